This design comes from an exercise in tuning for small area on the open sky130 flow, not from production work.
Where RTL was checked, it was by simulation tests only, not by an equivalence proof against the original.
The runs stand in the order in which they began. Some may have run side by side, so a run need not build on the results above it, and the first need not be the original design.
The series may have gaps, and a smaller design here may also do less where the tests do not look.
Only the layout flow was run in runs 1 to 3 and 26; the RTL was not checked for function there.
The flow treats the clock pin as an ideal source. Dropping or thinning the clock tree relies on that and would not hold on a real chip.

==> design.v <==
`timescale 1ns / 1ps
module  n4fpga_PWM_detection #(
	parameter				WIDTH = 20              
	) (
	input 					clock_3,                 
	input 					RGBval,                  
	input                   Reset,		             
	output reg	[WIDTH-1:0]	high_counter,		     
	output reg	[WIDTH-1:0]	low_counter              
	);
	reg			[WIDTH-1:0]	counter1;                 
	reg			[WIDTH-1:0]	counter2;                 
	reg 					lastval; 		          
always@(posedge clock_3) begin
if(Reset)begin                                        
    counter1<={WIDTH{1'b0}};                          
    counter2<={WIDTH{1'b0}};                          
    high_counter<={WIDTH{1'b0}};                      
    low_counter<={WIDTH{1'b0}};                       
    lastval<=1'b0;                                   
    end
else begin
	if (RGBval == 1'b1) begin                          
			if (lastval == 1'b0)                         
			begin
					high_counter<=counter1;                
					counter1<={WIDTH{1'b0}};                
					lastval<=1'b1;                          
			end
			else begin
					counter1 <= counter1 + 1'b1;            
					lastval<=1'b1;                          
			end
	end
	else begin                                              
			if(lastval==1'b1)                               
			begin
				low_counter <= counter2;                     
				counter2<={WIDTH{1'b0}};                     
				lastval<=1'b0;                               
			end
			else begin
				counter2<=counter2+1'b1;                     
				lastval<=1'b0;                               
			end
		end
end
end
endmodule
`timescale 1ns / 1ps
module color_wheel_pwm (
    input               clk,
    input               reset,           
    input               rgb_red,
    input               rgb_green,
    input               rgb_blue,
    output [19:0]       red_high,
    output [19:0]       red_low,
    output [19:0]       green_high,
    output [19:0]       green_low,
    output [19:0]       blue_high,
    output [19:0]       blue_low
);
n4fpga_PWM_detection #(.WIDTH(20)) Red
           (
               .clock_3(clk),
               .Reset(reset),
               .RGBval(rgb_red),
               .high_counter(red_high),
               .low_counter(red_low)
           );
n4fpga_PWM_detection #(.WIDTH(20)) Green
           (
               .clock_3(clk),
               .Reset(reset),
               .RGBval(rgb_green),
               .high_counter(green_high),
               .low_counter(green_low)
           );
n4fpga_PWM_detection #(.WIDTH(20)) Blue
           (
               .clock_3(clk),
               .Reset(reset),
               .RGBval(rgb_blue),
               .high_counter(blue_high),
               .low_counter(blue_low)
           );
endmodule
==> run.sh <==
#!/bin/bash
# synth_recipe.tcl (not shown) runs the flow's synth.tcl, then flattens the netlist and writes it again
# the make line also repeats each setting of config.mk as NAME=value (left out here)
make -C /OpenROAD-flow-scripts/flow DESIGN_CONFIG=/design/flow/config.mk WORK_HOME=/design/flow/orfs CLKGATE_MAP_FILE= SYNTH_SCRIPT=/design/flow/synth_recipe.tcl finish
==> config.mk <==
export PLATFORM = sky130hd
export DESIGN_NAME = color_wheel_pwm
export DESIGN_NICKNAME = color_wheel_pwm
export VERILOG_FILES = /design/flow/design.v
export SDC_FILE = /design/flow/constraint.sdc
export NUM_CORES = 4
export LEC_CHECK = 0
export CAP_MARGIN = 20
export CORE_MARGIN = 2
export CORE_UTILIZATION = 40
export SLEW_MARGIN = 20
==> constraint.sdc <==
create_clock -name core_clock -period 6.0 [get_ports {clk}]
set_input_delay 1.2000 -clock core_clock [delete_from_list [all_inputs] [get_ports {clk}]]
set_output_delay 1.2000 -clock core_clock [all_outputs]
set_load 0.01 [all_outputs]
==> results.cfg, run 1 <==
[clock_tree]
clk_pin_slew_ns = 0.06
cts_sinks = 243
clock-root-buffer = clkbuf_16
postCtsSetupBuffers = 0
cts_max_level = 1
cts_resized = 0
cts_tree = done
clk_path_buf_depth = 3
cts_inserted_buffers = 27
clk_latency_ns = 0.53
postCtsHoldBufs = 0

[yosys]
synthArstFlopShare_pct = 0
syn_inst = 1165
yosys_warnings = 1
synth.distinct_cells = 40
ys_ff_latch = 243
yosysSeqAreaShare_pct = 50.71
synth_ff_type = dfxtp_1
synth.avg_cell_area_um2 = 8.234
synth_edf_count = 0
syn-cell-area_mm2 = 0.009593
syn_nets = 1176

[setup_path]
worst_r2r_path_depth = 3
worstPathCellList = clkdlybuf4s50_1 -> nand2b_1 -> nand2b_1 -> a21oi_1
crit_top_cell = nand2b_1
critPathSlowestCell = clkdlybuf4s50_1
r2r_start = Blue.lastval$_SDFF_PP0_
worstSetupStartpointType = input port
rrSetupSlack_ns = 3.87
timing.rr.end = Blue.counter1[15]$_SDFFE_PP0P_
worstPathMaxFanout = 21
slowest_delay_ns = 0.88
cp-end-kind = register
cp-startpoint = rgb_green
cp.arrival_ns = 3.63
crit_type = in -> reg
required_ns = 6.44

[global_route]
grt_pass1_vias = 7494
grt_use_total_pct = 16.49
grt_first_pass_wirelength_mm = 36.16
antenna_found_initial = 0
gr-total-overflow = 0
grt_max_degree = 75

[routing]
post_drt_wl_per_cell_um = 13.20
dr.first_iter.drc_count = 362
route.vias.total = 7900
via_per_inst = 4.925
ant_nets = 0
routed_wl_mm = 21.17
drtPass1Iterations = 4
drcViolationCount = 0

[place]
gp_congestion = 0.7646
port_buffers = 124
place_hpwl_mm = 14.02

[sta]
slew_headroom_pct = 43.40
worst_slew_pin_slew_ns = 0.8489
post-route-min-period_ns = 3.195
rsz0062_at_grt = false
post-route-period-util_pct = 53.25
clock_skew_ns = 0.01340
slew_violations = 0
setup-violations-final = 0
hold_violations = 0
fmax_mhz = 313.0
setup_tns_ns = 0

[layout]
final_layout_size_suffix_gt1_share_pct = 4.669
n_antenna_cell = 0
fill_cells = 2339
layout_commonest_cell = nand2_1
area_delta_synth_final_pct = 24.25
final_nets = 1276
layout_common_cells = nand2_1 (280), dfxtp_1 (243), a21oi_1 (164)

[min_path]
hp-start = Blue.high_counter[14]$_SDFFE_PP0P_
hold_class = reg -> reg
holdPathEnd = Blue.high_counter[14]$_SDFFE_PP0P_
holdPathStages = 2

[floorplanning]
rows = 56
die_y_um = 158.9
die_area_mm2 = 0.02524
initial_core_util_pct = 40.75
die_x_um = 158.9
core_area_mm2 = 0.02354
io_pins = 125

[run_status]
status = timing/DRC/antenna clean

[run]
drv_cap = 0
-- synth_stat cells, types with 2 or more instances --
master	n	area share (%)
nand2_1	280	11
dfxtp_1	243	51
a21oi_1	164	8.6
nor2_1	79	3.1
clkbuf_1	59	2.3
nand4_1	39	2.5
or3_1	37	2.4
xor2_1	35	3.2
o21ai_0	33	1.7
nand3_1	31	1.6
xnor2_1	30	2.7
and4_1	14	1.3
inv_1	14	0.55
nand2b_1	14	0.91
nor2b_1	12	0.78
nor4_1	11	0.72
nor3_1	9	0.47
and3_1	8	0.52
or4_1	7	0.55
ha_1	6	0.78
mux2i_1	5	0.52
o31ai_1	5	0.39
a211o_1	3	0.27
a22oi_1	3	0.23
buf_2	3	0.16
nand4b_1	3	0.27
and2_1	2	0.13
and3b_1	2	0.18
and4b_1	2	0.21
nand4_2	2	0.26
-- worst max-delay path: cells and delay by family --
family                 cells  cell delay [ns]
AO/OA/AOI/OAI              1             0.27
buffers and inverters      1             0.88
AND/OR/NAND/NOR            2             1.27
-- metrics by stage --
step	hold slack, ns	util (%)	worst slack, ns	instance area [µm²]	std cells
6_report	0.4507	50.63	2.805	11920	1604
3_5_place_dp	0.4456	47.00	2.264	11070	1555
5_1_grt	0.4678	50.63	2.517	11920	1604
2_1_floorplan	0.4319	-	3.425	9593	1165
4_1_cts	0.4538	50.62	2.797	11920	1604
3_3_place_gp	0.4437	47.00	2.317	11070	1555
-- cell families (layout without fill, tap and decap cells) --
| group | count (synthesis) | in the layout | share of synthesized area, % |
|---|---|---|---|
| buffers and inverters | 77 | 197 | 3.052 |
| AOI/OAI and AO/OA | 210 | 210 | 11.35 |
| muxes | 5 | 5 | 0.5217 |
| and+or+nand+nor | 559 | 559 | 27.65 |
| adders and majority gates | 6 | 6 | 0.7826 |
| xor gates and xnor gates | 65 | 65 | 5.934 |
| DFF | 243 | 243 | 50.71 |
-- per-layer routing --
metal	part of all wire (%)	vias up	track usage (%)
li1	-	4177	-
met1	50	3583	22.41
met2	44	113	26.82
met3	4.9	27	3.683
met4	1.6	0	3.719
met5	0	-	0
-- how the worst max path moves through the flow --
stage	slack (ns)	depth (start not counted)	to
after floorplan	3.43	5	Red.counter2[19]$_SDFFE_PP0N_
after global routing	2.52	4	Green.counter2[19]$_SDFFE_PP0N_
after CTS	2.80	4	Green.counter2[19]$_SDFFE_PP0N_
final	2.81	4	Green.counter2[19]$_SDFFE_PP0N_
after global placement	2.32	6	Blue.counter2[16]$_SDFFE_PP0N_
after detailed placement	2.26	4	Green.counter2[5]$_SDFFE_PP0N_
-- area by class of cell --
cell class | count | area, µm² | share of cell area [%]
multi-input combinational | 845 | 4438 | 37.24
inverter | 14 | 52.55 | 0.4409
clock buffer | 40 | 774.5 | 6.498
timing repair buffer | 134 | 1314 | 11.02
sequential | 243 | 4865 | 40.81
clock inverter | 9 | 76.32 | 0.6404
tap | 319 | 399.1 | 3.349
Power of run 1 is not shown: the default activity estimate is doubtful for this run.
==> inputs of run 2 (changes only) <==
==> design.v (replaced) <==
`timescale 1ns / 1ps
module  n4fpga_PWM_detection #(
	parameter				WIDTH = 20              
	) (
	input 					clock_3,
	input 					RGBval,                  
	input                   Reset,                   
	output reg	[WIDTH-1:0]	high_counter,            
	output reg	[WIDTH-1:0]	low_counter              
	);
	reg			[WIDTH-1:0]	run;                     
	reg			[WIDTH-1:0]	frz;                     
	reg 					lastval;                 
	wire edge_det = RGBval ^ lastval;
always @(posedge clock_3) begin
	lastval <= RGBval & ~Reset;
	if (Reset | edge_det)
		run <= {WIDTH{1'b0}};
	else
		run <= run + 1'b1;
	if (Reset)
		frz <= {WIDTH{1'b0}};
	else if (edge_det)
		frz <= run;
	if (Reset)
		high_counter <= {WIDTH{1'b0}};
	else if (edge_det & RGBval)
		high_counter <= frz;
	if (Reset)
		low_counter <= {WIDTH{1'b0}};
	else if (edge_det & ~RGBval)
		low_counter <= frz;
end
endmodule
`timescale 1ns / 1ps
module color_wheel_pwm (
    input               clk,
    input               reset,           
    input               rgb_red,
    input               rgb_green,
    input               rgb_blue,
    output [19:0]       red_high,
    output [19:0]       red_low,
    output [19:0]       green_high,
    output [19:0]       green_low,
    output [19:0]       blue_high,
    output [19:0]       blue_low
);
n4fpga_PWM_detection #(.WIDTH(20)) Red
           (
               .clock_3(clk),
               .Reset(reset),
               .RGBval(rgb_red),
               .high_counter(red_high),
               .low_counter(red_low)
           );
n4fpga_PWM_detection #(.WIDTH(20)) Green
           (
               .clock_3(clk),
               .Reset(reset),
               .RGBval(rgb_green),
               .high_counter(green_high),
               .low_counter(green_low)
           );
n4fpga_PWM_detection #(.WIDTH(20)) Blue
           (
               .clock_3(clk),
               .Reset(reset),
               .RGBval(rgb_blue),
               .high_counter(blue_high),
               .low_counter(blue_low)
           );
endmodule
==> results.cfg, run 2 <==
[routing]
post_drt_wl_per_cell_um = 14.24
drcViolationCount = 0
dr.first_iter.drc_count = 281
drtPass1Iterations = 6
route.vias.total = 6359
ant_nets = 0
routed_wl_mm = 18.65
via_per_inst = 4.854

[setup_path]
cp.arrival_ns = 3.53
rrSetupSlack_ns = 3.86
worstPathMaxFanout = 22
crit_buf_inv = 3
required_ns = 6.47
r2r_start = Red.lastval$_DFF_P_
worstSetupStartpointType = input port
slowest_delay_ns = 0.63
critPathTopFamily = simple AND/OR/NAND/NOR gates
cp-startpoint = rgb_red
crit_type = in -> reg
cp-end-kind = register
timing.rr.end = Red.run[16]$_SDFF_PP0_
critPathSlowestCell = or4_1
worst_r2r_path_depth = 5
worstPathCellList = clkdlybuf4s50_1 -> inv_1 -> ha_1 -> buf_4 -> nand2b_1 -> or4_1 -> nand2_1
cp_num_cells = 7

[yosys]
syn-cell-area_mm2 = 0.009020
ys_ff_latch = 243
netlist_top_cells_count = dfxtp_1 (243), nor2_1 (226), mux2i_1 (182), clkbuf_1 (38), xnor2_1 (27)
synth_edf_count = 0
synth_ff_type = dfxtp_1
synth.distinct_cells = 33
synth_top_cell_by_area = dfxtp_1
syn_inst = 899
yosysSeqAreaShare_pct = 53.93
syn_nets = 913
synthArstFlopShare_pct = 0
synthTopCellsByArea = dfxtp_1 (54%), mux2i_1 (20%), nor2_1 (9.4%)
yosysMostFrequentCell = dfxtp_1
synth.avg_cell_area_um2 = 10.03
yosys.area.top_type_share_pct = 53.93
yosys_warnings = 1

[clock_tree]
clk_path_buf_depth = 3
cts_tree = done
clk_latency_ns = 0.52
cts_max_level = 1
cts_sinks = 243
cts_resized = 0
postCtsSetupBuffers = 0
cts_inserted_buffers = 27
postCtsHoldBufs = 0
clk_pin_slew_ns = 0.06
clock-root-buffer = clkbuf_16

[place]
port_buffers = 124
place_hpwl_mm = 12.12
pre_cts_ws_ns = 2.334
gp_congestion = 0.7501

[floorplanning]
die_x_um = 154.2
initial_core_util_pct = 41.08
io_pins = 125
core_area_mm2 = 0.02196
rows = 54
die_y_um = 154.2
die_area_mm2 = 0.02377

[global_route]
gr-total-overflow = 0
grt_max_degree = 130
grt_use_total_pct = 15.54
use_met3_pct = 3.495
met2_usage_pct = 24.28
grt_first_pass_wirelength_mm = 31.31
gr-usage-met1_pct = 21.88
busiest_layer = met2
antenna_found_initial = 0
grt_pass1_vias = 5950

[run_status]
status = timing/DRC/antenna clean

[sta]
slew_headroom_pct = 33.08
setup-violations-final = 0
clock_skew_ns = 0.007909
post-route-period-util_pct = 51.01
hold_violations = 0
worst_slack_ns = 2.939
setup_tns_ns = 0
fmax_mhz = 326.7
rsz0062_at_grt = false
post-route-min-period_ns = 3.061
slew_violations = 0
worst_slew_pin_slew_ns = 1.004
holdWs_ns = 0.4625

[layout]
final_nets = 1026
seqCellArea_mm2 = 0.004865
layout_commonest_cell = dfxtp_1
final_layout_size_suffix_gt1_share_pct = 6.019
fill_cells = 1944
area_delta_synth_final_pct = 26.02
n_antenna_cell = 0
multiInputGateArea_mm2 = 0.003896
layout_common_cells = dfxtp_1 (243), nor2_1 (226), mux2i_1 (182)

[run]
drv_cap = 0

[min_path]
hp-start = Blue.run[0]$_SDFF_PP0_
holdPathEnd = Blue.run[0]$_SDFF_PP0_
holdPathStages = 1
hold_class = reg -> reg
==> run 2: cell count changes in the layout (fill, tap and decap cells not counted), sizes merged, moves of 21 or more <==
cell	before	now
nand2	280	17
a21oi	164	15
nand4	41	14
mux2i	5	182
xor2	35	9
o21ai	33	12
or3	38	16
nor2	79	226
==> run 2: worst max path at each step <==
stage / slack (ns) / endpoint
after global placement: 2.35 / Green.run[16]$_SDFF_PP0_
after global routing: 2.76 / Red.run[16]$_SDFF_PP0_
after floorplan: 3.61 / Red.frz[0]$_SDFFE_PP0P_
after detailed placement: 2.33 / Green.run[16]$_SDFF_PP0_
after CTS: 2.88 / Green.run[16]$_SDFF_PP0_
final: 2.94 / Red.run[16]$_SDFF_PP0_
==> run 2: logic make-up (layout without fill, tap and decap cells) <==
kind of cell               count (synthesis)  count (layout)  synth area share (%)
buffers and inverters                     66             197                 2.899
and+or+nand+nor                          332             332                 16.35
xor gates and xnor gates                  36              36                 3.496
DFF                                      243             243                 53.93
AOI/OAI and AO/OA                         31              31                 1.873
adders and majority gates                  9               9                 1.248
muxes                                    182             182                 20.20
==> run 2: per-stage QoR <==
stage / util [%] / std cells / cell area [µm²]
after global routing: 51.77 / 1310 / 11370
after CTS: 51.75 / 1310 / 11360
after floorplan: - / 899 / 9020
after global placement: 47.74 / 1263 / 10480
after detailed placement: 47.74 / 1263 / 10480
final: 51.77 / 1310 / 11370
==> run 2: area by class of cell <==
cell class                      count  share of cell area [%]
Multi-Input combinational cell    590                   34.28
Clock inverter                      7                  0.5944
Tap cell                          280                   3.082
Inverter                           17                  0.5614
Timing Repair Buffer              133                   11.52
Sequential cell                   243                   42.80
Clock buffer                       40                   7.166
==> run 2: worst reg2reg max path, delay by kind of cell (launching register included) <==
kind          cells  cell delay (ns)
fa+ha+maj         1             0.27
buf+inv           1             0.33
flops             1             0.31
simple gates      3             1.18
==> run 2: per-layer routing <==
layer  up-vias  share of wire, %
met4         0               2.0
met3        23               4.6
met5         -                 0
met1      2968                50
li1       3246                 -
met2       122                43
Power of run 2 is not shown: the default activity estimate is doubtful for this run.
==> inputs of run 3 (changes only) <==
--- a/config.mk
+++ b/config.mk
@@ -6,6 +6,9 @@
 export NUM_CORES = 4
 export LEC_CHECK = 0
+export ABC_AREA = 1
+export ABC_CLOCK_PERIOD_IN_PS = 6000
 export CAP_MARGIN = 20
 export CORE_MARGIN = 2
 export CORE_UTILIZATION = 40
+export CTS_BUF_LIST = sky130_fd_sc_hd__clkbuf_4 sky130_fd_sc_hd__clkbuf_8
 export SLEW_MARGIN = 20
==> results.cfg, run 3 <==
[run_status]
status = timing/DRC/antenna clean

[run]
drv_cap = 0

[floorplanning]
initial_core_util_pct = 40.91
rows = 54
die_area_mm2 = 0.02367
die_y_um = 153.9
die_x_um = 153.9
io_pins = 125
core_area_mm2 = 0.02196

[sta]
clock_skew_ns = 0.01522
post-route-min-period_ns = 3.252
worst_slew_pin_slew_ns = 0.9215
rsz0062_at_grt = false
post-route-period-util_pct = 54.20
holdWs_ns = 0.4683
hold_violations = 0
setup_tns_ns = 0
fmax_mhz = 307.5
slew_headroom_pct = 38.34
slew_violations = 0
setup-violations-final = 0

[yosys]
synth_ff_type = dfxtp_1
synth_top_cell_by_area = dfxtp_1
synth.avg_cell_area_um2 = 7.561
yosys.area.top_type_share_pct = 54.16
yosys_warnings = 1
yosysMostFrequentCell = nor2_1
synthArstFlopShare_pct = 0
synth_edf_count = 0
synth.distinct_cells = 20
syn-cell-area_mm2 = 0.008982
synthTopCellsByArea = dfxtp_1 (54%), nor2_1 (15%), o21ai_0 (11%)
ys_ff_latch = 243
yosysSeqAreaShare_pct = 54.16
syn_nets = 1202
netlist_top_cells_count = nor2_1 (366), dfxtp_1 (243), o21ai_0 (198), nand2_1 (99), a21oi_1 (80)
syn_inst = 1188

[routing]
post_drt_wl_per_cell_um = 14.44
via_per_inst = 4.874
drcViolationCount = 0
drtPass1Iterations = 5
ant_nets = 0
routed_wl_mm = 23.28
dr.first_iter.drc_count = 459
route.vias.total = 7857

[global_route]
met2_usage_pct = 32.48
busiest_layer = met2
antenna_found_initial = 0
gr-total-overflow = 0
gr-usage-met1_pct = 25.62
use_met3_pct = 3.749
grt_max_degree = 82
grt_pass1_vias = 7318
grt_use_total_pct = 19.54
grt_first_pass_wirelength_mm = 37.94

[setup_path]
rrSetupSlack_ns = 3.67
cp.arrival_ns = 3.71
crit_buf_inv = 4
crit_type = in -> reg
critPathTopFamily = buffers and inverters
slowest_delay_ns = 0.77
cp-end-kind = register
required_ns = 6.46
worstPathMaxFanout = 36
critPathSlowestCell = nor2_1
crit_top_cell = inv_1
worstSetupStartpointType = input port
worstPathCellList = clkdlybuf4s50_1 -> inv_1 -> ha_1 -> inv_2 -> nor2_1 -> inv_1 -> a21oi_1

[clock_tree]
cts_tree = done
postCtsHoldBufs = 0
postCtsSetupBuffers = 0
clock-root-buffer = clkbuf_8
clk_pin_slew_ns = 0.06
cts_inserted_buffers = 41
cts_resized = 0
cts_sinks = 243
clk_path_buf_depth = 3
clk_latency_ns = 0.53
cts_max_level = 2

[layout]
area_delta_synth_final_pct = 25.52
layout_commonest_cell = nor2_1
final_nets = 1316
fill_cells = 2196
final_layout_size_suffix_gt1_share_pct = 6.757
n_antenna_cell = 0
layout_common_cells = nor2_1 (366), dfxtp_1 (243), o21ai_0 (198)

[place]
port_buffers = 124
gp_congestion = 0.8381
place_hpwl_mm = 15.79

[min_path]
hold_class = reg -> reg
## run 3: cell types whose count changed in the layout (fill, tap and decap cells not counted), sizes merged, moves of 7 or more
cell	before	now
mux2i	182	0
nand2	17	99
nand3	19	28
inv	19	75
a21oi	15	80
xor2	9	2
xnor2	27	0
nor4	10	0
buf	10	2
nand4	14	7
or3	16	0
clkbuf	40	67
nor2	226	375
o21ai	12	208
## run 3: worst paths after layout
path / cells after the start / to / startpoint
max: 7 / Red.run[15]$_SDFF_PP0_ / rgb_red
min: 1 / Blue.run[0]$_SDFF_PP0_ / Blue.run[0]$_SDFF_PP0_
max reg2reg: 5 / Red.run[15]$_SDFF_PP0_ / Red.lastval$_DFF_P_
min reg2reg: 1 / Blue.run[0]$_SDFF_PP0_ / Blue.run[0]$_SDFF_PP0_
## run 3: worst register-to-register path: cells and delay by family, from the launching register on
kind | cells | cell delay [ns]
simple gates | 1 | 0.77
buf+inv | 2 | 0.59
flops | 1 | 0.31
fa+ha+maj | 1 | 0.40
compound gates | 1 | 0.19
## run 3: cell families after synthesis
family,Yosys count,share of synthesized area [%]
AND/OR/NAND/NOR,514,22.44
AO/OA/AOI/OAI,290,16.21
flip-flops,243,54.16
buffers and inverters,130,5.739
adder cells (fa/ha/maj),9,1.254
XOR/XNOR,2,0.1950
## run 3: through the flow
step                std cells  utilization (%)  area, µm²  worst slack [ns]
floorplan                1188                -       8982             3.772
global placement         1539            47.17      10360             2.179
detailed placement       1539            47.17      10360             2.178
CTS                      1612            51.34      11270             2.738
global route             1612            51.34      11270             2.542
finish                   1612            51.34      11270             2.748
## run 3: area by class of cell
type                            count  area [µm²]  share of cell area, %
Sequential cell                   243        4865                  43.15
Multi-Input combinational cell    815        3602                  31.95
Timing Repair Buffer              126        1256                  11.14
Clock buffer                       67       859.6                  7.624
Tap cell                          280       350.3                  3.107
Inverter                           75       284.0                  2.519
Clock inverter                      6       57.56                 0.5105
## run 3: layer usage
metal / wire length [µm] / vias to the layer above
li1: - / 4081
met1: 10980 / 3586
met2: 10900 / 146
met3: 889 / 44
met4: 516 / 0
met5: 0 / -
Power of run 3 is not shown: the default activity estimate is doubtful for this run.
==> inputs of run 4 (changes only) <==
--- a/design.v
+++ b/design.v
@@ -13,23 +13,57 @@
 	reg 					lastval;                 
 	wire edge_det = RGBval ^ lastval;
-always @(posedge clock_3) begin
-	lastval <= RGBval & ~Reset;
-	if (Reset | edge_det)
-		run <= {WIDTH{1'b0}};
-	else
-		run <= run + 1'b1;
-	if (Reset)
-		frz <= {WIDTH{1'b0}};
-	else if (edge_det)
-		frz <= run;
-	if (Reset)
-		high_counter <= {WIDTH{1'b0}};
-	else if (edge_det & RGBval)
-		high_counter <= frz;
-	if (Reset)
-		low_counter <= {WIDTH{1'b0}};
-	else if (edge_det & ~RGBval)
-		low_counter <= frz;
-end
+	wire clr      = Reset | edge_det;                
+	wire keep     = ~clr;
+	wire ld_f     = edge_det & ~Reset;               
+	wire hd_f     = ~edge_det & ~Reset;              
+	wire rise     = RGBval & ~lastval;
+	wire fall     = ~RGBval & lastval;
+	wire ld_h     = rise & ~Reset;                   
+	wire hd_h     = ~rise & ~Reset;                  
+	wire ld_l     = fall & ~Reset;                   
+	wire hd_l     = ~fall & ~Reset;                  
+	wire [WIDTH-1:0] run_d, frz_d, high_d, low_d;
+	wire [WIDTH:0]   carry;                          
+	wire [WIDTH-1:0] cnt_x;
+	assign carry[0] = 1'b1;
+	assign carry[1] = run[0];
+	cw_nor2 u_b0 (.a(clr), .b(run[0]), .y(run_d[0]));
+	genvar i;
+	generate
+		for (i = 1; i < WIDTH; i = i + 1) begin : g_cnt
+			cw_oai21 u_x (.a(run[i]), .b(carry[i]), .c(keep), .y(cnt_x[i]));
+			cw_aoi21 u_y (.a(run[i]), .b(carry[i]), .c(cnt_x[i]), .y(run_d[i]));
+			if (i < WIDTH - 1) begin : g_c
+				cw_and2 u_c (.a(carry[i]), .b(run[i]), .y(carry[i+1]));
+			end
+		end
+		for (i = 0; i < WIDTH; i = i + 1) begin : g_hold
+			cw_ao22 u_f (.a(ld_f), .b(run[i]), .c(hd_f), .d(frz[i]),          .y(frz_d[i]));
+			cw_ao22 u_h (.a(ld_h), .b(frz[i]), .c(hd_h), .d(high_counter[i]), .y(high_d[i]));
+			cw_ao22 u_l (.a(ld_l), .b(frz[i]), .c(hd_l), .d(low_counter[i]),  .y(low_d[i]));
+		end
+	endgenerate
+	always @(posedge clock_3) begin
+		lastval      <= RGBval & ~Reset;
+		run          <= run_d;
+		frz          <= frz_d;
+		high_counter <= high_d;
+		low_counter  <= low_d;
+	end
+endmodule
+module cw_nor2 (input a, input b, output y);
+	assign y = ~(a | b);
+endmodule
+module cw_and2 (input a, input b, output y);
+	assign y = a & b;
+endmodule
+module cw_oai21 (input a, input b, input c, output y);
+	assign y = ~((a | b) & c);
+endmodule
+module cw_aoi21 (input a, input b, input c, output y);
+	assign y = ~((a & b) | c);
+endmodule
+module cw_ao22 (input a, input b, input c, input d, output y);
+	assign y = (a & b) | (c & d);
 endmodule
 `timescale 1ns / 1ps
--- a/config.mk
+++ b/config.mk
@@ -10,5 +10,8 @@
 export CAP_MARGIN = 20
 export CORE_MARGIN = 2
-export CORE_UTILIZATION = 40
-export CTS_BUF_LIST = sky130_fd_sc_hd__clkbuf_4 sky130_fd_sc_hd__clkbuf_8
+export CORE_UTILIZATION = 70
+export CTS_BUF_LIST = sky130_fd_sc_hd__clkbuf_8 sky130_fd_sc_hd__clkbuf_16
+export CTS_CLUSTER_DIAMETER = 100
+export CTS_CLUSTER_SIZE = 30
 export SLEW_MARGIN = 20
+export SYNTH_HIERARCHICAL = 1
==> results.cfg, run 4 <==
[routing]
wl_met3_um = 620
drtPass1Iterations = 5
dr.first_iter.drc_count = 439
routed.top_layer = met4
via_per_inst = 5.034
post_drt_wl_per_cell_um = 12.45
route.vias.total = 6771
drcViolationCount = 0
dr_wl_met2_mm = 8.300
ant_nets = 0
routed_wl_mm = 16.75
wl_met1_mm = 7.410

[yosys]
synth_top_family_by_area = simple AND/OR/NAND/NOR gates
synthTopCellsByArea = dfxtp_1 (58%), nand2_1 (26%), a21oi_2 (5.9%)
synth_ff_type = dfxtp_1
yosys_warnings = 7
yosys.area.top_type_share_pct = 57.78
synth-simple-area-share_pct = 28.40
synthArstFlopShare_pct = 0
syn_nets = 1070
synth.distinct_cells = 11
netlist_top_cells_count = nand2_1 (594), dfxtp_1 (243), inv_1 (69), a21oi_2 (57), o21ai_1 (57)
synth_edf_count = 0
yosysMostFrequentCell = nand2_1
synthXorXnorAreaFrac_pct = 0
yosysSeqAreaShare_pct = 57.78
syn-cell-area_mm2 = 0.008419
ys_ff_latch = 243
synthAdderAreaFrac_pct = 0.8917
synthMuxAreaShare_pct = 0
synth.avg_cell_area_um2 = 7.950
synth_compound_area_share_pct = 9.318
synth_top_cell_by_area = dfxtp_1
syn_inst = 1059

[sta]
slew_violations = 0
rsz0062_at_grt = false
setup-violations-final = 0
post-route-min-period_ns = 3.704
worst_slew_pin_slew_ns = 0.9518
fmax_mhz = 270.0
post-route-period-util_pct = 61.73
slew_headroom_pct = 36.48
clock_skew_ns = 0.03159
hold_violations = 0
setup_tns_ns = 0
holdWs_ns = 0.4392

[global_route]
grt_pass1_vias = 6335
grt_max_degree = 40
grt_first_pass_wirelength_mm = 27.99
antenna_found_initial = 0
gr-total-overflow = 0
grt_use_total_pct = 25.82

[clock_tree]
cts_max_level = 1
postCtsSetupBuffers = 0
clock-root-buffer = clkbuf_16
cts_tree = done
clk_latency_ns = 0.47
cts_sinks = 243
clk_pin_slew_ns = 0.11
clk_path_buf_depth = 3
cts_inserted_buffers = 12
cts_resized = 0
postCtsHoldBufs = 0

[layout]
layout_common_cells = nand2_1 (594), dfxtp_1 (243), clkdlybuf4s50_1 (124)
final_nets = 1209
layout_commonest_cell = nand2_1
final_layout_size_suffix_gt1_share_pct = 8.514
area_delta_synth_final_pct = 21.10
finish.instance_area_mm2 = 0.01020
n_antenna_cell = 0

[setup_path]
slowest_delay_ns = 0.41
rrSetupSlack_ns = 2.30
cp.arrival_ns = 4.12
worstPathMaxFanout = 5
worst_r2r_path_depth = 38
critPathSlowestCell = dfxtp_1
worstSetupStartpointType = register
required_ns = 6.41
cp-end-kind = register
crit_type = reg -> reg

[run_status]
status = timing/DRC/antenna clean

[place]
port_buffers = 124
place_hpwl_mm = 11.04
gp_congestion = 0.7553
place_area_mm2 = 0.009841

[floorplanning]
die_x_um = 113.7
die_y_um = 113.7
rows = 40
io_pins = 125
die_area_mm2 = 0.01292
initial_core_util_pct = 70.98
core_area_mm2 = 0.01186

[min_path]
holdPathStages = 2
hold_class = reg -> reg

[run]
drv_cap = 0
[run 4: cell types whose count changed in the layout (fill, tap and decap cells not counted), sizes merged, moves of 5 or more]
cell and delta:
a21oi -23, clkbuf -54, nand2 +498, nand3 -28, nand4 -7, nor2 -351
nor3 -5, o21ai -151
[run 4: per-stage QoR]
step / util (%) / cells / setup slack [ns]
global placement: 82.96 / 1331 / 2.655
detailed placement: 82.96 / 1331 / 2.429
finish: 85.96 / 1345 / 2.296
CTS: 85.96 / 1345 / 2.304
global route: 85.96 / 1345 / 1.625
floorplan: - / 1059 / 2.825
[run 4: per-module statistics from Yosys (local to each module, per instance), excerpt]
| module | flops+latches | cells inside | cell area, µm² |
|---|---|---|---|
| cw_aoi21 | 0 | 1 | 8.758 |
| cw_and2 | 0 | 2 | 7.507 |
| cw_oai21 | 0 | 1 | 5.005 |
| cw_nor2 | 0 | 1 | 3.754 |
| cw_ao22 | 0 | 3 | 11.26 |
[run 4: kinds of logic after synthesis]
| family | Yosys count |
|---|---|
| adders and majority gates | 6 |
| DFF | 243 |
| buffers and inverters | 75 |
| and+or+nand+nor | 621 |
| AOI/OAI and AO/OA | 114 |
[run 4: worst paths after layout]
kind | startpoint | end
setup / recovery | Blue.run[0]$_DFF_P_ | Blue.run[19]$_DFF_P_
setup reg to reg | Blue.run[0]$_DFF_P_ | Blue.run[19]$_DFF_P_
hold / removal | Red.low_counter[2]$_DFF_P_ | Red.low_counter[2]$_DFF_P_
hold reg to reg | Red.low_counter[2]$_DFF_P_ | Red.low_counter[2]$_DFF_P_
[run 4: area by class of cell]
| type | instances | area, µm² |
|---|---|---|
| Sequential cell | 243 | 4865 |
| Multi-Input combinational cell | 741 | 3251 |
| Fill cell | 711 | 1665 |
| Timing Repair Buffer | 128 | 1271 |
| Clock buffer | 13 | 325.3 |
| Inverter | 72 | 270.3 |
| Tap cell | 147 | 183.9 |
| Clock inverter | 1 | 30.03 |
[run 4: critical path, delay by kind of cell (launching register included)]
family	cells	cell delay [ns]
AO/OA/AOI/OAI	2	0.24
buffers and inverters	18	1.81
AND/OR/NAND/NOR	18	1.17
flip-flops	1	0.41
[run 4: per-layer routing]
layer  vias to the layer above  GRT usage [%]
li1                       3525              -
met1                      3068          32.02
met2                       143          46.35
met3                        35          3.719
met4                         0          8.699
met5                         -              0
Power of run 4 is not shown: the default activity estimate is doubtful for this run.
==> inputs of run 5 (changes only) <==
--- a/config.mk
+++ b/config.mk
@@ -10,5 +10,5 @@
 export CAP_MARGIN = 20
 export CORE_MARGIN = 2
-export CORE_UTILIZATION = 70
+export CORE_UTILIZATION = 40
 export CTS_BUF_LIST = sky130_fd_sc_hd__clkbuf_8 sky130_fd_sc_hd__clkbuf_16
 export CTS_CLUSTER_DIAMETER = 100
==> results.cfg, run 5 <==
[yosys]
yosys_warnings = 7
yosysMostFrequentCell = nand2_1
syn_inst = 1059
synth_edf_count = 0
netlist_top_cells_count = nand2_1 (594), dfxtp_1 (243), inv_1 (69), a21oi_2 (57), o21ai_1 (57)
synth_compound_area_share_pct = 9.318
syn_nets = 1070
synthAdderAreaFrac_pct = 0.8917
ys_ff_latch = 243
synthTopCellsByArea = dfxtp_1 (58%), nand2_1 (26%), a21oi_2 (5.9%)
synth_ff_type = dfxtp_1
synthArstFlopShare_pct = 0
synth_top_cell_by_area = dfxtp_1
synth-simple-area-share_pct = 28.40
synth.distinct_cells = 11
synthXorXnorAreaFrac_pct = 0
syn-cell-area_mm2 = 0.008419
synth.avg_cell_area_um2 = 7.950
yosysSeqAreaShare_pct = 57.78
synthMuxAreaShare_pct = 0
synth_top_family_by_area = simple AND/OR/NAND/NOR gates
yosys.area.top_type_share_pct = 57.78

[setup_path]
crit_type = reg -> reg
critPathSlowestCell = dfxtp_1
worstSetupStartpointType = register
cp-end-kind = register
cp.arrival_ns = 3.94
required_ns = 6.43
slowest_delay_ns = 0.41
worstPathMaxFanout = 5

[sta]
hold_violations = 0
setup_tns_ns = 0
post-route-period-util_pct = 58.48
post-route-min-period_ns = 3.509
worst_slew_pin_slew_ns = 1.001
rsz0062_at_grt = false
clock_skew_ns = 0.03465
fmax_mhz = 285.0
slew_headroom_pct = 33.17
holdWs_ns = 0.4409
slew_violations = 0
setup-violations-final = 0

[clock_tree]
cts_max_level = 1
cts_resized = 0
clk_path_buf_depth = 3
postCtsSetupBuffers = 0
clock-root-buffer = clkbuf_16
postCtsHoldBufs = 0
clk_pin_slew_ns = 0.11
clk_latency_ns = 0.48
cts_sinks = 243
cts_inserted_buffers = 12
cts_tree = done

[layout]
layout_commonest_cell = nand2_1
area_delta_synth_final_pct = 23.01
seqCellArea_mm2 = 0.004865
final_layout_size_suffix_gt1_share_pct = 8.514
n_antenna_cell = 0
finish.instance_area_mm2 = 0.01036
fill_cells = 2078
final_nets = 1209
layout_common_cells = nand2_1 (594), dfxtp_1 (243), clkdlybuf4s50_1 (124)
multiInputGateArea_mm2 = 0.003251

[place]
place_area_mm2 = 0.01000
place_hpwl_mm = 11.12
gp_congestion = 0.7155
port_buffers = 124

[routing]
drtPass1Iterations = 4
ant_nets = 0
via_per_inst = 4.390
post_drt_wl_per_cell_um = 11.44
routed_wl_mm = 16.85
route.vias.total = 6466
dr.first_iter.drc_count = 293
drcViolationCount = 0

[floorplanning]
die_y_um = 149.1
io_pins = 125
core_area_mm2 = 0.02082
die_area_mm2 = 0.02222
initial_core_util_pct = 40.43
die_x_um = 149.1
rows = 53

[global_route]
gr-total-overflow = 0
grt_first_pass_wirelength_mm = 28.27
antenna_found_initial = 0
grt_pass1_vias = 5881
grt_max_degree = 40
grt_use_total_pct = 15.14

[run]
drv_cap = 0

[run_status]
status = timing/DRC/antenna clean

[min_path]
hold_class = reg -> reg
==> run 5: cell counts after synthesis <==
No cell type changed its count.
==> run 5: worst max-delay path, delay by kind of cell (launching register included) <==
family	cells	cell delay, ns
AND/OR/NAND/NOR	18	1.11
AO/OA/AOI/OAI	2	0.20
buffers and inverters	18	1.77
flip-flops	1	0.41
==> run 5: logic make-up (layout without fill, tap and decap cells) <==
| group | count (synthesis) | after routing |
|---|---|---|
| and+or+nand+nor | 621 | 621 |
| adders and majority gates | 6 | 6 |
| AOI/OAI and AO/OA | 114 | 114 |
| DFF | 243 | 243 |
| buffers and inverters | 75 | 214 |
==> run 5: worst paths after layout <==
path	slack, ns	from	end	cells after the start
max	2.49	Green.run[0]$_DFF_P_	Green.run[19]$_DFF_P_	38
min	0.44	Blue.high_counter[4]$_DFF_P_	Blue.high_counter[4]$_DFF_P_	2
max reg2reg	2.49	Green.run[0]$_DFF_P_	Green.run[19]$_DFF_P_	38
min reg2reg	0.44	Blue.high_counter[4]$_DFF_P_	Blue.high_counter[4]$_DFF_P_	2
==> run 5: area by class of cell <==
type	count	share of cell area [%]
Tap cell	275	3.322
Clock buffer	13	3.141
Sequential cell	243	46.97
Clock inverter	1	0.2900
Multi-Input combinational cell	741	31.39
Timing Repair Buffer	128	12.27
Inverter	72	2.610
==> run 5: per-layer routing <==
metal | vias to the layer above | track usage (%) | part of all wire (%)
met5 | - | 0 | 0
met4 | 0 | 3.381 | 1.2
met3 | 14 | 2.355 | 4.0
met2 | 88 | 24.93 | 44
met1 | 2846 | 21.07 | 50
li1 | 3518 | - | -
==> run 5: stage by stage <==
| step | instances | util (%) | worst slack, ns |
|---|---|---|---|
| final | 1473 | 49.74 | 2.491 |
| after global routing | 1473 | 49.74 | 1.856 |
| after CTS | 1473 | 49.74 | 2.456 |
| after detailed placement | 1459 | 48.03 | 2.487 |
| after global placement | 1459 | 48.03 | 2.583 |
| after floorplan | 1059 | - | 2.825 |
==> run 5: Yosys stat by module, one instance, submodules excluded, excerpt <==
module,copies in the design,cell area [µm²],flops+latches,cells inside
cw_aoi21,57,8.758,0,1
cw_oai21,57,5.005,0,1
cw_nor2,3,3.754,0,1
cw_and2,54,7.507,0,2
cw_ao22,180,11.26,0,3
Power of run 5 is not shown: the default activity estimate is doubtful for this run.
==> inputs of run 6 (changes only) <==
==> flow/run.sh (new file) <==
#!/bin/bash
# Layout flow: the standard ORFS flow (standard.sh) with three changes.
#  1. Synthesis maps logic with an area-oriented ABC script (amap) instead of
#     ORFS's delay-oriented one; everything else in synthesis is unchanged
#     (same registers, same names).
#  2. Port buffers use the smallest buffer cell (buf_1).
#  3. CTS uses no dummy loads and larger sink clusters.
# Each make run's full output goes to a log file in the work folder; ORFS
# also keeps its per-step logs under orfs/logs.
set -euo pipefail
W=$PWD

rm -rf "$W/scripts_area"
cp -r "$FLOW_HOME/scripts" "$W/scripts_area"
cp "$W/flow/abc_area.script" "$W/scripts_area/abc_area.script"

bash "$W/standard.sh" SCRIPTS_DIR="$W/scripts_area" synth > "$W/flow_synth.log" 2>&1

bash "$W/standard.sh" \
  BUFFER_PORTS_ARGS="-buffer_cell sky130_fd_sc_hd__buf_1" \
  CTS_ARGS="$(cat "$W/flow/cts_args.txt")" \
  finish > "$W/flow_layout.log" 2>&1
==> flow/abc_area.script (new file) <==
strash
dch
amap
topo
==> flow/cts_args.txt (new file) <==
-sink_clustering_enable -repair_clock_nets -dont_use_dummy_load -buf_list {sky130_fd_sc_hd__clkbuf_8 sky130_fd_sc_hd__clkbuf_16} -sink_clustering_size 30 -sink_clustering_max_diameter 100
==> standard.sh (new file) <==
#!/bin/bash
# synth_recipe.tcl (not shown) runs the flow's synth.tcl, then flattens the netlist and writes it again
# the make line also repeats each setting of config.mk as NAME=value (left out here)
make -C /OpenROAD-flow-scripts/flow DESIGN_CONFIG=/design/flow/config.mk WORK_HOME=/design/flow/orfs CLKGATE_MAP_FILE= SYNTH_SCRIPT=/design/flow/synth_recipe.tcl "${@:-finish}"
removed: run.sh
==> results.cfg, run 6 <==
[layout]
final_nets = 797
final_layout_size_suffix_gt1_share_pct = 4.209
multiInputGateArea_mm2 = 0.002680
layout_common_cells = dfxtp_1 (243), a22o_1 (180), buf_1 (124)
layout_commonest_cell = dfxtp_1
seqCellArea_mm2 = 0.004865
n_antenna_cell = 0
fill_cells = 1722
area_delta_synth_final_pct = 15.87

[yosys]
syn_nets = 641
syn-cell-area_mm2 = 0.007571
synth_ff_type = dfxtp_1
syn_inst = 630
synth_edf_count = 0
synth.avg_cell_area_um2 = 12.02
netlist_top_cells_count = dfxtp_1 (243), a22o_1 (180), a21oi_1 (57), o21ai_0 (57), and2_0 (54)
yosysMostFrequentCell = dfxtp_1
yosysSeqAreaShare_pct = 64.25
synth.distinct_cells = 9
yosys.area.top_type_share_pct = 64.25
yosys_warnings = 7
synth_top_cell_by_area = dfxtp_1
synthArstFlopShare_pct = 0
ys_ff_latch = 243
synthTopCellsByArea = dfxtp_1 (64%), a22o_1 (21%), and2_0 (4.5%)

[clock_tree]
clk_latency_ns = 0.47
postCtsHoldBufs = 0
cts_sinks = 243
cts_tree = done
postCtsSetupBuffers = 0
cts_inserted_buffers = 12
clk_path_buf_depth = 3
cts_resized = 0
cts_max_level = 1
clock-root-buffer = clkbuf_16
clk_pin_slew_ns = 0.11

[sta]
slew_violations = 0
hold_violations = 0
fmax_mhz = 245.5
post-route-min-period_ns = 4.074
slew_headroom_pct = 36.11
setup-violations-final = 0
clock_skew_ns = 0.05983
post-route-period-util_pct = 67.90
setup_tns_ns = 0
rsz0062_at_grt = false
worst_slew_pin_slew_ns = 0.9584

[routing]
post_drt_wl_per_cell_um = 15.84
route.vias.total = 5480
drtPass1Iterations = 4
ant_nets = 0
routed_wl_mm = 16.13
dr.first_iter.drc_count = 318
via_per_inst = 5.383
drcViolationCount = 0

[run_status]
status = timing/DRC/antenna clean

[floorplanning]
rows = 50
die_y_um = 141.6
die_x_um = 141.6
io_pins = 125
initial_core_util_pct = 40.61
die_area_mm2 = 0.02004
core_area_mm2 = 0.01864

[setup_path]
cp-end-kind = register
worstPathMaxFanout = 5
critPathSlowestCell = dfxtp_1
crit_top_cell = and2_0
worstSetupStartpointType = register
crit_type = reg -> reg
slowest_delay_ns = 0.36
worstPathCellList = and2_0 -> and2_0 -> and2_0 -> and2_0 -> and2_0 -> and2_0 -> and2_0 -> and2_0 -> and2_0 -> and2_0 -> and2_0 -> and2_0 -> and2_0 -> and2_0 -> and2_0 -> and2_0 -> and2_0 -> and2_0 -> o21ai_0 -> a21oi_1
cp.arrival_ns = 4.43
required_ns = 6.35

[global_route]
gr-total-overflow = 0
grt_pass1_vias = 5144
grt_max_degree = 41
grt_first_pass_wirelength_mm = 26.44
antenna_found_initial = 0
grt_use_total_pct = 15.68

[min_path]
hold_class = reg -> reg

[place]
port_buffers = 124
place_hpwl_mm = 11.00
gp_congestion = 0.7152

[run]
drv_cap = 0
run 6: path summary, 6_finish.rpt:
path / endpoint / startpoint / slack [ns] / cells after the start
setup / recovery: Red.run[19]$_DFF_P_ / Red.run[0]$_DFF_P_ / 1.93 / 20
hold / removal: Blue.low_counter[7]$_DFF_P_ / Blue.frz[7]$_DFF_P_ / 0.47 / 1
setup reg to reg: Red.run[19]$_DFF_P_ / Red.run[0]$_DFF_P_ / 1.93 / 20
hold reg to reg: Blue.low_counter[7]$_DFF_P_ / Blue.frz[7]$_DFF_P_ / 0.47 / 1
run 6: modules after synthesis (local to each module, per instance), excerpt:
| module | flops+latches | area, µm² | copies in the design | cells |
|---|---|---|---|---|
| cw_aoi21 | 0 | 5.005 | 57 | 1 |
| cw_nor2 | 0 | 3.754 | 3 | 1 |
| cw_oai21 | 0 | 5.005 | 57 | 1 |
| cw_ao22 | 0 | 8.758 | 180 | 1 |
| cw_and2 | 0 | 6.256 | 54 | 1 |
run 6: cell type report:
| class | instances | share of cell area (%) |
|---|---|---|
| multi-input combinational | 378 | 30.55 |
| inverter | 9 | 0.3851 |
| timing repair buffer | 142 | 6.846 |
| sequential | 243 | 55.46 |
| clock buffer | 12 | 3.423 |
| tap | 234 | 3.338 |
run 6: cells by family (layout without fill, tap and decap cells):
family | count (synthesis) | count (layout) | synth area share [%]
simple gates | 78 | 78 | 5.949
flops | 243 | 243 | 64.25
fa+ha+maj | 6 | 6 | 0.9915
buf+inv | 9 | 163 | 0.4462
compound gates | 294 | 294 | 28.36
run 6: stage by stage:
stage / utilization [%] / cell area [µm²] / setup WS, ns / instances / hold WS, ns
after floorplan: - / 7571 / 2.303 / 630 / 0.4302
after global placement: 45.44 / 8472 / 2.048 / 1006 / 0.4444
after detailed placement: 45.44 / 8472 / 1.973 / 1006 / 0.4640
after CTS: 47.05 / 8772 / 1.914 / 1018 / 0.4685
after global routing: 47.05 / 8772 / 1.467 / 1018 / 0.4817
final: 47.05 / 8772 / 1.926 / 1018 / 0.4727
run 6: critical path, delay by kind of cell, from the launching register on:
kind	cells	cell delay (ns)
AND/OR/NAND/NOR	18	3.35
flip-flops	1	0.36
AO/OA/AOI/OAI	2	0.23
run 6: layer usage:
metal / wire [µm] / vias up / GRT usage (%)
li1: - / 2705 / -
met1: 7583 / 2649 / 21.35
met2: 7704 / 113 / 26.88
met3: 633 / 13 / 2.126
met4: 205 / 0 / 3.105
met5: 0 / - / 0
Power of run 6 is not shown: the default activity estimate is doubtful for this run.
==> inputs of run 7 (changes only) <==
==> flow/cts_args.txt (replaced) <==
-sink_clustering_enable -repair_clock_nets -dont_use_dummy_load -buf_list {sky130_fd_sc_hd__clkbuf_8} -sink_clustering_size 18 -sink_clustering_max_diameter 80
==> results.cfg, run 7 <==
[run_status]
status = timing/DRC/antenna clean

[sta]
hold_violations = 0
post-route-min-period_ns = 4.060
rsz0062_at_grt = false
slew_headroom_pct = 38.08
fmax_mhz = 246.3
post-route-period-util_pct = 67.66
setup-violations-final = 0
clock_skew_ns = 0.05401
slew_violations = 0
worst_slew_pin_slew_ns = 0.9287
setup_tns_ns = 0

[floorplanning]
io_pins = 125
initial_core_util_pct = 40.61
core_area_mm2 = 0.01864
die_y_um = 141.6
die_area_mm2 = 0.02004
die_x_um = 141.6
rows = 50

[global_route]
antenna_found_initial = 0
grt_use_total_pct = 15.85
gr-total-overflow = 0
grt_max_degree = 41
grt_pass1_vias = 5184
grt_first_pass_wirelength_mm = 26.61

[layout]
final_nets = 802
layout_common_cells = dfxtp_1 (243), a22o_1 (180), buf_1 (124)
layout_commonest_cell = dfxtp_1
final_layout_size_suffix_gt1_share_pct = 4.816
n_antenna_cell = 0
area_delta_synth_final_pct = 14.99

[setup_path]
crit_buf_inv = 0
critPathTopFamily = simple AND/OR/NAND/NOR gates
crit_type = reg -> reg
worst_r2r_path_depth = 20
slowest_delay_ns = 0.36
worstSetupStartpointType = register
cp.arrival_ns = 4.49
critPathSlowestCell = dfxtp_1
worstPathCellList = and2_0 -> and2_0 -> and2_0 -> and2_0 -> and2_0 -> and2_0 -> and2_0 -> and2_0 -> and2_0 -> and2_0 -> and2_0 -> and2_0 -> and2_0 -> and2_0 -> and2_0 -> and2_0 -> and2_0 -> and2_0 -> o21ai_0 -> a21oi_1
cp-end-kind = register
worstPathMaxFanout = 5
crit_top_cell = and2_0
cp_num_cells = 20
required_ns = 6.43

[yosys]
syn_nets = 641
synth_ff_type = dfxtp_1
synth_edf_count = 0
synthArstFlopShare_pct = 0
synth_top_cell_by_area = dfxtp_1
yosys.area.top_type_share_pct = 64.25
netlist_top_cells_count = dfxtp_1 (243), a22o_1 (180), a21oi_1 (57), o21ai_0 (57), and2_0 (54)
synth.avg_cell_area_um2 = 12.02
syn_inst = 630
syn-cell-area_mm2 = 0.007571
yosysSeqAreaShare_pct = 64.25
yosysMostFrequentCell = dfxtp_1
synth.distinct_cells = 9
synthTopCellsByArea = dfxtp_1 (64%), a22o_1 (21%), and2_0 (4.5%)
ys_ff_latch = 243
yosys_warnings = 7

[routing]
route.vias.total = 5452
post_drt_wl_per_cell_um = 15.91
drtPass1Iterations = 4
ant_nets = 0
dr.first_iter.drc_count = 314
drcViolationCount = 0
routed.top_layer = met4
via_per_inst = 5.329
routed_wl_mm = 16.28
dr_wl_met2_mm = 7.692
wl_met3_um = 698
wl_met1_mm = 7.585

[clock_tree]
cts_max_level = 1
clock-root-buffer = clkbuf_8
clk_latency_ns = 0.53
cts_resized = 0
cts_sinks = 243
postCtsSetupBuffers = 0
clk_pin_slew_ns = 0.11
cts_tree = done
postCtsHoldBufs = 0
clk_path_buf_depth = 3
cts_inserted_buffers = 17

[place]
port_buffers = 124
gp_congestion = 0.7152
place_hpwl_mm = 11.00

[min_path]
holdPathStages = 1
hold_class = reg -> reg

[run]
drv_cap = 0
## run 7: cell counts after synthesis
No cell type changed its count.
## run 7: per-layer routing
metal / up-vias / track usage [%]
li1: 2705 / -
met1: 2614 / 21.23
met2: 111 / 26.83
met3: 22 / 2.565
met4: 0 / 4.105
met5: - / 0
## run 7: worst paths after layout
| kind | startpoint | end | slack, ns |
|---|---|---|---|
| max reg2reg | Red.run[0]$_DFF_P_ | Red.run[19]$_DFF_P_ | 1.94 |
| max | Red.run[0]$_DFF_P_ | Red.run[19]$_DFF_P_ | 1.94 |
| min | Green.run[0]$_DFF_P_ | Green.run[1]$_DFF_P_ | 0.45 |
| min reg2reg | Green.run[0]$_DFF_P_ | Green.run[1]$_DFF_P_ | 0.45 |
## run 7: cell families after synthesis
| family | synth area share [%] |
|---|---|
| AOI/OAI and AO/OA | 28.36 |
| DFF | 64.25 |
| and+or+nand+nor | 5.949 |
| buffers and inverters | 0.4462 |
| adders and majority gates | 0.9915 |
## run 7: cell type report
| type | instances | area, µm² |
|---|---|---|
| flip-flops and latches | 243 | 4865 |
| clock buffers | 17 | 234.0 |
| repair buffers | 142 | 600.6 |
| inverters | 9 | 33.78 |
| well taps | 234 | 292.8 |
| fillers | 1729 | 9937 |
| multi-input cells | 378 | 2680 |
## run 7: worst reg2reg max path, cell delays in order, from the launching register on
cell,delay [ns]
dfxtp_1,0.36
and2_0,0.19
and2_0,0.19
and2_0,0.19
and2_0,0.19
and2_0,0.19
and2_0,0.19
and2_0,0.19
and2_0,0.18
and2_0,0.18
and2_0,0.19
and2_0,0.19
and2_0,0.18
and2_0,0.19
and2_0,0.19
and2_0,0.19
and2_0,0.19
and2_0,0.18
and2_0,0.17
o21ai_0,0.17
a21oi_1,0.06
## run 7: Yosys stat by module (local to each module, per instance), excerpt
module / copies in the design / flip-flops and latches
cw_and2: 54 / 0
cw_nor2: 3 / 0
cw_oai21: 57 / 0
cw_aoi21: 57 / 0
cw_ao22: 180 / 0
## run 7: stage by stage
step	hold slack [ns]	area (µm²)	std cells	worst slack [ns]	util, %
2_1_floorplan	0.4302	7571	630	2.303	-
6_report	0.4472	8706	1023	1.940	46.70
5_1_grt	0.4721	8706	1023	1.477	46.70
3_3_place_gp	0.4444	8472	1006	2.048	45.44
3_5_place_dp	0.4640	8472	1006	1.973	45.44
4_1_cts	0.4644	8706	1023	1.912	46.70
Power of run 7 is not shown: the default activity estimate is doubtful for this run.
==> inputs of run 8 (changes only) <==
--- a/config.mk
+++ b/config.mk
@@ -8,5 +8,5 @@
 export ABC_AREA = 1
 export ABC_CLOCK_PERIOD_IN_PS = 6000
-export CAP_MARGIN = 20
+export CAP_MARGIN = 5
 export CORE_MARGIN = 2
 export CORE_UTILIZATION = 40
@@ -14,4 +14,4 @@
 export CTS_CLUSTER_DIAMETER = 100
 export CTS_CLUSTER_SIZE = 30
-export SLEW_MARGIN = 20
+export SLEW_MARGIN = 5
 export SYNTH_HIERARCHICAL = 1
==> results.cfg, run 8 <==
[sta]
hold_violations = 0
rsz0062_at_grt = false
worst_slew_pin_slew_ns = 0.9287
clock_skew_ns = 0.05401
fmax_mhz = 246.3
post-route-period-util_pct = 67.66
slew_headroom_pct = 38.08
setup_tns_ns = 0
post-route-min-period_ns = 4.060
slew_violations = 0
setup-violations-final = 0

[routing]
dr_wl_met2_mm = 7.692
post_drt_wl_per_cell_um = 15.91
wl_met1_mm = 7.585
routed_wl_mm = 16.28
drtPass1Iterations = 4
drcViolationCount = 0
routed.top_layer = met4
dr.first_iter.drc_count = 314
wl_met3_um = 698
via_per_inst = 5.329
ant_nets = 0
route.vias.total = 5452

[setup_path]
worst_r2r_path_depth = 20
critPathTopFamily = simple AND/OR/NAND/NOR gates
crit_type = reg -> reg
worstPathMaxFanout = 5
slowest_delay_ns = 0.36
worstPathCellList = and2_0 -> and2_0 -> and2_0 -> and2_0 -> and2_0 -> and2_0 -> and2_0 -> and2_0 -> and2_0 -> and2_0 -> and2_0 -> and2_0 -> and2_0 -> and2_0 -> and2_0 -> and2_0 -> and2_0 -> and2_0 -> o21ai_0 -> a21oi_1
required_ns = 6.43
critPathSlowestCell = dfxtp_1
worstSetupStartpointType = register
cp_num_cells = 20
crit_buf_inv = 0
cp-end-kind = register
cp.arrival_ns = 4.49
crit_top_cell = and2_0

[yosys]
yosys_warnings = 7
synth-simple-area-share_pct = 5.949
synth.distinct_cells = 9
synth_ff_type = dfxtp_1
netlist_top_cells_count = dfxtp_1 (243), a22o_1 (180), a21oi_1 (57), o21ai_0 (57), and2_0 (54)
synth_top_family_by_area = compound AO/OA/AOI/OAI gates
synthTopCellsByArea = dfxtp_1 (64%), a22o_1 (21%), and2_0 (4.5%)
syn_inst = 630
synth_edf_count = 0
synth_compound_area_share_pct = 28.36
yosysSeqAreaShare_pct = 64.25
ys_ff_latch = 243
yosysMostFrequentCell = dfxtp_1
synthAdderAreaFrac_pct = 0.9916
synthXorXnorAreaFrac_pct = 0
synthArstFlopShare_pct = 0
yosys.area.top_type_share_pct = 64.25
syn-cell-area_mm2 = 0.007571
synth_top_cell_by_area = dfxtp_1
synthMuxAreaShare_pct = 0
syn_nets = 641
synth.avg_cell_area_um2 = 12.02

[clock_tree]
postCtsSetupBuffers = 0
clk_pin_slew_ns = 0.11
cts_max_level = 1
postCtsHoldBufs = 0
clock-root-buffer = clkbuf_8
clk_latency_ns = 0.53
cts_tree = done
cts_inserted_buffers = 17
cts_sinks = 243
clk_path_buf_depth = 3
cts_resized = 0

[layout]
multiInputGateArea_mm2 = 0.002680
layout_commonest_cell = dfxtp_1
area_delta_synth_final_pct = 14.99
seqCellArea_mm2 = 0.004865
layout_common_cells = dfxtp_1 (243), a22o_1 (180), buf_1 (124)
n_antenna_cell = 0
final_nets = 802
fill_cells = 1729
final_layout_size_suffix_gt1_share_pct = 4.816

[global_route]
gr-total-overflow = 0
grt_pass1_vias = 5184
grt_first_pass_wirelength_mm = 26.61
antenna_found_initial = 0
grt_use_total_pct = 15.85
grt_max_degree = 41

[floorplanning]
initial_core_util_pct = 40.61
core_area_mm2 = 0.01864
die_x_um = 141.6
die_area_mm2 = 0.02004
io_pins = 125
rows = 50
die_y_um = 141.6

[place]
gp_congestion = 0.7152
place_hpwl_mm = 11.00
port_buffers = 124

[min_path]
hold_class = reg -> reg
holdPathStages = 1

[run_status]
status = timing/DRC/antenna clean

[run]
drv_cap = 0
==> run 8: cell type report <==
type	instances	area share (%)
multi-input combinational	378	30.78
sequential	243	55.88
clock buffer	17	2.688
tap	234	3.363
inverter	9	0.3880
timing repair buffer	142	6.899
==> run 8: modules after synthesis (local to each module, per instance), a selection <==
module | area (µm²) | times used | cells inside | flip-flops and latches
cw_ao22 | 8.758 | 180 | 1 | 0
cw_oai21 | 5.005 | 57 | 1 | 0
cw_and2 | 6.256 | 54 | 1 | 0
cw_aoi21 | 5.005 | 57 | 1 | 0
cw_nor2 | 3.754 | 3 | 1 | 0
==> run 8: cell families (layout without fill, tap and decap cells) <==
group	after synthesis	in the layout
AND/OR/NAND/NOR	78	78
buffers and inverters	9	168
AO/OA/AOI/OAI	294	294
flip-flops	243	243
adder cells (fa/ha/maj)	6	6
==> run 8: path summary, 6_finish.rpt <==
kind | start | slack, ns | to
worst max register to register | Red.run[0]$_DFF_P_ | 1.94 | Red.run[19]$_DFF_P_
worst max-delay path | Red.run[0]$_DFF_P_ | 1.94 | Red.run[19]$_DFF_P_
worst min-delay path | Green.run[0]$_DFF_P_ | 0.45 | Green.run[1]$_DFF_P_
worst min register to register | Green.run[0]$_DFF_P_ | 0.45 | Green.run[1]$_DFF_P_
==> run 8: worst register-to-register path: cells and delay by family, from the launching register on <==
kind	cells	cell delay, ns
and+or+nand+nor	18	3.36
AOI/OAI and AO/OA	2	0.23
DFF	1	0.36
==> run 8: metal layers <==
layer  global-route usage, %  up-vias
li1                        -     2705
met1                   21.23     2614
met2                   26.83      111
met3                   2.565       22
met4                   4.105        0
met5                       0        -
==> run 8: metrics by stage <==
step           area [µm²]  hold slack, ns  util (%)  setup WS [ns]  cells
2_1_floorplan        7571          0.4302         -          2.303    630
6_report             8706          0.4472     46.70          1.940   1023
3_3_place_gp         8472          0.4444     45.44          2.048   1006
5_1_grt              8706          0.4721     46.70          1.477   1023
4_1_cts              8706          0.4644     46.70          1.912   1023
3_5_place_dp         8472          0.4640     45.44          1.973   1006
Power of run 8 is not shown: the default activity estimate is doubtful for this run.
==> inputs of run 9 (changes only) <==
--- a/design.v
+++ b/design.v
@@ -12,21 +12,20 @@
 	reg			[WIDTH-1:0]	frz;                     
 	reg 					lastval;                 
-	wire edge_det = RGBval ^ lastval;
-	wire clr      = Reset | edge_det;                
-	wire keep     = ~clr;
-	wire ld_f     = edge_det & ~Reset;               
-	wire hd_f     = ~edge_det & ~Reset;              
-	wire rise     = RGBval & ~lastval;
-	wire fall     = ~RGBval & lastval;
-	wire ld_h     = rise & ~Reset;                   
-	wire hd_h     = ~rise & ~Reset;                  
-	wire ld_l     = fall & ~Reset;                   
-	wire hd_l     = ~fall & ~Reset;                  
+	wire rise, fall;                                 
+	wire ld_h, hd_h, ld_l, hd_l, ld_f, keep, lastval_d;
+	cw_nor2b u_rise (.a(lastval), .bn(RGBval),  .y(rise));    
+	cw_nor2b u_fall (.a(RGBval),  .bn(lastval), .y(fall));    
+	cw_nor2b u_ldh  (.a(Reset), .bn(rise), .y(ld_h));         
+	cw_nor2  u_hdh  (.a(Reset), .b(rise),  .y(hd_h));         
+	cw_nor2b u_ldl  (.a(Reset), .bn(fall), .y(ld_l));         
+	cw_nor2  u_hdl  (.a(Reset), .b(fall),  .y(hd_l));         
+	cw_or2   u_ldf  (.a(ld_h), .b(ld_l), .y(ld_f));           
+	cw_nor3  u_keep (.a(Reset), .b(rise), .c(fall), .y(keep));  
+	cw_nor2b u_last (.a(Reset), .bn(RGBval), .y(lastval_d));
 	wire [WIDTH-1:0] run_d, frz_d, high_d, low_d;
-	wire [WIDTH:0]   carry;                          
+	wire [WIDTH-1:0] carry;                          
 	wire [WIDTH-1:0] cnt_x;
-	assign carry[0] = 1'b1;
 	assign carry[1] = run[0];
-	cw_nor2 u_b0 (.a(clr), .b(run[0]), .y(run_d[0]));
+	cw_nor2b u_b0 (.a(run[0]), .bn(keep), .y(run_d[0]));
 	genvar i;
 	generate
@@ -39,5 +38,5 @@
 		end
 		for (i = 0; i < WIDTH; i = i + 1) begin : g_hold
-			cw_ao22 u_f (.a(ld_f), .b(run[i]), .c(hd_f), .d(frz[i]),          .y(frz_d[i]));
+			cw_ao22 u_f (.a(ld_f), .b(run[i]), .c(keep), .d(frz[i]),          .y(frz_d[i]));
 			cw_ao22 u_h (.a(ld_h), .b(frz[i]), .c(hd_h), .d(high_counter[i]), .y(high_d[i]));
 			cw_ao22 u_l (.a(ld_l), .b(frz[i]), .c(hd_l), .d(low_counter[i]),  .y(low_d[i]));
@@ -45,5 +44,5 @@
 	endgenerate
 	always @(posedge clock_3) begin
-		lastval      <= RGBval & ~Reset;
+		lastval      <= lastval_d;
 		run          <= run_d;
 		frz          <= frz_d;
@@ -54,4 +53,13 @@
 module cw_nor2 (input a, input b, output y);
 	assign y = ~(a | b);
+endmodule
+module cw_nor2b (input a, input bn, output y);
+	assign y = ~a & bn;
+endmodule
+module cw_nor3 (input a, input b, input c, output y);
+	assign y = ~(a | b | c);
+endmodule
+module cw_or2 (input a, input b, output y);
+	assign y = a | b;
 endmodule
 module cw_and2 (input a, input b, output y);
--- a/config.mk
+++ b/config.mk
@@ -8,5 +8,5 @@
 export ABC_AREA = 1
 export ABC_CLOCK_PERIOD_IN_PS = 6000
-export CAP_MARGIN = 5
+export CAP_MARGIN = 20
 export CORE_MARGIN = 2
 export CORE_UTILIZATION = 40
@@ -14,4 +14,5 @@
 export CTS_CLUSTER_DIAMETER = 100
 export CTS_CLUSTER_SIZE = 30
-export SLEW_MARGIN = 5
+export GPL_TIMING_DRIVEN = 0
+export SLEW_MARGIN = 20
 export SYNTH_HIERARCHICAL = 1
==> results.cfg, run 9 <==
[clock_tree]
clk_latency_ns = 0.51
cts_max_level = 1
clk_path_buf_depth = 3
cts_tree = done
postCtsHoldBufs = 0
cts_resized = 0
postCtsSetupBuffers = 0
cts_inserted_buffers = 17
clk_pin_slew_ns = 0.11
clock-root-buffer = clkbuf_8
cts_sinks = 243

[sta]
rsz0062_at_grt = false
setup_tns_ns = 0
clock_skew_ns = 0.03225
post-route-period-util_pct = 69.27
worst_slew_pin_slew_ns = 0.9747
holdWs_ns = 0.4560
setup-violations-final = 0
fmax_mhz = 240.6
slew_headroom_pct = 34.95
post-route-min-period_ns = 4.156
hold_violations = 0
slew_violations = 0

[floorplanning]
die_y_um = 141.1
initial_core_util_pct = 40.46
die_area_mm2 = 0.01991
die_x_um = 141.1
rows = 50
core_area_mm2 = 0.01858
io_pins = 125

[yosys]
syn_nets = 626
syn_inst = 621
synthArstFlopShare_pct = 0
ys_ff_latch = 243
synthTopCellsByArea = dfxtp_1 (65%), a22o_1 (21%), and2_0 (4.5%)
synth.avg_cell_area_um2 = 12.11
syn-cell-area_mm2 = 0.007518
synth_edf_count = 0
yosysMostFrequentCell = dfxtp_1
synth.distinct_cells = 9
yosys.area.top_type_share_pct = 64.70
netlist_top_cells_count = dfxtp_1 (243), a22o_1 (180), a21oi_1 (57), o21ai_0 (57), and2_0 (54)
synth_ff_type = dfxtp_1
yosysSeqAreaShare_pct = 64.70
yosys_warnings = 7
synth_top_cell_by_area = dfxtp_1

[routing]
dr.first_iter.drc_count = 221
post_drt_wl_per_cell_um = 15.79
drtPass1Iterations = 4
via_per_inst = 5.291
drcViolationCount = 0
route.vias.total = 5349
wl_met3_um = 502
wl_met1_mm = 7.758
routed_wl_mm = 15.97
ant_nets = 0
routed.top_layer = met4
dr_wl_met2_mm = 7.342

[layout]
seqCellArea_mm2 = 0.004865
final_nets = 784
layout_common_cells = dfxtp_1 (243), a22o_1 (180), buf_1 (123)
n_antenna_cell = 0
fill_cells = 1715
layout_commonest_cell = dfxtp_1
final_layout_size_suffix_gt1_share_pct = 6.178
area_delta_synth_final_pct = 16.01
multiInputGateArea_mm2 = 0.002699

[setup_path]
worstPathMaxFanout = 5
rrSetupSlack_ns = 1.84
crit_type = reg -> reg
worstSetupStartpointType = register
required_ns = 6.42
cp-end-kind = register
cp.arrival_ns = 4.58

[place]
port_buffers = 124
place_hpwl_mm = 10.98
gp_congestion = 0.7208

[run_status]
status = timing/DRC/antenna clean

[global_route]
gr-total-overflow = 0
grt_first_pass_wirelength_mm = 26.23
grt_max_degree = 21
grt_use_total_pct = 15.63
antenna_found_initial = 0
grt_pass1_vias = 5148

[min_path]
hold_class = reg -> reg

[run]
drv_cap = 0
run 9: cell types whose count changed in the layout (fill, tap and decap cells not counted):
cell	change
ha_1	-6
buf_4	-11
nor2_1	-15
or2_1	+3
nor3_2	+3
buf_1	-1
nor2_2	+6
nor2b_1	+6
clkbuf_2	+1
buf_6	+2
clkinv_1	-9
nor2b_2	+3
buf_8	+6
run 9: modules after synthesis (local to each module, per instance), a selection:
module,cells inside,cell area (µm²)
cw_ao22,1,8.758
cw_or2,1,6.256
cw_oai21,1,5.005
cw_nor3,1,5.005
cw_aoi21,1,5.005
cw_nor2,1,3.754
run 9: layer usage:
metal | vias to the layer above | GRT usage (%)
met2 | 95 | 25.98
met3 | 22 | 2.310
li1 | 2675 | -
met1 | 2557 | 21.23
met5 | - | 0
met4 | 0 | 4.526
run 9: critical path, cell delays in order, from the launching register on:
cell and delay [ns]:
dfxtp_1 0.40, and2_0 0.19, and2_0 0.19, and2_0 0.18, and2_0 0.18, and2_0 0.20, and2_0 0.21, and2_0 0.21
and2_0 0.20, and2_0 0.19, and2_0 0.18, and2_0 0.19, and2_0 0.18, and2_0 0.19, and2_0 0.22, and2_0 0.20
and2_0 0.19, and2_0 0.19, and2_0 0.16, o21ai_0 0.09, a21oi_1 0.14
run 9: path summary, 6_finish.rpt:
| path | startpoint | end | cells after the start |
|---|---|---|---|
| worst max-delay path | Blue.run[0]$_DFF_P_ | Blue.run[19]$_DFF_P_ | 20 |
| worst min-delay path | Red.run[19]$_DFF_P_ | Red.run[19]$_DFF_P_ | 1 |
| worst max register to register | Blue.run[0]$_DFF_P_ | Blue.run[19]$_DFF_P_ | 20 |
| worst min register to register | Red.run[19]$_DFF_P_ | Red.run[19]$_DFF_P_ | 1 |
run 9: logic make-up after synthesis:
| group | after synthesis | share of synthesized area, % |
|---|---|---|
| simple gates | 84 | 6.740 |
| compound gates | 294 | 28.56 |
| flops | 243 | 64.70 |
run 9: stage by stage:
stage               setup slack (ns)  cells  instance area, µm²  util, %
floorplan                      2.303    621                7518        -
global placement               1.086    979                8277    44.55
detailed placement             1.902    994                8487    45.68
CTS                            1.803   1011                8721    46.94
global route                   1.253   1011                8722    46.94
finish                         1.844   1011                8722    46.94
run 9: cell type report:
| type | instances | area share [%] |
|---|---|---|
| tap | 234 | 3.357 |
| sequential | 243 | 55.77 |
| multi-input combinational | 378 | 30.94 |
| timing repair buffer | 139 | 7.244 |
| clock buffer | 17 | 2.683 |
Power of run 9 is not shown: the default activity estimate is doubtful for this run.
==> inputs of run 10 (changes only) <==
--- a/config.mk
+++ b/config.mk
@@ -8,5 +8,5 @@
 export ABC_AREA = 1
 export ABC_CLOCK_PERIOD_IN_PS = 6000
-export CAP_MARGIN = 20
+export CAP_MARGIN = 5
 export CORE_MARGIN = 2
 export CORE_UTILIZATION = 40
@@ -15,4 +15,4 @@
 export CTS_CLUSTER_SIZE = 30
 export GPL_TIMING_DRIVEN = 0
-export SLEW_MARGIN = 20
+export SLEW_MARGIN = 5
 export SYNTH_HIERARCHICAL = 1
==> results.cfg, run 10 <==
[yosys]
netlist_top_cells_count = dfxtp_1 (243), a22o_1 (180), a21oi_1 (57), o21ai_0 (57), and2_0 (54)
synth_top_cell_by_area = dfxtp_1
ys_ff_latch = 243
synth.avg_cell_area_um2 = 12.11
synthTopCellsByArea = dfxtp_1 (65%), a22o_1 (21%), and2_0 (4.5%)
synth_ff_type = dfxtp_1
yosysMostFrequentCell = dfxtp_1
synth.distinct_cells = 9
yosys_warnings = 7
syn_nets = 626
syn_inst = 621
synthArstFlopShare_pct = 0
synth_edf_count = 0
yosys.area.top_type_share_pct = 64.70
syn-cell-area_mm2 = 0.007518
yosysSeqAreaShare_pct = 64.70

[routing]
dr.first_iter.drc_count = 179
dr_wl_met2_mm = 7.182
routed.top_layer = met4
routed_wl_mm = 15.79
drtPass1Iterations = 4
drcViolationCount = 0
post_drt_wl_per_cell_um = 15.68
route.vias.total = 5366
via_per_inst = 5.329
wl_met1_mm = 7.592
ant_nets = 0
wl_met3_um = 637

[setup_path]
crit_type = reg -> reg
cp-end-kind = register
worstPathMaxFanout = 5
cp.arrival_ns = 4.53
required_ns = 6.40
worstSetupStartpointType = register

[run_status]
status = timing/DRC/antenna clean

[clock_tree]
cts_tree = done
cts_max_level = 1
clk_path_buf_depth = 3
postCtsSetupBuffers = 0
cts_sinks = 243
cts_inserted_buffers = 17
clk_pin_slew_ns = 0.11
cts_resized = 0
clk_latency_ns = 0.51
postCtsHoldBufs = 0
clock-root-buffer = clkbuf_8

[floorplanning]
die_y_um = 141.1
die_x_um = 141.1
die_area_mm2 = 0.01991
io_pins = 125
rows = 50
initial_core_util_pct = 40.46
core_area_mm2 = 0.01858

[sta]
setup-violations-final = 0
post-route-min-period_ns = 4.130
setup_tns_ns = 0
fmax_mhz = 242.1
hold_violations = 0
worst_slew_pin_slew_ns = 1.264
slew_violations = 0
rsz0062_at_grt = false
clock_skew_ns = 0.03720
post-route-period-util_pct = 68.84
slew_headroom_pct = 15.73

[run]
drv_cap = 0

[layout]
n_antenna_cell = 0
final_layout_size_suffix_gt1_share_pct = 5.563
area_delta_synth_final_pct = 15.54
layout_common_cells = dfxtp_1 (243), a22o_1 (180), buf_1 (124)
fin_cells = 1007
final_nets = 780
layout_commonest_cell = dfxtp_1

[place]
place_hpwl_mm = 10.70
port_buffers = 124
dp_cells = 990
gp_congestion = 0.7208

[min_path]
hold_class = reg -> reg

[global_route]
gr-total-overflow = 0
grt_first_pass_wirelength_mm = 25.96
grt_use_total_pct = 15.48
grt_pass1_vias = 5074
grt_max_degree = 22
antenna_found_initial = 0
## run 10: cell counts after synthesis
No cell type changed its count.
## run 10: final cells by class
type                    instances  area (µm²)
fillers                      1713        9893
flip-flops and latches        243        4865
multi-input cells             378        2699
repair buffers                135       596.8
well taps                     234       292.8
clock buffers                  17       234.0
## run 10: final timing paths
path | end | slack (ns) | depth (start not counted) | start
max | Blue.run[19]$_DFF_P_ | 1.87 | 20 | Blue.run[0]$_DFF_P_
max reg2reg | Blue.run[19]$_DFF_P_ | 1.87 | 20 | Blue.run[0]$_DFF_P_
min reg2reg | Red.run[19]$_DFF_P_ | 0.46 | 1 | Red.run[19]$_DFF_P_
min | Red.run[19]$_DFF_P_ | 0.46 | 1 | Red.run[19]$_DFF_P_
## run 10: stage by stage
step                      setup slack (ns)  util, %  hold WS, ns  area [µm²]
final                                1.870    46.75       0.4564        8687
after global routing                 1.318    46.75       0.4661        8687
after CTS                            1.881    46.75       0.4599        8687
after detailed placement             1.907    45.49       0.4472        8453
after global placement               1.086    44.55       0.4488        8277
after floorplan                      2.303        -       0.4302        7518
## run 10: routing by layer
metal / global-route usage, % / up-vias
li1: - / 2683
met1: 20.99 / 2540
met2: 25.50 / 114
met3: 2.548 / 29
met4: 4.632 / 0
met5: 0 / -
## run 10: per-module statistics from Yosys (local to each module, per instance), a selection
| module | cells | times used |
|---|---|---|
| cw_oai21 | 1 | 57 |
| cw_aoi21 | 1 | 57 |
| cw_or2 | 1 | 3 |
| cw_and2 | 1 | 54 |
| cw_nor2b | 1 | 18 |
| cw_nor2 | 1 | 6 |
| cw_nor3 | 1 | 3 |
## run 10: kinds of logic (layout without fill, tap and decap cells)
family	count (synthesis)	count (layout)	synth area share, %
AND/OR/NAND/NOR	84	84	6.740
flip-flops	243	243	64.70
AO/OA/AOI/OAI	294	294	28.56
buffers and inverters	0	152	0
## run 10: worst max-delay path, stage by stage (launching register included)
cell and delay (ns):
dfxtp_1 0.36, and2_0 0.19, and2_0 0.19, and2_0 0.19, and2_0 0.19, and2_0 0.20
and2_0 0.19, and2_0 0.19, and2_0 0.20, and2_0 0.19, and2_0 0.18, and2_0 0.20
and2_0 0.19, and2_0 0.19, and2_0 0.19, and2_0 0.20, and2_0 0.19, and2_0 0.19
and2_0 0.18, o21ai_0 0.16, a21oi_1 0.06
Power of run 10 is not shown: the default activity estimate is doubtful for this run.
==> inputs of run 11 (changes only) <==
--- a/config.mk
+++ b/config.mk
@@ -10,5 +10,5 @@
 export CAP_MARGIN = 5
 export CORE_MARGIN = 2
-export CORE_UTILIZATION = 40
+export CORE_UTILIZATION = 70
 export CTS_BUF_LIST = sky130_fd_sc_hd__clkbuf_8 sky130_fd_sc_hd__clkbuf_16
 export CTS_CLUSTER_DIAMETER = 100
==> results.cfg, run 11 <==
[sta]
holdWs_ns = 0.4554
rsz0062_at_grt = false
worst_slew_pin_slew_ns = 1.243
clock_skew_ns = 0.03544
fmax_mhz = 237.1
setup-violations-final = 0
hold_violations = 0
post-route-period-util_pct = 70.29
slew_violations = 0
post-route-min-period_ns = 4.217
slew_headroom_pct = 17.16
setup_tns_ns = 0

[global_route]
grt_pass1_vias = 5109
antenna_found_initial = 0
grt_first_pass_wirelength_mm = 24.09
gr-total-overflow = 0
grt_use_total_pct = 25.26
grt_max_degree = 22

[clock_tree]
clk_pin_slew_ns = 0.10
cts_resized = 0
cts_tree = done
cts_sinks = 243
postCtsHoldBufs = 0
clk_path_buf_depth = 3
postCtsSetupBuffers = 0
clock-root-buffer = clkbuf_8
cts_inserted_buffers = 17
clk_latency_ns = 0.48
cts_max_level = 1

[floorplanning]
die_area_mm2 = 0.01159
initial_core_util_pct = 72.50
die_y_um = 107.6
rows = 37
io_pins = 125
core_area_mm2 = 0.01037
die_x_um = 107.6

[layout]
fill_cells = 624
n_antenna_cell = 0
layout_commonest_cell = dfxtp_1
area_delta_synth_final_pct = 13.48
layout_common_cells = dfxtp_1 (243), a22o_1 (180), buf_1 (124)
final_layout_size_suffix_gt1_share_pct = 4.922
finish.instance_area_mm2 = 0.008532
final_nets = 779

[yosys]
synth_top_cell_by_area = dfxtp_1
synth.distinct_cells = 9
yosysSeqAreaShare_pct = 64.70
synth_ff_type = dfxtp_1
synthArstFlopShare_pct = 0
synthTopCellsByArea = dfxtp_1 (65%), a22o_1 (21%), and2_0 (4.5%)
yosys_warnings = 7
netlist_top_cells_count = dfxtp_1 (243), a22o_1 (180), a21oi_1 (57), o21ai_0 (57), and2_0 (54)
syn-cell-area_mm2 = 0.007518
syn_inst = 621
ys_ff_latch = 243
synth_edf_count = 0
yosys.area.top_type_share_pct = 64.70
yosysMostFrequentCell = dfxtp_1
syn_nets = 626
synth.avg_cell_area_um2 = 12.11

[setup_path]
worstPathCellList = and2_0 -> and2_0 -> and2_0 -> and2_0 -> and2_0 -> and2_0 -> and2_0 -> and2_0 -> and2_0 -> and2_0 -> and2_0 -> and2_0 -> and2_0 -> and2_0 -> and2_0 -> and2_0 -> and2_0 -> and2_0 -> o21ai_0 -> a21oi_1
slowest_delay_ns = 0.36
cp.arrival_ns = 4.61
rrSetupSlack_ns = 1.78
worstSetupStartpointType = register
critPathSlowestCell = dfxtp_1
critPathTopFamily = simple AND/OR/NAND/NOR gates
crit_top_cell = and2_0
crit_buf_inv = 0
crit_type = reg -> reg
cp-end-kind = register
worstPathMaxFanout = 5
required_ns = 6.39

[routing]
via_per_inst = 6.056
dr.first_iter.drc_count = 399
ant_nets = 0
drcViolationCount = 0
route.vias.total = 5499
post_drt_wl_per_cell_um = 16.72
routed_wl_mm = 15.18
drtPass1Iterations = 4

[place]
place_area_mm2 = 0.008298
port_buffers = 124
place_hpwl_mm = 10.27
gp_congestion = 0.7331

[min_path]
hold_class = reg -> reg

[run]
drv_cap = 0

[run_status]
status = timing/DRC/antenna clean
## run 11: final timing paths
kind / start / cells past startpoint / end
max: Red.run[0]$_DFF_P_ / 20 / Red.run[19]$_DFF_P_
min: Red.run[19]$_DFF_P_ / 1 / Red.run[19]$_DFF_P_
max reg2reg: Red.run[0]$_DFF_P_ / 20 / Red.run[19]$_DFF_P_
min reg2reg: Red.run[19]$_DFF_P_ / 1 / Red.run[19]$_DFF_P_
## run 11: cells by family (layout without fill, tap and decap cells)
logic type             after synthesis  in the layout  share of synthesized area (%)
DFF                                243            243                          64.70
buffers and inverters                0            151                              0
AOI/OAI and AO/OA                  294            294                          28.56
and+or+nand+nor                     84             84                          6.740
## run 11: routing by layer
metal	GRT usage [%]	part of all wire, %	routed length [µm]	vias to the layer above
li1	-	-	-	2677
met1	33.53	45	6755	2646
met2	42.72	48	7361	152
met3	4.237	5.2	782	24
met4	7.234	1.8	279	0
met5	0	0	0	-
## run 11: worst reg2reg max path, cell delays in order (launching register included)
cell,delay (ns)
dfxtp_1,0.36
and2_0,0.20
and2_0,0.20
and2_0,0.21
and2_0,0.21
and2_0,0.20
and2_0,0.18
and2_0,0.19
and2_0,0.20
and2_0,0.22
and2_0,0.20
and2_0,0.18
and2_0,0.19
and2_0,0.19
and2_0,0.20
and2_0,0.20
and2_0,0.20
and2_0,0.20
and2_0,0.17
o21ai_0,0.16
a21oi_1,0.05
## run 11: Yosys stat by module (local to each module, per instance), a selection
module    area, µm²  cells  copies in the design  flip-flops and latches
cw_oai21      5.005      1                    57                       0
cw_aoi21      5.005      1                    57                       0
cw_and2       6.256      1                    54                       0
cw_nor3       5.005      1                     3                       0
cw_nor2       3.754      1                     6                       0
cw_or2        6.256      1                     3                       0
cw_ao22       8.758      1                   180                       0
cw_nor2b      6.256      1                    18                       0
## run 11: final cells by class
class	instances	area [µm²]	area share, %
multi-input cells	378	2689	31.51
well taps	136	170.2	1.994
flip-flops and latches	243	4865	57.02
clock buffers	17	234.0	2.742
repair buffers	134	574.3	6.731
## run 11: through the flow
| step | setup slack, ns | cells | util [%] |
|---|---|---|---|
| 2_1_floorplan | 2.303 | 621 | - |
| 3_3_place_gp | 1.260 | 881 | 78.63 |
| 3_5_place_dp | 1.857 | 891 | 80.02 |
| 4_1_cts | 1.827 | 908 | 82.28 |
| 5_1_grt | 1.310 | 908 | 82.28 |
| 6_report | 1.783 | 908 | 82.28 |
Power of run 11 is not shown: the default activity estimate is doubtful for this run.
==> inputs of run 12 (changes only) <==
--- a/design.v
+++ b/design.v
@@ -12,24 +12,33 @@
 	reg			[WIDTH-1:0]	frz;                     
 	reg 					lastval;                 
+	localparam NG = 2;
+	localparam GS = (WIDTH + NG - 1) / NG;           
 	wire rise, fall;                                 
-	wire ld_h, hd_h, ld_l, hd_l, ld_f, keep, lastval_d;
+	wire lastval_d;
+	wire [NG-1:0] ld_h, hd_h, ld_l, hd_l, ld_f, keep_c, keep_f;
 	cw_nor2b u_rise (.a(lastval), .bn(RGBval),  .y(rise));    
 	cw_nor2b u_fall (.a(RGBval),  .bn(lastval), .y(fall));    
-	cw_nor2b u_ldh  (.a(Reset), .bn(rise), .y(ld_h));         
-	cw_nor2  u_hdh  (.a(Reset), .b(rise),  .y(hd_h));         
-	cw_nor2b u_ldl  (.a(Reset), .bn(fall), .y(ld_l));         
-	cw_nor2  u_hdl  (.a(Reset), .b(fall),  .y(hd_l));         
-	cw_or2   u_ldf  (.a(ld_h), .b(ld_l), .y(ld_f));           
-	cw_nor3  u_keep (.a(Reset), .b(rise), .c(fall), .y(keep));  
 	cw_nor2b u_last (.a(Reset), .bn(RGBval), .y(lastval_d));
+	genvar g;
+	generate
+		for (g = 0; g < NG; g = g + 1) begin : g_ctl
+			cw_nor2b u_ldh  (.a(Reset), .bn(rise), .y(ld_h[g]));    
+			cw_nor2  u_hdh  (.a(Reset), .b(rise),  .y(hd_h[g]));    
+			cw_nor2b u_ldl  (.a(Reset), .bn(fall), .y(ld_l[g]));    
+			cw_nor2  u_hdl  (.a(Reset), .b(fall),  .y(hd_l[g]));    
+			cw_or2   u_ldf  (.a(ld_h[g]), .b(ld_l[g]), .y(ld_f[g]));  
+			cw_nor3  u_kc   (.a(Reset), .b(rise), .c(fall), .y(keep_c[g]));  
+			cw_nor3  u_kf   (.a(Reset), .b(rise), .c(fall), .y(keep_f[g]));  
+		end
+	endgenerate
 	wire [WIDTH-1:0] run_d, frz_d, high_d, low_d;
 	wire [WIDTH-1:0] carry;                          
 	wire [WIDTH-1:0] cnt_x;
 	assign carry[1] = run[0];
-	cw_nor2b u_b0 (.a(run[0]), .bn(keep), .y(run_d[0]));
+	cw_nor2b u_b0 (.a(run[0]), .bn(keep_c[0]), .y(run_d[0]));
 	genvar i;
 	generate
 		for (i = 1; i < WIDTH; i = i + 1) begin : g_cnt
-			cw_oai21 u_x (.a(run[i]), .b(carry[i]), .c(keep), .y(cnt_x[i]));
+			cw_oai21 u_x (.a(run[i]), .b(carry[i]), .c(keep_c[i/GS]), .y(cnt_x[i]));
 			cw_aoi21 u_y (.a(run[i]), .b(carry[i]), .c(cnt_x[i]), .y(run_d[i]));
 			if (i < WIDTH - 1) begin : g_c
@@ -38,7 +47,7 @@
 		end
 		for (i = 0; i < WIDTH; i = i + 1) begin : g_hold
-			cw_ao22 u_f (.a(ld_f), .b(run[i]), .c(keep), .d(frz[i]),          .y(frz_d[i]));
-			cw_ao22 u_h (.a(ld_h), .b(frz[i]), .c(hd_h), .d(high_counter[i]), .y(high_d[i]));
-			cw_ao22 u_l (.a(ld_l), .b(frz[i]), .c(hd_l), .d(low_counter[i]),  .y(low_d[i]));
+			cw_ao22 u_f (.a(ld_f[i/GS]), .b(run[i]), .c(keep_f[i/GS]), .d(frz[i]),          .y(frz_d[i]));
+			cw_ao22 u_h (.a(ld_h[i/GS]), .b(frz[i]), .c(hd_h[i/GS]), .d(high_counter[i]), .y(high_d[i]));
+			cw_ao22 u_l (.a(ld_l[i/GS]), .b(frz[i]), .c(hd_l[i/GS]), .d(low_counter[i]),  .y(low_d[i]));
 		end
 	endgenerate
==> flow/cts_args.txt (replaced) <==
-sink_clustering_enable -repair_clock_nets -dont_use_dummy_load -buf_list {sky130_fd_sc_hd__clkbuf_8} -sink_clustering_size 20 -sink_clustering_max_diameter 60
--- a/config.mk
+++ b/config.mk
@@ -10,5 +10,5 @@
 export CAP_MARGIN = 5
 export CORE_MARGIN = 2
-export CORE_UTILIZATION = 70
+export CORE_UTILIZATION = 40
 export CTS_BUF_LIST = sky130_fd_sc_hd__clkbuf_8 sky130_fd_sc_hd__clkbuf_16
 export CTS_CLUSTER_DIAMETER = 100
==> results.cfg, run 12 <==
[floorplanning]
die_x_um = 142.2
io_pins = 125
rows = 50
initial_core_util_pct = 40.86
core_area_mm2 = 0.01871
die_y_um = 142.2
die_area_mm2 = 0.02023

[yosys]
syn-cell-area_mm2 = 0.007642
synth_compound_area_share_pct = 28.09
synthAdderAreaFrac_pct = 0
synthMuxAreaShare_pct = 0
syn_inst = 645
synthXorXnorAreaFrac_pct = 0
synthTopCellsByArea = dfxtp_1 (64%), a22o_1 (21%), and2_0 (4.4%)
synth-simple-area-share_pct = 8.251
yosys.area.top_type_share_pct = 63.65
synthArstFlopShare_pct = 0
yosysMostFrequentCell = dfxtp_1
synth_ff_type = dfxtp_1
synth.distinct_cells = 9
synth_edf_count = 0
synth_top_cell_by_area = dfxtp_1
yosysSeqAreaShare_pct = 63.65
syn_nets = 650
synth_top_family_by_area = compound AO/OA/AOI/OAI gates
yosys_warnings = 7
synth.avg_cell_area_um2 = 11.85
ys_ff_latch = 243
netlist_top_cells_count = dfxtp_1 (243), a22o_1 (180), a21oi_1 (57), o21ai_0 (57), and2_0 (54)

[sta]
fmax_mhz = 245.1
rsz0062_at_grt = false
post-route-min-period_ns = 4.080
worst_slew_pin_slew_ns = 1.147
slew_headroom_pct = 22.92
clock_skew_ns = 0.04584
hold_violations = 0
post-route-period-util_pct = 68.00
setup_tns_ns = 0
setup-violations-final = 0
slew_violations = 0

[routing]
route.vias.total = 5438
via_per_inst = 5.331
drcViolationCount = 0
drtPass1Iterations = 4
dr.first_iter.drc_count = 316
post_drt_wl_per_cell_um = 15.70
routed_wl_mm = 16.02
ant_nets = 0

[setup_path]
cp.arrival_ns = 4.49
cp-startpoint = Green.run[0]$_DFF_P_
r2r_start = Green.run[0]$_DFF_P_
worstPathMaxFanout = 5
slowest_delay_ns = 0.36
required_ns = 6.41
cp-end-kind = register
critPathSlowestCell = dfxtp_1
worstSetupStartpointType = register
crit_top_cell = and2_0
worstPathCellList = and2_0 -> and2_0 -> and2_0 -> and2_0 -> and2_0 -> and2_0 -> and2_0 -> and2_0 -> and2_0 -> and2_0 -> and2_0 -> and2_0 -> and2_0 -> and2_0 -> and2_0 -> and2_0 -> and2_0 -> and2_0 -> o21ai_0 -> a21oi_1
crit_type = reg -> reg

[place]
port_buffers = 124
gp_congestion = 0.7428
place_hpwl_mm = 11.22
place_area_mm2 = 0.008402

[layout]
area_delta_synth_final_pct = 13.00
finish.instance_area_mm2 = 0.008636
final_nets = 793
n_antenna_cell = 0
layout_common_cells = dfxtp_1 (243), a22o_1 (180), buf_1 (123)
layout_commonest_cell = dfxtp_1
final_layout_size_suffix_gt1_share_pct = 2.290

[min_path]
hp-start = Red.run[17]$_DFF_P_
hold_class = reg -> reg

[clock_tree]
cts_max_level = 1
clk_pin_slew_ns = 0.11
clk_path_buf_depth = 3
clk_latency_ns = 0.52
cts_resized = 0
postCtsSetupBuffers = 0
cts_inserted_buffers = 17
clock-root-buffer = clkbuf_8
cts_sinks = 243
cts_tree = done
postCtsHoldBufs = 0

[global_route]
antenna_found_initial = 0
grt_pass1_vias = 5130
grt_first_pass_wirelength_mm = 26.01
grt_use_total_pct = 15.39
gr-total-overflow = 0
grt_max_degree = 40

[run]
drv_cap = 0

[run_status]
status = timing/DRC/antenna clean
## run 12: final timing paths
check / endpoint / slack, ns / cells after the start
setup / recovery: Green.run[19]$_DFF_P_ / 1.92 / 20
hold / removal: Red.frz[17]$_DFF_P_ / 0.47 / 1
setup reg to reg: Green.run[19]$_DFF_P_ / 1.92 / 20
hold reg to reg: Red.frz[17]$_DFF_P_ / 0.47 / 1
## run 12: cells by family (layout without fill, tap and decap cells)
kind of cell	Yosys count	after routing
flops	243	243
buf+inv	0	141
compound gates	294	294
simple gates	108	108
## run 12: final cells by class
cell class                      count  area, µm²
Tap cell                          234      292.8
Timing Repair Buffer              124      466.7
Fill cell                        1747      10070
Multi-Input combinational cell    402       2778
Sequential cell                   243       4865
Clock buffer                       17      234.0
## run 12: per-layer routing
layer,up-vias,global-route usage [%],part of all wire [%],wire length [µm]
met3,21,2.658,4.0,638
met2,103,26.14,47,7506
met1,2581,20.50,47,7585
met5,-,0,0,0
met4,0,3.632,1.8,286
li1,2733,-,-,-
## run 12: through the flow
step	utilization [%]	instances	setup slack, ns	hold WS [ns]
finish	46.17	1020	1.920	0.4658
global route	46.17	1020	1.354	0.4862
CTS	46.17	1020	1.908	0.4636
detailed placement	44.92	1003	1.897	0.4541
global placement	44.91	1003	2.038	0.4433
floorplan	-	645	2.303	0.4270
## run 12: worst max-delay path, delay by kind of cell, from the launching register on
family | cells | cell delay (ns)
compound gates | 2 | 0.21
flops | 1 | 0.36
simple gates | 18 | 3.40
## run 12: modules after synthesis, one instance, submodules excluded, a selection
module    times used  cells  area [µm²]
cw_ao22          180      1       8.758
cw_and2           54      1       6.256
cw_nor2b          24      1       6.256
cw_or2             6      1       6.256
cw_aoi21          57      1       5.005
cw_nor3           12      1       5.005
cw_oai21          57      1       5.005
cw_nor2           12      1       3.754
Power of run 12 is not shown: the default activity estimate is doubtful for this run.
==> inputs of run 13 (changes only) <==
==> flow/cts_args.txt (replaced) <==
-sink_clustering_enable -repair_clock_nets -dont_use_dummy_load -buf_list {sky130_fd_sc_hd__clkbuf_16} -sink_clustering_size 35 -sink_clustering_max_diameter 80
==> results.cfg, run 13 <==
[yosys]
syn_inst = 645
synthAdderAreaFrac_pct = 0
synthTopCellsByArea = dfxtp_1 (64%), a22o_1 (21%), and2_0 (4.4%)
ys_ff_latch = 243
syn_nets = 650
yosysMostFrequentCell = dfxtp_1
yosysSeqAreaShare_pct = 63.65
synth-simple-area-share_pct = 8.251
syn-cell-area_mm2 = 0.007642
netlist_top_cells_count = dfxtp_1 (243), a22o_1 (180), a21oi_1 (57), o21ai_0 (57), and2_0 (54)
yosys_warnings = 7
synth_top_cell_by_area = dfxtp_1
yosys.area.top_type_share_pct = 63.65
synth_ff_type = dfxtp_1
synth_edf_count = 0
synthXorXnorAreaFrac_pct = 0
synth_top_family_by_area = compound AO/OA/AOI/OAI gates
synth.avg_cell_area_um2 = 11.85
synth.distinct_cells = 9
synth_compound_area_share_pct = 28.09
synthMuxAreaShare_pct = 0
synthArstFlopShare_pct = 0

[layout]
n_antenna_cell = 0
final_nets = 788
layout_commonest_cell = dfxtp_1
fill_cells = 1743
area_delta_synth_final_pct = 13.87
final_layout_size_suffix_gt1_share_pct = 1.665
layout_common_cells = dfxtp_1 (243), a22o_1 (180), buf_1 (123)

[global_route]
antenna_found_initial = 0
gr-total-overflow = 0
grt_pass1_vias = 5087
grt_max_degree = 40
grt_first_pass_wirelength_mm = 25.70
grt_use_total_pct = 15.18

[sta]
rsz0062_at_grt = false
post-route-min-period_ns = 4.083
fmax_mhz = 244.9
post-route-period-util_pct = 68.06
clock_skew_ns = 0.03799
slew_violations = 0
hold_violations = 0
setup_tns_ns = 0
worst_slew_pin_slew_ns = 1.150
setup-violations-final = 0
slew_headroom_pct = 22.76

[place]
gp_congestion = 0.7428
place_hpwl_mm = 11.22
port_buffers = 124

[routing]
routed_wl_mm = 15.85
ant_nets = 0
route.vias.total = 5401
via_per_inst = 5.321
drcViolationCount = 0
dr.first_iter.drc_count = 304
drtPass1Iterations = 4
post_drt_wl_per_cell_um = 15.61

[floorplanning]
initial_core_util_pct = 40.86
die_area_mm2 = 0.02023
core_area_mm2 = 0.01871
die_x_um = 142.2
rows = 50
io_pins = 125
die_y_um = 142.2

[clock_tree]
postCtsHoldBufs = 0
postCtsSetupBuffers = 0
clk_latency_ns = 0.47
cts_max_level = 1
clock-root-buffer = clkbuf_16
cts_sinks = 243
cts_tree = done
cts_resized = 0
clk_pin_slew_ns = 0.12
cts_inserted_buffers = 12
clk_path_buf_depth = 3

[setup_path]
worstPathCellList = and2_0 -> and2_0 -> and2_0 -> and2_0 -> and2_0 -> and2_0 -> and2_0 -> and2_0 -> and2_0 -> and2_0 -> and2_0 -> and2_0 -> and2_0 -> and2_0 -> and2_0 -> and2_0 -> and2_0 -> and2_0 -> o21ai_0 -> a21oi_1
critPathTopFamily = simple AND/OR/NAND/NOR gates
slowest_delay_ns = 0.36
critPathSlowestCell = dfxtp_1
cp.arrival_ns = 4.45
crit_type = reg -> reg
cp-end-kind = register
crit_buf_inv = 0
worstPathMaxFanout = 5
required_ns = 6.37
crit_top_cell = and2_0
worstSetupStartpointType = register

[min_path]
hold_class = reg -> reg

[run_status]
status = timing/DRC/antenna clean

[run]
drv_cap = 0
[run 13: cell counts after synthesis]
No cell type changed its count.
[run 13: worst paths after layout]
| kind | slack [ns] | from | end | cells past startpoint |
|---|---|---|---|---|
| worst min register to register | 0.47 | Green.run[19]$_DFF_P_ | Green.run[19]$_DFF_P_ | 1 |
| worst max-delay path | 1.92 | Blue.run[0]$_DFF_P_ | Blue.run[19]$_DFF_P_ | 20 |
| worst min-delay path | 0.47 | Green.run[19]$_DFF_P_ | Green.run[19]$_DFF_P_ | 1 |
| worst max register to register | 1.92 | Blue.run[0]$_DFF_P_ | Blue.run[19]$_DFF_P_ | 20 |
[run 13: cell families (layout without fill, tap and decap cells)]
group                  count (synthesis)  count (layout)
AO/OA/AOI/OAI                        294             294
AND/OR/NAND/NOR                      108             108
buffers and inverters                  0             136
flip-flops                           243             243
[run 13: modules after synthesis (local to each module, per instance), a selection]
module    cells inside  cell area, µm²
cw_ao22              1           8.758
cw_aoi21             1           5.005
cw_nor2              1           3.754
cw_or2               1           6.256
cw_oai21             1           5.005
cw_nor3              1           5.005
cw_nor2b             1           6.256
cw_and2              1           6.256
[run 13: per-stage QoR]
stage / std cells / hold slack, ns / setup WS (ns) / util, % / area, µm²
after floorplan: 645 / 0.4270 / 2.303 / - / 7642
after global placement: 1003 / 0.4433 / 2.038 / 44.91 / 8401
after detailed placement: 1003 / 0.4541 / 1.897 / 44.92 / 8402
after CTS: 1015 / 0.4690 / 1.908 / 46.52 / 8702
after global routing: 1015 / 0.4803 / 1.364 / 46.52 / 8702
final: 1015 / 0.4746 / 1.917 / 46.52 / 8702
[run 13: per-layer routing]
layer	part of all wire (%)	vias to the layer above	GRT usage, %
met4	2.0	0	3.737
met5	0	-	0
met3	2.9	18	2.052
met2	48	88	25.96
met1	47	2571	20.40
li1	-	2724	-
[run 13: cell type report]
cell class	instances	area [µm²]	area share (%)
well taps	234	292.8	3.364
repair buffers	124	466.7	5.363
clock buffers	12	300.3	3.451
multi-input cells	402	2778	31.92
flip-flops and latches	243	4865	55.90
Power of run 13 is not shown: the default activity estimate is doubtful for this run.
==> inputs of run 14 (changes only) <==
==> flow/cts_args.txt (replaced) <==
-sink_clustering_enable -repair_clock_nets -dont_use_dummy_load -buf_list {sky130_fd_sc_hd__clkbuf_8} -sink_clustering_size 18 -sink_clustering_max_diameter 80
--- a/config.mk
+++ b/config.mk
@@ -10,5 +10,5 @@
 export CAP_MARGIN = 5
 export CORE_MARGIN = 2
-export CORE_UTILIZATION = 40
+export CORE_UTILIZATION = 70
 export CTS_BUF_LIST = sky130_fd_sc_hd__clkbuf_8 sky130_fd_sc_hd__clkbuf_16
 export CTS_CLUSTER_DIAMETER = 100
==> results.cfg, run 14 <==
[sta]
hold_violations = 0
worst_slew_pin_slew_ns = 1.203
slew_violations = 0
slew_headroom_pct = 19.18
post-route-min-period_ns = 4.247
post-route-period-util_pct = 70.78
holdWs_ns = 0.4702
rsz0062_at_grt = false
setup_tns_ns = 0
fmax_mhz = 235.5
clock_skew_ns = 0.03749
worst_slack_ns = 1.753
setup-violations-final = 0

[place]
place_hpwl_mm = 10.44
pre_cts_ws_ns = 1.879
port_buffers = 124
gp_congestion = 0.7553

[floorplanning]
die_y_um = 108.5
io_pins = 125
initial_core_util_pct = 71.12
die_area_mm2 = 0.01177
rows = 38
core_area_mm2 = 0.01075
die_x_um = 108.5

[global_route]
gr-total-overflow = 0
grt_first_pass_wirelength_mm = 24.25
grt_pass1_vias = 5022
grt_max_degree = 40
antenna_found_initial = 0
grt_use_total_pct = 24.86

[clock_tree]
cts_sinks = 243
postCtsHoldBufs = 0
cts_inserted_buffers = 17
cts_max_level = 1
cts_tree = done
clock-root-buffer = clkbuf_8
clk_latency_ns = 0.49
postCtsSetupBuffers = 0
clk_path_buf_depth = 3
clk_pin_slew_ns = 0.10
cts_resized = 0

[min_path]
hp-start = Red.run[19]$_DFF_P_
hold_class = reg -> reg

[routing]
dr.first_iter.drc_count = 369
post_drt_wl_per_cell_um = 16.33
drtPass1Iterations = 4
drcViolationCount = 0
route.vias.total = 5622
via_per_inst = 6.071
routed_wl_mm = 15.12
ant_nets = 0

[layout]
final_nets = 793
n_antenna_cell = 0
area_delta_synth_final_pct = 11.46
final_layout_size_suffix_gt1_share_pct = 2.290
layout_commonest_cell = dfxtp_1
layout_common_cells = dfxtp_1 (243), a22o_1 (180), buf_1 (123)
final_core_util_pct = 79.27
fill_cells = 730

[setup_path]
crit_top_cell = and2_0
crit_buf_inv = 0
required_ns = 6.41
critPathSlowestCell = dfxtp_1
r2r_start = Blue.run[0]$_DFF_P_
worstPathMaxFanout = 5
cp-startpoint = Blue.run[0]$_DFF_P_
cp.arrival_ns = 4.65
cp-end-kind = register
crit_type = reg -> reg
critPathTopFamily = simple AND/OR/NAND/NOR gates
worstPathCellList = and2_0 -> and2_0 -> and2_0 -> and2_0 -> and2_0 -> and2_0 -> and2_0 -> and2_0 -> and2_0 -> and2_0 -> and2_0 -> and2_0 -> and2_0 -> and2_0 -> and2_0 -> and2_0 -> and2_0 -> and2_0 -> o21ai_0 -> a21oi_1
slowest_delay_ns = 0.41
worstSetupStartpointType = register

[run_status]
status = timing/DRC/antenna clean

[yosys]
yosysSeqAreaShare_pct = 63.65
synth.avg_cell_area_um2 = 11.85
syn-cell-area_mm2 = 0.007642
synth.distinct_cells = 9
netlist_top_cells_count = dfxtp_1 (243), a22o_1 (180), a21oi_1 (57), o21ai_0 (57), and2_0 (54)
synth_top_cell_by_area = dfxtp_1
synth_ff_type = dfxtp_1
synthTopCellsByArea = dfxtp_1 (64%), a22o_1 (21%), and2_0 (4.4%)
synth_edf_count = 0
yosys_warnings = 7
synthArstFlopShare_pct = 0
syn_nets = 650
yosysMostFrequentCell = dfxtp_1
syn_inst = 645
yosys.area.top_type_share_pct = 63.65
ys_ff_latch = 243

[run]
drv_cap = 0
==> run 14: cell count changes in the layout (fill, tap and decap cells not counted), sizes merged <==
| cell | before | now |
|---|---|---|
| clkbuf | 12 | 17 |
==> run 14: cells by family (layout without fill, tap and decap cells) <==
kind of cell	Yosys count	in the layout	share of synthesized area, %
and+or+nand+nor	108	108	8.251
DFF	243	243	63.65
AOI/OAI and AO/OA	294	294	28.09
buffers and inverters	0	141	0
==> run 14: path summary, 6_finish.rpt <==
| check | to | slack (ns) | cells after the start |
|---|---|---|---|
| worst max-delay path | Blue.run[19]$_DFF_P_ | 1.75 | 20 |
| worst min-delay path | Red.run[19]$_DFF_P_ | 0.47 | 1 |
| worst max register to register | Blue.run[19]$_DFF_P_ | 1.75 | 20 |
| worst min register to register | Red.run[19]$_DFF_P_ | 0.47 | 1 |
==> run 14: per-stage QoR <==
step           cell area [µm²]  instances
2_1_floorplan             7642        645
3_5_place_dp              8284        909
3_3_place_gp              8283        909
5_1_grt                   8518        926
6_report                  8518        926
4_1_cts                   8518        926
==> run 14: modules after synthesis, one instance, submodules excluded, a selection <==
module / cells / times used / cell area, µm² / flops+latches
cw_ao22: 1 / 180 / 8.758 / 0
cw_and2: 1 / 54 / 6.256 / 0
cw_nor2b: 1 / 24 / 6.256 / 0
cw_or2: 1 / 6 / 6.256 / 0
cw_aoi21: 1 / 57 / 5.005 / 0
cw_nor3: 1 / 12 / 5.005 / 0
cw_oai21: 1 / 57 / 5.005 / 0
cw_nor2: 1 / 12 / 3.754 / 0
==> run 14: per-layer routing <==
metal	vias to the layer above	track usage, %	wire length (µm)
met5	-	0	0
met4	0	5.495	176
met3	17	3.737	832
met2	160	38.97	6777
met1	2713	36.66	7335
li1	2732	-	-
==> run 14: cell type report <==
type / count / area (µm²) / share of cell area [%]
timing repair buffer: 124 / 466.7 / 5.479
clock buffer: 17 / 234.0 / 2.747
multi-input combinational: 402 / 2778 / 32.61
sequential: 243 / 4865 / 57.11
tap: 140 / 175.2 / 2.056
Power of run 14 is not shown: the default activity estimate is doubtful for this run.
==> inputs of run 15 (changes only) <==
==> flow/cts_args.txt (replaced) <==
-sink_clustering_enable -repair_clock_nets -dont_use_dummy_load -buf_list {sky130_fd_sc_hd__clkbuf_8} -sink_clustering_size 18 -sink_clustering_max_diameter 80 -branching_point_buffers_distance 1000
--- a/config.mk
+++ b/config.mk
@@ -10,5 +10,5 @@
 export CAP_MARGIN = 5
 export CORE_MARGIN = 2
-export CORE_UTILIZATION = 70
+export CORE_UTILIZATION = 40
 export CTS_BUF_LIST = sky130_fd_sc_hd__clkbuf_8 sky130_fd_sc_hd__clkbuf_16
 export CTS_CLUSTER_DIAMETER = 100
==> results.cfg, run 15 <==
[run_status]
status = timing/DRC/antenna clean

[routing]
routed_wl_mm = 15.92
drcViolationCount = 0
via_per_inst = 5.337
ant_nets = 0
post_drt_wl_per_cell_um = 15.61
route.vias.total = 5444
dr.first_iter.drc_count = 315
drtPass1Iterations = 4

[yosys]
synth.avg_cell_area_um2 = 11.85
netlist_top_cells_count = dfxtp_1 (243), a22o_1 (180), a21oi_1 (57), o21ai_0 (57), and2_0 (54)
synthArstFlopShare_pct = 0
synth_ff_type = dfxtp_1
yosys_warnings = 7
synth_edf_count = 0
yosys.area.top_type_share_pct = 63.65
synth_top_family_by_area = compound AO/OA/AOI/OAI gates
yosysMostFrequentCell = dfxtp_1
synthAdderAreaFrac_pct = 0
yosysSeqAreaShare_pct = 63.65
synthMuxAreaShare_pct = 0
synth-simple-area-share_pct = 8.251
synthTopCellsByArea = dfxtp_1 (64%), a22o_1 (21%), and2_0 (4.4%)
syn_inst = 645
synth_compound_area_share_pct = 28.09
ys_ff_latch = 243
synth.distinct_cells = 9
syn_nets = 650
synthXorXnorAreaFrac_pct = 0
syn-cell-area_mm2 = 0.007642
synth_top_cell_by_area = dfxtp_1

[sta]
worst_slack_ns = 1.873
setup_tns_ns = 0
worst_slew_pin_slew_ns = 1.153
hold_violations = 0
setup-violations-final = 0
post-route-period-util_pct = 68.78
slew_headroom_pct = 22.56
rsz0062_at_grt = false
slew_violations = 0
fmax_mhz = 242.3
clock_skew_ns = 0.03587
post-route-min-period_ns = 4.127

[setup_path]
r2r_start = Blue.run[0]$_DFF_P_
crit_top_cell = and2_0
critPathSlowestCell = dfxtp_1
timing.rr.end = Blue.run[19]$_DFF_P_
cp.arrival_ns = 4.53
rrSetupSlack_ns = 1.87
slowest_delay_ns = 0.36
worstPathCellList = and2_0 -> and2_0 -> and2_0 -> and2_0 -> and2_0 -> and2_0 -> and2_0 -> and2_0 -> and2_0 -> and2_0 -> and2_0 -> and2_0 -> and2_0 -> and2_0 -> and2_0 -> and2_0 -> and2_0 -> and2_0 -> o21ai_0 -> a21oi_1
worstPathMaxFanout = 5
required_ns = 6.40
worst_r2r_path_depth = 20
cp-end-kind = register
worstSetupStartpointType = register
crit_type = reg -> reg

[layout]
final_nets = 793
layout_common_cells = dfxtp_1 (243), a22o_1 (180), buf_1 (123)
finish.instance_area_mm2 = 0.008636
final_layout_size_suffix_gt1_share_pct = 2.290
fin_cells = 1020
layout_commonest_cell = dfxtp_1
area_delta_synth_final_pct = 13.00
n_antenna_cell = 0

[place]
dp_cells = 1003
gp_congestion = 0.7428
port_buffers = 124
place_area_mm2 = 0.008402
place_hpwl_mm = 11.22
pre_cts_ws_ns = 1.897

[global_route]
grt_pass1_vias = 5133
grt_first_pass_wirelength_mm = 25.94
grt_max_degree = 40
grt_use_total_pct = 15.32
gr-total-overflow = 0
antenna_found_initial = 0

[floorplanning]
io_pins = 125
die_y_um = 142.2
core_area_mm2 = 0.01871
initial_core_util_pct = 40.86
rows = 50
die_area_mm2 = 0.02023
die_x_um = 142.2

[clock_tree]
postCtsHoldBufs = 0
cts_inserted_buffers = 17
postCtsSetupBuffers = 0
cts_sinks = 243
clk_path_buf_depth = 3
clk_latency_ns = 0.50
cts_tree = done
clk_pin_slew_ns = 0.11
cts_resized = 0
clock-root-buffer = clkbuf_8
cts_max_level = 1

[min_path]
holdPathEnd = Red.run[19]$_DFF_P_
hold_class = reg -> reg
hp-start = Red.run[19]$_DFF_P_
holdPathStages = 1

[run]
drv_cap = 0
==> run 15: cell counts after synthesis <==
No cell type changed its count.
==> run 15: area by class of cell <==
cell class,count,area (µm²)
clock buffers,17,234.0
fillers,1746,10070
multi-input cells,402,2778
well taps,234,292.8
flip-flops and latches,243,4865
repair buffers,124,466.7
==> run 15: cell families (layout without fill, tap and decap cells) <==
family / after synthesis / count (layout)
compound gates: 294 / 294
flops: 243 / 243
buf+inv: 0 / 141
simple gates: 108 / 108
==> run 15: layer usage <==
layer	track usage (%)	up-vias	routed length (µm)
met5	0	-	0
met4	3.737	0	282
met3	2.624	21	625
met2	26.16	105	7515
met1	20.26	2587	7500
li1	-	2731	-
==> run 15: how the worst max path moves through the flow <==
stage	startpoint	to	slack (ns)	depth (start not counted)
after CTS	Blue.run[0]$_DFF_P_	Blue.run[19]$_DFF_P_	1.88	20
final	Blue.run[0]$_DFF_P_	Blue.run[19]$_DFF_P_	1.87	20
after detailed placement	Blue.run[0]$_DFF_P_	Blue.run[19]$_DFF_P_	1.90	20
after global placement	Blue.run[0]$_DFF_P_	Blue.run[19]$_DFF_P_	2.04	20
after global routing	Blue.run[0]$_DFF_P_	Blue.run[19]$_DFF_P_	1.33	20
after floorplan	Blue.run[0]$_DFF_P_	Blue.run[19]$_DFF_P_	2.30	20
==> run 15: per-stage QoR <==
| step | util (%) | hold WS [ns] |
|---|---|---|
| 3_3_place_gp | 44.91 | 0.4433 |
| 4_1_cts | 46.17 | 0.4699 |
| 3_5_place_dp | 44.92 | 0.4541 |
| 5_1_grt | 46.17 | 0.4855 |
| 6_report | 46.17 | 0.4625 |
| 2_1_floorplan | - | 0.4270 |
==> run 15: critical path, delay by kind of cell (launching register included) <==
family	cells	cell delay [ns]
compound gates	2	0.24
simple gates	18	3.43
flops	1	0.36
==> run 15: Yosys stat by module, one instance, submodules excluded, excerpt <==
module / cell area (µm²) / cells / flip-flops and latches
cw_and2: 6.256 / 1 / 0
cw_nor3: 5.005 / 1 / 0
cw_nor2b: 6.256 / 1 / 0
cw_oai21: 5.005 / 1 / 0
cw_ao22: 8.758 / 1 / 0
cw_aoi21: 5.005 / 1 / 0
cw_nor2: 3.754 / 1 / 0
cw_or2: 6.256 / 1 / 0
Power of run 15 is not shown: the default activity estimate is doubtful for this run.
==> inputs of run 16 (changes only) <==
==> flow/cts_args.txt (replaced) <==
-sink_clustering_enable -repair_clock_nets -dont_use_dummy_load -buf_list {sky130_fd_sc_hd__clkbuf_8} -sink_clustering_size 18 -sink_clustering_max_diameter 80
==> results.cfg, run 16 <==
[run_status]
status = timing/DRC/antenna clean

[sta]
fmax_mhz = 242.3
rsz0062_at_grt = false
slew_violations = 0
clock_skew_ns = 0.03587
setup_tns_ns = 0
slew_headroom_pct = 22.56
post-route-period-util_pct = 68.78
setup-violations-final = 0
post-route-min-period_ns = 4.127
holdWs_ns = 0.4625
worst_slew_pin_slew_ns = 1.153
hold_violations = 0

[setup_path]
crit_type = reg -> reg
rrSetupSlack_ns = 1.87
worstPathMaxFanout = 5
crit_top_cell = and2_0
cp-end-kind = register
slowest_delay_ns = 0.36
worstPathCellList = and2_0 -> and2_0 -> and2_0 -> and2_0 -> and2_0 -> and2_0 -> and2_0 -> and2_0 -> and2_0 -> and2_0 -> and2_0 -> and2_0 -> and2_0 -> and2_0 -> and2_0 -> and2_0 -> and2_0 -> and2_0 -> o21ai_0 -> a21oi_1
required_ns = 6.40
worstSetupStartpointType = register
critPathTopFamily = simple AND/OR/NAND/NOR gates
cp.arrival_ns = 4.53
critPathSlowestCell = dfxtp_1
crit_buf_inv = 0

[clock_tree]
postCtsHoldBufs = 0
postCtsSetupBuffers = 0
clk_latency_ns = 0.50
clk_path_buf_depth = 3
cts_sinks = 243
cts_tree = done
clock-root-buffer = clkbuf_8
cts_inserted_buffers = 17
cts_max_level = 1
clk_pin_slew_ns = 0.11
cts_resized = 0

[yosys]
yosys.area.top_type_share_pct = 63.65
netlist_top_cells_count = dfxtp_1 (243), a22o_1 (180), a21oi_1 (57), o21ai_0 (57), and2_0 (54)
syn-cell-area_mm2 = 0.007642
yosysSeqAreaShare_pct = 63.65
synth_ff_type = dfxtp_1
synthMuxAreaShare_pct = 0
synth-simple-area-share_pct = 8.251
syn_nets = 650
synthArstFlopShare_pct = 0
synthXorXnorAreaFrac_pct = 0
synth_edf_count = 0
synth_top_cell_by_area = dfxtp_1
ys_ff_latch = 243
synth.distinct_cells = 9
synth_top_family_by_area = compound AO/OA/AOI/OAI gates
synthAdderAreaFrac_pct = 0
yosys_warnings = 7
synth_compound_area_share_pct = 28.09
syn_inst = 645
synth.avg_cell_area_um2 = 11.85
yosysMostFrequentCell = dfxtp_1
synthTopCellsByArea = dfxtp_1 (64%), a22o_1 (21%), and2_0 (4.4%)

[routing]
via_per_inst = 5.337
ant_nets = 0
routed_wl_mm = 15.92
route.vias.total = 5444
post_drt_wl_per_cell_um = 15.61
drtPass1Iterations = 4
dr.first_iter.drc_count = 315
drcViolationCount = 0

[floorplanning]
rows = 50
core_area_mm2 = 0.01871
io_pins = 125
die_x_um = 142.2
die_y_um = 142.2
die_area_mm2 = 0.02023
initial_core_util_pct = 40.86

[layout]
area_delta_synth_final_pct = 13.00
final_nets = 793
layout_common_cells = dfxtp_1 (243), a22o_1 (180), buf_1 (123)
n_antenna_cell = 0
final_core_util_pct = 46.17
layout_commonest_cell = dfxtp_1
final_layout_size_suffix_gt1_share_pct = 2.290

[global_route]
grt_use_total_pct = 15.32
grt_max_degree = 40
grt_pass1_vias = 5133
gr-total-overflow = 0
antenna_found_initial = 0
grt_first_pass_wirelength_mm = 25.94

[min_path]
hold_class = reg -> reg

[place]
port_buffers = 124
place_hpwl_mm = 11.22
gp_congestion = 0.7428

[run]
drv_cap = 0
[run 16: cell counts after synthesis]
Identical to the previous run, type by type.
[run 16: cells by family after synthesis]
group	count (synthesis)
simple gates	108
flops	243
compound gates	294
[run 16: final timing paths]
kind                        from              endpoint  cells past startpoint
max          Blue.run[0]$_DFF_P_  Blue.run[19]$_DFF_P_                     20
min          Red.run[19]$_DFF_P_   Red.run[19]$_DFF_P_                      1
max reg2reg  Blue.run[0]$_DFF_P_  Blue.run[19]$_DFF_P_                     20
min reg2reg  Red.run[19]$_DFF_P_   Red.run[19]$_DFF_P_                      1
[run 16: through the flow]
stage | cell area [µm²] | cells | worst slack [ns]
after floorplan | 7642 | 645 | 2.303
after global placement | 8401 | 1003 | 2.038
after detailed placement | 8402 | 1003 | 1.897
after CTS | 8636 | 1020 | 1.876
after global routing | 8636 | 1020 | 1.332
final | 8636 | 1020 | 1.873
[run 16: modules after synthesis, one instance, submodules excluded, a selection]
| module | cells inside | times used |
|---|---|---|
| cw_ao22 | 1 | 180 |
| cw_and2 | 1 | 54 |
| cw_nor2b | 1 | 24 |
| cw_or2 | 1 | 6 |
| cw_aoi21 | 1 | 57 |
| cw_nor3 | 1 | 12 |
| cw_oai21 | 1 | 57 |
| cw_nor2 | 1 | 12 |
[run 16: layout make-up]
class / count / area, µm²
multi-input cells: 402 / 2778
fillers: 1746 / 10070
clock buffers: 17 / 234.0
repair buffers: 124 / 466.7
well taps: 234 / 292.8
flip-flops and latches: 243 / 4865
[run 16: metal layers]
| metal | part of all wire (%) | routed length [µm] | vias to the layer above | GRT usage, % |
|---|---|---|---|---|
| met5 | 0 | 0 | - | 0 |
| met4 | 1.8 | 282 | 0 | 3.737 |
| met3 | 3.9 | 625 | 21 | 2.624 |
| met2 | 47 | 7515 | 105 | 26.16 |
| met1 | 47 | 7500 | 2587 | 20.26 |
| li1 | - | - | 2731 | - |
Power of run 16 is not shown: the default activity estimate is doubtful for this run.
==> inputs of run 17 (changes only) <==
--- a/flow/run.sh
+++ b/flow/run.sh
@@ -5,5 +5,7 @@
 #     (same registers, same names).
 #  2. Port buffers use the smallest buffer cell (buf_1).
-#  3. CTS uses no dummy loads and larger sink clusters.
+#  3. CTS uses no dummy loads and larger sink clusters, and after CTS the
+#     branch buffers between the root and the leaf buffers are removed
+#     (flow/post_cts.tcl).
 # Each make run's full output goes to a log file in the work folder; ORFS
 # also keeps its per-step logs under orfs/logs.
@@ -20,3 +22,4 @@
   BUFFER_PORTS_ARGS="-buffer_cell sky130_fd_sc_hd__buf_1" \
   CTS_ARGS="$(cat "$W/flow/cts_args.txt")" \
+  POST_CTS_TCL="$W/flow/post_cts.tcl" \
   finish > "$W/flow_layout.log" 2>&1
==> flow/post_cts.tcl (new file) <==
# After CTS: remove the clock tree's branch buffers, the buffers between the
# root buffer and the leaf buffers, and drive the leaf buffers from the root
# buffer directly. Every register keeps the same number of clock buffers
# (root and leaf) on its clock path.
set block [ord::get_db_block]
proc cw_is_clkbuf {inst} {
  return [string match "sky130_fd_sc_hd__clkbuf_*" [[$inst getMaster] getName]]
}
proc cw_out_net {inst} {
  foreach it [$inst getITerms] {
    if {[$it isOutputSignal]} { return [$it getNet] }
  }
  return "NULL"
}
set clk_net [$block findNet clk]
set roots {}
foreach it [$clk_net getITerms] { lappend roots [$it getInst] }
puts "cw_post_cts: clock port drives [llength $roots] cell(s)"
if {[llength $roots] == 1 && [cw_is_clkbuf [lindex $roots 0]]} {
  set root [lindex $roots 0]
  set rnet [cw_out_net $root]
  set branches {}
  foreach it [$rnet getITerms] {
    set inst [$it getInst]
    if {$inst == $root} { continue }
    if {![cw_is_clkbuf $inst]} { continue }
    set onet [cw_out_net $inst]
    set ok 1
    foreach it2 [$onet getITerms] {
      set i2 [$it2 getInst]
      if {$i2 == $inst} { continue }
      if {![cw_is_clkbuf $i2]} { set ok 0 }
    }
    if {$ok} { lappend branches $inst }
  }
  foreach inst $branches {
    set onet [cw_out_net $inst]
    set loads {}
    foreach it2 [$onet getITerms] {
      if {[$it2 getInst] != $inst} { lappend loads $it2 }
    }
    foreach it2 $loads {
      $it2 disconnect
      $it2 connect $rnet
    }
    puts "cw_post_cts: removed branch buffer [$inst getName] ([llength $loads] leaf buffers moved to the root)"
    odb::dbInst_destroy $inst
    odb::dbNet_destroy $onet
  }
  estimate_parasitics -placement
  report_clock_skew
}
==> results.cfg, run 17 <==
[routing]
route.vias.total = 5406
ant_nets = 0
dr.first_iter.drc_count = 303
drtPass1Iterations = 4
post_drt_wl_per_cell_um = 15.60
routed_wl_mm = 15.89
drcViolationCount = 0
via_per_inst = 5.310

[setup_path]
slowest_delay_ns = 0.36
worstSetupStartpointType = register
crit_top_cell = and2_0
cp-end-kind = register
worstPathCellList = and2_0 -> and2_0 -> and2_0 -> and2_0 -> and2_0 -> and2_0 -> and2_0 -> and2_0 -> and2_0 -> and2_0 -> and2_0 -> and2_0 -> and2_0 -> and2_0 -> and2_0 -> and2_0 -> and2_0 -> and2_0 -> o21ai_0 -> a21oi_1
worstPathMaxFanout = 5
required_ns = 6.37
cp.arrival_ns = 4.50
critPathSlowestCell = dfxtp_1
crit_type = reg -> reg

[place]
dp_cells = 1003
port_buffers = 124
place_hpwl_mm = 11.22
gp_congestion = 0.7428

[sta]
setup-violations-final = 0
rsz0062_at_grt = false
setup_tns_ns = 0
slew_violations = 0
post-route-period-util_pct = 68.70
slew_headroom_pct = 22.22
fmax_mhz = 242.6
holdWs_ns = 0.4729
post-route-min-period_ns = 4.122
clock_skew_ns = 0.03958
worst_slew_pin_slew_ns = 1.158
hold_violations = 0

[clock_tree]
clk_pin_slew_ns = 0.11
clk_latency_ns = 0.48
cts_sinks = 243

[yosys]
synth_top_cell_by_area = dfxtp_1
synth_ff_type = dfxtp_1
synthTopCellsByArea = dfxtp_1 (64%), a22o_1 (21%), and2_0 (4.4%)
syn-cell-area_mm2 = 0.007642
synth.distinct_cells = 9
yosysMostFrequentCell = dfxtp_1
synth_edf_count = 0
yosys.area.top_type_share_pct = 63.65
netlist_top_cells_count = dfxtp_1 (243), a22o_1 (180), a21oi_1 (57), o21ai_0 (57), and2_0 (54)
ys_ff_latch = 243
syn_nets = 650
synthArstFlopShare_pct = 0
yosys_warnings = 7
synth.avg_cell_area_um2 = 11.85
syn_inst = 645
yosysSeqAreaShare_pct = 63.65

[layout]
n_antenna_cell = 0
multiInputGateArea_mm2 = 0.002778
area_delta_synth_final_pct = 12.64
layout_common_cells = dfxtp_1 (243), a22o_1 (180), buf_1 (123)
seqCellArea_mm2 = 0.004865
final_nets = 791
final_layout_size_suffix_gt1_share_pct = 2.041
fill_cells = 1747
layout_commonest_cell = dfxtp_1
fin_cells = 1018

[floorplanning]
die_x_um = 142.2
die_y_um = 142.2
core_area_mm2 = 0.01871
io_pins = 125
die_area_mm2 = 0.02023
rows = 50
initial_core_util_pct = 40.86

[global_route]
gr-total-overflow = 0
antenna_found_initial = 0
grt_max_degree = 40
grt_first_pass_wirelength_mm = 25.86
grt_pass1_vias = 5117
grt_use_total_pct = 16.06

[run]
drv_cap = 0

[min_path]
hold_class = reg -> reg

[run_status]
status = timing/DRC/antenna clean
run 17: stage by stage:
stage	setup slack, ns	utilization, %	instance area (µm²)
6_report	1.878	46.02	8608
5_1_grt	1.332	46.02	8608
3_5_place_dp	1.897	44.92	8402
3_3_place_gp	2.038	44.91	8401
2_1_floorplan	2.303	-	7642
run 17: area by class of cell:
cell class / instances / area share [%]
Timing Repair Buffer: 124 / 5.422
Sequential cell: 243 / 56.51
Multi-Input combinational cell: 402 / 32.27
Tap cell: 234 / 3.401
Clock buffer: 15 / 2.398
run 17: cell families (layout without fill, tap and decap cells):
group / count (synthesis) / in the layout / share of synthesized area, %
flops: 243 / 243 / 63.65
compound gates: 294 / 294 / 28.09
buf+inv: 0 / 139 / 0
simple gates: 108 / 108 / 8.251
run 17: worst max-delay path, delay by kind of cell (launching register included):
kind | cells | cell delay [ns]
DFF | 1 | 0.36
AOI/OAI and AO/OA | 2 | 0.24
and+or+nand+nor | 18 | 3.42
run 17: worst paths after layout:
path                       startpoint                   end  slack, ns  depth (start not counted)
hold / removal    Red.run[19]$_DFF_P_   Red.run[19]$_DFF_P_       0.47                          1
setup / recovery  Blue.run[0]$_DFF_P_  Blue.run[19]$_DFF_P_       1.88                         20
setup reg to reg  Blue.run[0]$_DFF_P_  Blue.run[19]$_DFF_P_       1.88                         20
hold reg to reg   Red.run[19]$_DFF_P_   Red.run[19]$_DFF_P_       0.47                          1
run 17: layer usage:
layer  share of wire [%]  routed length [µm]  track usage, %
met5                   0                   0               0
met4                 1.2                 195           5.947
met3                 3.7                 589           4.711
met2                  47                7507           26.16
met1                  48                7592           20.26
run 17: Yosys stat by module (local to each module, per instance), excerpt:
module	cells	flops+latches	cell area, µm²
cw_ao22	1	0	8.758
cw_and2	1	0	6.256
cw_nor2b	1	0	6.256
cw_or2	1	0	6.256
cw_aoi21	1	0	5.005
cw_nor3	1	0	5.005
cw_oai21	1	0	5.005
cw_nor2	1	0	3.754
Power of run 17 is not shown: the default activity estimate is doubtful for this run.
==> inputs of run 18 (changes only) <==
--- a/design.v
+++ b/design.v
@@ -27,6 +27,6 @@
 			cw_nor2b u_ldl  (.a(Reset), .bn(fall), .y(ld_l[g]));    
 			cw_nor2  u_hdl  (.a(Reset), .b(fall),  .y(hd_l[g]));    
-			cw_or2   u_ldf  (.a(ld_h[g]), .b(ld_l[g]), .y(ld_f[g]));  
 			cw_nor3  u_kc   (.a(Reset), .b(rise), .c(fall), .y(keep_c[g]));  
+			cw_nor2  u_ldf  (.a(Reset), .b(keep_c[g]), .y(ld_f[g]));  
 			cw_nor3  u_kf   (.a(Reset), .b(rise), .c(fall), .y(keep_f[g]));  
 		end
@@ -68,7 +68,4 @@
 module cw_nor3 (input a, input b, input c, output y);
 	assign y = ~(a | b | c);
-endmodule
-module cw_or2 (input a, input b, output y);
-	assign y = a | b;
 endmodule
 module cw_and2 (input a, input b, output y);
==> results.cfg, run 18 <==
[run_status]
status = timing/DRC/antenna clean

[routing]
via_per_inst = 5.270
wl_met1_mm = 7.912
wl_met3_um = 764
drtPass1Iterations = 4
ant_nets = 0
dr_wl_met2_mm = 6.981
route.vias.total = 5365
post_drt_wl_per_cell_um = 15.66
routed.top_layer = met4
routed_wl_mm = 15.94
drcViolationCount = 0
dr.first_iter.drc_count = 152

[yosys]
synth_top_cell_by_area = dfxtp_1
netlist_top_cells_count = dfxtp_1 (243), a22o_1 (180), a21oi_1 (57), o21ai_0 (57), and2_0 (54)
synth_ff_type = dfxtp_1
synth.distinct_cells = 8
synthTopCellsByArea = dfxtp_1 (64%), a22o_1 (21%), and2_0 (4.4%)
yosys_warnings = 7
synthArstFlopShare_pct = 0
syn-cell-area_mm2 = 0.007627
ys_ff_latch = 243
syn_inst = 645
yosysMostFrequentCell = dfxtp_1
yosysSeqAreaShare_pct = 63.78
syn_nets = 650
synth_edf_count = 0
synth.avg_cell_area_um2 = 11.83
yosys.area.top_type_share_pct = 63.78

[floorplanning]
die_x_um = 142.1
core_area_mm2 = 0.01871
die_area_mm2 = 0.02019
io_pins = 125
rows = 50
die_y_um = 142.1
initial_core_util_pct = 40.78

[global_route]
grt_first_pass_wirelength_mm = 25.23
grt_pass1_vias = 4964
grt_use_total_pct = 15.91
grt_max_degree = 46
gr-total-overflow = 0
antenna_found_initial = 0

[layout]
final_nets = 791
area_delta_synth_final_pct = 12.66
layout_commonest_cell = dfxtp_1
fill_cells = 1738
n_antenna_cell = 0
final_core_util_pct = 45.94
layout_common_cells = dfxtp_1 (243), a22o_1 (180), buf_1 (123)
final_layout_size_suffix_gt1_share_pct = 2.041

[setup_path]
crit_type = reg -> reg
worst_r2r_path_depth = 20
cp_num_cells = 20
critPathSlowestCell = dfxtp_1
worstPathCellList = and2_0 -> and2_0 -> and2_0 -> and2_0 -> and2_0 -> and2_0 -> and2_0 -> and2_0 -> and2_0 -> and2_0 -> and2_0 -> and2_0 -> and2_0 -> and2_0 -> and2_0 -> and2_0 -> and2_0 -> and2_0 -> o21ai_0 -> a21oi_1
slowest_delay_ns = 0.40
cp.arrival_ns = 4.56
cp-end-kind = register
critPathTopFamily = simple AND/OR/NAND/NOR gates
crit_top_cell = and2_0
required_ns = 6.41
worstPathMaxFanout = 5
worstSetupStartpointType = register
crit_buf_inv = 0

[clock_tree]
cts_sinks = 243
clk_latency_ns = 0.48
clk_pin_slew_ns = 0.10

[sta]
worst_slew_pin_slew_ns = 1.209
setup-violations-final = 0
slew_violations = 0
post-route-min-period_ns = 4.152
post-route-period-util_pct = 69.21
hold_violations = 0
clock_skew_ns = 0.03626
fmax_mhz = 240.8
rsz0062_at_grt = false
setup_tns_ns = 0
slew_headroom_pct = 18.79

[min_path]
holdPathStages = 1
hold_class = reg -> reg

[run]
drv_cap = 0

[place]
port_buffers = 124
place_hpwl_mm = 10.96
gp_congestion = 0.7263
## run 18: final timing paths
check | start | endpoint | slack, ns
hold reg to reg | Blue.run[19]$_DFF_P_ | Blue.run[19]$_DFF_P_ | 0.46
setup / recovery | Blue.run[0]$_DFF_P_ | Blue.run[19]$_DFF_P_ | 1.85
hold / removal | Blue.run[19]$_DFF_P_ | Blue.run[19]$_DFF_P_ | 0.46
setup reg to reg | Blue.run[0]$_DFF_P_ | Blue.run[19]$_DFF_P_ | 1.85
## run 18: kinds of logic (layout without fill, tap and decap cells)
family          Yosys count  after routing  synth area share, %
compound gates          294            294                28.15
buf+inv                   0            139                    0
simple gates            108            108                8.071
flops                   243            243                63.78
## run 18: worst register-to-register path: stages, from the launching register on
cell	delay, ns
dfxtp_1	0.40
and2_0	0.20
and2_0	0.20
and2_0	0.20
and2_0	0.19
and2_0	0.18
and2_0	0.18
and2_0	0.19
and2_0	0.19
and2_0	0.20
and2_0	0.18
and2_0	0.18
and2_0	0.18
and2_0	0.18
and2_0	0.19
and2_0	0.21
and2_0	0.23
and2_0	0.20
and2_0	0.16
o21ai_0	0.09
a21oi_1	0.16
## run 18: routing by layer
metal	track usage (%)	vias to the layer above
met1	21.04	2494
met3	4.610	17
met5	0	-
li1	-	2731
met2	24.46	123
met4	6.474	0
## run 18: cell type report
class                           instances  area, µm²  share of cell area, %
Tap cell                              234      292.8                  3.407
Clock buffer                           15      206.4                  2.402
Sequential cell                       243       4865                  56.61
Multi-Input combinational cell        402       2763                  32.15
Timing Repair Buffer                  124      466.7                  5.431
## run 18: stage by stage
stage	cell area, µm²	hold WS [ns]	worst slack [ns]	instances
6_report	8593	0.4602	1.848	1018
5_1_grt	8593	0.4785	1.283	1018
3_5_place_dp	8387	0.4493	1.900	1003
3_3_place_gp	8386	0.4482	1.994	1003
2_1_floorplan	7627	0.4271	2.303	645
## run 18: per-module statistics from Yosys (local to each module, per instance), a selection
module	cell area [µm²]	times used	flops+latches
cw_and2	6.256	54	0
cw_ao22	8.758	180	0
cw_aoi21	5.005	57	0
cw_nor2	3.754	18	0
cw_nor2b	6.256	24	0
cw_nor3	5.005	12	0
cw_oai21	5.005	57	0
Power of run 18 is not shown: the default activity estimate is doubtful for this run.
==> inputs of run 19 (changes only) <==
==> flow/cts_args.txt (replaced) <==
-sink_clustering_enable -repair_clock_nets -dont_use_dummy_load -buf_list {sky130_fd_sc_hd__clkbuf_8} -sink_clustering_size 20 -sink_clustering_max_diameter 150
==> results.cfg, run 19 <==
[layout]
final_nets = 790
area_delta_synth_final_pct = 12.48
n_antenna_cell = 0
layout_commonest_cell = dfxtp_1
multiInputGateArea_mm2 = 0.002763
fill_cells = 1725
final_layout_size_suffix_gt1_share_pct = 1.916
layout_common_cells = dfxtp_1 (243), a22o_1 (180), buf_1 (123)
seqCellArea_mm2 = 0.004865

[floorplanning]
die_y_um = 142.1
rows = 50
io_pins = 125
die_area_mm2 = 0.02019
initial_core_util_pct = 40.78
core_area_mm2 = 0.01871
die_x_um = 142.1

[yosys]
syn_inst = 645
synthArstFlopShare_pct = 0
synth.avg_cell_area_um2 = 11.83
syn_nets = 650
synthTopCellsByArea = dfxtp_1 (64%), a22o_1 (21%), and2_0 (4.4%)
yosys_warnings = 7
synth_top_cell_by_area = dfxtp_1
yosysSeqAreaShare_pct = 63.78
synth.distinct_cells = 8
synthXorXnorAreaFrac_pct = 0
yosysMostFrequentCell = dfxtp_1
synthAdderAreaFrac_pct = 0
synth_top_family_by_area = compound AO/OA/AOI/OAI gates
ys_ff_latch = 243
synth_edf_count = 0
synth-simple-area-share_pct = 8.071
synth_compound_area_share_pct = 28.15
synthMuxAreaShare_pct = 0
synth_ff_type = dfxtp_1
netlist_top_cells_count = dfxtp_1 (243), a22o_1 (180), a21oi_1 (57), o21ai_0 (57), and2_0 (54)
yosys.area.top_type_share_pct = 63.78
syn-cell-area_mm2 = 0.007627

[sta]
setup_tns_ns = 0
rsz0062_at_grt = false
post-route-period-util_pct = 68.97
post-route-min-period_ns = 4.138
worst_slew_pin_slew_ns = 1.211
clock_skew_ns = 0.06862
hold_violations = 0
slew_headroom_pct = 18.67
slew_violations = 0
fmax_mhz = 241.6
setup-violations-final = 0

[setup_path]
timing.rr.end = Blue.run[19]$_DFF_P_
rrSetupSlack_ns = 1.86
worstSetupStartpointType = register
worstPathMaxFanout = 5
cp.arrival_ns = 4.55
cp-end-kind = register
required_ns = 6.41
r2r_start = Blue.run[0]$_DFF_P_
crit_type = reg -> reg
worst_r2r_path_depth = 20

[run]
drv_cap = 0

[run_status]
status = timing/DRC/antenna clean

[global_route]
met2_usage_pct = 24.59
grt_pass1_vias = 4976
use_met3_pct = 4.913
grt_use_total_pct = 15.80
busiest_layer = met2
grt_first_pass_wirelength_mm = 25.16
gr-usage-met1_pct = 20.60
antenna_found_initial = 0
grt_max_degree = 46
gr-total-overflow = 0

[routing]
post_drt_wl_per_cell_um = 15.61
routed_wl_mm = 15.88
via_per_inst = 5.294
drtPass1Iterations = 4
drcViolationCount = 0
dr.first_iter.drc_count = 197
ant_nets = 0
route.vias.total = 5384

[min_path]
hold_class = reg -> reg
holdPathEnd = Red.frz[3]$_DFF_P_
hp-start = Red.run[3]$_DFF_P_
holdPathStages = 1

[place]
gp_congestion = 0.7263
port_buffers = 124
place_hpwl_mm = 10.96

[clock_tree]
clk_latency_ns = 0.47
cts_sinks = 243
clk_pin_slew_ns = 0.11
[run 19: cell count changes in the layout (fill, tap and decap cells not counted), sizes merged]
cell / before / now
clkbuf: 15 / 14
[run 19: metrics by stage]
stage          hold WS, ns  setup WS, ns  area, µm²  cells  utilization (%)
6_report            0.4293         1.862       8579   1017            45.87
3_5_place_dp        0.4493         1.900       8387   1003            44.84
2_1_floorplan       0.4271         2.303       7627    645                -
5_1_grt             0.4539         1.279       8579   1017            45.87
3_3_place_gp        0.4482         1.994       8386   1003            44.83
[run 19: per-module statistics from Yosys, one instance, submodules excluded, a selection]
module	cell area [µm²]	flops+latches
cw_and2	6.256	0
cw_ao22	8.758	0
cw_aoi21	5.005	0
cw_nor2	3.754	0
cw_nor2b	6.256	0
cw_nor3	5.005	0
cw_oai21	5.005	0
[run 19: area by class of cell]
cell class	instances	share of cell area [%]
Sequential cell	243	56.70
Timing Repair Buffer	124	5.440
Clock buffer	14	2.246
Tap cell	234	3.413
Multi-Input combinational cell	402	32.20
[run 19: worst max-delay path by stage]
| stage | startpoint | slack, ns | end | cells after the start |
|---|---|---|---|---|
| after floorplan | Blue.run[0]$_DFF_P_ | 2.30 | Blue.run[19]$_DFF_P_ | 20 |
| after global placement | Red.run[0]$_DFF_P_ | 1.99 | Red.run[19]$_DFF_P_ | 20 |
| after detailed placement | Blue.run[0]$_DFF_P_ | 1.90 | Blue.run[19]$_DFF_P_ | 20 |
| after global routing | Blue.run[0]$_DFF_P_ | 1.28 | Blue.run[19]$_DFF_P_ | 20 |
| final | Blue.run[0]$_DFF_P_ | 1.86 | Blue.run[19]$_DFF_P_ | 20 |
[run 19: layer usage]
layer  part of all wire [%]  vias to the layer above
met5                      0                        -
met4                    1.6                        0
met3                    5.7                       17
met2                     44                      129
met1                     49                     2516
li1                       -                     2722
[run 19: kinds of logic after synthesis]
| logic type | Yosys count |
|---|---|
| AO/OA/AOI/OAI | 294 |
| AND/OR/NAND/NOR | 108 |
| flip-flops | 243 |
[run 19: critical path, stage by stage (launching register included)]
cell     delay [ns]
dfxtp_1        0.40
and2_0         0.20
and2_0         0.20
and2_0         0.20
and2_0         0.19
and2_0         0.18
and2_0         0.18
and2_0         0.18
and2_0         0.19
and2_0         0.20
and2_0         0.18
and2_0         0.18
and2_0         0.18
and2_0         0.18
and2_0         0.19
and2_0         0.20
and2_0         0.22
and2_0         0.20
and2_0         0.16
o21ai_0        0.09
a21oi_1        0.16
Power of run 19 is not shown: the default activity estimate is doubtful for this run.
==> inputs of run 20 (changes only) <==
==> flow/run.sh (replaced) <==
#!/bin/bash
set -euo pipefail
W=$PWD

rm -rf "$W/scripts_area"
cp -r "$FLOW_HOME/scripts" "$W/scripts_area"
cp "$W/flow/abc_area.script" "$W/scripts_area/abc_area.script"

bash "$W/standard.sh" SCRIPTS_DIR="$W/scripts_area" synth > "$W/flow_synth.log" 2>&1

bash "$W/standard.sh" \
  BUFFER_PORTS_ARGS="-buffer_cell sky130_fd_sc_hd__buf_1" \
  CTS_ARGS="$(cat "$W/flow/cts_args.txt")" \
  POST_CTS_TCL="$W/flow/post_cts.tcl" \
  finish > "$W/flow_layout.log" 2>&1
--- a/config.mk
+++ b/config.mk
@@ -11,7 +11,4 @@
 export CORE_MARGIN = 2
 export CORE_UTILIZATION = 40
-export CTS_BUF_LIST = sky130_fd_sc_hd__clkbuf_8 sky130_fd_sc_hd__clkbuf_16
-export CTS_CLUSTER_DIAMETER = 100
-export CTS_CLUSTER_SIZE = 30
 export GPL_TIMING_DRIVEN = 0
 export SLEW_MARGIN = 5
==> results.cfg, run 20 <==
[setup_path]
timing.rr.end = Blue.run[19]$_DFF_P_
required_ns = 6.41
worstPathMaxFanout = 5
rrSetupSlack_ns = 1.86
worstSetupStartpointType = register
r2r_start = Blue.run[0]$_DFF_P_
cp.arrival_ns = 4.55
worst_r2r_path_depth = 20
cp-end-kind = register
crit_type = reg -> reg

[yosys]
netlist_top_cells_count = dfxtp_1 (243), a22o_1 (180), a21oi_1 (57), o21ai_0 (57), and2_0 (54)
yosys_warnings = 7
synthArstFlopShare_pct = 0
synthTopCellsByArea = dfxtp_1 (64%), a22o_1 (21%), and2_0 (4.4%)
synth_edf_count = 0
syn-cell-area_mm2 = 0.007627
yosys.area.top_type_share_pct = 63.78
yosysMostFrequentCell = dfxtp_1
syn_inst = 645
synth.avg_cell_area_um2 = 11.83
syn_nets = 650
yosysSeqAreaShare_pct = 63.78
synth.distinct_cells = 8
synth_ff_type = dfxtp_1
ys_ff_latch = 243
synth_top_cell_by_area = dfxtp_1

[routing]
route.vias.total = 5384
dr.first_iter.drc_count = 197
drtPass1Iterations = 4
drcViolationCount = 0
post_drt_wl_per_cell_um = 15.61
via_per_inst = 5.294
routed_wl_mm = 15.88
ant_nets = 0

[global_route]
grt_pass1_vias = 4976
grt_first_pass_wirelength_mm = 25.16
gr-total-overflow = 0
grt_max_degree = 46
antenna_found_initial = 0
grt_use_total_pct = 15.80

[sta]
clock_skew_ns = 0.06862
post-route-min-period_ns = 4.138
post-route-period-util_pct = 68.97
setup_tns_ns = 0
setup-violations-final = 0
slew_headroom_pct = 18.67
fmax_mhz = 241.6
worst_slew_pin_slew_ns = 1.211
slew_violations = 0
rsz0062_at_grt = false
hold_violations = 0

[layout]
fill_cells = 1725
layout_common_cells = dfxtp_1 (243), a22o_1 (180), buf_1 (123)
final_nets = 790
multiInputGateArea_mm2 = 0.002763
seqCellArea_mm2 = 0.004865
fin_cells = 1017
layout_commonest_cell = dfxtp_1
n_antenna_cell = 0
area_delta_synth_final_pct = 12.48
final_layout_size_suffix_gt1_share_pct = 1.916

[min_path]
holdPathStages = 1
hold_class = reg -> reg
holdPathEnd = Red.frz[3]$_DFF_P_
hp-start = Red.run[3]$_DFF_P_

[place]
port_buffers = 124
dp_cells = 1003
place_hpwl_mm = 10.96
gp_congestion = 0.7263

[floorplanning]
rows = 50
initial_core_util_pct = 40.78
die_x_um = 142.1
io_pins = 125
die_area_mm2 = 0.02019
die_y_um = 142.1
core_area_mm2 = 0.01871

[clock_tree]
clk_latency_ns = 0.47
clk_pin_slew_ns = 0.11
cts_sinks = 243

[run_status]
status = timing/DRC/antenna clean

[run]
drv_cap = 0
==> run 20: how the worst max path moves through the flow <==
stage | start | cells past startpoint | slack, ns | end
floorplan | Blue.run[0]$_DFF_P_ | 20 | 2.30 | Blue.run[19]$_DFF_P_
global placement | Red.run[0]$_DFF_P_ | 20 | 1.99 | Red.run[19]$_DFF_P_
detailed placement | Blue.run[0]$_DFF_P_ | 20 | 1.90 | Blue.run[19]$_DFF_P_
global route | Blue.run[0]$_DFF_P_ | 20 | 1.28 | Blue.run[19]$_DFF_P_
finish | Blue.run[0]$_DFF_P_ | 20 | 1.86 | Blue.run[19]$_DFF_P_
==> run 20: layout make-up <==
type,instances,area share [%]
flip-flops and latches,243,56.70
well taps,234,3.413
multi-input cells,402,32.20
repair buffers,124,5.440
clock buffers,14,2.246
==> run 20: logic make-up (layout without fill, tap and decap cells) <==
family | count (synthesis) | after routing | synth area share (%)
AO/OA/AOI/OAI | 294 | 294 | 28.15
flip-flops | 243 | 243 | 63.78
AND/OR/NAND/NOR | 108 | 108 | 8.071
buffers and inverters | 0 | 138 | 0
==> run 20: worst max-delay path: stages (launching register included) <==
cell     delay [ns]
dfxtp_1        0.40
and2_0         0.20
and2_0         0.20
and2_0         0.20
and2_0         0.19
and2_0         0.18
and2_0         0.18
and2_0         0.18
and2_0         0.19
and2_0         0.20
and2_0         0.18
and2_0         0.18
and2_0         0.18
and2_0         0.18
and2_0         0.19
and2_0         0.20
and2_0         0.22
and2_0         0.20
and2_0         0.16
o21ai_0        0.09
a21oi_1        0.16
==> run 20: modules after synthesis (local to each module, per instance), excerpt <==
module    times used  flip-flops and latches  cells inside  cell area, µm²
cw_and2           54                       0             1           6.256
cw_ao22          180                       0             1           8.758
cw_oai21          57                       0             1           5.005
cw_nor2           18                       0             1           3.754
cw_nor2b          24                       0             1           6.256
cw_nor3           12                       0             1           5.005
cw_aoi21          57                       0             1           5.005
==> run 20: layer usage <==
metal / GRT usage, % / vias to the layer above / wire (µm)
li1: - / 2722 / -
met1: 20.60 / 2516 / 7710
met2: 24.59 / 129 / 7008
met3: 4.913 / 17 / 907
met4: 6.053 / 0 / 253
met5: 0 / - / 0
==> run 20: stage by stage <==
step	setup slack (ns)	util, %	hold WS [ns]	instance area [µm²]
floorplan	2.303	-	0.4271	7627
finish	1.862	45.87	0.4293	8579
detailed placement	1.900	44.84	0.4493	8387
global route	1.279	45.87	0.4539	8579
global placement	1.994	44.83	0.4482	8386
Power of run 20 is not shown: the default activity estimate is doubtful for this run.
==> inputs of run 21 (changes only) <==
--- a/design.v
+++ b/design.v
@@ -11,13 +11,13 @@
 	reg			[WIDTH-1:0]	run;                     
 	reg			[WIDTH-1:0]	frz;                     
-	reg 					lastval;                 
+	reg 					lastval_n;               
 	localparam NG = 2;
 	localparam GS = (WIDTH + NG - 1) / NG;           
 	wire rise, fall;                                 
-	wire lastval_d;
+	wire lastval_n_d;
 	wire [NG-1:0] ld_h, hd_h, ld_l, hd_l, ld_f, keep_c, keep_f;
-	cw_nor2b u_rise (.a(lastval), .bn(RGBval),  .y(rise));    
-	cw_nor2b u_fall (.a(RGBval),  .bn(lastval), .y(fall));    
-	cw_nor2b u_last (.a(Reset), .bn(RGBval), .y(lastval_d));
+	cw_and2  u_rise (.a(RGBval), .b(lastval_n), .y(rise));    
+	cw_nor2  u_fall (.a(RGBval), .b(lastval_n), .y(fall));    
+	cw_nand2b u_last (.an(Reset), .b(RGBval), .y(lastval_n_d));  
 	genvar g;
 	generate
@@ -53,5 +53,5 @@
 	endgenerate
 	always @(posedge clock_3) begin
-		lastval      <= lastval_d;
+		lastval_n    <= lastval_n_d;
 		run          <= run_d;
 		frz          <= frz_d;
@@ -65,4 +65,7 @@
 module cw_nor2b (input a, input bn, output y);
 	assign y = ~a & bn;
+endmodule
+module cw_nand2b (input an, input b, output y);
+	assign y = an | ~b;
 endmodule
 module cw_nor3 (input a, input b, input c, output y);
==> results.cfg, run 21 <==
[floorplanning]
io_pins = 125
initial_core_util_pct = 40.74
die_y_um = 142.0
rows = 50
die_area_mm2 = 0.02017
die_x_um = 142.0
core_area_mm2 = 0.01871

[sta]
setup-violations-final = 0
worst_slack_ns = 1.873
worst_slew_pin_slew_ns = 1.224
setup_tns_ns = 0
holdWs_ns = 0.4425
fmax_mhz = 242.3
post-route-min-period_ns = 4.127
clock_skew_ns = 0.07025
slew_violations = 0
post-route-period-util_pct = 68.79
rsz0062_at_grt = false
slew_headroom_pct = 17.77
hold_violations = 0

[clock_tree]
cts_sinks = 243
clk_pin_slew_ns = 0.12
clk_latency_ns = 0.47

[yosys]
yosysMostFrequentCell = dfxtp_1
synth_edf_count = 0
synthArstFlopShare_pct = 0
yosys.area.top_type_share_pct = 63.84
syn_nets = 650
syn-cell-area_mm2 = 0.007620
synth.avg_cell_area_um2 = 11.81
ys_ff_latch = 243
yosysSeqAreaShare_pct = 63.84
yosys_warnings = 7
synth_top_cell_by_area = dfxtp_1
synth.distinct_cells = 9
netlist_top_cells_count = dfxtp_1 (243), a22o_1 (180), a21oi_1 (57), and2_0 (57), o21ai_0 (57)
syn_inst = 645
synth_ff_type = dfxtp_1
synthTopCellsByArea = dfxtp_1 (64%), a22o_1 (21%), and2_0 (4.7%)

[routing]
ant_nets = 0
drtPass1Iterations = 4
post_drt_wl_per_cell_um = 15.56
via_per_inst = 5.307
drcViolationCount = 0
route.vias.total = 5397
routed_wl_mm = 15.83
dr.first_iter.drc_count = 294

[layout]
area_delta_synth_final_pct = 12.50
fill_cells = 1802
multiInputGateArea_mm2 = 0.002755
layout_commonest_cell = dfxtp_1
seqCellArea_mm2 = 0.004865
layout_common_cells = dfxtp_1 (243), a22o_1 (180), buf_1 (123)
fin_cells = 1017
final_layout_size_suffix_gt1_share_pct = 1.916
final_nets = 790
n_antenna_cell = 0

[setup_path]
required_ns = 6.41
cp.arrival_ns = 4.54
worstSetupStartpointType = register
crit_type = reg -> reg
cp-end-kind = register
worstPathMaxFanout = 5

[place]
place_hpwl_mm = 11.08
pre_cts_ws_ns = 1.904
gp_congestion = 0.7092
dp_cells = 1003
port_buffers = 124

[global_route]
antenna_found_initial = 0
grt_use_total_pct = 16.04
grt_first_pass_wirelength_mm = 25.88
gr-total-overflow = 0
grt_pass1_vias = 5014
grt_max_degree = 46

[min_path]
hold_class = reg -> reg

[run_status]
status = timing/DRC/antenna clean

[run]
drv_cap = 0
## run 21: cell types whose count changed after synthesis
cell | previous run | this run
and2_0 | 54 | 57
nand2b_1 | 0 | 3
nor2_1 | 18 | 21
nor2b_1 | 24 | 15
## run 21: final timing paths
kind                      startpoint             endpoint  slack [ns]  depth (start not counted)
setup / recovery  Red.run[0]$_DFF_P_  Red.run[19]$_DFF_P_        1.87                         20
hold / removal    Red.run[4]$_DFF_P_   Red.frz[4]$_DFF_P_        0.44                          1
setup reg to reg  Red.run[0]$_DFF_P_  Red.run[19]$_DFF_P_        1.87                         20
hold reg to reg   Red.run[4]$_DFF_P_   Red.frz[4]$_DFF_P_        0.44                          1
## run 21: per-module statistics from Yosys (local to each module, per instance), a selection
module	area, µm²	copies in the design	flip-flops and latches
cw_nor2b	6.256	15	0
cw_oai21	5.005	57	0
cw_and2	6.256	57	0
cw_ao22	8.758	180	0
cw_nor2	3.754	21	0
cw_nand2b	6.256	3	0
cw_nor3	5.005	12	0
cw_aoi21	5.005	57	0
## run 21: stage by stage
stage	utilization [%]	area [µm²]
2_1_floorplan	-	7620
3_5_place_dp	44.80	8379
3_3_place_gp	44.79	8378
5_1_grt	45.83	8572
6_report	45.83	8572
## run 21: layout make-up
type / instances / share of cell area [%]
clock buffers: 14 / 2.248
multi-input cells: 402 / 32.14
flip-flops and latches: 243 / 56.75
well taps: 234 / 3.416
repair buffers: 124 / 5.444
## run 21: layer usage
layer	part of all wire (%)	GRT usage, %	vias up
li1	-	-	2728
met1	49	22.11	2557
met2	46	24.31	101
met3	3.7	4.206	11
met4	1.1	5.842	0
met5	0	0	-
## run 21: worst max-delay path, cell delays in order, from the launching register on
cell     delay, ns
dfxtp_1       0.42
and2_0        0.20
and2_0        0.20
and2_0        0.19
and2_0        0.18
and2_0        0.20
and2_0        0.19
and2_0        0.19
and2_0        0.18
and2_0        0.18
and2_0        0.19
and2_0        0.20
and2_0        0.19
and2_0        0.18
and2_0        0.19
and2_0        0.18
and2_0        0.18
and2_0        0.21
and2_0        0.17
o21ai_0       0.09
a21oi_1       0.15
## run 21: cells by family (layout without fill, tap and decap cells)
kind of cell / count (synthesis) / after routing / share of synthesized area (%)
simple gates: 108 / 108 / 7.980
flops: 243 / 243 / 63.84
compound gates: 294 / 294 / 28.18
buf+inv: 0 / 138 / 0
Power of run 21 is not shown: the default activity estimate is doubtful for this run.
==> inputs of run 22 (changes only) <==
==> flow/cts_args.txt (replaced) <==
-sink_clustering_enable -repair_clock_nets -dont_use_dummy_load -buf_list {sky130_fd_sc_hd__clkbuf_8} -sink_clustering_size 22 -sink_clustering_max_diameter 150
--- a/flow/post_cts.tcl
+++ b/flow/post_cts.tcl
@@ -51,2 +51,51 @@
   report_clock_skew
 }
+
+# Then make the clock tree of inverters: the root buffer and the leaf buffers
+# become inverters (two inversions on every register's clock path, as before
+# two buffers). An inv_8 drives the leaf loads with a faster edge than a
+# clkbuf_8 and takes less area.
+proc cw_to_inverter {inst master_name} {
+  set block [ord::get_db_block]
+  set master [[ord::get_db] findMaster $master_name]
+  set name [$inst getName]
+  set loc [$inst getLocation]
+  set orient [$inst getOrient]
+  set in_net [[$inst findITerm A] getNet]
+  set out_net [[$inst findITerm X] getNet]
+  odb::dbInst_destroy $inst
+  set new [odb::dbInst_create $block $master $name]
+  $new setOrient $orient
+  $new setLocation [lindex $loc 0] [lindex $loc 1]
+  $new setPlacementStatus PLACED
+  $new setSourceType TIMING
+  [$new findITerm A] connect $in_net
+  [$new findITerm Y] connect $out_net
+  return $new
+}
+set clk_net [$block findNet clk]
+set roots {}
+foreach it [$clk_net getITerms] { lappend roots [$it getInst] }
+if {[llength $roots] == 1 && [cw_is_clkbuf [lindex $roots 0]]} {
+  set root [lindex $roots 0]
+  set rnet [cw_out_net $root]
+  set leaves {}
+  set ok 1
+  foreach it [$rnet getITerms] {
+    set inst [$it getInst]
+    if {$inst == $root} { continue }
+    if {![cw_is_clkbuf $inst]} { set ok 0 }
+    lappend leaves $inst
+  }
+  if {$ok} {
+    foreach inst $leaves { cw_to_inverter $inst sky130_fd_sc_hd__inv_8 }
+    cw_to_inverter $root sky130_fd_sc_hd__inv_12
+    puts "cw_post_cts: clock tree made of inverters: root and [llength $leaves] leaves"
+    global_connect
+    detailed_placement
+    check_placement -verbose
+    estimate_parasitics -placement
+    report_clock_skew
+    report_check_types -max_slew -max_capacitance -violators
+  }
+}
==> results.cfg, run 22 <==
[run_status]
status = timing/DRC/antenna clean

[layout]
seqCellArea_mm2 = 0.004865
layout_commonest_cell = dfxtp_1
n_antenna_cell = 0
multiInputGateArea_mm2 = 0.002755
layout_common_cells = dfxtp_1 (243), a22o_1 (180), buf_1 (123)
fill_cells = 1814
final_nets = 789
final_layout_size_suffix_gt1_share_pct = 1.790
final_core_util_pct = 45.61
area_delta_synth_final_pct = 11.95

[yosys]
ys_ff_latch = 243
synth-simple-area-share_pct = 7.980
synth.avg_cell_area_um2 = 11.81
synthMuxAreaShare_pct = 0
syn_nets = 650
netlist_top_cells_count = dfxtp_1 (243), a22o_1 (180), a21oi_1 (57), and2_0 (57), o21ai_0 (57)
synth_compound_area_share_pct = 28.18
yosysSeqAreaShare_pct = 63.84
yosys_warnings = 7
synthTopCellsByArea = dfxtp_1 (64%), a22o_1 (21%), and2_0 (4.7%)
yosys.area.top_type_share_pct = 63.84
synth_edf_count = 0
yosysMostFrequentCell = dfxtp_1
synth_ff_type = dfxtp_1
synthXorXnorAreaFrac_pct = 0
synth_top_cell_by_area = dfxtp_1
syn-cell-area_mm2 = 0.007620
synthAdderAreaFrac_pct = 0
synth_top_family_by_area = compound AO/OA/AOI/OAI gates
synth.distinct_cells = 9
syn_inst = 645
synthArstFlopShare_pct = 0

[routing]
dr_wl_met2_mm = 7.159
wl_met1_mm = 7.622
dr.first_iter.drc_count = 270
via_per_inst = 5.321
routed_wl_mm = 15.74
routed.top_layer = met4
wl_met3_um = 715
drcViolationCount = 0
ant_nets = 0
drtPass1Iterations = 5
post_drt_wl_per_cell_um = 15.49
route.vias.total = 5406

[place]
place_hpwl_mm = 11.08
port_buffers = 124
gp_congestion = 0.7092

[setup_path]
worstSetupStartpointType = register
worstPathMaxFanout = 5
crit_type = reg -> reg
cp-end-kind = register
cp.arrival_ns = 4.27
cp-startpoint = Blue.run[0]$_DFF_P_
r2r_start = Blue.run[0]$_DFF_P_
required_ns = 6.17

[global_route]
grt_first_pass_wirelength_mm = 25.83
grt_pass1_vias = 5028
antenna_found_initial = 0
gr-total-overflow = 0
grt_max_degree = 46
grt_use_total_pct = 15.98

[sta]
slew_violations = 0
worst_slew_pin_slew_ns = 1.221
hold_violations = 0
rsz0062_at_grt = false
fmax_mhz = 243.7
setup-violations-final = 0
slew_headroom_pct = 17.97
post-route-min-period_ns = 4.104
setup_tns_ns = 0
post-route-period-util_pct = 68.40
clock_skew_ns = 0.07366

[floorplanning]
die_area_mm2 = 0.02017
core_area_mm2 = 0.01871
io_pins = 125
initial_core_util_pct = 40.74
rows = 50
die_x_um = 142.0
die_y_um = 142.0

[run]
drv_cap = 0

[clock_tree]
cts_sinks = 243
clk_pin_slew_ns = 0.11
clk_latency_ns = 0.24

[min_path]
hold_class = reg -> reg
hp-start = Red.run[0]$_DFF_P_
[run 22: cell counts after synthesis]
Identical to the previous run, type by type.
[run 22: path summary, 6_finish.rpt]
path | end | slack [ns] | cells after the start
max | Blue.run[19]$_DFF_P_ | 1.90 | 20
min | Red.run[1]$_DFF_P_ | 0.43 | 1
max reg2reg | Blue.run[19]$_DFF_P_ | 1.90 | 20
min reg2reg | Red.run[1]$_DFF_P_ | 0.43 | 1
[run 22: layout make-up]
cell class	count	share of cell area, %
flip-flops and latches	243	57.03
multi-input cells	402	32.30
repair buffers	124	5.471
well taps	234	3.432
clock inverters	13	1.775
[run 22: per-stage QoR]
step / hold slack [ns] / setup slack, ns / instances / instance area [µm²]
floorplan: 0.4271 / 2.303 / 645 / 7620
global placement: 0.4510 / 1.873 / 1003 / 8378
detailed placement: 0.4513 / 1.904 / 1003 / 8379
global route: 0.4523 / 1.246 / 1016 / 8531
finish: 0.4270 / 1.896 / 1016 / 8531
[run 22: cells by family (layout without fill, tap and decap cells)]
group           Yosys count  after routing
compound gates          294            294
flops                   243            243
simple gates            108            108
buf+inv                   0            137
[run 22: per-module statistics from Yosys, one instance, submodules excluded, a selection]
module,flops+latches,times used,cells inside,cell area [µm²]
cw_nor2,0,21,1,3.754
cw_oai21,0,57,1,5.005
cw_nor2b,0,15,1,6.256
cw_ao22,0,180,1,8.758
cw_and2,0,57,1,6.256
cw_aoi21,0,57,1,5.005
cw_nand2b,0,3,1,6.256
cw_nor3,0,12,1,5.005
[run 22: worst max-delay path: stages (launching register included)]
cell and delay [ns]:
dfxtp_1 0.41, and2_0 0.19, and2_0 0.18, and2_0 0.18, and2_0 0.19, and2_0 0.19
and2_0 0.18, and2_0 0.22, and2_0 0.20, and2_0 0.20, and2_0 0.19, and2_0 0.20
and2_0 0.18, and2_0 0.18, and2_0 0.18, and2_0 0.19, and2_0 0.19, and2_0 0.18
and2_0 0.16, o21ai_0 0.09, a21oi_1 0.16
[run 22: per-layer routing]
metal  up-vias  track usage (%)
met3        17            4.509
met5         -                0
met2       106            24.43
li1       2728                -
met1      2555            21.57
met4         0            5.947
Power of run 22 is not shown: the default activity estimate is doubtful for this run.
==> inputs of run 23 (changes only) <==
==> flow/cts_args.txt (replaced) <==
-sink_clustering_enable -repair_clock_nets -dont_use_dummy_load -buf_list {sky130_fd_sc_hd__clkbuf_8} -sink_clustering_size 25 -sink_clustering_max_diameter 150
==> results.cfg, run 23 <==
[setup_path]
cp.arrival_ns = 4.30
worstSetupStartpointType = register
crit_type = reg -> reg
cp-end-kind = register
worstPathMaxFanout = 5
required_ns = 6.17

[yosys]
synth_top_cell_by_area = dfxtp_1
ys_ff_latch = 243
synth_ff_type = dfxtp_1
yosys.area.top_type_share_pct = 63.84
yosysSeqAreaShare_pct = 63.84
syn_nets = 650
synthArstFlopShare_pct = 0
syn-cell-area_mm2 = 0.007620
syn_inst = 645
synth.avg_cell_area_um2 = 11.81
synth.distinct_cells = 9
yosys_warnings = 7
synthTopCellsByArea = dfxtp_1 (64%), a22o_1 (21%), and2_0 (4.7%)
netlist_top_cells_count = dfxtp_1 (243), a22o_1 (180), a21oi_1 (57), and2_0 (57), o21ai_0 (57)
yosysMostFrequentCell = dfxtp_1
synth_edf_count = 0

[layout]
final_nets = 787
final_layout_size_suffix_gt1_share_pct = 1.538
fin_cells = 1014
area_delta_synth_final_pct = 11.66
fill_cells = 1809
n_antenna_cell = 0
layout_commonest_cell = dfxtp_1
layout_common_cells = dfxtp_1 (243), a22o_1 (180), buf_1 (123)

[floorplanning]
die_area_mm2 = 0.02017
core_area_mm2 = 0.01871
initial_core_util_pct = 40.74
die_y_um = 142.0
io_pins = 125
die_x_um = 142.0
rows = 50

[sta]
fmax_mhz = 241.9
setup_tns_ns = 0
slew_violations = 0
setup-violations-final = 0
worst_slew_pin_slew_ns = 1.202
hold_violations = 0
rsz0062_at_grt = false
clock_skew_ns = 0.02157
holdWs_ns = 0.4620
post-route-period-util_pct = 68.90
slew_headroom_pct = 19.27
post-route-min-period_ns = 4.134

[global_route]
grt_first_pass_wirelength_mm = 25.77
grt_pass1_vias = 4998
gr-total-overflow = 0
antenna_found_initial = 0
grt_use_total_pct = 15.83
grt_max_degree = 46

[routing]
dr.first_iter.drc_count = 280
post_drt_wl_per_cell_um = 15.55
drtPass1Iterations = 4
via_per_inst = 5.331
drcViolationCount = 0
routed_wl_mm = 15.77
ant_nets = 0
route.vias.total = 5406
routed.top_layer = met4
dr_wl_met2_mm = 7.203
wl_met1_mm = 7.826
wl_met3_um = 469

[clock_tree]
cts_sinks = 243
clk_latency_ns = 0.22
clk_pin_slew_ns = 0.12

[place]
dp_cells = 1003
gp_congestion = 0.7092
port_buffers = 124
place_hpwl_mm = 11.08

[min_path]
hold_class = reg -> reg

[run]
drv_cap = 0

[run_status]
status = timing/DRC/antenna clean
[run 23: cell type report]
| class | instances | area, µm² | area share, % |
|---|---|---|---|
| clock inverters | 11 | 128.9 | 1.515 |
| multi-input cells | 402 | 2755 | 32.38 |
| flip-flops and latches | 243 | 4865 | 57.18 |
| well taps | 234 | 292.8 | 3.441 |
| repair buffers | 124 | 466.7 | 5.485 |
[run 23: final timing paths]
kind	from	to	slack [ns]	cells after the start
hold / removal	Green.run[19]$_DFF_P_	Green.run[19]$_DFF_P_	0.46	1
hold reg to reg	Green.run[19]$_DFF_P_	Green.run[19]$_DFF_P_	0.46	1
setup reg to reg	Blue.run[0]$_DFF_P_	Blue.run[19]$_DFF_P_	1.87	20
setup / recovery	Blue.run[0]$_DFF_P_	Blue.run[19]$_DFF_P_	1.87	20
[run 23: through the flow]
step,cell area [µm²],utilization [%],worst slack (ns)
after global placement,8378,44.79,1.873
after detailed placement,8379,44.80,1.904
final,8508,45.48,1.866
after floorplan,7620,-,2.303
after global routing,8508,45.48,1.238
[run 23: kinds of logic after synthesis]
kind of cell | count (synthesis) | share of synthesized area (%)
AO/OA/AOI/OAI | 294 | 28.18
flip-flops | 243 | 63.84
AND/OR/NAND/NOR | 108 | 7.980
[run 23: worst max-delay path, stage by stage, from the launching register on]
cell and delay [ns]:
dfxtp_1 0.41, and2_0 0.19, and2_0 0.19, and2_0 0.18, and2_0 0.19, and2_0 0.19
and2_0 0.18, and2_0 0.22, and2_0 0.20, and2_0 0.20, and2_0 0.19, and2_0 0.20
and2_0 0.18, and2_0 0.18, and2_0 0.18, and2_0 0.19, and2_0 0.19, and2_0 0.19
and2_0 0.16, o21ai_0 0.09, a21oi_1 0.16
[run 23: routing by layer]
metal / global-route usage [%] / vias up
met1: 22.05 / 2578
met5: 0 / -
met3: 2.692 / 17
li1: - / 2727
met2: 24.26 / 84
met4: 6.947 / 0
[run 23: per-module statistics from Yosys (local to each module, per instance), a selection]
| module | cell area [µm²] | times used | cells inside | flops+latches |
|---|---|---|---|---|
| cw_oai21 | 5.005 | 57 | 1 | 0 |
| cw_nand2b | 6.256 | 3 | 1 | 0 |
| cw_nor2 | 3.754 | 21 | 1 | 0 |
| cw_aoi21 | 5.005 | 57 | 1 | 0 |
| cw_nor2b | 6.256 | 15 | 1 | 0 |
| cw_nor3 | 5.005 | 12 | 1 | 0 |
| cw_ao22 | 8.758 | 180 | 1 | 0 |
Power of run 23 is not shown: the default activity estimate is doubtful for this run.
==> inputs of run 24 (changes only) <==
--- a/flow/post_cts.tcl
+++ b/flow/post_cts.tcl
@@ -90,5 +90,5 @@
   if {$ok} {
     foreach inst $leaves { cw_to_inverter $inst sky130_fd_sc_hd__inv_8 }
-    cw_to_inverter $root sky130_fd_sc_hd__inv_12
+    cw_to_inverter $root sky130_fd_sc_hd__inv_8
     puts "cw_post_cts: clock tree made of inverters: root and [llength $leaves] leaves"
     global_connect
==> results.cfg, run 24 <==
[run_status]
status = timing/DRC/antenna clean

[clock_tree]
cts_sinks = 243
clk_latency_ns = 0.27
clk_pin_slew_ns = 0.12

[global_route]
grt_pass1_vias = 4998
grt_first_pass_wirelength_mm = 25.77
grt_max_degree = 46
gr-total-overflow = 0
grt_use_total_pct = 15.83
antenna_found_initial = 0

[layout]
layout_commonest_cell = dfxtp_1
final_layout_size_suffix_gt1_share_pct = 1.538
area_delta_synth_final_pct = 11.59
finish.instance_area_mm2 = 0.008503
seqCellArea_mm2 = 0.004865
multiInputGateArea_mm2 = 0.002755
n_antenna_cell = 0
final_nets = 787
fill_cells = 1809
layout_common_cells = dfxtp_1 (243), a22o_1 (180), buf_1 (123)

[setup_path]
rrSetupSlack_ns = 1.87
required_ns = 6.21
cp.arrival_ns = 4.34
cp_num_cells = 20
worstSetupStartpointType = register
crit_end = Blue.run[19]$_DFF_P_
worstPathCellList = and2_0 -> and2_0 -> and2_0 -> and2_0 -> and2_0 -> and2_0 -> and2_0 -> and2_0 -> and2_0 -> and2_0 -> and2_0 -> and2_0 -> and2_0 -> and2_0 -> and2_0 -> and2_0 -> and2_0 -> and2_0 -> o21ai_0 -> a21oi_1
crit_buf_inv = 0
cp-end-kind = register
crit_top_cell = and2_0
r2r_start = Blue.run[0]$_DFF_P_
slowest_delay_ns = 0.41
cp-startpoint = Blue.run[0]$_DFF_P_
critPathTopFamily = simple AND/OR/NAND/NOR gates
crit_type = reg -> reg
critPathSlowestCell = dfxtp_1
timing.rr.end = Blue.run[19]$_DFF_P_
worst_r2r_path_depth = 20
worstPathMaxFanout = 5

[yosys]
syn_inst = 645
synthArstFlopShare_pct = 0
synth_edf_count = 0
yosys_warnings = 7
yosysSeqAreaShare_pct = 63.84
synth_ff_type = dfxtp_1
synthTopCellsByArea = dfxtp_1 (64%), a22o_1 (21%), and2_0 (4.7%)
yosysMostFrequentCell = dfxtp_1
synth.avg_cell_area_um2 = 11.81
syn_nets = 650
synth.distinct_cells = 9
yosys.area.top_type_share_pct = 63.84
ys_ff_latch = 243
synth_top_cell_by_area = dfxtp_1
netlist_top_cells_count = dfxtp_1 (243), a22o_1 (180), a21oi_1 (57), and2_0 (57), o21ai_0 (57)
syn-cell-area_mm2 = 0.007620

[routing]
drcViolationCount = 0
drtPass1Iterations = 4
ant_nets = 0
via_per_inst = 5.331
dr.first_iter.drc_count = 280
post_drt_wl_per_cell_um = 15.55
routed_wl_mm = 15.77
route.vias.total = 5406

[floorplanning]
rows = 50
core_area_mm2 = 0.01871
initial_core_util_pct = 40.74
die_area_mm2 = 0.02017
die_x_um = 142.0
die_y_um = 142.0
io_pins = 125

[min_path]
hold_class = reg -> reg

[sta]
slew_violations = 0
worst_slew_pin_slew_ns = 1.202
setup-violations-final = 0
fmax_mhz = 241.8
clock_skew_ns = 0.02227
post-route-period-util_pct = 68.92
hold_violations = 0
slew_headroom_pct = 19.27
worst_slack_ns = 1.865
post-route-min-period_ns = 4.135
setup_tns_ns = 0
rsz0062_at_grt = false

[place]
place_hpwl_mm = 11.08
port_buffers = 124
gp_congestion = 0.7092
pre_cts_ws_ns = 1.904
place_area_mm2 = 0.008379

[run]
drv_cap = 0
[run 24: cell types whose count changed in the layout (fill, tap and decap cells not counted)]
cell    before  now
inv_8       10   11
inv_12       1    0
[run 24: worst min-delay path by stage]
stage	startpoint	to	slack [ns]	cells past startpoint
global placement	Green.run[19]$_DFF_P_	Green.run[19]$_DFF_P_	0.45	1
detailed placement	Green.run[19]$_DFF_P_	Green.run[19]$_DFF_P_	0.45	1
floorplan	Blue.run[19]$_DFF_P_	Blue.run[19]$_DFF_P_	0.43	1
finish	Green.run[19]$_DFF_P_	Green.run[19]$_DFF_P_	0.46	1
global route	Green.run[16]$_DFF_P_	Green.run[16]$_DFF_P_	0.51	1
[run 24: routing by layer]
metal / share of wire [%] / track usage (%) / up-vias / routed length, µm
met5: 0 / 0 / - / 0
met4: 1.7 / 6.947 / 0 / 271
met3: 3.0 / 2.692 / 17 / 469
met2: 46 / 24.26 / 84 / 7203
met1: 50 / 22.05 / 2578 / 7826
li1: - / - / 2727 / -
[run 24: logic make-up after synthesis]
group and share of synthesized area (%):
AND/OR/NAND/NOR 7.980, AO/OA/AOI/OAI 28.18, flip-flops 63.84
[run 24: modules after synthesis (local to each module, per instance), a selection]
module,cells inside,times used
cw_and2,1,57
cw_ao22,1,180
cw_aoi21,1,57
cw_nand2b,1,3
cw_nor2,1,21
cw_nor2b,1,15
cw_nor3,1,12
cw_oai21,1,57
[run 24: area by class of cell]
type                    count  area share [%]
clock inverters            11           1.457
multi-input cells         402           32.40
flip-flops and latches    243           57.21
well taps                 234           3.443
repair buffers            124           5.489
[run 24: through the flow]
step | utilization [%] | cells | hold WS (ns)
final | 45.46 | 1014 | 0.4624
after detailed placement | 44.80 | 1003 | 0.4513
after floorplan | - | 645 | 0.4271
after global routing | 45.46 | 1014 | 0.5056
after global placement | 44.79 | 1003 | 0.4510
Power of run 24 is not shown: the default activity estimate is doubtful for this run.
==> inputs of run 25 (changes only) <==
--- a/flow/post_cts.tcl
+++ b/flow/post_cts.tcl
@@ -90,5 +90,5 @@
   if {$ok} {
     foreach inst $leaves { cw_to_inverter $inst sky130_fd_sc_hd__inv_8 }
-    cw_to_inverter $root sky130_fd_sc_hd__inv_8
+    cw_to_inverter $root sky130_fd_sc_hd__inv_12
     puts "cw_post_cts: clock tree made of inverters: root and [llength $leaves] leaves"
     global_connect
--- a/config.mk
+++ b/config.mk
@@ -10,5 +10,5 @@
 export CAP_MARGIN = 5
 export CORE_MARGIN = 2
-export CORE_UTILIZATION = 40
+export CORE_UTILIZATION = 70
 export GPL_TIMING_DRIVEN = 0
 export SLEW_MARGIN = 5
==> results.cfg, run 25 <==
[sta]
post-route-period-util_pct = 70.53
setup_tns_ns = 0
rsz0062_at_grt = false
fmax_mhz = 236.3
clock_skew_ns = 0.03252
worst_slew_pin_slew_ns = 1.150
holdWs_ns = 0.4785
post-route-min-period_ns = 4.232
slew_violations = 0
slew_headroom_pct = 22.73
hold_violations = 0
setup-violations-final = 0

[floorplanning]
initial_core_util_pct = 70.91
die_area_mm2 = 0.01174
die_y_um = 108.3
die_x_um = 108.3
rows = 38
core_area_mm2 = 0.01075
io_pins = 125

[setup_path]
required_ns = 6.15
worstPathMaxFanout = 5
crit_type = reg -> reg
cp-end-kind = register
rrSetupSlack_ns = 1.77
worstSetupStartpointType = register
cp.arrival_ns = 4.38

[yosys]
synthTopCellsByArea = dfxtp_1 (64%), a22o_1 (21%), and2_0 (4.7%)
synth_edf_count = 0
synth.distinct_cells = 9
syn-cell-area_mm2 = 0.007620
netlist_top_cells_count = dfxtp_1 (243), a22o_1 (180), a21oi_1 (57), and2_0 (57), o21ai_0 (57)
yosys_warnings = 7
ys_ff_latch = 243
synth.avg_cell_area_um2 = 11.81
yosysMostFrequentCell = dfxtp_1
synthArstFlopShare_pct = 0
synth_ff_type = dfxtp_1
syn_nets = 650
syn_inst = 645
synth_top_cell_by_area = dfxtp_1
yosys.area.top_type_share_pct = 63.84
yosysSeqAreaShare_pct = 63.84

[routing]
route.vias.total = 5596
routed_wl_mm = 15.20
drcViolationCount = 0
ant_nets = 0
via_per_inst = 6.083
dr.first_iter.drc_count = 350
drtPass1Iterations = 4
post_drt_wl_per_cell_um = 16.52

[min_path]
hold_class = reg -> reg

[layout]
final_layout_size_suffix_gt1_share_pct = 1.538
n_antenna_cell = 0
area_delta_synth_final_pct = 10.11
final_core_util_pct = 78.09
fin_cells = 920
final_nets = 787
layout_common_cells = dfxtp_1 (243), a22o_1 (180), buf_1 (123)
layout_commonest_cell = dfxtp_1

[place]
place_hpwl_mm = 10.63
dp_cells = 909
gp_congestion = 0.7358
port_buffers = 124

[clock_tree]
cts_sinks = 243
clk_pin_slew_ns = 0.12
clk_latency_ns = 0.22

[global_route]
gr-total-overflow = 0
grt_pass1_vias = 5034
antenna_found_initial = 0
grt_first_pass_wirelength_mm = 24.45
grt_use_total_pct = 26.20
grt_max_degree = 46

[run]
drv_cap = 0

[run_status]
status = timing/DRC/antenna clean
==> run 25: cell types whose count changed in the layout (fill, tap and decap cells not counted) <==
cell	delta
inv_12	+1
inv_8	-1
==> run 25: modules after synthesis, one instance, submodules excluded, excerpt <==
module     flip-flops and latches  cells inside  cell area [µm²]  times used
cw_ao22                         0             1            8.758         180
cw_and2                         0             1            6.256          57
cw_nand2b                       0             1            6.256           3
cw_nor2b                        0             1            6.256          15
cw_aoi21                        0             1            5.005          57
cw_nor3                         0             1            5.005          12
cw_oai21                        0             1            5.005          57
cw_nor2                         0             1            3.754          21
==> run 25: final cells by class <==
| cell class | count | area [µm²] |
|---|---|---|
| multi-input cells | 402 | 2755 |
| flip-flops and latches | 243 | 4865 |
| repair buffers | 124 | 466.7 |
| well taps | 140 | 175.2 |
| fillers | 715 | 2355 |
| clock inverters | 11 | 128.9 |
==> run 25: logic make-up (layout without fill, tap and decap cells) <==
logic type             after synthesis  after routing  share of synthesized area (%)
AOI/OAI and AO/OA                  294            294                          28.18
buffers and inverters                0            135                              0
DFF                                243            243                          63.84
and+or+nand+nor                    108            108                          7.980
==> run 25: per-stage QoR <==
stage,cell area [µm²],worst slack [ns]
finish,8391,1.768
global placement,8260,2.062
detailed placement,8262,1.875
floorplan,7620,2.303
global route,8391,1.298
==> run 25: worst paths after layout <==
check | to | cells past startpoint | startpoint
setup reg to reg | Red.run[19]$_DFF_P_ | 20 | Red.run[0]$_DFF_P_
hold / removal | Green.run[5]$_DFF_P_ | 1 | Green.run[5]$_DFF_P_
setup / recovery | Red.run[19]$_DFF_P_ | 20 | Red.run[0]$_DFF_P_
hold reg to reg | Green.run[5]$_DFF_P_ | 1 | Green.run[5]$_DFF_P_
==> run 25: critical path: stages, from the launching register on <==
cell,delay [ns]
dfxtp_1,0.39
and2_0,0.20
and2_0,0.20
and2_0,0.19
and2_0,0.18
and2_0,0.18
and2_0,0.19
and2_0,0.19
and2_0,0.19
and2_0,0.20
and2_0,0.18
and2_0,0.19
and2_0,0.19
and2_0,0.20
and2_0,0.21
and2_0,0.19
and2_0,0.20
and2_0,0.21
and2_0,0.20
o21ai_0,0.12
a21oi_1,0.19
==> run 25: per-layer routing <==
metal / track usage, % / share of wire (%) / vias to the layer above
li1: - / - / 2718
met1: 37.11 / 48 / 2700
met2: 39.94 / 46 / 156
met3: 6.570 / 4.9 / 22
met4: 8.059 / 1.6 / 0
met5: 0 / 0 / -
Power of run 25 is not shown: the default activity estimate is doubtful for this run.
==> inputs of run 26 (changes only) <==
--- a/design.v
+++ b/design.v
@@ -12,5 +12,5 @@
 	reg			[WIDTH-1:0]	frz;                     
 	reg 					lastval_n;               
-	localparam NG = 2;
+	localparam NG = 1;
 	localparam GS = (WIDTH + NG - 1) / NG;           
 	wire rise, fall;                                 
==> results.cfg, run 26 <==
[sta]
post-route-period-util_pct = 69.37
slew_headroom_pct = 37.43
hold_violations = 0
post-route-min-period_ns = 4.162
fmax_mhz = 240.3
worst_slew_pin_slew_ns = 0.9375
rsz0062_at_grt = false
setup-violations-final = 0
setup_tns_ns = 0
slew_violations = 0
clock_skew_ns = 0.02636

[place]
place_hpwl_mm = 10.36
gp_congestion = 0.7492
port_buffers = 124

[layout]
area_delta_synth_final_pct = 11.85
layout_common_cells = dfxtp_1 (243), a22o_1 (180), buf_1 (123)
final_layout_size_suffix_gt1_share_pct = 5.091
n_antenna_cell = 0
layout_commonest_cell = dfxtp_1
final_nets = 773

[floorplanning]
die_area_mm2 = 0.01159
initial_core_util_pct = 72.50
rows = 37
core_area_mm2 = 0.01037
io_pins = 125
die_y_um = 107.6
die_x_um = 107.6

[global_route]
antenna_found_initial = 0
grt_first_pass_wirelength_mm = 24.80
grt_use_total_pct = 27.05
grt_pass1_vias = 5144
grt_max_degree = 26
gr-total-overflow = 0

[run_status]
status = timing/DRC/antenna clean

[yosys]
synthTopCellsByArea = dfxtp_1 (65%), a22o_1 (21%), and2_0 (4.7%)
synth_ff_type = dfxtp_1
synth_edf_count = 0
yosys_warnings = 7
syn_inst = 624
synth.avg_cell_area_um2 = 12.05
yosysMostFrequentCell = dfxtp_1
synthArstFlopShare_pct = 0
ys_ff_latch = 243
yosysSeqAreaShare_pct = 64.70
yosys.area.top_type_share_pct = 64.70
netlist_top_cells_count = dfxtp_1 (243), a22o_1 (180), a21oi_1 (57), and2_0 (57), o21ai_0 (57)
syn-cell-area_mm2 = 0.007518
synth.distinct_cells = 9
synth_top_cell_by_area = dfxtp_1
syn_nets = 629

[setup_path]
slowest_delay_ns = 0.35
required_ns = 6.12
cp.arrival_ns = 4.28
worstPathCellList = and2_0 -> and2_0 -> and2_0 -> and2_0 -> and2_0 -> and2_0 -> and2_0 -> and2_0 -> and2_0 -> and2_0 -> and2_0 -> and2_0 -> and2_0 -> and2_0 -> and2_0 -> and2_0 -> and2_0 -> and2_0 -> o21ai_0 -> a21oi_1
worstPathMaxFanout = 5
cp-end-kind = register
crit_buf_inv = 0
worstSetupStartpointType = register
crit_top_cell = and2_0
critPathSlowestCell = dfxtp_1
crit_type = reg -> reg
critPathTopFamily = simple AND/OR/NAND/NOR gates

[clock_tree]
cts_sinks = 243
clk_pin_slew_ns = 0.11
clk_latency_ns = 0.22

[routing]
ant_nets = 0
post_drt_wl_per_cell_um = 16.91
routed_wl_mm = 15.26
drtPass1Iterations = 5
via_per_inst = 6.082
drcViolationCount = 0
dr.first_iter.drc_count = 343
route.vias.total = 5486

[run]
drv_cap = 0

[min_path]
hold_class = reg -> reg
[run 26: changes by cell type after synthesis]
| cell | delta |
|---|---|
| nor2_1 | -9 |
| nor3_1 | -6 |
| nor2b_1 | -6 |
[run 26: worst register-to-register path, stage by stage, from the launching register on]
cell and delay, ns:
dfxtp_1 0.35, and2_0 0.18, and2_0 0.20, and2_0 0.20, and2_0 0.21, and2_0 0.20
and2_0 0.19, and2_0 0.21, and2_0 0.21, and2_0 0.20, and2_0 0.20, and2_0 0.19
and2_0 0.19, and2_0 0.19, and2_0 0.19, and2_0 0.20, and2_0 0.20, and2_0 0.19
and2_0 0.17, o21ai_0 0.15, a21oi_1 0.05
[run 26: cells by family after synthesis]
| family | Yosys count | share of synthesized area (%) |
|---|---|---|
| AND/OR/NAND/NOR | 87 | 6.740 |
| AO/OA/AOI/OAI | 294 | 28.56 |
| flip-flops | 243 | 64.70 |
[run 26: area by class of cell]
class	instances	area (µm²)
well taps	136	170.2
clock inverters	11	128.9
flip-flops and latches	243	4865
repair buffers	131	526.8
multi-input cells	381	2719
fillers	684	1961
[run 26: path summary, 6_finish.rpt]
check | cells after the start | slack (ns) | start | to
min | 1 | 0.47 | Red.run[19]$_DFF_P_ | Red.run[19]$_DFF_P_
min reg2reg | 1 | 0.47 | Red.run[19]$_DFF_P_ | Red.run[19]$_DFF_P_
max reg2reg | 20 | 1.84 | Blue.run[0]$_DFF_P_ | Blue.run[19]$_DFF_P_
max | 20 | 1.84 | Blue.run[0]$_DFF_P_ | Blue.run[19]$_DFF_P_
[run 26: layer usage]
metal  global-route usage (%)  part of all wire, %  up-vias
li1                         -                    -     2672
met1                    35.64                   45     2634
met2                    43.58                   48      156
met3                    5.932                  4.8       24
met4                    10.71                  1.9        0
met5                        0                    0        -
[run 26: per-module statistics from Yosys (local to each module, per instance), a selection]
module,cells inside,area [µm²],times used
cw_aoi21,1,5.005,57
cw_nor2b,1,6.256,9
cw_ao22,1,8.758,180
cw_nand2b,1,6.256,3
cw_and2,1,6.256,57
cw_nor3,1,5.005,6
cw_nor2,1,3.754,12
[run 26: per-stage QoR]
step	util, %	setup slack (ns)	std cells	cell area, µm²	hold slack [ns]
after floorplan	-	2.303	624	7518	0.4285
after global placement	78.63	1.743	884	8154	0.4416
after detailed placement	79.60	1.888	891	8254	0.4494
after global routing	81.09	1.262	902	8409	0.4940
final	81.09	1.838	902	8409	0.4660
Power of run 26 is not shown: the default activity estimate is doubtful for this run.

re-timing with driven ports:
In the flow no input, the clock included, has a driving cell. The finished layouts below were timed again as built, in two steps. Step 1 assumes that a clkbuf_16 drives the clock port and a buf_2 every other input. Step 2 adds t to the input delays and takes it off the output delays; t is the mean of the earliest and latest rising clock arrival at the registers after step 1. Input paths then give back, and output paths get back, about the clock's delay inside the block. a / b / c = ideal ports / drivers / drivers and shift; a / b = the first two.
run | t, ns | setup slack, ns | worst setup path at the end | clock arrival spread, ns | worst slew at a driven data input, ns
run 1 | 0.568 | 2.805 / 2.808 / 2.240 | input to register | 0.016 / 0.016 | 0.04
run 2 | 0.559 | 2.939 / 2.956 / 2.396 | input to register | 0.008 / 0.007 | 0.04
run 3 | 0.569 | 2.748 / 2.771 / 2.202 | input to register | 0.016 / 0.016 | 0.06
run 4 | 0.497 | 2.296 / 2.296 / 2.296 | register to register | 0.041 / 0.041 | 0.06
run 5 | 0.505 | 2.491 / 2.491 / 2.491 | register to register | 0.036 / 0.036 | 0.06
run 6 | 0.483 | 1.926 / 1.926 / 1.926 | register to register | 0.061 / 0.062 | 0.06
run 7 | 0.539 | 1.940 / 1.940 / 1.940 | register to register | 0.055 / 0.055 | 0.06
run 8 | 0.539 | 1.940 / 1.940 / 1.940 | register to register | 0.055 / 0.055 | 0.06
run 9 | 0.529 | 1.844 / 1.844 / 1.844 | register to register | 0.039 / 0.038 | 0.06
run 10 | 0.526 | 1.870 / 1.870 / 1.870 | register to register | 0.038 / 0.037 | 0.07
run 11 | 0.508 | 1.783 / 1.783 / 1.783 | register to register | 0.043 / 0.043 | 0.05
run 12 | 0.533 | 1.920 / 1.920 / 1.920 | register to register | 0.046 / 0.046 | 0.04
run 13 | 0.498 | 1.917 / 1.917 / 1.917 | register to register | 0.049 / 0.049 | 0.05
run 14 | 0.504 | 1.753 / 1.753 / 1.753 | register to register | 0.038 / 0.038 | 0.05
run 15 | 0.525 | 1.873 / 1.873 / 1.873 | register to register | 0.036 / 0.036 | 0.04
run 16 | 0.525 | 1.873 / 1.873 / 1.873 | register to register | 0.036 / 0.036 | 0.04
run 17 | 0.497 | 1.878 / 1.878 / 1.878 | register to register | 0.040 / 0.039 | 0.04
run 18 | 0.497 | 1.848 / 1.848 / 1.848 | register to register | 0.038 / 0.038 | 0.05
run 19 | 0.475 | 1.862 / 1.862 / 1.862 | register to register | 0.070 / 0.071 | 0.05
run 20 | 0.475 | 1.862 / 1.862 / 1.862 | register to register | 0.070 / 0.071 | 0.05
run 21 | 0.476 | 1.873 / 1.873 / 1.873 | register to register | 0.070 / 0.071 | 0.04
run 22 | 0.265 | 1.896 / 1.896 / 1.896 | register to register | 0.075 / 0.075 | 0.04
run 23 | 0.279 | 1.866 / 1.866 / 1.866 | register to register | 0.029 / 0.029 | 0.04
run 24 | 0.312 | 1.865 / 1.865 / 1.865 | register to register | 0.029 / 0.029 | 0.04
run 25 | 0.269 | 1.768 / 1.768 / 1.768 | register to register | 0.032 / 0.032 | 0.04
run 26 | 0.268 | 1.838 / 1.838 / 1.838 | register to register | 0.027 / 0.027 | 0.05
After both steps every run listed still meets setup and hold. For run 1, which loses most, drivers alone change the setup slack by +0.003 ns; drivers and shift together by -0.565 ns.
